What follows belongs to an exercise in optimizing a design on an open flow for small area; a production flow would make more cautious choices. Where RTL was checked, it was by simulation tests only, not by an equivalence proof against the original. Runs are listed by start time; runs that overlapped did not see each other's results, and the first one shown may already differ from the original design. Not every run is shown, and edits may drop behaviour that the tests do not exercise. Only the layout flow was run in runs 10 to 13; the RTL was not checked for function there. Power and IR drop assume default switching activity.

`flow/run.sh`:
```
#!/bin/bash
# synth_recipe.tcl (not shown) runs the flow's synth.tcl, then flattens the netlist and writes it again
# the make line also repeats each setting of config.mk as NAME=value (left out here)
make -C /OpenROAD-flow-scripts/flow DESIGN_CONFIG=/design/flow/config.mk WORK_HOME=/design/flow/orfs CLKGATE_MAP_FILE= SYNTH_SCRIPT=/design/flow/synth_recipe.tcl finish
```
`flow/config.mk`:
```
export PLATFORM = sky130hd
export DESIGN_NAME = lidar_system_top
export DESIGN_NICKNAME = lidar_system_top
export VERILOG_FILES = /design/flow/design.v
export SDC_FILE = /design/flow/constraint.sdc
export NUM_CORES = 4
export LEC_CHECK = 0
export CAP_MARGIN = 20
export CORE_MARGIN = 2
export CORE_UTILIZATION = 40
export PLACE_DENSITY = 0.6
export SLEW_MARGIN = 20
```
`flow/constraint.sdc`:
```
create_clock -name core_clock -period 10.0 [get_ports {clk}]
set_input_delay 2.0000 -clock core_clock [delete_from_list [all_inputs] [get_ports {clk}]]
set_output_delay 2.0000 -clock core_clock [all_outputs]
set_load 0.01 [all_outputs]
```
`flow/design.v`:
```
`timescale 1ns/1ps
module RxD (
    input  wire       clk,
    input  wire       rx,        
    input  wire       rst,       
    output reg [7:0]  data,
    output reg        data_valid
);
    parameter CLK_FREQ = 100_000_000;            
    parameter BAUD     = 115200;
    localparam integer BAUD_TICKS = 868;         
    localparam integer HALF_BAUD  = 434;         
    reg [15:0] counter;                          
    reg [3:0]  bit_index;                        
    reg [9:0]  shift_reg;       
    reg [9:0]  next_shift;                      
    reg        receiving;                
    reg rx_ff1, rx_ff2; 
    wire rx_sync;
    always @(posedge clk) begin
        if (rst) begin
            rx_ff1 <= 1'b1;
            rx_ff2 <= 1'b1;
        end else begin
            rx_ff1 <= rx;
            rx_ff2 <= rx_ff1;
        end
    end
    assign rx_sync = rx_ff2;
    always @(posedge clk) begin
        if (rst) begin                           
            receiving  <= 1'b0;
            counter    <= 0;
            bit_index  <= 0;
            shift_reg  <= 10'b1111111111;
            data       <= 8'h00;
            data_valid <= 1'b0;
        end else begin
            data_valid <= 1'b0;                  
            if (!receiving) begin                
                if (rx_sync == 1'b0) begin
                    receiving <= 1'b1;           
                    counter   <= HALF_BAUD;      
                    bit_index <= 0;              
                end
            end else begin                       
                if (counter == BAUD_TICKS - 1) begin     
                    counter <= 0;                
                    next_shift = {rx_sync, shift_reg[9:1]};
                    shift_reg <= next_shift;
                    if (bit_index == 9) begin    
                        receiving  <= 1'b0;
                        data       <= next_shift[8:1];       
                        data_valid <= 1'b1;                  
                    end
                    bit_index <= bit_index + 1;      
                end else begin
                    counter <= counter + 1;          
                end
            end
        end
    end
endmodule
module TxD (
    input wire clk,
    input wire [7:0] data,
    input wire send,
    input wire rst,
    output reg tx,
    output reg busy
);
    parameter CLK_FREQ = 100000000;  
    parameter BAUD     = 115200;
    localparam integer BAUD_TICKS = 868;
    reg [15:0] counter;
    reg [3:0]  bit_index;
    reg [9:0]  shift_reg;
    always @(posedge clk) begin
        if (rst) begin
            busy      <= 1'b0;                 
            tx        <= 1'b1;                 
            counter   <= 0;
            bit_index <= 0;
            shift_reg <= 10'b1111111111;
        end 
        else begin
            if (!busy) begin
                tx <= 1'b1;  
                if (send) begin
                    shift_reg <= {1'b1, data, 1'b0}; 
                    busy      <= 1'b1;
                    counter   <= 0;
                    bit_index <= 0;
                end
            end 
            else begin 
                if (counter == BAUD_TICKS - 1) begin
                    counter   <= 0;
                    tx        <= shift_reg[0];  
                    shift_reg <= {1'b1, shift_reg[9:1]};  
                    bit_index <= bit_index + 1;
                    if (bit_index == 9) begin
                        busy <= 1'b0; 
                    end
                end 
                else begin
                    counter <= counter + 1;
                end
            end
        end
    end
endmodule
module data_parser (
    input  wire        clk,
    input  wire        rst,
    input  wire [7:0]  data_in,              
    input  wire        data_valid,           
    output reg  [7:0]  CT_out,               
    output reg [15:0]  FSA_out,
    output reg [15:0]  LSA_out,
    output reg         start_frame,          
    output reg         frame_done,
    output reg         sample_valid,         
    output reg [15:0]  sample_value,         
    output reg [15:0]  sample_idx           
);
    localparam S_HDR1      = 4'd0;          
    localparam S_HDR2      = 4'd1;
    localparam S_CT        = 4'd2;
    localparam S_FSA_LO    = 4'd3;
    localparam S_FSA_HI    = 4'd4;
    localparam S_LSA_LO    = 4'd5;
    localparam S_LSA_HI    = 4'd6;
    localparam S_SAMPLE_LO = 4'd7;
    localparam S_SAMPLE_HI = 4'd8;
    reg [3:0] state;                         
    reg [7:0] sample_lo;                     
    reg [15:0] next_sample_idx;              
    reg [15:0] sample_value_buf;
    reg [15:0] sample_idx_buf;
    reg        sample_ready;          
    reg        frame_done_pending;    
    always @(posedge clk) begin
        if (rst) begin                       
            state            <= S_HDR1;
            CT_out           <= 8'd0;
            FSA_out          <= 16'd0;
            LSA_out          <= 16'd0;
            start_frame      <= 1'b0;
            sample_valid     <= 1'b0;
            sample_value     <= 16'd0;
            sample_idx       <= 16'd0;
            frame_done       <= 1'b0;
            sample_lo        <= 8'd0;
            next_sample_idx  <= 16'd0;
            sample_value_buf <= 16'd0;
            sample_idx_buf   <= 16'd0;
            sample_ready     <= 1'b0;
            frame_done_pending<=1'b0;
        end else begin                       
            start_frame  <= 1'b0;
            sample_valid <= 1'b0;
            frame_done   <= 1'b0;
            if (sample_ready) begin
                sample_valid <= 1'b1;
                sample_value <= sample_value_buf;
                sample_idx   <= sample_idx_buf;
                if (frame_done_pending) begin
                    frame_done <= 1'b1;
                end
                sample_ready      <= 1'b0;
                frame_done_pending<= 1'b0;
            end
            case (state)
                S_HDR1: if (data_valid && data_in == 8'h55) state <= S_HDR2;      
                S_HDR2: if (data_valid) begin                       
                    if (data_in == 8'hAA) state <= S_CT;
                    else if (data_in == 8'h55) state <= S_HDR2;      
                    else state <= S_HDR1;                            
                end
                S_CT: if (data_valid) begin              
                    CT_out <= data_in;
                    start_frame <= 1'b1;
                    state <= S_FSA_LO;
                end
                S_FSA_LO: if (data_valid) begin          
                    FSA_out[7:0] <= data_in;
                    state <= S_FSA_HI;
                end
                S_FSA_HI: if (data_valid) begin          
                    FSA_out[15:8] <= data_in;
                    state <= S_LSA_LO;
                end
                S_LSA_LO: if (data_valid) begin          
                    LSA_out[7:0] <= data_in;
                    state <= S_LSA_HI;
                end
                S_LSA_HI: if (data_valid) begin          
                    LSA_out[15:8] <= data_in;
                    next_sample_idx <= 16'd0;            
                    state <= S_SAMPLE_LO;
                end
                S_SAMPLE_LO: if (data_valid) begin       
                    sample_lo <= data_in;
                    state <= S_SAMPLE_HI;
                end
                S_SAMPLE_HI: if (data_valid) begin
                    sample_value_buf <= {data_in, sample_lo};        
                    sample_idx_buf   <= next_sample_idx;
                    sample_ready     <= 1'b1;
                    if (next_sample_idx + 1 == CT_out) begin         
                        frame_done_pending <= 1'b1;
                        next_sample_idx <= 16'd0;
                        state <= S_HDR1;
                    end else begin
                        next_sample_idx <= next_sample_idx + 1;      
                        state <= S_SAMPLE_LO;
                    end
                end
                default: state <= S_HDR1;                            
            endcase
        end
    end
endmodule
module sample_processor (
    input  wire        clk,
    input  wire        rst,
    input  wire        start_frame,
    input  wire        sample_valid,
    input  wire [15:0] sample_value,
    input  wire [15:0] sample_idx_in,
    output reg  [15:0] max_idx,
    output reg  [15:0] min_idx,
    output reg  [15:0] max_dist,
    output reg  [15:0] min_dist,
    output reg  [15:0] obs_alert
);
    wire [10:0] THRESH = 11'b10000000000;
    wire is_close = sample_value < THRESH;
    wire [15:0] mask = (sample_idx_in < 16) ? (16'h1 << sample_idx_in) : 16'h0;
    always @(posedge clk) begin
        if (rst) begin                       
            max_idx  <= 16'd0;
            min_idx  <= 16'd0;
            max_dist <= 16'd0;
            min_dist <= 16'hFFFF;
            obs_alert<= 16'd0;
        end else if (start_frame) begin
            max_idx  <= 16'd0;                       
            min_idx  <= 16'd0;
            max_dist <= 16'd0;
            min_dist <= 16'hFFFF;
            obs_alert<= 16'd0;
        end else if (sample_valid) begin
            if (sample_value > max_dist) begin       
                max_dist <= sample_value;
                max_idx  <= sample_idx_in;
            end
            if (sample_value < min_dist) begin
                min_dist <= sample_value;
                min_idx  <= sample_idx_in;
            end
            obs_alert <= obs_alert | (mask & {16{is_close}});
        end
    end
endmodule
module angle_calc_simple (
    input  wire        clk,
    input  wire        rst,         
    input  wire        start,       
    input  wire [15:0] FSA,
    input  wire [15:0] LSA,
    input  wire [7:0]  CT,         
    input  wire [15:0] max_idx, 
    input  wire [15:0] min_idx,
    output reg  [15:0] max_angle,
    output reg  [15:0] min_angle,
    output reg         done         
);
    function [4:0] ct_log2;
        input [7:0] in_ct;
        begin
            case (in_ct)
                8'd1:   ct_log2 = 5'd0;
                8'd2:   ct_log2 = 5'd1;
                8'd4:   ct_log2 = 5'd2;
                8'd8:   ct_log2 = 5'd3;
                8'd16:  ct_log2 = 5'd4;
                8'd32:  ct_log2 = 5'd5;
                8'd64:  ct_log2 = 5'd6;
                8'd128: ct_log2 = 5'd7;
                default: ct_log2 = 5'd0;
            endcase
        end
    endfunction
    reg [15:0] FSA_r, LSA_r;
    reg [7:0]  CT_r;
    reg [15:0] max_idx_r, min_idx_r;
    reg [31:0] span_r;    
    reg [4:0]  k_r;       
    reg        do_calc;   
    wire [31:0] delta_w;
    assign delta_w = (k_r == 5'd0) ? span_r : (span_r >> k_r);
    wire [47:0] prod_max_w = delta_w * max_idx_r;
    wire [47:0] prod_min_w = delta_w * min_idx_r;
    wire [47:0] sum_max_w = prod_max_w + {32'd0, FSA_r};
    wire [47:0] sum_min_w = prod_min_w + {32'd0, FSA_r};
    wire [47:0] sum_max_adj_w = (sum_max_w >= 48'd36000) ? (sum_max_w - 48'd36000) : sum_max_w;
    wire [47:0] sum_min_adj_w = (sum_min_w >= 48'd36000) ? (sum_min_w - 48'd36000) : sum_min_w;
    always @(posedge clk) begin
        if (rst) begin                                   
            FSA_r     <= 16'd0;
            LSA_r     <= 16'd0;
            CT_r      <= 8'd0;
            max_idx_r <= 16'd0;
            min_idx_r <= 16'd0;
            span_r    <= 32'd0;
            k_r       <= 5'd0;
            do_calc   <= 1'b0;
            max_angle <= 16'd0;
            min_angle <= 16'd0;
            done      <= 1'b0;
        end else begin
            done <= 1'b0;
            if (start) begin                             
                FSA_r     <= FSA;
                LSA_r     <= LSA;
                CT_r      <= CT;
                max_idx_r <= max_idx;
                min_idx_r <= min_idx;
                if (LSA >= FSA) span_r <= LSA - FSA;     
                else             span_r <= (LSA + 16'd36000) - FSA;
                k_r <= ct_log2(CT);
                do_calc <= 1'b1;
            end else if (do_calc) begin                  
                max_angle <= sum_max_adj_w[15:0];
                min_angle <= sum_min_adj_w[15:0];
                done <= 1'b1;
                do_calc <= 1'b0;
            end
        end
    end
endmodule
`timescale 1ns/1ps
module distance_process (
    input  wire        clk,
    input  wire        rst,
    input  wire [7:0]  data_in,
    input  wire        data_valid,
    output wire [15:0] max_idx,
    output wire [15:0] min_idx,
    output wire [15:0] max_dist,
    output wire [15:0] min_dist,
    output wire [15:0] obs_alert,
    output wire [15:0] max_angle,
    output wire [15:0] min_angle,
    output wire        angle_done
);
    wire [7:0]  CT_w;
    wire [15:0] FSA_w, LSA_w;
    wire        start_frame_w;
    wire        sample_valid_w;
    wire [15:0] sample_value_w;
    wire [15:0] sample_idx_w;
    wire        frame_done_w;
    data_parser u_parser (
        .clk(clk),
        .rst(rst),
        .data_in(data_in),
        .data_valid(data_valid),
        .CT_out(CT_w),
        .FSA_out(FSA_w),
        .LSA_out(LSA_w),
        .start_frame(start_frame_w),
        .sample_valid(sample_valid_w),
        .sample_value(sample_value_w),
        .sample_idx(sample_idx_w),
        .frame_done(frame_done_w)
    );
    sample_processor u_sp (
        .clk(clk),
        .rst(rst),
        .start_frame(start_frame_w),
        .sample_valid(sample_valid_w),
        .sample_value(sample_value_w),
        .sample_idx_in(sample_idx_w),
        .max_idx(max_idx),
        .min_idx(min_idx),
        .max_dist(max_dist),
        .min_dist(min_dist),
        .obs_alert(obs_alert)
    );
    reg frame_done_d;
    reg angle_start_pulse;
    always @(posedge clk) begin
        if (rst) begin
            frame_done_d <= 1'b0;                
            angle_start_pulse <= 1'b0;
        end else begin
            frame_done_d <= frame_done_w;        
            angle_start_pulse <= frame_done_d;
        end
    end
    angle_calc_simple u_angle (
        .clk(clk),
        .rst(rst),
        .start(angle_start_pulse),
        .FSA(FSA_w),
        .LSA(LSA_w),
        .CT(CT_w),
        .max_idx(max_idx),
        .min_idx(min_idx),
        .max_angle(max_angle),
        .min_angle(min_angle),
        .done(angle_done)
    );
endmodule
`timescale 1ns/1ps
module lidar_system_top (
    input  wire clk,
    input  wire rst,
    input  wire rx,      
    output wire tx,      
    output wire [15:0] dbg_max_idx,
    output wire [15:0] dbg_min_idx,
    output wire [15:0] dbg_max_dist,
    output wire [15:0] dbg_min_dist,
    output wire [15:0] dbg_obs_alert,
    output wire [15:0] dbg_max_angle,
    output wire [15:0] dbg_min_angle,
    output wire        dbg_angle_done
);
    wire [7:0] rx_data;
    wire       rx_valid;
    RxD u_rxd (
        .clk(clk),
        .rx(rx),
        .rst(rst),
        .data(rx_data),
        .data_valid(rx_valid)
    );
    wire [15:0] max_idx, min_idx, max_dist, min_dist, obs_alert;
    wire [15:0] max_angle, min_angle;
    wire        angle_done;
    distance_process u_dp (
        .clk(clk),
        .rst(rst),
        .data_in(rx_data),
        .data_valid(rx_valid),
        .max_idx(max_idx),
        .min_idx(min_idx),
        .max_dist(max_dist),
        .min_dist(min_dist),
        .obs_alert(obs_alert),
        .max_angle(max_angle),
        .min_angle(min_angle),
        .angle_done(angle_done)
    );
    reg [7:0] tx_data;               
    reg       tx_send;               
    wire      tx_busy;               
    reg [31:0] tx_packet;            
    TxD u_txd (
        .clk(clk),
        .rst(rst),
        .data(tx_data),
        .send(tx_send),
        .tx(tx),
        .busy(tx_busy)
    );
    localparam TX_IDLE  = 3'd0;  
    localparam TX_PREP  = 3'd1;  
    localparam TX_SEND  = 3'd2;  
    localparam TX_WAIT  = 3'd3;  
    reg [2:0] tx_state;     
    reg [1:0] byte_ptr;     
    reg [15:0] send_word;   
    reg angle_done_d;
    always @(posedge clk) begin
        if (rst) angle_done_d <= 1'b0;
        else     angle_done_d <= angle_done;
    end
    always @(posedge clk) begin
        if (rst) begin                           
            tx_state   <= TX_IDLE;
            tx_send    <= 1'b0;
            tx_data    <= 8'd0;
            tx_packet  <= 32'd0;
            byte_ptr   <= 2'd0;
        end else begin
            tx_send <= 1'b0;
            case (tx_state)
                TX_IDLE: begin
                    if (angle_done_d) begin
                        tx_packet <= { min_angle[15:8], min_angle[7:0], max_angle[15:8], max_angle[7:0] };
                        byte_ptr <= 2'd0;            
                        tx_state <= TX_PREP;         
                    end
                end
                TX_PREP: begin
                    case (byte_ptr)                 
                        2'd0: tx_data <= tx_packet[7:0];     
                        2'd1: tx_data <= tx_packet[15:8];    
                        2'd2: tx_data <= tx_packet[23:16];   
                        2'd3: tx_data <= tx_packet[31:24];   
                        default: tx_data <= 8'h00;
                    endcase
                    tx_state <= TX_SEND;
                end
                TX_SEND: begin
                    if (!tx_busy) begin          
                        tx_send <= 1'b1;
                        tx_state <= TX_WAIT;
                    end
                end
                TX_WAIT: begin                       
                    if (!tx_busy) begin
                        if (byte_ptr == 2'd3) begin  
                            byte_ptr <= 2'd0;
                            tx_state <= TX_IDLE;
                       end else begin                
                            byte_ptr <= byte_ptr + 1'b1;
                            tx_state <= TX_PREP;
                        end
                    end
                end
                default: tx_state <= TX_IDLE;        
            endcase
        end
    end
    assign dbg_max_idx   = max_idx;
    assign dbg_min_idx   = min_idx;
    assign dbg_max_dist  = max_dist;
    assign dbg_min_dist  = min_dist;
    assign dbg_obs_alert = obs_alert;
    assign dbg_max_angle = max_angle;
    assign dbg_min_angle = min_angle;
    assign dbg_angle_done = angle_done;
endmodule
```
==> run notes, run 1 <==
worst setup path endpoint: u_dp.u_angle.min_angle[8]
Met1 Wirelength: 70.9 mm
Total GRT Usage: 0.238
Reg2Reg Setup Slack: 0.60 ns
synthesized area: 0.0528 mm^2
ys flop type: dfxtp_1
largest net degree at the start of global routing: 64
Top Metal Used: met4
CTS root buf: clkbuf_16
Fill cells: 13059
share of cells above drive strength 1: 0.0435
port bufs: 116
Post-Synthesis Cells: 6231
Ports: 117
drt drc: 0
via density per instance: 5.26
Post-synth EDFFs: 0
share of the synthesized area in the top cell type: 0.308
Max Clk Rate: 0.106 GHz
Setup TNS Final: 0 ns
RSZ-0062 raised after global routing: false
Die ar.: 0.135 mm^2
H-tree Lvls: 2
RePlAce Congestion: 0.912
sequential fraction of the synthesis area: 0.166
CTS tree: yes
max FFs per register: 32
Layout Utilization: 0.438
largest register by flop count: tx_packet
n_diodes: 0
Critical Path RT: 10.52 ns
total CTS buffers: 47
RR Endpoint: u_dp.u_angle.min_angle[8]
critical path fanouts, max: 21
Layout area overhead: 8.87%
worst skew pair latency: 0.64 ns
Hold WC Path Type: reg2reg
leading registers by flop count: tx_packet x32, u_dp.u_angle.span_r x18
relative slew slack: 0.247
site row count: 133
Buf+Inv Stages, Crit Path: 7
# resized after CTS: 0
Arrival @ worst endpoint: 9.92 ns
Place WS: 0.429 ns
Async S/R FF share, synth: 0
Tmin final: 9.40 ns
Slowest-stage cell, CP: mux2i_2
Final Max Slew Viols: 0
DR WL/cell: 19.9 um
crit path capture type: flip-flop
Core Region: 0.131 mm^2
worst slew pin tran: 1.13 ns
dominant cell type by area after synthesis: fa_1
Top Family by Delay on Critical Path: adder cells
global route overflow: 0
CTS Sinks: 439
post-route setup slack: 0.603 ns
status: complete, no violations
setup violators final: 0
largest cells by area after synthesis: fa_1 31%, dfxtp_1 17%, ha_1 8.6%
Crit Path Category: reg2reg
FF+latch count, synth: 439
hold path start: u_dp.frame_done_d
met3 WL post-DR: 8.61 mm
Post-Layout Inst Area: 0.0575 mm^2
Crit path largest cell delay: 0.62 ns
Tcrit/Tclk final: 0.940
FF-to-FF Start: u_dp.u_angle.k_r[1]
crit path from: u_dp.u_angle.k_r[1]
Ys Warns: 7
Max clock buf depth: 3
clock transition at the registers of the reported paths: 0.06 ns
DP Area: 0.0558 mm^2
chip width: 367 um
Post-CTS Setup Bufs: 0
CP Depth: 31
first-pass GRT wire length: 254 mm
reg2reg path depth: 31
CTS Hold Bufs: 0
Initial Util: 0.402
average cell area after synthesis: 8.48 um^2
die height: 367 um
Post-DP HPWL: 126 mm
initial antenna violation count: 2
1st-iter DRT viols: 2945
max cap viols: 0
vias in the first global route: 43715
Fin. Hold Viols: 0
Top cell by count, worst path: fa_1
WL final: 158 mm
Nets: 7350
clock skew: 0.0322 ns
Synth cell types: 98
Final ANT Viol Nets: 0
via count: 41873
TritonRoute pass-1 iters: 7
WL met2: 73.6 mm
CP startpoint kind: flip-flop
==> Yosys cell counts, types with 7 or more instances <==
master    instances
inv_1          1073
nand3_1          89
or3_1            24
a211oi_1         36
o21ai_1          21
mux2i_1         231
nand3b_1         11
nor2_1          513
nor3b_1          14
nand2_1         850
a21oi_1         299
dfxtp_1         439
o211ai_1         25
o21ai_0         165
and3_1           42
ha_1            362
a22o_1           11
nand2b_1         32
mux2_2            9
buf_1             8
a211o_1          10
nor3_1           44
or2_2            10
nand4_1          40
a22oi_1           8
a31oi_1          34
a311oi_1         11
nor2b_1          30
o21bai_1         10
nor4_1           27
o31ai_1          12
a222oi_1          8
buf_2             9
o21a_1           21
and2_1          295
o22ai_1           7
xnor2_1          66
clkbuf_1        305
fa_1            814
a21o_1           46
xor2_1           49
==> worst min path at each step <==
stage,to,slack [ns],depth (start not counted)
6_report,u_dp.angle_start_pulse,0.43,1
5_1_grt,u_dp.angle_start_pulse,0.44,1
4_1_cts,u_rxd.rx_ff2,0.43,1
2_1_floorplan,u_rxd.rx_ff2,0.39,1
3_3_place_gp,u_rxd.rx_ff2,0.41,1
3_5_place_dp,u_rxd.rx_ff2,0.41,1
==> final cells by class <==
cell class                      count  area (um^2)  area share
Clock buffer                       67         1420      0.0247
Clock inverter                     18          256     0.00446
Inverter                         1075         4040      0.0702
Multi-Input combinational cell   4389        38900       0.676
Sequential cell                   439         8800       0.153
Tap cell                         1755         2200      0.0382
Timing Repair Buffer              219         1950      0.0339
==> cells in the final DEF (no fill, tap or decap), types with 34 or more instances in the layout <==
master,n
a211oi_1,34
a21o_1,46
a21oi_1,298
a31oi_1,34
and2_1,294
and3_1,42
buf_4,102
clkbuf_16,48
clkdlybuf4s50_1,115
dfxtp_1,435
fa_1,814
ha_1,362
inv_1,1073
mux2i_1,229
nand2_1,849
nand3_1,88
nand4_1,40
nor2_1,510
nor3_1,44
o21ai_0,156
xnor2_1,66
xor2_1,49
==> worst reg2reg max path: cells and delay by family (launching register included) <==
kind	cells	cell delay, ns
adders and majority gates	7	3.45
and+or+nand+nor	7	1.66
AOI/OAI and AO/OA	7	1.59
buffers and inverters	7	0.97
muxes	2	0.74
DFF	1	0.59
xor gates and xnor gates	1	0.30
==> metal layers <==
| metal | track usage | vias up |
|---|---|---|
| met5 | 0 | - |
| met4 | 0.0742 | 0 |
| met3 | 0.0305 | 213 |
| met2 | 0.390 | 1099 |
| met1 | 0.326 | 21092 |
| li1 | - | 19469 |
==> kinds of logic after synthesis <==
| family | after synthesis | share of synthesized area |
|---|---|---|
| compound gates | 803 | 0.0952 |
| xor+xnor | 115 | 0.0191 |
| fa+ha+maj | 1176 | 0.394 |
| buf+inv | 1403 | 0.101 |
| flops | 439 | 0.166 |
| mux | 242 | 0.0462 |
| simple gates | 2053 | 0.178 |
==> metrics by stage <==
stage | cells | hold slack [ns]
floorplan | 6231 | 0.389
global placement | 7877 | 0.407
detailed placement | 7877 | 0.413
CTS | 7962 | 0.428
global route | 7962 | 0.439
finish | 7962 | 0.426
Power of run 1 is not shown: the default activity estimate is doubtful for this run.
==> run 2: changes to the inputs <==
==> flow/design.v (replaced) <==
`timescale 1ns/1ps
module lidar_system_top (
    input  wire clk,
    input  wire rst,
    input  wire rx,
    output wire tx,
    output wire [15:0] dbg_max_idx,
    output wire [15:0] dbg_min_idx,
    output wire [15:0] dbg_max_dist,
    output wire [15:0] dbg_min_dist,
    output wire [15:0] dbg_obs_alert,
    output wire [15:0] dbg_max_angle,
    output wire [15:0] dbg_min_angle,
    output wire        dbg_angle_done
);
    localparam [15:0] K36 = 16'd36000;
    localparam [15:0] K29 = 16'd29536;           
    reg        rxs;
    reg        rbusy;
    reg  [9:0] rcnt;
    reg  [3:0] rbit;
    reg [15:0] rsh;                              
    reg        rvalid;
    wire rtick = rbusy && (rcnt == 10'd867);
    always @(posedge clk) rxs <= rx;
    always @(posedge clk) begin
        if (rst) begin
            rbusy  <= 1'b0;
            rvalid <= 1'b0;
        end else begin
            rvalid <= rtick && (rbit == 4'd9);
            if (!rbusy) begin
                if (!rxs) rbusy <= 1'b1;
            end else if (rtick && (rbit == 4'd9)) begin
                rbusy <= 1'b0;
            end
        end
    end
    always @(posedge clk) begin
        if (!rbusy) begin
            rcnt <= 10'd434;
            rbit <= 4'd0;
        end else if (rtick) begin
            rcnt <= 10'd0;
            rbit <= rbit + 4'd1;
        end else begin
            rcnt <= rcnt + 10'd1;
        end
    end
    localparam [3:0] P_H1 = 4'd0, P_H2 = 4'd1, P_CT = 4'd2, P_F0 = 4'd3, P_F1 = 4'd4,
                     P_L0 = 4'd5, P_L1 = 4'd6, P_S0 = 4'd7, P_S1 = 4'd8;
    localparam [2:0] J_IDLE = 3'd0, J_COPY = 3'd1, J_ADJ = 3'd2, J_SPAN = 3'd3,
                     J_ADD36 = 3'd4, J_SHIFT = 3'd5, J_SAMP = 3'd6;
    reg  [3:0] st;
    reg  [7:0] ct;
    reg  [7:0] idx;
    reg  [2:0] js;
    reg        arm;
    reg  [3:0] ph;
    reg [15:0] acc, delta;
    reg        c, ge, sub, neg;
    reg        done;
    reg [15:0] max_dist, min_dist, max_angle, min_angle, obs;
    reg  [7:0] max_idx, min_idx;
    wire [7:0] byte_in = rsh[15:8];
    wire [7:0] idx_inc = idx + 8'd1;
    wire       is_last = (idx_inc == ct);
    wire       pow2 = (ct != 8'd0) && ((ct & (ct - 8'd1)) == 8'd0);
    wire [2:0] kk   = pow2 ? {|ct[7:4], ct[7] | ct[6] | ct[3] | ct[2], ct[7] | ct[5] | ct[3] | ct[1]}
                           : 3'd0;
    wire       doshift = (idx[2:0] != kk);
    wire p0  = (ph == 4'd0);
    wire p15 = (ph == 4'd15);
    wire op_copy  = arm && (js == J_COPY);
    wire op_adj   = arm && (js == J_ADJ);
    wire op_span  = arm && (js == J_SPAN);
    wire op_add36 = arm && (js == J_ADD36);
    wire op_shift = arm && (js == J_SHIFT);
    wire op_samp  = arm && (js == J_SAMP);
    wire k36b = K36[ph];
    wire k29b = K29[ph];
    wire cin  = p0 ? op_span : c;
    wire fa_a = (op_copy || op_span) ? rsh[0] : op_add36 ? delta[0] : acc[0];
    wire fa_b = op_adj ? k29b : op_span ? ~acc[0] : op_add36 ? k36b : op_samp ? delta[0] : 1'b0;
    wire sum  = fa_a ^ fa_b ^ cin;
    wire cout = (fa_a & fa_b) | (cin & (fa_a ^ fa_b));
    wire ge_in  = p0 ? 1'b1 : ge;
    wire ge_new = (sum != k36b) ? sum : ge_in;    
    wire last = (st == P_H1);                     
    always @(posedge clk) begin
        c  <= cout;
        ge <= ge_new;
        ph <= rst ? 4'd0 : ph + 4'd1;
        acc   <= {(op_copy || op_adj || op_samp) ? sum : acc[0], acc[15:1]};
        delta <= {(op_span || op_add36) ? sum :
                  (op_shift && doshift) ? (p15 ? neg : delta[1]) : delta[0], delta[15:1]};
    end
    always @(posedge clk) begin
        if (op_copy || op_span)
            rsh <= {rsh[0], rsh[15:1]};
        else if (rtick && (rbit != 4'd0) && (rbit != 4'd9))
            rsh <= {rxs, rsh[15:1]};
    end
    always @(posedge clk) begin
        if (rst) begin
            st   <= P_H1;
            js   <= J_IDLE;
            arm  <= 1'b0;
            done <= 1'b0;
        end else begin
            done <= 1'b0;
            if (rvalid) begin
                case (st)
                    P_H1: if (byte_in == 8'h55) st <= P_H2;
                    P_H2: if (byte_in == 8'hAA) st <= P_CT;
                          else if (byte_in != 8'h55) st <= P_H1;
                    P_CT: st <= P_F0;
                    P_F0: st <= P_F1;
                    P_F1: begin st <= P_L0; js <= J_COPY; end
                    P_L0: st <= P_L1;
                    P_L1: begin st <= P_S0; js <= J_SPAN; end
                    P_S0: st <= P_S1;
                    P_S1: begin st <= is_last ? P_H1 : P_S0; js <= J_SAMP; end
                    default: st <= P_H1;
                endcase
            end
            if (p15) begin
                if (!arm) begin
                    arm <= (js != J_IDLE);
                end else begin
                    case (js)
                        J_COPY:  begin js <= J_IDLE; arm <= 1'b0; end
                        J_ADJ:   begin js <= J_IDLE; arm <= 1'b0; end
                        J_SPAN:  begin js <= cout ? J_SHIFT : J_ADD36; end
                        J_ADD36: begin js <= J_SHIFT; end
                        J_SHIFT: if (!doshift) begin js <= sub ? J_ADJ : J_IDLE; arm <= sub; end
                        J_SAMP:  begin
                            js  <= (!sub && (cout || neg || ge_new)) ? J_ADJ : J_IDLE;
                            arm <= (!sub && (cout || neg || ge_new));
                            done <= last;
                        end
                        default: begin js <= J_IDLE; arm <= 1'b0; end
                    endcase
                end
            end
        end
    end
    always @(posedge clk) begin
        if (rvalid && st == P_CT) ct <= byte_in;
        if (p15 && op_copy) sub <= ge_new;
        if (p15 && op_adj)  sub <= 1'b1;
        if (p15 && op_span && cout) neg <= 1'b0;
        if (p15 && op_add36) neg <= ~cout;
        if (rvalid && st == P_L1) idx <= 8'd0;
        else if (op_shift && p15) idx <= doshift ? idx_inc : 8'd0;
        else if (op_samp && (p0 || (last && !idx[4] && !idx[7:5]))) idx <= idx_inc;
        if (op_samp && idx[7:4] == 4'd0) begin
            if (p0) obs <= {~|rsh[15:10], obs[15:1]};
            else if (last) obs <= {1'b0, obs[15:1]};
        end
        if (op_samp && p0) begin
            if ((idx == 8'd0) || (rsh > max_dist)) begin
                max_dist  <= rsh;
                max_idx   <= idx;
                max_angle <= acc;
            end
            if ((idx == 8'd0) || (rsh < min_dist)) begin
                min_dist  <= rsh;
                min_idx   <= idx;
                min_angle <= acc;
            end
        end
    end
    reg       tact;
    reg [1:0] tbyte;
    reg [3:0] tbit;
    reg [9:0] tcnt;
    wire ttick = (tcnt == 10'd867);
    always @(posedge clk) begin
        if (rst) tact <= 1'b0;
        else if (done) tact <= 1'b1;
        else if (ttick && (tbit == 4'd8) && (tbyte == 2'd3)) tact <= 1'b0;
    end
    always @(posedge clk) begin
        if (!tact) begin
            tcnt  <= 10'd0;
            tbit  <= 4'd15;
            tbyte <= 2'd0;
        end else if (ttick) begin
            tcnt <= 10'd0;
            if (tbit == 4'd8) begin
                tbit  <= 4'd15;
                tbyte <= tbyte + 2'd1;
            end else begin
                tbit <= tbit + 4'd1;
            end
        end else begin
            tcnt <= tcnt + 10'd1;
        end
    end
    wire [31:0] tword = {min_angle, max_angle};
    wire        tdata = tword[{tbyte, tbit[2:0]}];
    assign tx = ~tact | (tbit[3] ? ~tbit[0] : tdata);
    assign dbg_max_idx    = {8'd0, max_idx};
    assign dbg_min_idx    = {8'd0, min_idx};
    assign dbg_max_dist   = max_dist;
    assign dbg_min_dist   = min_dist;
    assign dbg_obs_alert  = obs;
    assign dbg_max_angle  = max_angle;
    assign dbg_min_angle  = min_angle;
    assign dbg_angle_done = done;
endmodule
==> run notes, run 2 <==
Layout area overhead: 22.8%
Die ar.: 0.0235 mm^2
Place WS: 5.14 ns
Commonest cells post-synth: 121 x edfxtp_1, 90 x dfxtp_1, 74 x nor2_1
n_diodes: 0
placed cells: 1102
Arrival @ worst endpoint: 3.37 ns
Ports: 117
VDD IR max: 103 uV
relative slew slack: 0.430
reg2reg path depth: 6
area of the multi-input gates: 0.00317 mm^2
clock skew: 0.0153 ns
CTS Hold Bufs: 0
commonest cells after routing, fill and taps aside: 121 x edfxtp_1, 100 x clkdlybuf4s50_1, 90 x dfxtp_1, 74 x nor2_1, 49 x inv_1
Post-CTS Setup Bufs: 0
total CTS buffers: 23
largest cells by area after synthesis: edfxtp_1 41%, dfxtp_1 20%, ha_1 6.2%
P_leak: 3.96 nW
status: complete, no violations
Fill cells: 1913
RSZ-0062 raised after global routing: false
sequential fraction of the synthesis area: 0.611
vias in the first global route: 5420
initial antenna violation count: 0
synthesized area: 0.00890 mm^2
crit path cell chain: mux4_2, mux4_2, mux2_2, o21ai_0, nand2_1, clkdlybuf4s50_1
Initial Util: 0.408
Core Region: 0.0218 mm^2
Max clock buf depth: 3
post-route setup slack: 4.63 ns
most common cell after layout, fill and taps aside: edfxtp_1
WL final: 17.8 mm
register area: 0.00544 mm^2
H-tree Lvls: 1
critical path fanouts, max: 13
via density per instance: 4.97
Tmin final: 5.37 ns
Synth cell types: 65
RePlAce Congestion: 0.819
Nets: 895
clock transition at the registers of the reported paths: 0.06 ns
worst skew pair latency: 0.52 ns
1st-iter DRT viols: 310
CP startpoint kind: flip-flop
Crit Path Category: reg2out
CTS root buf: clkbuf_16
ys flop type: edfxtp_1
share of the synthesized area in the top cell type: 0.408
Post-DP HPWL: 12.7 mm
via count: 5680
chip width: 153 um
drt drc: 0
Finished Layout Cells: 1144
Layout Utilization: 0.501
worst slew pin tran: 0.855 ns
Slowest-stage cell, CP: dfxtp_1
Top cell by count, worst path: mux4_2
Max Clk Rate: 0.186 GHz
Final ANT Viol Nets: 0
pwr dens: 163 mW/mm^2
max cap viols: 0
Crit path largest cell delay: 0.80 ns
Setup TNS Final: 0 ns
CTS tree: yes
share of cells above drive strength 1: 0.0729
Fin. Hold Viols: 0
Post-Synthesis Cells: 739
setup violators final: 0
Total GRT Usage: 0.151
DR WL/cell: 15.6 um
port bufs: 100
crit path capture type: primary output
average cell area after synthesis: 12.0 um^2
CTS Sinks: 211
Async S/R FF share, synth: 0
Final Max Slew Viols: 0
TritonRoute pass-1 iters: 5
# resized after CTS: 0
Critical Path RT: 8.00 ns
site row count: 54
Post-synth EDFFs: 121
Worst Hold Depth: 0
most common cell in the netlist: edfxtp_1
dominant cell type by area after synthesis: edfxtp_1
first-pass GRT wire length: 29.0 mm
hold_ws: 0.315 ns
largest net degree at the start of global routing: 41
global route overflow: 0
Hold WC Path Type: reg2reg
FF+latch count, synth: 211
Ys Warns: 1
Tcrit/Tclk final: 0.537
die height: 153 um
run 2: final timing paths:
check	start	to	slack, ns
worst max-delay path	tbit[0]	tx	4.63
worst min-delay path	delta[9]	delta[8]	0.32
worst max register to register	idx[4]	max_angle[12]	6.44
worst min register to register	delta[9]	delta[8]	0.32
run 2: report_power, final:
part | switching [W] | leakage, nW | total (W) | internal [W]
combinational | 0.0000169 | 1.82 | 0.0000277 | 0.0000108
clock | 0.000334 | 0.381 | 0.000835 | 0.000501
sequential | 0.00000866 | 1.76 | 0.000922 | 0.000913
run 2: cell families after synthesis:
logic type               after synthesis  share of synthesized area
AND/OR/NAND/NOR                      227                      0.127
flip-flops                           211                      0.611
AO/OA/AOI/OAI                        114                     0.0824
adder cells (fa/ha/maj)               46                     0.0652
other                                  1                   0.000421
XOR/XNOR                              40                     0.0394
buffers and inverters                 85                     0.0437
multiplexers                          15                     0.0311
run 2: metrics by stage:
step	instance area, um^2	total power, W
after floorplan	8960	0.000965
after global placement	10200	0.000968
after detailed placement	10200	0.000968
after CTS	10900	0.00181
after global routing	10900	0.00185
final	10900	0.00178
run 2: worst max-delay path: cells and delay by family, from the launching register on:
kind / cells / cell delay, ns
muxes: 3 / 1.35
DFF: 1 / 0.80
buffers and inverters: 1 / 0.48
AOI/OAI and AO/OA: 1 / 0.15
and+or+nand+nor: 1 / 0.07
run 2: final cells by class:
class,instances,share of cell area
flip-flops and latches,211,0.497
multi-input cells,458,0.290
repair buffers,104,0.0944
clock buffers,30,0.0578
well taps,280,0.0321
inverters,49,0.0168
clock inverters,12,0.0117
run 2: routing by layer:
layer,GRT usage,share of wire,up-vias
met1,0.219,0.48,2651
met3,0.0252,0.050,31
li1,-,-,2852
met2,0.233,0.45,146
met5,0,0,-
met4,0.0441,0.025,0
==> run 3: changes to the inputs <==
==> flow/design.v (replaced) <==
`timescale 1ns/1ps
module lidar_system_top (
    input  wire clk,
    input  wire rst,
    input  wire rx,
    output wire tx,
    output wire [15:0] dbg_max_idx,
    output wire [15:0] dbg_min_idx,
    output wire [15:0] dbg_max_dist,
    output wire [15:0] dbg_min_dist,
    output wire [15:0] dbg_obs_alert,
    output wire [15:0] dbg_max_angle,
    output wire [15:0] dbg_min_angle,
    output wire        dbg_angle_done
);
    localparam [15:0] K36 = 16'd36000;
    localparam [15:0] K29 = 16'd29536;           
    reg  [7:0] pre;
    wire       ptick = (pre == 8'd216);
    always @(posedge clk) pre <= (rst || ptick) ? 8'd0 : pre + 8'd1;
    reg  [3:0] ph;
    always @(posedge clk) ph <= rst ? 4'd0 : ph + 4'd1;
    wire p0  = (ph == 4'd0);
    wire p15 = (ph == 4'd15);
    reg        rxs;
    reg        rbusy;
    reg  [5:0] rq;
    reg        rpend;
    wire rsamp = ptick && rbusy && (rq[1:0] == 2'd1);
    always @(posedge clk) rxs <= rx;
    always @(posedge clk) begin
        if (rst) rbusy <= 1'b0;
        else if (ptick) begin
            if (!rbusy) rbusy <= !rxs;
            else if (rsamp && (rq[5:2] == 4'd9)) rbusy <= 1'b0;
        end
    end
    always @(posedge clk) begin
        if (!rbusy) rq <= 6'd0;
        else if (ptick) rq <= rq + 6'd1;
    end
    localparam [3:0] J_IDLE = 4'd0, J_RXBIT = 4'd1, J_COPY = 4'd2, J_ADJ = 4'd3,
                     J_SPAN = 4'd4, J_ADD36 = 4'd5, J_SHIFT = 4'd6, J_CMP = 4'd7,
                     J_SAMP = 4'd8;
    localparam [3:0] P_H1 = 4'd0, P_H2 = 4'd1, P_CT = 4'd2, P_F0 = 4'd3, P_F1 = 4'd4,
                     P_L0 = 4'd5, P_L1 = 4'd6, P_S0 = 4'd7, P_S1 = 4'd8;
    reg  [3:0] js;
    reg  [3:0] st;
    reg  [7:0] ct;
    reg  [7:0] idx;
    reg [15:0] rsh, acc, delta;
    reg        c, ge, sub, neg, gt, lt;
    reg        done;
    reg [15:0] max_dist, min_dist, max_angle, min_angle, obs;
    reg  [7:0] max_idx, min_idx;
    wire op_rxbit = (js == J_RXBIT);
    wire op_copy  = (js == J_COPY);
    wire op_adj   = (js == J_ADJ);
    wire op_span  = (js == J_SPAN);
    wire op_add36 = (js == J_ADD36);
    wire op_shift = (js == J_SHIFT);
    wire op_cmp   = (js == J_CMP);
    wire op_samp  = (js == J_SAMP);
    wire [7:0] byte_in = {rsh[0], rsh[15:9]};
    wire [7:0] idx_inc = idx + 8'd1;
    wire       is_last = (idx_inc == ct);
    wire       first   = (idx == 8'd0);
    wire       last    = (st == P_H1);            
    wire       pow2 = (ct != 8'd0) && ((ct & (ct - 8'd1)) == 8'd0);
    wire [2:0] kk   = pow2 ? {|ct[7:4], ct[7] | ct[6] | ct[3] | ct[2], ct[7] | ct[5] | ct[3] | ct[1]}
                           : 3'd0;
    wire       doshift = (idx[2:0] != kk);
    wire k36b = K36[ph];
    wire k29b = K29[ph];
    wire cin  = p0 ? op_span : c;
    wire fa_a = (op_copy || op_span) ? rsh[0] : op_add36 ? delta[0] : acc[0];
    wire fa_b = op_adj ? k29b : op_span ? ~acc[0] : op_add36 ? k36b : op_samp ? delta[0] : 1'b0;
    wire sum  = fa_a ^ fa_b ^ cin;
    wire cout = (fa_a & fa_b) | (cin & (fa_a ^ fa_b));
    wire ge_new = (sum != k36b) ? sum : (p0 | ge);    
    wire gt_new = (rsh[0] != max_dist[0]) ? rsh[0]       : (!p0 & gt);
    wire lt_new = (rsh[0] != min_dist[0]) ? min_dist[0]  : (!p0 & lt);
    always @(posedge clk) begin
        c  <= cout;
        ge <= ge_new;
        rsh   <= {op_rxbit ? (p15 ? rxs : rsh[1]) : rsh[0], rsh[15:1]};
        acc   <= {(op_copy || op_adj || op_samp) ? sum : acc[0], acc[15:1]};
        delta <= {(op_span || op_add36) ? sum :
                  (op_shift && doshift) ? (p15 ? neg : delta[1]) : delta[0], delta[15:1]};
        if (op_cmp) begin
            gt <= gt_new | (p15 & first);
            lt <= lt_new | (p15 & first);
        end
    end
    always @(posedge clk) begin
        if (rst) begin
            st    <= P_H1;
            js    <= J_IDLE;
            rpend <= 1'b0;
            done  <= 1'b0;
        end else begin
            if (rsamp && (rq[5:2] != 4'd0)) rpend <= 1'b1;
            done <= 1'b0;
            if (p15) begin
                case (js)
                    J_IDLE: if (rpend) begin
                        rpend <= 1'b0;
                        if (rbusy) js <= J_RXBIT;
                        else begin
                            case (st)
                                P_H1: if (byte_in == 8'h55) st <= P_H2;
                                P_H2: if (byte_in == 8'hAA) st <= P_CT;
                                      else if (byte_in != 8'h55) st <= P_H1;
                                P_CT: st <= P_F0;
                                P_F0: st <= P_F1;
                                P_F1: begin st <= P_L0; js <= J_COPY; end
                                P_L0: st <= P_L1;
                                P_L1: begin st <= P_S0; js <= J_SPAN; end
                                P_S0: st <= P_S1;
                                P_S1: begin st <= is_last ? P_H1 : P_S0; js <= J_CMP; end
                                default: st <= P_H1;
                            endcase
                        end
                    end
                    J_SPAN:  js <= cout ? J_SHIFT : J_ADD36;
                    J_ADD36: js <= J_SHIFT;
                    J_SHIFT: if (!doshift) js <= sub ? J_ADJ : J_IDLE;
                    J_CMP:   js <= J_SAMP;
                    J_SAMP:  begin
                        js   <= (!sub && (cout || neg || ge_new)) ? J_ADJ : J_IDLE;
                        done <= last;
                    end
                    default: js <= J_IDLE;
                endcase
            end
        end
    end
    always @(posedge clk) begin
        if (p15 && js == J_IDLE && rpend && !rbusy && st == P_CT) ct <= byte_in;
        if (p15 && op_copy) sub <= ge_new;
        if (p15 && op_adj)  sub <= 1'b1;
        if (p15 && op_span && cout) neg <= 1'b0;
        if (p15 && op_add36) neg <= ~cout;
        if (p15 && js == J_IDLE && st == P_L1) idx <= 8'd0;
        else if (op_shift && p15) idx <= doshift ? idx_inc : 8'd0;
        else if (op_samp && (p0 || (last && idx[7:4] == 4'd0))) idx <= idx_inc;
        if (op_samp && idx[7:4] == 4'd0) begin
            if (p0) obs <= {~|rsh[15:10], obs[15:1]};
            else if (last) obs <= {1'b0, obs[15:1]};
        end
        if (op_samp && p0) begin
            if (gt) max_idx <= idx;
            if (lt) min_idx <= idx;
        end
        if (op_cmp || op_samp) begin
            max_dist <= {(op_samp && gt) ? rsh[0] : max_dist[0], max_dist[15:1]};
            min_dist <= {(op_samp && lt) ? rsh[0] : min_dist[0], min_dist[15:1]};
        end
        if (op_samp) begin
            max_angle <= {gt ? acc[0] : max_angle[0], max_angle[15:1]};
            min_angle <= {lt ? acc[0] : min_angle[0], min_angle[15:1]};
        end
    end
    reg       tact;
    reg [1:0] tbyte;
    reg [3:0] tbit;
    reg [1:0] tq;
    wire      tend = ptick && (tbit == 4'd8) && (tq == 2'd3);
    always @(posedge clk) begin
        if (rst) tact <= 1'b0;
        else if (done) tact <= 1'b1;
        else if (tend && (tbyte == 2'd3)) tact <= 1'b0;
    end
    always @(posedge clk) begin
        if (!tact) begin
            tbit  <= 4'd14;
            tq    <= 2'd3;
            tbyte <= 2'd0;
        end else if (tend) begin
            tbit  <= 4'd15;
            tq    <= 2'd0;
            tbyte <= tbyte + 2'd1;
        end else if (ptick) begin
            {tbit, tq} <= {tbit, tq} + 6'd1;
        end
    end
    wire [31:0] tword = {min_angle, max_angle};
    wire        tdata = tword[{tbyte, tbit[2:0]}];
    assign tx = ~tact | (tbit[3] ? ~&tbit[2:0] : tdata);
    assign dbg_max_idx    = {8'd0, max_idx};
    assign dbg_min_idx    = {8'd0, min_idx};
    assign dbg_max_dist   = max_dist;
    assign dbg_min_dist   = min_dist;
    assign dbg_obs_alert  = obs;
    assign dbg_max_angle  = max_angle;
    assign dbg_min_angle  = min_angle;
    assign dbg_angle_done = done;
endmodule
==> run notes, run 3 <==
Top Family by Delay on Critical Path: multiplexers
Critical Path RT: 8.00 ns
ys flop type: edfxtp_1
TritonRoute pass-1 iters: 4
Die ar.: 0.0208 mm^2
RePlAce Congestion: 0.855
Nets: 730
crit path capture type: primary output
sequential fraction of the synthesis area: 0.657
Post-DP HPWL: 10.5 mm
clock transition at the registers of the reported paths: 0.06 ns
Max clock buf depth: 3
# resized after CTS: 0
H-tree Lvls: 1
via density per instance: 5.02
commonest cells after routing, fill and taps aside: 107 x edfxtp_1, 100 x clkdlybuf4s50_1, 98 x dfxtp_1, 48 x nand2_1, 41 x nor2_1
status: complete, no violations
Setup TNS Final: 0 ns
CTS Sinks: 205
pwr dens: 177 mW/mm^2
Crit Path Category: reg2out
Final Max Slew Viols: 0
Commonest cells post-synth: 107 x edfxtp_1, 98 x dfxtp_1, 48 x nand2_1
critical path fanouts, max: 14
share of cells above drive strength 1: 0.0848
Tmin final: 5.32 ns
Layout area overhead: 24.5%
Hold WC Path Type: reg2reg
Arrival @ worst endpoint: 3.32 ns
Slowest-stage cell, CP: dfxtp_1
most common cell in the netlist: edfxtp_1
initial antenna violation count: 0
CTS Hold Bufs: 0
dominant cell type by area after synthesis: edfxtp_1
via count: 5002
Post-CTS Setup Bufs: 0
die height: 144 um
Async S/R FF share, synth: 0
vias in the first global route: 4805
setup violators final: 0
Final ANT Viol Nets: 0
global route overflow: 0
register area: 0.00517 mm^2
drt drc: 0
average cell area after synthesis: 12.8 um^2
most common cell after layout, fill and taps aside: edfxtp_1
Fin. Hold Viols: 0
largest cells by area after synthesis: edfxtp_1 41%, dfxtp_1 25%, mux4_2 2.9%
Layout Utilization: 0.506
1st-iter DRT viols: 350
Fill cells: 1717
chip width: 144 um
CTS root buf: clkbuf_16
site row count: 51
worst slew pin tran: 1.04 ns
relative slew slack: 0.298
port bufs: 100
Ports: 117
Synth cell types: 66
Max Clk Rate: 0.188 GHz
area of the multi-input gates: 0.00248 mm^2
Crit path largest cell delay: 0.79 ns
Ys Warns: 1
max cap viols: 0
CP startpoint kind: flip-flop
synthesized area: 0.00788 mm^2
largest net degree at the start of global routing: 37
WL final: 15.5 mm
first-pass GRT wire length: 24.8 mm
CTS tree: yes
FF+latch count, synth: 205
Core Region: 0.0194 mm^2
Top cell by count, worst path: mux4_2
Buf+Inv Stages, Crit Path: 1
Post-synth EDFFs: 107
P_leak: 3.43 nW
Tcrit/Tclk final: 0.532
Initial Util: 0.406
share of the synthesized area in the top cell type: 0.408
clock skew: 0.0159 ns
RSZ-0062 raised after global routing: false
Post-Synthesis Cells: 616
total CTS buffers: 22
hold_ws: 0.322 ns
worst skew pair latency: 0.49 ns
Total GRT Usage: 0.148
DR WL/cell: 15.5 um
crit path cell chain: mux4_2, mux4_2, mux2_2, o21ai_1, nand2_1, clkdlybuf4s50_1
VDD IR max: 113 uV
n_diodes: 0
-- run 3: worst paths after layout --
| check | startpoint | endpoint | slack (ns) | cells after the start |
|---|---|---|---|---|
| setup reg to reg | js[2] | js[0] | 6.72 | 11 |
| hold / removal | delta[7] | delta[6] | 0.32 | 0 |
| setup / recovery | tbit[0] | tx | 4.68 | 6 |
| hold reg to reg | delta[7] | delta[6] | 0.32 | 0 |
-- run 3: routing by layer --
| layer | GRT usage | routed length [um] | vias to the layer above |
|---|---|---|---|
| li1 | - | - | 2394 |
| met1 | 0.204 | 6980 | 2410 |
| met2 | 0.236 | 7170 | 170 |
| met3 | 0.0288 | 976 | 28 |
| met4 | 0.0506 | 327 | 0 |
| met5 | 0 | 0 | - |
-- run 3: worst reg2reg max path, delay by kind of cell (launching register included) --
family	cells	cell delay (ns)
fa+ha+maj	2	0.92
compound gates	4	0.91
flops	1	0.51
simple gates	5	0.84
-- run 3: through the flow --
step / cell area (um^2) / instances / power, W / setup WS, ns
2_1_floorplan: 7940 / 631 / 0.000934 / 5.98
3_3_place_gp: 9070 / 956 / 0.000938 / 5.13
3_5_place_dp: 9070 / 956 / 0.000939 / 5.12
4_1_cts: 9810 / 996 / 0.00176 / 4.60
5_1_grt: 9810 / 996 / 0.00180 / 4.45
6_report: 9810 / 996 / 0.00174 / 4.68
-- run 3: cells by family after synthesis --
kind of cell / after synthesis / synth area share
flip-flops: 205 / 0.657
AND/OR/NAND/NOR: 196 / 0.128
AO/OA/AOI/OAI: 84 / 0.0710
buffers and inverters: 60 / 0.0380
XOR/XNOR: 38 / 0.0440
multiplexers: 18 / 0.0397
adder cells (fa/ha/maj): 14 / 0.0226
other: 1 / 0.000476
-- run 3: layout make-up --
| cell class | instances | share of cell area |
|---|---|---|
| clock inverters | 8 | 0.0114 |
| inverters | 18 | 0.00689 |
| multi-input cells | 366 | 0.253 |
| flip-flops and latches | 205 | 0.528 |
| clock buffers | 32 | 0.0642 |
| well taps | 265 | 0.0338 |
| repair buffers | 102 | 0.104 |
-- run 3: where the power goes --
part	internal (W)	switching, W
clock network	0.000512	0.000306
logic	0.0000110	0.0000186
registers	0.000883	0.00000822
total	0.00141	0.000332
==> run 4: changes to the inputs <==
--- a/flow/config.mk
+++ b/flow/config.mk
@@ -8,5 +8,8 @@
 export CAP_MARGIN = 20
 export CORE_MARGIN = 2
 export CORE_UTILIZATION = 40
+export CTS_BUF_LIST = sky130_fd_sc_hd__clkbuf_8
+export CTS_CLUSTER_DIAMETER = 60
+export CTS_CLUSTER_SIZE = 20
 export PLACE_DENSITY = 0.6
 export SLEW_MARGIN = 20
==> run notes, run 4 <==
Crit Path Category: reg2out
Hold WC Path Type: reg2reg
commonest cells after routing, fill and taps aside: 107 x edfxtp_1, 100 x clkdlybuf4s50_1, 98 x dfxtp_1, 48 x nand2_1, 41 x nor2_1
RSZ-0062 raised after global routing: false
most common cell after layout, fill and taps aside: edfxtp_1
Critical Path RT: 8.00 ns
design internal power: 0.00118 W
port bufs: 100
drt drc: 0
worst slew pin tran: 1.01 ns
H-tree Lvls: 1
ys flop type: edfxtp_1
Nets: 725
Synth cell types: 66
Tcrit/Tclk final: 0.537
Initial Util: 0.406
worst skew pair latency: 0.52 ns
CTS Sinks: 205
Max Clk Rate: 0.186 GHz
Clk network pwr share: 0.386
Core Region: 0.0194 mm^2
total CTS buffers: 17
WL final: 15.3 mm
P_leak: 3.31 nW
Ys Warns: 1
n_diodes: 0
chip width: 144 um
Tmin final: 5.37 ns
clock transition at the registers of the reported paths: 0.11 ns
critical path fanouts, max: 14
Pwr Total: 0.00150 W
crit path capture type: primary output
RePlAce Congestion: 0.855
1st-iter DRT viols: 380
DR WL/cell: 15.5 um
share of cells above drive strength 1: 0.0846
Post-synth EDFFs: 107
Max clock buf depth: 3
CTS Hold Bufs: 0
initial antenna violation count: 0
Post-CTS Setup Bufs: 0
Total GRT Usage: 0.146
Setup TNS Final: 0 ns
Final Max Slew Viols: 0
Ports: 117
register share of total power: 0.594
Post-DP HPWL: 10.5 mm
status: complete, no violations
Comb power frac: 0.020
via count: 4953
VDD IR max: 81.2 uV
Commonest cells post-synth: 107 x edfxtp_1, 98 x dfxtp_1, 48 x nand2_1
Final ANT Viol Nets: 0
CTS root buf: clkbuf_8
Die ar.: 0.0208 mm^2
CP startpoint kind: flip-flop
switch share: 0.213
TritonRoute pass-1 iters: 5
clock skew: 0.0277 ns
average cell area after synthesis: 12.8 um^2
largest cells by area after synthesis: edfxtp_1 41%, dfxtp_1 25%, mux4_2 2.9%
die height: 144 um
first-pass GRT wire length: 24.5 mm
dominant cell type by area after synthesis: edfxtp_1
setup violators final: 0
global route overflow: 0
FF+latch count, synth: 205
Post-Synthesis Cells: 616
largest net degree at the start of global routing: 37
sw power: 0.000320 W
# resized after CTS: 0
site row count: 51
synthesized area: 0.00788 mm^2
relative slew slack: 0.324
max cap viols: 0
sequential fraction of the synthesis area: 0.657
vias in the first global route: 4733
Arrival @ worst endpoint: 3.37 ns
Async S/R FF share, synth: 0
CTS tree: yes
Fin. Hold Viols: 0
share of the synthesized area in the top cell type: 0.408
via density per instance: 5.02
Layout area overhead: 20.9%
pwr dens: 157 mW/mm^2
most common cell in the netlist: edfxtp_1
[run 4: metal layers]
metal / vias up / track usage / part of all wire
met4: 0 / 0.0465 / 0.021
met1: 2405 / 0.203 / 0.46
li1: 2381 / - / -
met2: 138 / 0.233 / 0.46
met5: - / 0 / 0
met3: 29 / 0.0278 / 0.057
[run 4: final cells by class]
type / instances / area (um^2)
flip-flops and latches: 205 / 5170
fillers: 1742 / 9870
well taps: 265 / 332
clock buffers: 18 / 248
repair buffers: 102 / 1020
clock inverters: 12 / 209
inverters: 18 / 67.6
multi-input cells: 366 / 2480
[run 4: cells by family after synthesis]
family / share of synthesized area
compound gates: 0.0710
xor+xnor: 0.0440
fa+ha+maj: 0.0226
buf+inv: 0.0380
flops: 0.657
mux: 0.0397
other cells: 0.000476
simple gates: 0.128
[run 4: worst max-delay path: stages, from the launching register on]
cell and delay, ns:
dfxtp_1 0.82, mux4_2 0.61, mux4_2 0.46, mux2_2 0.27
o21ai_1 0.13, nand2_1 0.07, clkdlybuf4s50_1 0.49
[run 4: metrics by stage]
step	setup slack (ns)	hold slack [ns]	cells	cell area, um^2	utilization
final	4.63	0.333	986	9530	0.491
after global routing	4.39	0.333	986	9530	0.491
after CTS	4.54	0.333	986	9520	0.491
after detailed placement	5.12	0.312	956	9070	0.467
after global placement	5.13	0.313	956	9070	0.467
after floorplan	5.98	0.310	631	7940	-
[run 4: path summary, 6_finish.rpt]
path            from      to  slack, ns  depth (start not counted)
min           rsh[7]  rsh[6]       0.33                          0
min reg2reg   rsh[7]  rsh[6]       0.33                          0
max reg2reg    js[2]   js[0]       6.67                         11
max          tbit[0]      tx       4.63                          6
[run 4: power by group through the flow]
stage	clock (W)	combinational (W)	sequential, W
after floorplan	0	0.0000287	0.000905
after global placement	0	0.0000286	0.000909
after detailed placement	0	0.0000293	0.000910
after CTS	0.000604	0.0000295	0.000891
after global routing	0.000632	0.0000337	0.000892
final	0.000579	0.0000294	0.000890
==> run 5: changes to the inputs <==
--- a/flow/config.mk
+++ b/flow/config.mk
@@ -8,8 +8,8 @@
 export CAP_MARGIN = 20
 export CORE_MARGIN = 2
 export CORE_UTILIZATION = 40
-export CTS_BUF_LIST = sky130_fd_sc_hd__clkbuf_8
-export CTS_CLUSTER_DIAMETER = 60
-export CTS_CLUSTER_SIZE = 20
+export CTS_BUF_LIST = sky130_fd_sc_hd__clkbuf_4
+export CTS_CLUSTER_DIAMETER = 40
+export CTS_CLUSTER_SIZE = 10
 export PLACE_DENSITY = 0.6
 export SLEW_MARGIN = 20
==> run notes, run 5 <==
Arrival @ worst endpoint: 3.52 ns
initial antenna violation count: 1
Post-Synthesis Cells: 616
Top Family by Delay on Critical Path: multiplexers
Synth cell types: 66
commonest cells after routing, fill and taps aside: 107 x edfxtp_1, 100 x clkdlybuf4s50_1, 98 x dfxtp_1, 48 x nand2_1, 41 x nor2_1
Fin. Hold Viols: 0
worst skew pair latency: 0.67 ns
Post-DP HPWL: 10.5 mm
most common cell after layout, fill and taps aside: edfxtp_1
Total GRT Usage: 0.148
Layout area overhead: 21.9%
Post-synth EDFFs: 107
first-pass GRT wire length: 24.8 mm
Slowest-stage cell, CP: dfxtp_1
via count: 5042
synthesized area: 0.00788 mm^2
Commonest cells post-synth: 107 x edfxtp_1, 98 x dfxtp_1, 48 x nand2_1
critical path fanouts, max: 14
port bufs: 100
clock skew: 0.0424 ns
H-tree Lvls: 1
Max Clk Rate: 0.181 GHz
Reg2Reg Setup Slack: 6.67 ns
Buf+Inv Stages, Crit Path: 1
dominant cell type by area after synthesis: edfxtp_1
Clk network pwr share: 0.411
Final ANT Viol Nets: 0
max cap viols: 0
Setup TNS Final: 0 ns
Die ar.: 0.0208 mm^2
sequential fraction of the synthesis area: 0.657
CP startpoint kind: flip-flop
share of cells above drive strength 1: 0.113
P_leak: 3.37 nW
relative slew slack: 0.294
Post-Layout Inst Area: 0.00960 mm^2
sw power: 0.000324 W
RePlAce Congestion: 0.855
setup violators final: 0
DR WL/cell: 15.4 um
pwr dens: 163 mW/mm^2
Crit Path Category: reg2out
CTS Sinks: 205
switch share: 0.207
Tcrit/Tclk final: 0.552
Ys Warns: 1
CTS root buf: clkbuf_4
clock transition at the registers of the reported paths: 0.11 ns
# resized after CTS: 0
Max clock buf depth: 3
Post-CTS Setup Bufs: 0
site row count: 51
Comb power frac: 0.019
design internal power: 0.00124 W
via density per instance: 4.98
most common cell in the netlist: edfxtp_1
CTS Hold Bufs: 0
global route overflow: 0
status: complete, no violations
Layout Utilization: 0.495
largest cells by area after synthesis: edfxtp_1 41%, dfxtp_1 25%, mux4_2 2.9%
register share of total power: 0.570
DP Area: 0.00907 mm^2
vias in the first global route: 4835
1st-iter DRT viols: 346
largest net degree at the start of global routing: 37
TritonRoute pass-1 iters: 5
Critical Path RT: 8.00 ns
Tmin final: 5.52 ns
Initial Util: 0.406
Nets: 738
FF+latch count, synth: 205
crit path cell chain: mux4_2, mux4_2, mux2_2, o21ai_1, nand2_1, clkdlybuf4s50_1
chip width: 144 um
total CTS buffers: 30
share of the synthesized area in the top cell type: 0.408
Final Max Slew Viols: 0
Top cell by count, worst path: mux4_2
die height: 144 um
worst slew pin tran: 1.05 ns
ys flop type: edfxtp_1
average cell area after synthesis: 12.8 um^2
Ports: 117
RSZ-0062 raised after global routing: false
VDD IR max: 75.3 uV
Hold WC Path Type: reg2reg
Async S/R FF share, synth: 0
WL final: 15.6 mm
Core Region: 0.0194 mm^2
crit path capture type: primary output
Crit path largest cell delay: 0.81 ns
drt drc: 0
CTS tree: yes
run 5: cell counts after synthesis:
Identical to the previous run, type by type.
run 5: worst reg2reg max path, cell delays in order, from the launching register on:
cell and delay, ns:
dfxtp_1 0.53, nand2b_1 0.17, nor2_1 0.31, nand2_1 0.16, nor2_1 0.14, nor3_1 0.05, a41oi_1 0.24, fa_1 0.51
maj3_1 0.41, a311oi_1 0.38, a21oi_1 0.10, o41ai_2 0.21
run 5: final timing paths:
kind,endpoint,cells after the start,from
setup / recovery,tx,6,tbit[0]
hold / removal,rsh[4],0,rsh[5]
setup reg to reg,js[0],11,js[2]
hold reg to reg,rsh[4],0,rsh[5]
run 5: area by class of cell:
cell class	instances	area (um^2)
Antenna cell	1	2.50
Clock buffer	39	293
Clock inverter	16	239
Fill cell	1763	9800
Inverter	18	67.6
Multi-Input combinational cell	366	2480
Sequential cell	205	5170
Tap cell	265	332
Timing Repair Buffer	102	1020
run 5: kinds of logic (layout without fill, tap and decap cells):
| logic type | after synthesis | count (layout) | synth area share |
|---|---|---|---|
| flip-flops | 205 | 205 | 0.657 |
| AND/OR/NAND/NOR | 196 | 196 | 0.128 |
| AO/OA/AOI/OAI | 84 | 84 | 0.0710 |
| buffers and inverters | 60 | 175 | 0.0380 |
| XOR/XNOR | 38 | 38 | 0.0440 |
| multiplexers | 18 | 18 | 0.0397 |
| adder cells (fa/ha/maj) | 14 | 14 | 0.0226 |
| other | 1 | 17 | 0.000476 |
run 5: metal layers:
metal / track usage / wire (um)
met1: 0.202 / 7170
met4: 0.0521 / 385
met2: 0.233 / 7140
met5: 0 / 0
met3: 0.0331 / 880
run 5: power groups by stage:
stage,logic [W],registers (W),clock network (W)
final,0.0000295,0.000890,0.000641
after CTS,0.0000294,0.000890,0.000665
after global placement,0.0000286,0.000909,0
after global routing,0.0000338,0.000892,0.000700
after detailed placement,0.0000293,0.000910,0
after floorplan,0.0000287,0.000905,0
run 5: through the flow:
| stage | std cells | power, W | hold slack [ns] | setup slack, ns |
|---|---|---|---|---|
| floorplan | 631 | 0.000934 | 0.310 | 5.98 |
| global placement | 956 | 0.000938 | 0.313 | 5.13 |
| detailed placement | 956 | 0.000939 | 0.312 | 5.12 |
| CTS | 1011 | 0.00158 | 0.321 | 4.38 |
| global route | 1012 | 0.00163 | 0.327 | 4.22 |
| finish | 1012 | 0.00156 | 0.318 | 4.48 |
==> run 6: changes to the inputs <==
==> flow/flow/run.sh (new file) <==
#!/bin/bash
# Standard synthesis, then the standard ORFS steps with two changes:
#  - port buffers use sky130_fd_sc_hd__buf_1
#  - clock tree: small buffers and sink clusters, no dummy loads
set -euo pipefail
bash standard.sh synth > synth.log 2>&1
export BUFFER_PORTS_ARGS="-buffer_cell sky130_fd_sc_hd__buf_1"
export CTS_ARGS="-sink_clustering_enable -repair_clock_nets -dont_use_dummy_load -buf_list sky130_fd_sc_hd__clkbuf_4 -root_buf sky130_fd_sc_hd__clkbuf_16 -sink_clustering_size 12 -sink_clustering_max_diameter 50"
bash standard.sh finish > finish.log 2>&1
==> flow/standard.sh (new file) <==
#!/bin/bash
# synth_recipe.tcl (not shown) runs the flow's synth.tcl, then flattens the netlist and writes it again
# the make line also repeats each setting of config.mk as NAME=value (left out here)
make -C /OpenROAD-flow-scripts/flow DESIGN_CONFIG=/design/flow/config.mk WORK_HOME=/design/flow/orfs CLKGATE_MAP_FILE= SYNTH_SCRIPT=/design/flow/synth_recipe.tcl "${@:-finish}"
--- a/flow/config.mk
+++ b/flow/config.mk
@@ -8,8 +8,5 @@
 export CAP_MARGIN = 20
 export CORE_MARGIN = 2
 export CORE_UTILIZATION = 40
-export CTS_BUF_LIST = sky130_fd_sc_hd__clkbuf_4
-export CTS_CLUSTER_DIAMETER = 40
-export CTS_CLUSTER_SIZE = 10
 export PLACE_DENSITY = 0.6
 export SLEW_MARGIN = 20
removed: flow/run.sh
==> run notes, run 6 <==
Fin. Hold Viols: 0
Max clock buf depth: 3
worst skew pair latency: 0.49 ns
Synth Area in XOR/XNOR: 0.0440
site row count: 51
Fill cells: 1797
# resized after CTS: 0
Die ar.: 0.0208 mm^2
Total GRT Usage: 0.141
Simple-Gate Fraction of Synth Area: 0.128
Tcrit/Tclk final: 0.498
Post-CTS Setup Bufs: 0
largest cells by area after synthesis: edfxtp_1 41%, dfxtp_1 25%, mux4_2 2.9%
TritonRoute pass-1 iters: 5
max cap viols: 0
Arrival @ worst endpoint: 2.98 ns
Final Max Slew Viols: 0
Commonest cells post-synth: 107 x edfxtp_1, 98 x dfxtp_1, 48 x nand2_1
register area: 0.00517 mm^2
Async S/R FF share, synth: 0
sequential fraction of the synthesis area: 0.657
vias in the first global route: 4685
total CTS buffers: 23
Crit Path Category: reg2out
commonest cells after routing, fill and taps aside: 107 x edfxtp_1, 100 x buf_1, 98 x dfxtp_1, 48 x nand2_1, 41 x nor2_1
Nets: 732
VDD IR max: 83.6 uV
most common cell in the netlist: edfxtp_1
most common cell after layout, fill and taps aside: edfxtp_1
drt drc: 0
via count: 4913
P_leak: 2.93 nW
Worst Hold Path EP: delta[6]
clock transition at the registers of the reported paths: 0.11 ns
CTS Hold Bufs: 0
Ys Warns: 1
FF+latch count, synth: 205
share of the synthesized area in the top cell type: 0.408
H-tree Lvls: 1
status: complete, no violations
CP startpoint kind: flip-flop
hold path start: delta[7]
die height: 144 um
post-route setup slack: 5.02 ns
relative slew slack: 0.348
WL final: 14.8 mm
port bufs: 100
RePlAce Congestion: 0.874
CTS root buf: clkbuf_16
RSZ-0062 raised after global routing: false
largest net degree at the start of global routing: 38
pwr dens: 151 mW/mm^2
CTS tree: yes
area of the multi-input gates: 0.00248 mm^2
first-pass GRT wire length: 23.5 mm
Final ANT Viol Nets: 0
Layout area overhead: 10.1%
Reg2Reg Setup Slack: 6.73 ns
Hold WC Path Type: reg2reg
CTS Sinks: 205
Post-DP HPWL: 10.3 mm
FF-to-FF Start: js[3]
Initial Util: 0.406
Max Clk Rate: 0.201 GHz
global route overflow: 0
chip width: 144 um
Core Region: 0.0194 mm^2
share of cells above drive strength 1: 0.0783
1st-iter DRT viols: 310
critical path fanouts, max: 14
reg2reg path depth: 11
average cell area after synthesis: 12.8 um^2
Worst Hold Depth: 0
via density per instance: 5.01
Synth cell types: 66
Critical Path RT: 8.00 ns
Post-synth EDFFs: 107
dominant cell type by area after synthesis: edfxtp_1
complex-gate fraction of the synthesized area: 0.0710
Tmin final: 4.98 ns
DR WL/cell: 15.2 um
Ports: 117
Place WS: 5.46 ns
clock skew: 0.0599 ns
Setup TNS Final: 0 ns
RR Endpoint: js[0]
synthesized area: 0.00788 mm^2
worst slew pin tran: 0.970 ns
initial antenna violation count: 0
setup violators final: 0
multiplexer area fraction after synthesis: 0.0397
largest family of logic cells by synthesized area: simple AND/OR/NAND/NOR gates
crit path capture type: primary output
post-synthesis adder-cell area fraction: 0.0226
Post-Synthesis Cells: 616
Layout Utilization: 0.447
n_diodes: 0
ys flop type: edfxtp_1
Post-Layout Inst Area: 0.00867 mm^2
DP Area: 0.00845 mm^2
## run 6: logic make-up after synthesis
logic type | Yosys count
mux | 18
other cells | 1
fa+ha+maj | 14
simple gates | 196
flops | 205
buf+inv | 60
compound gates | 84
xor+xnor | 38
## run 6: how the worst max path moves through the flow
stage	from	to	slack [ns]	cells after the start
after global placement	tbit[0]	tx	5.48	6
after global routing	tbit[0]	tx	4.84	6
final	tbit[0]	tx	5.02	6
after floorplan	tbit[0]	tx	5.98	7
after detailed placement	tbit[0]	tx	5.46	6
after CTS	tbit[0]	tx	4.95	6
## run 6: layout make-up
type                       instances  area share
multi-input combinational        366       0.286
sequential                       205       0.597
clock buffer                      23      0.0260
inverter                          18     0.00779
tap                              265      0.0382
timing repair buffer             103      0.0459
## run 6: routing by layer
metal / part of all wire / global-route usage
met4: 0.021 / 0.0491
met5: 0 / 0
met2: 0.48 / 0.231
met1: 0.45 / 0.186
met3: 0.050 / 0.0291
## run 6: worst max-delay path, stage by stage, from the launching register on
cell,delay [ns]
dfxtp_1,0.81
mux4_2,0.60
mux4_2,0.48
mux2_2,0.27
o21ai_1,0.14
nand2_1,0.07
buf_1,0.15
## run 6: stage by stage
stage               hold slack [ns]  instances  power (W)
detailed placement            0.312        957   0.000938
floorplan                     0.310        631   0.000934
global route                  0.324        980    0.00137
global placement              0.312        957   0.000938
CTS                           0.322        980    0.00133
finish                        0.317        980    0.00131
## run 6: where the power goes
group	leakage (nW)	internal, W	switching [W]
Combinational	1.05	0.0000107	0.0000182
Clock	0.129	0.000147	0.000244
Sequential	1.76	0.000882	0.00000823
Total	2.93	0.00104	0.000270
==> run 7: changes to the inputs <==
==> flow/flow/run.sh (replaced) <==
#!/bin/bash
# Standard synthesis, then the standard ORFS steps with two changes:
#  - port buffers use sky130_fd_sc_hd__buf_1
#  - clock tree: small buffers and sink clusters, no dummy loads
set -euo pipefail
bash standard.sh synth > synth.log 2>&1
export BUFFER_PORTS_ARGS="-buffer_cell sky130_fd_sc_hd__buf_1"
export CTS_ARGS="-sink_clustering_enable -repair_clock_nets -dont_use_dummy_load -buf_list sky130_fd_sc_hd__clkbuf_4 -root_buf sky130_fd_sc_hd__clkbuf_8 -sink_clustering_size 10 -sink_clustering_max_diameter 40"
bash standard.sh finish > finish.log 2>&1
==> run notes, run 7 <==
share of the synthesized area in the top cell type: 0.408
n_diodes: 0
Finished Layout Cells: 986
CTS Hold Bufs: 0
crit path capture type: primary output
Critical Path RT: 8.00 ns
setup violators final: 0
share of cells above drive strength 1: 0.0860
TritonRoute pass-1 iters: 5
Post-Layout Inst Area: 0.00869 mm^2
Hold WC Path Type: reg2reg
Async S/R FF share, synth: 0
VDD IR max: 76.7 uV
chip width: 144 um
crit path cell chain: mux4_2, mux4_2, mux2_2, o21ai_1, nand2_1, buf_1
Max clock buf depth: 3
Crit path largest cell delay: 0.82 ns
Arrival @ worst endpoint: 3.06 ns
site row count: 51
CP startpoint kind: flip-flop
worst skew pair latency: 0.55 ns
Tmin final: 5.06 ns
Die ar.: 0.0208 mm^2
Layout area overhead: 10.2%
ys flop type: edfxtp_1
worst slew pin tran: 0.979 ns
Max Clk Rate: 0.197 GHz
CTS tree: yes
CTS root buf: clkbuf_8
global route overflow: 0
die height: 144 um
pwr dens: 152 mW/mm^2
DP Area: 0.00845 mm^2
clock skew: 0.0767 ns
Synth cell types: 66
max cap viols: 0
via count: 4935
# resized after CTS: 0
Final ANT Viol Nets: 0
Fin. Hold Viols: 0
status: complete, no violations
area of the multi-input gates: 0.00248 mm^2
average cell area after synthesis: 12.8 um^2
largest cells by area after synthesis: edfxtp_1 41%, dfxtp_1 25%, mux4_2 2.9%
critical path fanouts, max: 14
port bufs: 100
relative slew slack: 0.343
hold_ws: 0.279 ns
Post-Synthesis Cells: 616
CTS Sinks: 205
P_leak: 2.95 nW
Initial Util: 0.406
H-tree Lvls: 1
vias in the first global route: 4698
Ports: 117
Core Region: 0.0194 mm^2
most common cell after layout, fill and taps aside: edfxtp_1
drt drc: 0
Tcrit/Tclk final: 0.506
Total GRT Usage: 0.140
via density per instance: 5.01
dominant cell type by area after synthesis: edfxtp_1
Buf+Inv Stages, Crit Path: 1
Nets: 738
synthesized area: 0.00788 mm^2
Commonest cells post-synth: 107 x edfxtp_1, 98 x dfxtp_1, 48 x nand2_1
FF+latch count, synth: 205
1st-iter DRT viols: 318
Slowest-stage cell, CP: dfxtp_1
register area: 0.00517 mm^2
WL final: 14.8 mm
placed cells: 957
total CTS buffers: 29
Fill cells: 1801
Setup TNS Final: 0 ns
RSZ-0062 raised after global routing: false
sequential fraction of the synthesis area: 0.657
first-pass GRT wire length: 23.4 mm
Post-synth EDFFs: 107
RePlAce Congestion: 0.874
Top cell by count, worst path: mux4_2
Final Max Slew Viols: 0
Pwr Total: 0.00132 W
initial antenna violation count: 0
most common cell in the netlist: edfxtp_1
largest net degree at the start of global routing: 38
Top Family by Delay on Critical Path: multiplexers
Crit Path Category: reg2out
clock transition at the registers of the reported paths: 0.09 ns
Ys Warns: 1
commonest cells after routing, fill and taps aside: 107 x edfxtp_1, 100 x buf_1, 98 x dfxtp_1, 48 x nand2_1, 41 x nor2_1
DR WL/cell: 15.0 um
Post-CTS Setup Bufs: 0
Post-DP HPWL: 10.3 mm
==> run 7: path summary, 6_finish.rpt <==
check	slack [ns]	end	depth (start not counted)	from
hold reg to reg	0.28	acc[5]	0	acc[6]
hold / removal	0.28	acc[5]	0	acc[6]
setup reg to reg	6.78	js[0]	11	js[3]
setup / recovery	4.94	tx	6	tbit[0]
==> run 7: layer usage <==
metal	track usage	share of wire	vias up
li1	-	-	2384
met1	0.182	0.45	2356
met2	0.229	0.47	165
met4	0.0501	0.023	0
met3	0.0318	0.057	30
met5	0	0	-
==> run 7: where the power goes <==
group / internal (W) / switching [W]
registers: 0.000882 / 0.00000824
logic: 0.0000107 / 0.0000181
clock network: 0.000147 / 0.000250
==> run 7: worst register-to-register path, delay by kind of cell, from the launching register on <==
family                   cells  cell delay [ns]
AND/OR/NAND/NOR              5             0.87
AO/OA/AOI/OAI                4             0.94
adder cells (fa/ha/maj)      2             0.92
flip-flops                   1             0.41
==> run 7: cells by family (layout without fill, tap and decap cells) <==
group                    after synthesis  in the layout  synth area share
flip-flops                           205            205             0.657
AND/OR/NAND/NOR                      196            196             0.128
XOR/XNOR                              38             38            0.0440
other                                  1             16          0.000476
buffers and inverters                 60            150            0.0380
adder cells (fa/ha/maj)               14             14            0.0226
multiplexers                          18             18            0.0397
AO/OA/AOI/OAI                         84             84            0.0710
==> run 7: through the flow <==
stage / utilization / setup slack (ns)
floorplan: - / 5.98
global placement: 0.436 / 5.48
detailed placement: 0.436 / 5.46
CTS: 0.448 / 4.85
global route: 0.448 / 4.74
finish: 0.448 / 4.94
==> run 7: final cells by class <==
cell class,instances,area share
Sequential cell,205,0.596
Multi-Input combinational cell,366,0.285
Timing Repair Buffer,103,0.0458
Tap cell,265,0.0382
Clock buffer,29,0.0272
Inverter,18,0.00778
==> run 8: changes to the inputs <==
--- a/flow/flow/run.sh
+++ b/flow/flow/run.sh
@@ -1,7 +1,10 @@
 #!/bin/bash
-# Standard synthesis, then the standard ORFS steps with two changes:
+# Standard synthesis, then the standard ORFS steps with these changes:
 #  - port buffers use sky130_fd_sc_hd__buf_1
 #  - clock tree: small buffers and sink clusters, no dummy loads
+#  - non-critical gates downsized (RECOVER_POWER), one tie cell per constant
+export RECOVER_POWER=100
+export SKIP_REPAIR_TIE_FANOUT=1
 set -euo pipefail
 bash standard.sh synth > synth.log 2>&1
 export BUFFER_PORTS_ARGS="-buffer_cell sky130_fd_sc_hd__buf_1"
==> run notes, run 8 <==
ys flop type: edfxtp_1
commonest cells after routing, fill and taps aside: 107 x edfxtp_1, 100 x buf_1, 98 x dfxtp_1, 48 x nand2_1, 41 x nor2_1
Final ANT Viol Nets: 0
register share of total power: 0.671
area of the multi-input gates: 0.00238 mm^2
total CTS buffers: 31
sw power: 0.000278 W
clock skew: 0.0642 ns
Layout Utilization: 0.443
average cell area after synthesis: 12.8 um^2
worst slew pin tran: 4.20 ns
Synth cell types: 66
Arrival @ worst endpoint: 3.04 ns
WL final: 15.1 mm
synthesized area: 0.00788 mm^2
DR WL/cell: 15.5 um
die height: 144 um
largest cells by area after synthesis: edfxtp_1 41%, dfxtp_1 25%, mux4_2 2.9%
CTS tree: yes
Async S/R FF share, synth: 0
Post-CTS Setup Bufs: 0
RePlAce Congestion: 0.805
global route overflow: 0
Total GRT Usage: 0.143
Max Clk Rate: 0.199 GHz
Critical Path RT: 8.00 ns
most common cell in the netlist: edfxtp_1
pwr dens: 154 mW/mm^2
Clk network pwr share: 0.308
Hold WC Path Type: reg2reg
vias in the first global route: 4732
reg2reg path depth: 3
Nets: 726
Ports: 117
RSZ-0062 raised after global routing: false
drt drc: 0
worst skew pair latency: 0.55 ns
via count: 4927
Layout Check Failures: max-capacitance violations, max-slew violations
Max clock buf depth: 3
CTS Sinks: 205
dominant cell type by area after synthesis: edfxtp_1
P_leak: 2.88 nW
Tmin final: 5.04 ns
Layout area overhead: 9.05%
Initial Util: 0.406
H-tree Lvls: 1
CP startpoint kind: flip-flop
Worst Hold Depth: 0
1st-iter DRT viols: 363
sequential fraction of the synthesis area: 0.657
Commonest cells post-synth: 107 x edfxtp_1, 98 x dfxtp_1, 48 x nand2_1
site row count: 51
Fin. Hold Viols: 0
Final Max Slew Viols: 70
Post-DP HPWL: 10.3 mm
crit path capture type: primary output
register area: 0.00517 mm^2
relative slew slack: -1.83
Die ar.: 0.0208 mm^2
setup violators final: 0
largest net degree at the start of global routing: 37
n_diodes: 0
design internal power: 0.00105 W
CTS Hold Bufs: 0
Post-synth EDFFs: 107
switch share: 0.210
first-pass GRT wire length: 23.9 mm
status: finished with violations
clock transition at the registers of the reported paths: 0.09 ns
CTS root buf: clkbuf_8
Post-Synthesis Cells: 616
critical path fanouts, max: 14
Comb power frac: 0.021
share of the synthesized area in the top cell type: 0.408
initial antenna violation count: 0
Core Region: 0.0194 mm^2
Fill cells: 1831
max cap viols: 2
chip width: 144 um
Crit Path Category: reg2out
FF+latch count, synth: 205
Setup TNS Final: 0 ns
via density per instance: 5.06
VDD IR max: 81.0 uV
Tcrit/Tclk final: 0.504
share of cells above drive strength 1: 0.0733
# resized after CTS: 0
most common cell after layout, fill and taps aside: edfxtp_1
Ys Warns: 1
port bufs: 100
TritonRoute pass-1 iters: 5
run 8: cell counts after synthesis:
Identical to the previous run, type by type.
run 8: area by class of cell:
type | count | share of cell area
sequential | 205 | 0.602
multi-input combinational | 351 | 0.277
tap | 265 | 0.0386
inverter | 18 | 0.00786
timing repair buffer | 104 | 0.0454
clock buffer | 31 | 0.0293
run 8: final timing paths:
kind	start	end	slack (ns)
worst max-delay path	tbit[0]	tx	4.96
worst min-delay path	delta[11]	delta[10]	0.30
worst max register to register	js[2]	min_dist[7]	5.48
worst min register to register	delta[11]	delta[10]	0.30
run 8: power groups by stage:
stage                     Sequential, W  Combinational [W]  Clock, W
after floorplan                0.000905          0.0000287         0
after global placement         0.000910          0.0000286         0
after detailed placement       0.000910          0.0000290         0
after CTS                      0.000891          0.0000291  0.000428
after global routing           0.000892          0.0000319  0.000462
final                          0.000891          0.0000275  0.000408
run 8: critical path, cell delays in order (launching register included):
cell and delay [ns]:
dfxtp_1 0.80, mux4_2 0.59, mux4_2 0.49, mux2_2 0.28
o21ai_0 0.14, nand2_1 0.07, buf_1 0.14
run 8: cell families (layout without fill, tap and decap cells):
| kind of cell | Yosys count | count (layout) | synth area share |
|---|---|---|---|
| multiplexers | 18 | 18 | 0.0397 |
| buffers and inverters | 60 | 153 | 0.0380 |
| adder cells (fa/ha/maj) | 14 | 14 | 0.0226 |
| flip-flops | 205 | 205 | 0.657 |
| AND/OR/NAND/NOR | 196 | 196 | 0.128 |
| XOR/XNOR | 38 | 38 | 0.0440 |
| other | 1 | 1 | 0.000476 |
| AO/OA/AOI/OAI | 84 | 84 | 0.0710 |
run 8: through the flow:
step | power (W) | area, um^2 | hold slack (ns) | cells | setup WS (ns)
floorplan | 0.000934 | 7880 | 0.310 | 616 | 5.98
global placement | 0.000938 | 8390 | 0.314 | 942 | 5.48
detailed placement | 0.000939 | 8390 | 0.312 | 942 | 5.48
CTS | 0.00135 | 8640 | 0.297 | 973 | 4.91
global route | 0.00139 | 8590 | 0.297 | 974 | 4.71
finish | 0.00133 | 8590 | 0.298 | 974 | 4.96
run 8: routing by layer:
layer	wire, um	global-route usage	vias up
met5	0	0	-
met4	459	0.0531	0
met3	812	0.0315	41
met2	6990	0.231	152
met1	6790	0.189	2344
li1	-	-	2390
==> run 9: changes to the inputs <==
--- a/flow/flow/run.sh
+++ b/flow/flow/run.sh
@@ -2,9 +2,8 @@
 # Standard synthesis, then the standard ORFS steps with these changes:
 #  - port buffers use sky130_fd_sc_hd__buf_1
 #  - clock tree: small buffers and sink clusters, no dummy loads
-#  - non-critical gates downsized (RECOVER_POWER), one tie cell per constant
+#  - non-critical gates downsized (RECOVER_POWER)
 export RECOVER_POWER=100
-export SKIP_REPAIR_TIE_FANOUT=1
 set -euo pipefail
 bash standard.sh synth > synth.log 2>&1
 export BUFFER_PORTS_ARGS="-buffer_cell sky130_fd_sc_hd__buf_1"
==> run notes, run 9 <==
Post-synth EDFFs: 107
Fin. Hold Viols: 0
sequential fraction of the synthesis area: 0.657
n_diodes: 0
Crit path largest cell delay: 0.82 ns
port bufs: 100
status: finished with violations
Arrival @ worst endpoint: 3.11 ns
P_leak: 2.92 nW
dominant cell type by area after synthesis: edfxtp_1
most common cell after layout, fill and taps aside: edfxtp_1
chip width: 144 um
# resized after CTS: 0
drt drc: 0
critical path fanouts, max: 14
worst skew pair latency: 0.55 ns
1st-iter DRT viols: 314
CTS Hold Bufs: 0
Core Region: 0.0194 mm^2
Reg2Reg Setup Slack: 5.52 ns
vias in the first global route: 4698
WL final: 14.8 mm
largest net degree at the start of global routing: 38
max cap viols: 2
share of the synthesized area in the top cell type: 0.408
ys flop type: edfxtp_1
Post-CTS Setup Bufs: 0
Final ANT Viol Nets: 0
Final Max Slew Viols: 71
RSZ-0062 raised after global routing: false
pwr dens: 152 mW/mm^2
Post-Synthesis Cells: 616
clock transition at the registers of the reported paths: 0.09 ns
TritonRoute pass-1 iters: 5
Nets: 738
Setup TNS Final: 0 ns
RePlAce Congestion: 0.874
Total GRT Usage: 0.140
share of cells above drive strength 1: 0.0735
synthesized area: 0.00788 mm^2
Ys Warns: 1
CTS tree: yes
Async S/R FF share, synth: 0
VDD IR max: 76.9 uV
Initial Util: 0.406
Layout Check Failures: max-capacitance violations, max-slew violations
Die ar.: 0.0208 mm^2
Tcrit/Tclk final: 0.511
CTS Sinks: 205
Commonest cells post-synth: 107 x edfxtp_1, 98 x dfxtp_1, 48 x nand2_1
setup violators final: 0
initial antenna violation count: 0
clock skew: 0.0777 ns
Post-Layout Inst Area: 0.00865 mm^2
Tmin final: 5.11 ns
most common cell in the netlist: edfxtp_1
H-tree Lvls: 1
CP startpoint kind: flip-flop
FF+latch count, synth: 205
worst slew pin tran: 4.07 ns
commonest cells after routing, fill and taps aside: 107 x edfxtp_1, 100 x buf_1, 98 x dfxtp_1, 48 x nand2_1, 41 x nor2_1
average cell area after synthesis: 12.8 um^2
Critical Path RT: 8.00 ns
relative slew slack: -1.74
Hold WC Path Type: reg2reg
Ports: 117
Slowest-stage cell, CP: dfxtp_1
global route overflow: 0
Synth cell types: 66
total CTS buffers: 29
Max clock buf depth: 3
crit path capture type: primary output
Max Clk Rate: 0.196 GHz
die height: 144 um
largest cells by area after synthesis: edfxtp_1 41%, dfxtp_1 25%, mux4_2 2.9%
via count: 4964
first-pass GRT wire length: 23.4 mm
DP Area: 0.00845 mm^2
Post-DP HPWL: 10.3 mm
Layout area overhead: 9.80%
site row count: 51
DR WL/cell: 15.1 um
Top cell by count, worst path: mux4_2
via density per instance: 5.03
CTS root buf: clkbuf_8
crit path cell chain: mux4_2, mux4_2, mux2_2, o21ai_0, nand2_1, buf_1
Crit Path Category: reg2out
==> run 9: cell count changes in the layout (fill, tap and decap cells not counted) <==
cell	before	now
inv_2	0	1
o2111ai_2	0	1
and2_1	8	3
clkbuf_4	28	26
nor4_4	0	1
nor4_1	7	6
clkbuf_1	4	3
conb_1	1	16
o2111ai_1	1	0
and2_0	2	7
inv_1	18	17
==> run 9: worst max-delay path: cells and delay by family (launching register included) <==
| kind | cells | cell delay, ns |
|---|---|---|
| compound gates | 1 | 0.18 |
| simple gates | 1 | 0.08 |
| flops | 1 | 0.82 |
| mux | 3 | 1.36 |
| buf+inv | 1 | 0.15 |
==> run 9: layout make-up <==
type | count | area (um^2)
clock buffer | 29 | 236
fill | 1808 | 10700
inverter | 18 | 67.6
multi-input combinational | 366 | 2450
sequential | 205 | 5170
tap | 265 | 332
timing repair buffer | 103 | 387
==> run 9: power by group <==
group / switching, W / internal (W) / total [W]
Sequential: 0.00000823 / 0.000882 / 0.000890
Combinational: 0.0000179 / 0.0000103 / 0.0000283
Clock: 0.000250 / 0.000147 / 0.000397
==> run 9: cell families (layout without fill, tap and decap cells) <==
family,after synthesis,count (layout),synth area share
and+or+nand+nor,196,196,0.128
xor gates and xnor gates,38,38,0.0440
DFF,205,205,0.657
muxes,18,18,0.0397
adders and majority gates,14,14,0.0226
AOI/OAI and AO/OA,84,84,0.0710
other,1,16,0.000476
buffers and inverters,60,150,0.0380
==> run 9: worst paths after layout <==
| check | from | depth (start not counted) | endpoint |
|---|---|---|---|
| worst min-delay path | acc[6] | 0 | acc[5] |
| worst max register to register | js[1] | 2 | max_dist[2] |
| worst min register to register | acc[6] | 0 | acc[5] |
| worst max-delay path | tbit[0] | 6 | tx |
==> run 9: routing by layer <==
layer | track usage | share of wire | up-vias
met3 | 0.0318 | 0.061 | 31
met4 | 0.0501 | 0.023 | 0
met1 | 0.182 | 0.45 | 2373
met5 | 0 | 0 | -
met2 | 0.229 | 0.47 | 177
li1 | - | - | 2383
==> run 9: metrics by stage <==
step	total power (W)	std cells	hold WS (ns)	utilization	worst slack, ns
6_report	0.00132	986	0.279	0.446	4.89
2_1_floorplan	0.000934	631	0.310	-	5.98
4_1_cts	0.00134	986	0.281	0.448	4.85
3_3_place_gp	0.000938	957	0.312	0.436	5.48
5_1_grt	0.00137	986	0.279	0.446	4.69
3_5_place_dp	0.000938	957	0.312	0.436	5.46
==> run 10: changes to the inputs <==
--- a/flow/design.v
+++ b/flow/design.v
@@ -80,12 +80,15 @@
     wire ge_new = (sum != k36b) ? sum : (p0 | ge);    
     wire gt_new = (rsh[0] != max_dist[0]) ? rsh[0]       : (!p0 & gt);
     wire lt_new = (rsh[0] != min_dist[0]) ? min_dist[0]  : (!p0 & lt);
+    wire max_angle_in = gt ? acc[0] : max_angle[0];
+    wire min_angle_in = lt ? acc[0] : min_angle[0];
     always @(posedge clk) begin
         c  <= cout;
         ge <= ge_new;
         rsh   <= {op_rxbit ? (p15 ? rxs : rsh[1]) : rsh[0], rsh[15:1]};
-        acc   <= {(op_copy || op_adj || op_samp) ? sum : acc[0], acc[15:1]};
-        delta <= {(op_span || op_add36) ? sum :
+        acc   <= {(op_samp && last) ? max_angle_in : (op_copy || op_adj || op_samp) ? sum : acc[0],
+                  acc[15:1]};
+        delta <= {(op_samp && last) ? min_angle_in : (op_span || op_add36) ? sum :
                   (op_shift && doshift) ? (p15 ? neg : delta[1]) : delta[0], delta[15:1]};
         if (op_cmp) begin
             gt <= gt_new | (p15 & first);
@@ -127,7 +130,7 @@
                     J_SHIFT: if (!doshift) js <= sub ? J_ADJ : J_IDLE;
                     J_CMP:   js <= J_SAMP;
                     J_SAMP:  begin
-                        js   <= (!sub && (cout || neg || ge_new)) ? J_ADJ : J_IDLE;
+                        js   <= (!last && !sub && (cout || neg || ge_new)) ? J_ADJ : J_IDLE;
                         done <= last;
                     end
                     default: js <= J_IDLE;
@@ -157,8 +160,8 @@
             min_dist <= {(op_samp && lt) ? rsh[0] : min_dist[0], min_dist[15:1]};
         end
         if (op_samp) begin
-            max_angle <= {gt ? acc[0] : max_angle[0], max_angle[15:1]};
-            min_angle <= {lt ? acc[0] : min_angle[0], min_angle[15:1]};
+            max_angle <= {max_angle_in, max_angle[15:1]};
+            min_angle <= {min_angle_in, min_angle[15:1]};
         end
     end
     reg       tact;
@@ -184,9 +187,13 @@
             {tbit, tq} <= {tbit, tq} + 6'd1;
         end
     end
-    wire [31:0] tword = {min_angle, max_angle};
-    wire        tdata = tword[{tbyte, tbit[2:0]}];
-    assign tx = ~tact | (tbit[3] ? ~&tbit[2:0] : tdata);
+    reg        tnext, tcur;
+    wire [3:0] tnidx = {tbyte[0], tbit[2:0] + 3'd1};
+    always @(posedge clk) begin
+        if (ph == tnidx) tnext <= tbyte[1] ? delta[0] : acc[0];
+        if (ptick && tq == 2'd3) tcur <= tnext;
+    end
+    assign tx = ~tact | (tbit[3] ? ~&tbit[2:0] : tcur);
     assign dbg_max_idx    = {8'd0, max_idx};
     assign dbg_min_idx    = {8'd0, min_idx};
     assign dbg_max_dist   = max_dist;
--- a/flow/flow/run.sh
+++ b/flow/flow/run.sh
@@ -1,9 +1,7 @@
 #!/bin/bash
-# Standard synthesis, then the standard ORFS steps with these changes:
+# Standard synthesis, then the standard ORFS steps with two changes:
 #  - port buffers use sky130_fd_sc_hd__buf_1
 #  - clock tree: small buffers and sink clusters, no dummy loads
-#  - non-critical gates downsized (RECOVER_POWER)
-export RECOVER_POWER=100
 set -euo pipefail
 bash standard.sh synth > synth.log 2>&1
 export BUFFER_PORTS_ARGS="-buffer_cell sky130_fd_sc_hd__buf_1"
==> run notes, run 10 <==
DR WL/cell: 14.5 um
Total GRT Usage: 0.137
critical path fanouts, max: 4
Die ar.: 0.0206 mm^2
die height: 144 um
via density per instance: 4.90
Clk network pwr share: 0.302
VDD IR max: 72.8 uV
Max Clk Rate: 0.270 GHz
Hold WC Path Type: reg2reg
Post-DP HPWL: 9.96 mm
Post-CTS Setup Bufs: 0
RePlAce Congestion: 0.862
CTS root buf: clkbuf_8
n_diodes: 0
Core Region: 0.0193 mm^2
crit path capture type: primary output
setup violators final: 0
Slowest-stage cell, CP: dfxtp_1
Ys Warns: 1
Initial Util: 0.405
port bufs: 100
Layout area overhead: 10.4%
# resized after CTS: 0
FF+latch count, synth: 207
sw power: 0.000280 W
commonest cells after routing, fill and taps aside: 109 x edfxtp_1, 100 x buf_1, 98 x dfxtp_1, 52 x nor2_1, 50 x nand2_1
worst skew pair latency: 0.53 ns
P_leak: 2.95 nW
Arrival @ worst endpoint: 1.71 ns
max cap viols: 0
register share of total power: 0.672
Tcrit/Tclk final: 0.371
Ports: 117
Final Max Slew Viols: 0
Comb power frac: 0.026
Synth cell types: 64
drt drc: 0
1st-iter DRT viols: 268
worst slew pin tran: 0.784 ns
share of the synthesized area in the top cell type: 0.420
synthesized area: 0.00780 mm^2
Async S/R FF share, synth: 0
Critical Path RT: 8.00 ns
CTS Sinks: 207
largest cells by area after synthesis: edfxtp_1 42%, dfxtp_1 25%, nor2_1 2.5%
H-tree Lvls: 1
CP startpoint kind: flip-flop
pwr dens: 156 mW/mm^2
clock skew: 0.0701 ns
dominant cell type by area after synthesis: edfxtp_1
total CTS buffers: 31
Post-Synthesis Cells: 621
WL final: 14.4 mm
Commonest cells post-synth: 109 x edfxtp_1, 98 x dfxtp_1, 52 x nor2_1
RSZ-0062 raised after global routing: false
share of cells above drive strength 1: 0.0729
crit path cell chain: ha_1, ha_1, nand2_1, o21ai_0, nand2_1, buf_1
Final ANT Viol Nets: 0
average cell area after synthesis: 12.6 um^2
Setup TNS Final: 0 ns
Worst Hold Path EP: rsh[3]
FF-to-FF Start: js[2]
most common cell after layout, fill and taps aside: edfxtp_1
sequential fraction of the synthesis area: 0.671
initial antenna violation count: 0
site row count: 51
switch share: 0.208
clock transition at the registers of the reported paths: 0.10 ns
via count: 4864
TritonRoute pass-1 iters: 4
reg2reg path depth: 11
relative slew slack: 0.478
Post-synth EDFFs: 109
most common cell in the netlist: edfxtp_1
first-pass GRT wire length: 22.9 mm
Reg2Reg Setup Slack: 6.46 ns
Worst Hold Depth: 0
ys flop type: edfxtp_1
Nets: 747
hold path start: rsh[4]
CTS Hold Bufs: 0
hold_ws: 0.296 ns
Max clock buf depth: 3
chip width: 144 um
largest net degree at the start of global routing: 37
Crit Path Category: reg2out
design internal power: 0.00106 W
CTS tree: yes
vias in the first global route: 4627
Tmin final: 3.71 ns
Crit path largest cell delay: 0.36 ns
global route overflow: 0
RR Endpoint: js[1]
status: complete, no violations
Fin. Hold Viols: 0
-- run 10: power groups by stage --
stage,Sequential [W],Combinational [W],Clock (W)
2_1_floorplan,0.000915,0.0000368,0
3_3_place_gp,0.000920,0.0000342,0
3_5_place_dp,0.000921,0.0000352,0
4_1_cts,0.000902,0.0000354,0.000432
5_1_grt,0.000903,0.0000398,0.000467
6_report,0.000901,0.0000352,0.000405
-- run 10: worst max-delay path by stage --
stage | startpoint | to | slack, ns
after floorplan | js[3] | obs[0] | 6.65
after global placement | js[2] | js[1] | 6.70
after detailed placement | js[2] | js[1] | 6.57
after CTS | tbit[0] | tx | 6.24
after global routing | js[2] | js[1] | 6.13
final | tbit[0] | tx | 6.29
-- run 10: cells by family after synthesis --
group,Yosys count,share of synthesized area
simple gates,204,0.131
compound gates,79,0.0704
flops,207,0.671
buf+inv,61,0.0384
fa+ha+maj,17,0.0276
mux,11,0.0148
other cells,1,0.000481
xor+xnor,41,0.0461
-- run 10: metal layers --
layer,GRT usage,part of all wire,vias up
li1,-,-,2388
met1,0.178,0.44,2305
met2,0.224,0.47,141
met3,0.0327,0.065,30
met4,0.0454,0.021,0
met5,0,0,-
-- run 10: cell type report --
| type | count | area [um^2] |
|---|---|---|
| Tap cell | 265 | 332 |
| Inverter | 16 | 60.1 |
| Multi-Input combinational cell | 368 | 2320 |
| Timing Repair Buffer | 105 | 413 |
| Clock buffer | 31 | 251 |
| Fill cell | 1799 | 10700 |
| Sequential cell | 207 | 5240 |
-- run 10: metrics by stage --
stage                util  worst slack, ns  total power [W]  area [um^2]  std cells
global placement    0.434             6.70         0.000954         8360        961
floorplan               -             6.65         0.000952         7850        636
finish              0.447             6.29          0.00134         8610        992
global route        0.447             6.13          0.00141         8610        992
CTS                 0.447             6.24          0.00137         8610        992
detailed placement  0.434             6.57         0.000956         8360        961
-- run 10: worst max-delay path, delay by kind of cell, from the launching register on --
| kind | cells | cell delay [ns] |
|---|---|---|
| buffers and inverters | 1 | 0.15 |
| AOI/OAI and AO/OA | 1 | 0.08 |
| DFF | 1 | 0.36 |
| adders and majority gates | 2 | 0.43 |
| and+or+nand+nor | 2 | 0.15 |
==> run 11: changes to the inputs <==
==> flow/flow/run.sh (replaced) <==
#!/bin/bash
# Standard synthesis, then the standard ORFS steps with two changes:
#  - port buffers use sky130_fd_sc_hd__buf_1
#  - clock tree: small buffers and sink clusters, no dummy loads
set -euo pipefail
bash standard.sh synth > synth.log 2>&1
export BUFFER_PORTS_ARGS="-buffer_cell sky130_fd_sc_hd__buf_1"
export CTS_ARGS="-sink_clustering_enable -repair_clock_nets -dont_use_dummy_load -buf_list sky130_fd_sc_hd__clkbuf_8 -root_buf sky130_fd_sc_hd__clkbuf_16 -sink_clustering_size 20 -sink_clustering_max_diameter 60"
bash standard.sh finish > finish.log 2>&1
==> run notes, run 11 <==
Tmin final: 3.65 ns
hold_ws: 0.318 ns
largest family of logic cells by synthesized area: simple AND/OR/NAND/NOR gates
via density per instance: 4.90
Ys Warns: 1
Commonest cells post-synth: 109 x edfxtp_1, 98 x dfxtp_1, 52 x nor2_1
relative slew slack: 0.479
Met1 Wirelength: 6.54 mm
first-pass GRT wire length: 22.5 mm
largest cells by area after synthesis: edfxtp_1 42%, dfxtp_1 25%, nor2_1 2.5%
met3 WL post-DR: 773 um
1st-iter DRT viols: 312
complex-gate fraction of the synthesized area: 0.0704
Fill cells: 1802
DR WL/cell: 14.7 um
Pwr Total: 0.00136 W
share of cells above drive strength 1: 0.0534
Async S/R FF share, synth: 0
CTS tree: yes
post-synthesis adder-cell area fraction: 0.0276
n_diodes: 0
# resized after CTS: 0
Crit path largest cell delay: 0.37 ns
Arrival @ worst endpoint: 1.65 ns
crit path capture type: primary output
dominant cell type by area after synthesis: edfxtp_1
Final ANT Viol Nets: 0
Post-DP HPWL: 9.96 mm
Synth Area in XOR/XNOR: 0.0461
clock transition at the registers of the reported paths: 0.10 ns
Layout area overhead: 10.5%
worst skew pair latency: 0.47 ns
RePlAce Congestion: 0.862
P_leak: 2.93 nW
CP startpoint kind: flip-flop
Hold WC Path Type: reg2reg
Setup TNS Final: 0 ns
RSZ-0062 raised after global routing: false
ys flop type: edfxtp_1
largest net degree at the start of global routing: 37
sw power: 0.000279 W
crit path cell chain: ha_1, ha_1, nand2_1, o21ai_0, nand2_1, buf_1
port bufs: 100
Ports: 117
die height: 144 um
switch share: 0.205
setup violators final: 0
multiplexer area fraction after synthesis: 0.0148
VDD IR max: 79.9 uV
average cell area after synthesis: 12.6 um^2
DP Area: 0.00836 mm^2
status: complete, no violations
worst slew pin tran: 0.781 ns
total CTS buffers: 16
chip width: 144 um
vias in the first global route: 4487
Slowest-stage cell, CP: dfxtp_1
Nets: 732
Post-CTS Setup Bufs: 0
via count: 4786
max cap viols: 0
Max clock buf depth: 3
initial antenna violation count: 0
Core Region: 0.0193 mm^2
site row count: 51
CTS Sinks: 207
share of the synthesized area in the top cell type: 0.420
Buf+Inv Stages, Crit Path: 1
Top Family by Delay on Critical Path: adder cells
Max Clk Rate: 0.274 GHz
CTS root buf: clkbuf_16
Die ar.: 0.0206 mm^2
clock skew: 0.0662 ns
drt drc: 0
WL final: 14.4 mm
Tcrit/Tclk final: 0.365
Critical Path RT: 8.00 ns
register share of total power: 0.665
Post-Layout Inst Area: 0.00861 mm^2
Crit Path Category: reg2out
FF+latch count, synth: 207
Post-synth EDFFs: 109
WL met2: 6.71 mm
sequential fraction of the synthesis area: 0.671
Total GRT Usage: 0.135
CTS Hold Bufs: 0
Post-Synthesis Cells: 621
Clk network pwr share: 0.309
Fin. Hold Viols: 0
most common cell in the netlist: edfxtp_1
Simple-Gate Fraction of Synth Area: 0.131
pwr dens: 157 mW/mm^2
Top Metal Used: met4
H-tree Lvls: 1
global route overflow: 0
synthesized area: 0.00780 mm^2
Initial Util: 0.405
Comb power frac: 0.026
Final Max Slew Viols: 0
Synth cell types: 64
TritonRoute pass-1 iters: 5
critical path fanouts, max: 4
commonest cells after routing, fill and taps aside: 109 x edfxtp_1, 100 x buf_1, 98 x dfxtp_1, 52 x nor2_1, 50 x nand2_1
design internal power: 0.00108 W
most common cell after layout, fill and taps aside: edfxtp_1
run 11: cell counts after synthesis:
No cell type changed its count.
run 11: metal layers:
layer	up-vias	global-route usage
li1	2347	-
met1	2298	0.179
met2	117	0.222
met3	24	0.0280
met4	0	0.0408
met5	-	0
run 11: per-stage QoR:
step | utilization | instances | setup WS, ns
2_1_floorplan | - | 636 | 6.65
3_3_place_gp | 0.434 | 961 | 6.70
3_5_place_dp | 0.434 | 961 | 6.57
4_1_cts | 0.447 | 977 | 6.32
5_1_grt | 0.447 | 977 | 6.21
6_report | 0.447 | 977 | 6.35
run 11: cell type report:
cell class | instances | area, um^2 | area share
inverter | 16 | 60.1 | 0.00697
clock buffer | 16 | 254 | 0.0295
multi-input combinational | 368 | 2320 | 0.269
timing repair buffer | 105 | 413 | 0.0479
sequential | 207 | 5240 | 0.608
tap | 265 | 332 | 0.0385
run 11: power by group through the flow:
stage                     Sequential, W  Combinational, W  Clock (W)
after detailed placement       0.000921         0.0000352          0
final                          0.000902         0.0000352   0.000419
after CTS                      0.000902         0.0000354   0.000438
after global routing           0.000903         0.0000398   0.000465
after global placement         0.000920         0.0000342          0
after floorplan                0.000915         0.0000368          0
run 11: cell families (layout without fill, tap and decap cells):
| logic type | after synthesis | in the layout |
|---|---|---|
| flip-flops | 207 | 207 |
| AND/OR/NAND/NOR | 204 | 204 |
| AO/OA/AOI/OAI | 79 | 79 |
| buffers and inverters | 61 | 137 |
| XOR/XNOR | 41 | 41 |
| adder cells (fa/ha/maj) | 17 | 17 |
| multiplexers | 11 | 11 |
| other | 1 | 16 |
run 11: path summary, 6_finish.rpt:
path                               end  depth (start not counted)  slack [ns]    start
worst max-delay path                tx                          6        6.35  tbit[0]
worst min-delay path            rsh[3]                          0        0.32   rsh[4]
worst max register to register   js[1]                         11        6.53    js[2]
worst min register to register  rsh[3]                          0        0.32   rsh[4]
==> run 12: changes to the inputs <==
==> flow/flow/run.sh (replaced) <==
#!/bin/bash
# Standard synthesis, then the standard ORFS steps with two changes:
#  - port buffers use sky130_fd_sc_hd__buf_1
#  - clock tree: small buffers and sink clusters, no dummy loads
set -euo pipefail
bash standard.sh synth > synth.log 2>&1
export BUFFER_PORTS_ARGS="-buffer_cell sky130_fd_sc_hd__buf_1"
export CTS_ARGS="-sink_clustering_enable -repair_clock_nets -dont_use_dummy_load -buf_list sky130_fd_sc_hd__clkbuf_4 -root_buf sky130_fd_sc_hd__clkbuf_8 -sink_clustering_size 10 -sink_clustering_max_diameter 40"
bash standard.sh finish > finish.log 2>&1
--- a/flow/config.mk
+++ b/flow/config.mk
@@ -7,6 +7,6 @@
 export LEC_CHECK = 0
 export CAP_MARGIN = 20
 export CORE_MARGIN = 2
-export CORE_UTILIZATION = 40
-export PLACE_DENSITY = 0.6
+export CORE_UTILIZATION = 60
+export PLACE_DENSITY = 0.75
 export SLEW_MARGIN = 20
==> run notes, run 12 <==
Post-DP HPWL: 9.69 mm
worst slew pin tran: 0.845 ns
H-tree Lvls: 1
TritonRoute pass-1 iters: 5
initial antenna violation count: 0
Tmin final: 3.59 ns
Nets: 746
first-pass GRT wire length: 22.6 mm
Tcrit/Tclk final: 0.359
vias in the first global route: 4697
P_leak: 2.94 nW
largest net degree at the start of global routing: 37
placed cells: 868
worst skew pair latency: 0.51 ns
Critical Path RT: 8.00 ns
grt peak-use layer: met2
FF+latch count, synth: 207
hold_ws: 0.334 ns
met2 Track Usage GR: 0.313
via count: 4973
dominant cell type by area after synthesis: edfxtp_1
DP Area: 0.00824 mm^2
Post-CTS Setup Bufs: 0
pwr dens: 157 mW/mm^2
CP startpoint kind: flip-flop
Die ar.: 0.0139 mm^2
DR WL/cell: 15.5 um
Initial Util: 0.615
Top Family by Delay on Critical Path: adder cells
Post-synth EDFFs: 109
Max Clk Rate: 0.278 GHz
Post-Layout Inst Area: 0.00849 mm^2
WL final: 14.0 mm
# resized after CTS: 0
total CTS buffers: 30
drt drc: 0
crit path capture type: primary output
VDD IR max: 95.5 uV
via density per instance: 5.54
most common cell after layout, fill and taps aside: edfxtp_1
Commonest cells post-synth: 109 x edfxtp_1, 98 x dfxtp_1, 52 x nor2_1
most common cell in the netlist: edfxtp_1
Pwr Total: 0.00133 W
1st-iter DRT viols: 412
largest family of logic cells by synthesized area: simple AND/OR/NAND/NOR gates
Hold WC Path Type: reg2reg
clock skew: 0.0560 ns
global route overflow: 0
Total GRT Usage: 0.198
CTS Hold Bufs: 0
share of the synthesized area in the top cell type: 0.420
Setup TNS Final: 0 ns
Finished Layout Cells: 898
Final Max Slew Viols: 0
Buf+Inv Stages, Crit Path: 1
RSZ-0062 raised after global routing: false
commonest cells after routing, fill and taps aside: 109 x edfxtp_1, 100 x buf_1, 98 x dfxtp_1, 52 x nor2_1, 50 x nand2_1
ys flop type: edfxtp_1
clock transition at the registers of the reported paths: 0.09 ns
register area: 0.00524 mm^2
share of cells above drive strength 1: 0.0716
critical path fanouts, max: 4
CTS root buf: clkbuf_8
Ys Warns: 1
site row count: 41
Async S/R FF share, synth: 0
Fill cells: 934
Synth Area in XOR/XNOR: 0.0461
port bufs: 100
Simple-Gate Fraction of Synth Area: 0.131
area of the multi-input gates: 0.00232 mm^2
met3 GRT Util: 0.0475
RePlAce Congestion: 0.894
average cell area after synthesis: 12.6 um^2
Global Route met1 Usage: 0.272
CTS tree: yes
crit path cell chain: ha_1, ha_1, nand2_1, o21ai_0, nand2_1, buf_1
Ports: 117
die height: 118 um
Max clock buf depth: 3
Final ANT Viol Nets: 0
Arrival @ worst endpoint: 1.59 ns
Slowest-stage cell, CP: dfxtp_1
Core Region: 0.0127 mm^2
largest cells by area after synthesis: edfxtp_1 42%, dfxtp_1 25%, nor2_1 2.5%
Crit Path Category: reg2out
sequential fraction of the synthesis area: 0.671
status: complete, no violations
synthesized area: 0.00780 mm^2
Crit path largest cell delay: 0.36 ns
Post-Synthesis Cells: 621
max cap viols: 0
Synth cell types: 64
setup violators final: 0
multiplexer area fraction after synthesis: 0.0148
relative slew slack: 0.436
Layout area overhead: 8.84%
chip width: 118 um
CTS Sinks: 207
complex-gate fraction of the synthesized area: 0.0704
post-synthesis adder-cell area fraction: 0.0276
Fin. Hold Viols: 0
n_diodes: 0
==> run 12: cell counts after synthesis <==
Identical to the previous run, type by type.
==> run 12: cells by family after synthesis <==
family,Yosys count
flops,207
simple gates,204
compound gates,79
buf+inv,61
xor+xnor,41
fa+ha+maj,17
mux,11
other cells,1
==> run 12: worst register-to-register path, cell delays in order, from the launching register on <==
cell	delay (ns)
dfxtp_1	0.49
nor2b_1	0.32
nand2b_1	0.26
mux2i_1	0.18
a221o_1	0.38
fa_1	0.62
inv_1	0.06
maj3_1	0.38
nor3_1	0.15
nor3_1	0.09
a211oi_1	0.29
a311oi_2	0.13
==> run 12: final cells by class <==
type,count,area share
clock buffers,30,0.0287
well taps,172,0.0254
multi-input cells,368,0.273
inverters,16,0.00708
repair buffers,105,0.0487
flip-flops and latches,207,0.617
==> run 12: layer usage <==
layer,vias up,routed length [um]
met1,2349,6390
met3,25,973
li1,2384,-
met2,215,6350
met4,0,247
met5,-,0
==> run 12: power breakdown <==
part	internal [W]	total (W)	switching, W	leakage (nW)
clock network	0.000152	0.000391	0.000239	0.146
logic	0.0000143	0.0000363	0.0000219	1.04
registers	0.000892	0.000902	0.0000102	1.75
==> run 12: worst paths after layout <==
kind,from,to,cells past startpoint,slack (ns)
hold / removal,delta[13],delta[12],0,0.33
setup reg to reg,js[2],js[1],11,6.50
hold reg to reg,delta[13],delta[12],0,0.33
setup / recovery,tbit[0],tx,6,6.41
==> run 12: metrics by stage <==
step,util,setup WS (ns)
5_1_grt,0.670,6.25
3_5_place_dp,0.651,6.59
3_3_place_gp,0.651,6.61
4_1_cts,0.670,6.37
2_1_floorplan,-,6.65
6_report,0.670,6.41
==> run 13: changes to the inputs <==
--- a/flow/config.mk
+++ b/flow/config.mk
@@ -5,8 +5,9 @@
 export SDC_FILE = /design/flow/constraint.sdc
 export NUM_CORES = 4
 export LEC_CHECK = 0
+export ABC_AREA = 1
 export CAP_MARGIN = 20
 export CORE_MARGIN = 2
-export CORE_UTILIZATION = 60
-export PLACE_DENSITY = 0.75
+export CORE_UTILIZATION = 40
+export PLACE_DENSITY = 0.6
 export SLEW_MARGIN = 20
==> run notes, run 13 <==
total CTS buffers: 30
Tmin final: 3.61 ns
met3 GRT Util: 0.0337
RSZ-0062 raised after global routing: false
dominant cell type by area after synthesis: edfxtp_1
drt drc: 0
average cell area after synthesis: 10.9 um^2
CTS root buf: clkbuf_8
Worst Hold Depth: 0
critical path fanouts, max: 6
Post-DP HPWL: 10.2 mm
reg2reg path depth: 16
Arrival @ worst endpoint: 1.61 ns
Post-Synthesis Cells: 716
Post-CTS Setup Bufs: 0
Final Max Slew Viols: 0
Final ANT Viol Nets: 0
Ports: 117
commonest cells after routing, fill and taps aside: 124 x nand2_1, 109 x edfxtp_1, 100 x buf_1, 98 x dfxtp_1, 82 x inv_1
Post-synth EDFFs: 109
n_diodes: 0
Setup TNS Final: 0 ns
via count: 5101
port bufs: 100
chip width: 144 um
synthesized area: 0.00779 mm^2
Max Clk Rate: 0.277 GHz
global route overflow: 0
CP startpoint kind: flip-flop
die height: 144 um
FF+latch count, synth: 207
sequential fraction of the synthesis area: 0.672
site row count: 51
share of cells above drive strength 1: 0.0607
clock transition at the registers of the reported paths: 0.08 ns
crit path capture type: primary output
Die ar.: 0.0206 mm^2
Place WS: 6.85 ns
Critical Path RT: 8.00 ns
post-route setup slack: 6.39 ns
via density per instance: 4.62
Pwr Total: 0.00131 W
max cap viols: 0
setup violators final: 0
Nets: 860
Async S/R FF share, synth: 0
clock skew: 0.0574 ns
largest net degree at the start of global routing: 38
worst skew pair latency: 0.53 ns
1st-iter DRT viols: 339
Layout Utilization: 0.449
Core Region: 0.0193 mm^2
DP Area: 0.00840 mm^2
worst slew pin tran: 0.793 ns
Post-Layout Inst Area: 0.00865 mm^2
most common cell in the netlist: nand2_1
Global Route met1 Usage: 0.194
Total GRT Usage: 0.140
Synth cell types: 45
largest cells by area after synthesis: edfxtp_1 42%, dfxtp_1 25%, nand2_1 6.0%
met2 Track Usage GR: 0.215
Initial Util: 0.404
CTS tree: yes
Crit Path Category: reg2out
grt peak-use layer: met2
first-pass GRT wire length: 23.2 mm
share of the synthesized area in the top cell type: 0.420
initial antenna violation count: 0
Layout area overhead: 11.1%
most common cell after layout, fill and taps aside: nand2_1
TritonRoute pass-1 iters: 4
P_leak: 3.15 nW
relative slew slack: 0.472
Tcrit/Tclk final: 0.361
pwr dens: 152 mW/mm^2
WL final: 14.4 mm
CTS Hold Bufs: 0
H-tree Lvls: 1
Max clock buf depth: 3
VDD IR max: 79.2 uV
status: complete, no violations
# resized after CTS: 0
CTS Sinks: 207
vias in the first global route: 4776
RePlAce Congestion: 0.832
Commonest cells post-synth: 124 x nand2_1, 109 x edfxtp_1, 98 x dfxtp_1
ys flop type: edfxtp_1
Ys Warns: 1
Hold WC Path Type: reg2reg
DR WL/cell: 13.0 um
Fin. Hold Viols: 0
[run 13: layout make-up]
| type | count | area [um^2] |
|---|---|---|
| Timing Repair Buffer | 101 | 383 |
| Fill cell | 1884 | 10600 |
| Tap cell | 265 | 332 |
| Clock buffer | 30 | 244 |
| Sequential cell | 207 | 5240 |
| Inverter | 86 | 327 |
| Multi-Input combinational cell | 416 | 2130 |
[run 13: metrics by stage]
stage	instances	hold slack (ns)
finish	1105	0.276
global route	1105	0.285
CTS	1105	0.271
detailed placement	1075	0.312
global placement	1075	0.310
floorplan	731	0.310
[run 13: path summary, 6_finish.rpt]
path / from / to / slack [ns]
worst max-delay path: tbit[0] / tx / 6.39
worst min-delay path: delta[11] / delta[10] / 0.28
worst max register to register: ph[0] / js[0] / 7.18
worst min register to register: delta[11] / delta[10] / 0.28
[run 13: worst max-delay path, stage by stage, from the launching register on]
cell	delay (ns)
dfxtp_1	0.37
ha_1	0.24
ha_1	0.17
o21ai_0	0.15
buf_1	0.17
[run 13: layer usage]
| layer | share of wire | up-vias |
|---|---|---|
| met5 | 0 | - |
| met4 | 0.020 | 0 |
| met3 | 0.064 | 27 |
| met2 | 0.42 | 133 |
| met1 | 0.50 | 2319 |
| li1 | - | 2622 |
[run 13: logic make-up (layout without fill, tap and decap cells)]
family,count (synthesis),after routing,share of synthesized area
other,1,16,0.000481
AND/OR/NAND/NOR,286,286,0.161
adder cells (fa/ha/maj),15,15,0.0251
AO/OA/AOI/OAI,87,87,0.0636
buffers and inverters,108,217,0.0622
flip-flops,207,207,0.672
multiplexers,1,1,0.00129
XOR/XNOR,11,11,0.0141
[run 13: report_power, final]
part	total (W)	internal [W]	leakage (nW)	switching, W
registers	0.000893	0.000889	1.74	0.00000385
clock network	0.000398	0.000152	0.146	0.000246
logic	0.0000216	0.00000624	1.27	0.0000153
==> run 14: changes to the inputs <==
--- a/flow/design.v
+++ b/flow/design.v
@@ -24,20 +24,26 @@
     wire p15 = (ph == 4'd15);
     reg        rxs;
     reg        rbusy;
-    reg  [5:0] rq;
+    reg  [3:0] rqb;
+    reg  [1:0] rqq;
     reg        rpend;
-    wire rsamp = ptick && rbusy && (rq[1:0] == 2'd1);
+    wire rsamp = ptick && rbusy && (rqq == 2'b01);
     always @(posedge clk) rxs <= rx;
     always @(posedge clk) begin
         if (rst) rbusy <= 1'b0;
         else if (ptick) begin
             if (!rbusy) rbusy <= !rxs;
-            else if (rsamp && (rq[5:2] == 4'd9)) rbusy <= 1'b0;
-        end
-    end
-    always @(posedge clk) begin
-        if (!rbusy) rq <= 6'd0;
-        else if (ptick) rq <= rq + 6'd1;
+            else if (rsamp && (rqb == 4'd9)) rbusy <= 1'b0;
+        end
+    end
+    always @(posedge clk) begin
+        if (!rbusy) begin
+            rqq <= 2'b00;
+            rqb <= 4'd0;
+        end else if (ptick) begin
+            rqq <= {rqq[0], ~rqq[1]};
+            if (rqq == 2'b10) rqb <= rqb + 4'd1;
+        end
     end
     localparam [3:0] J_IDLE = 4'd0, J_RXBIT = 4'd1, J_COPY = 4'd2, J_ADJ = 4'd3,
                      J_SPAN = 4'd4, J_ADD36 = 4'd5, J_SHIFT = 4'd6, J_CMP = 4'd7,
@@ -102,7 +108,7 @@
             rpend <= 1'b0;
             done  <= 1'b0;
         end else begin
-            if (rsamp && (rq[5:2] != 4'd0)) rpend <= 1'b1;
+            if (rsamp && (rqb != 4'd0)) rpend <= 1'b1;
             done <= 1'b0;
             if (p15) begin
                 case (js)
@@ -168,7 +174,7 @@
     reg [1:0] tbyte;
     reg [3:0] tbit;
     reg [1:0] tq;
-    wire      tend = ptick && (tbit == 4'd8) && (tq == 2'd3);
+    wire      tend = ptick && (tbit == 4'd8) && (tq == 2'b10);
     always @(posedge clk) begin
         if (rst) tact <= 1'b0;
         else if (done) tact <= 1'b1;
@@ -177,21 +183,22 @@
     always @(posedge clk) begin
         if (!tact) begin
             tbit  <= 4'd14;
-            tq    <= 2'd3;
+            tq    <= 2'b10;
             tbyte <= 2'd0;
         end else if (tend) begin
             tbit  <= 4'd15;
-            tq    <= 2'd0;
+            tq    <= 2'b00;
             tbyte <= tbyte + 2'd1;
         end else if (ptick) begin
-            {tbit, tq} <= {tbit, tq} + 6'd1;
+            tq <= {tq[0], ~tq[1]};
+            if (tq == 2'b10) tbit <= tbit + 4'd1;
         end
     end
     reg        tnext, tcur;
     wire [3:0] tnidx = {tbyte[0], tbit[2:0] + 3'd1};
     always @(posedge clk) begin
         if (ph == tnidx) tnext <= tbyte[1] ? delta[0] : acc[0];
-        if (ptick && tq == 2'd3) tcur <= tnext;
+        if (ptick && tq == 2'b10) tcur <= tnext;
     end
     assign tx = ~tact | (tbit[3] ? ~&tbit[2:0] : tcur);
     assign dbg_max_idx    = {8'd0, max_idx};
==> run notes, run 14 <==
hold_ws: 0.307 ns
max cap viols: 0
Post-Layout Inst Area: 0.00866 mm^2
CTS root buf: clkbuf_8
VDD IR max: 97.1 uV
setup violators final: 0
P_leak: 3.18 nW
most common cell after layout, fill and taps aside: nand2_1
Critical Path RT: 8.00 ns
crit path capture type: primary output
CP startpoint kind: flip-flop
Nets: 859
pwr dens: 152 mW/mm^2
Place WS: 6.95 ns
initial antenna violation count: 0
die height: 144 um
worst skew pair latency: 0.53 ns
clock skew: 0.0600 ns
RSZ-0062 raised after global routing: false
Tmin final: 3.52 ns
area of the multi-input gates: 0.00214 mm^2
Post-synth EDFFs: 109
Tcrit/Tclk final: 0.352
Max Clk Rate: 0.284 GHz
relative slew slack: 0.483
WL final: 14.4 mm
Async S/R FF share, synth: 0
vias in the first global route: 4693
post-route setup slack: 6.48 ns
site row count: 51
Final Max Slew Viols: 0
Initial Util: 0.404
Arrival @ worst endpoint: 1.52 ns
synthesized area: 0.00779 mm^2
post-synthesis adder-cell area fraction: 0.0250
Simple-Gate Fraction of Synth Area: 0.164
multiplexer area fraction after synthesis: 0
port bufs: 100
DR WL/cell: 13.0 um
1st-iter DRT viols: 298
largest family of logic cells by synthesized area: simple AND/OR/NAND/NOR gates
share of cells above drive strength 1: 0.0691
n_diodes: 0
Core Region: 0.0193 mm^2
Fill cells: 1885
CTS Sinks: 207
complex-gate fraction of the synthesized area: 0.0641
Fin. Hold Viols: 0
total CTS buffers: 30
chip width: 144 um
Final ANT Viol Nets: 0
CTS tree: yes
Pwr Total: 0.00132 W
most common cell in the netlist: nand2_1
Max clock buf depth: 3
clock transition at the registers of the reported paths: 0.09 ns
via count: 5138
Die ar.: 0.0206 mm^2
register area: 0.00524 mm^2
Total GRT Usage: 0.136
Ports: 117
share of the synthesized area in the top cell type: 0.420
DP Area: 0.00842 mm^2
Commonest cells post-synth: 118 x nand2_1, 109 x edfxtp_1, 98 x dfxtp_1
TritonRoute pass-1 iters: 4
FF+latch count, synth: 207
dominant cell type by area after synthesis: edfxtp_1
Synth Area in XOR/XNOR: 0.0135
H-tree Lvls: 1
RePlAce Congestion: 0.879
CTS Hold Bufs: 0
largest net degree at the start of global routing: 40
via density per instance: 4.65
commonest cells after routing, fill and taps aside: 118 x nand2_1, 109 x edfxtp_1, 100 x buf_1, 98 x dfxtp_1, 78 x inv_1
ys flop type: edfxtp_1
critical path fanouts, max: 5
Post-DP HPWL: 10.3 mm
drt drc: 0
# resized after CTS: 0
Setup TNS Final: 0 ns
worst slew pin tran: 0.772 ns
Post-Synthesis Cells: 714
global route overflow: 0
Crit Path Category: reg2out
Synth cell types: 43
sequential fraction of the synthesis area: 0.672
Post-CTS Setup Bufs: 0
first-pass GRT wire length: 22.7 mm
reg2reg path depth: 19
largest cells by area after synthesis: edfxtp_1 42%, dfxtp_1 25%, nand2_1 5.7%
Worst Hold Depth: 0
Layout area overhead: 11.1%
Hold WC Path Type: reg2reg
average cell area after synthesis: 10.9 um^2
Ys Warns: 1
status: complete, no violations
run 14: cell count changes in the layout (fill, tap and decap cells not counted), sizes merged, moves of 4 or more:
| cell | before | now |
|---|---|---|
| a21oi | 34 | 39 |
| nand2 | 125 | 121 |
| nand3 | 34 | 44 |
| nand4 | 14 | 6 |
| o211ai | 3 | 7 |
| o21ai | 35 | 30 |
run 14: logic make-up after synthesis:
group / Yosys count
xor+xnor: 12
buf+inv: 107
fa+ha+maj: 15
compound gates: 88
flops: 207
other cells: 1
simple gates: 284
run 14: area by class of cell:
cell class	instances	area share
well taps	265	0.0383
multi-input cells	415	0.247
flip-flops and latches	207	0.605
repair buffers	101	0.0442
inverters	86	0.0376
clock buffers	30	0.0282
run 14: metal layers:
layer,GRT usage,share of wire
met2,0.214,0.46
met4,0.0526,0.023
met3,0.0323,0.053
met5,0,0
met1,0.183,0.47
run 14: through the flow:
step                       util  std cells
final                     0.449       1104
after global routing      0.449       1104
after CTS                 0.449       1104
after detailed placement  0.437       1074
after global placement    0.437       1074
after floorplan               -        729
run 14: where the power goes:
part | internal (W) | total, W | leakage, nW | switching, W
combinational | 0.00000618 | 0.0000215 | 1.26 | 0.0000153
clock | 0.000151 | 0.000402 | 0.146 | 0.000251
sequential | 0.000889 | 0.000892 | 1.77 | 0.00000359
run 14: path summary, 6_finish.rpt:
kind	startpoint	slack [ns]	endpoint
max	tbit[0]	6.48	tx
min reg2reg	rsh[5]	0.31	rsh[4]
min	rsh[5]	0.31	rsh[4]
max reg2reg	js[2]	7.05	js[0]
run 14: worst max-delay path: stages, from the launching register on:
cell and delay, ns:
dfxtp_1 0.35, ha_1 0.21, ha_1 0.17, o21ai_0 0.14
buf_1 0.16
==> run 15: changes to the inputs <==
--- a/flow/design.v
+++ b/flow/design.v
@@ -15,9 +15,11 @@
 );
     localparam [15:0] K36 = 16'd36000;
     localparam [15:0] K29 = 16'd29536;           
+    localparam [7:0] PEND = 8'd202;
     reg  [7:0] pre;
-    wire       ptick = (pre == 8'd216);
-    always @(posedge clk) pre <= (rst || ptick) ? 8'd0 : pre + 8'd1;
+    wire       ptick = (pre == PEND);
+    always @(posedge clk)
+        pre <= (rst || ptick) ? 8'd1 : {pre[6:0], pre[7] ^ pre[5] ^ pre[4] ^ pre[3]};
     reg  [3:0] ph;
     always @(posedge clk) ph <= rst ? 4'd0 : ph + 4'd1;
     wire p0  = (ph == 4'd0);
@@ -33,16 +35,16 @@
         if (rst) rbusy <= 1'b0;
         else if (ptick) begin
             if (!rbusy) rbusy <= !rxs;
-            else if (rsamp && (rqb == 4'd9)) rbusy <= 1'b0;
+            else if (rsamp && (rqb == 4'd11)) rbusy <= 1'b0;
         end
     end
     always @(posedge clk) begin
         if (!rbusy) begin
             rqq <= 2'b00;
-            rqb <= 4'd0;
+            rqb <= 4'd1;
         end else if (ptick) begin
             rqq <= {rqq[0], ~rqq[1]};
-            if (rqq == 2'b10) rqb <= rqb + 4'd1;
+            if (rqq == 2'b10) rqb <= {rqb[2:0], rqb[3] ^ rqb[2]};
         end
     end
     localparam [3:0] J_IDLE = 4'd0, J_RXBIT = 4'd1, J_COPY = 4'd2, J_ADJ = 4'd3,
@@ -108,7 +110,7 @@
             rpend <= 1'b0;
             done  <= 1'b0;
         end else begin
-            if (rsamp && (rqb != 4'd0)) rpend <= 1'b1;
+            if (rsamp && (rqb != 4'd1)) rpend <= 1'b1;
             done <= 1'b0;
             if (p15) begin
                 case (js)
--- a/flow/config.mk
+++ b/flow/config.mk
@@ -5,7 +5,6 @@
 export SDC_FILE = /design/flow/constraint.sdc
 export NUM_CORES = 4
 export LEC_CHECK = 0
-export ABC_AREA = 1
 export CAP_MARGIN = 20
 export CORE_MARGIN = 2
 export CORE_UTILIZATION = 40
==> run notes, run 15 <==
status: complete, no violations
largest net degree at the start of global routing: 40
crit path capture type: primary output
Die ar.: 0.0207 mm^2
Arrival @ worst endpoint: 1.64 ns
Core Region: 0.0193 mm^2
Post-CTS Setup Bufs: 0
Tmin final: 3.64 ns
largest cells by area after synthesis: edfxtp_1 42%, dfxtp_1 25%, nand2_1 2.2%
Post-Synthesis Cells: 612
largest family of logic cells by synthesized area: simple AND/OR/NAND/NOR gates
max cap viols: 0
Ys Warns: 1
clock transition at the registers of the reported paths: 0.10 ns
Nets: 735
Reg2Reg Setup Slack: 6.38 ns
chip width: 144 um
Final Max Slew Viols: 0
TritonRoute pass-1 iters: 5
P_leak: 2.94 nW
ys flop type: edfxtp_1
Total GRT Usage: 0.147
die height: 144 um
first-pass GRT wire length: 24.2 mm
Synth cell types: 77
Tcrit/Tclk final: 0.364
worst skew pair latency: 0.55 ns
most common cell after layout, fill and taps aside: edfxtp_1
Fin. Hold Viols: 0
Hold WC Path Type: reg2reg
Post-DP HPWL: 10.5 mm
setup violators final: 0
hold_ws: 0.297 ns
WL final: 15.2 mm
CTS tree: yes
area of the multi-input gates: 0.00232 mm^2
worst slew pin tran: 1.01 ns
via count: 4949
synthesized area: 0.00784 mm^2
critical path fanouts, max: 6
sequential fraction of the synthesis area: 0.668
Fill cells: 1789
port bufs: 100
post-synthesis adder-cell area fraction: 0.0214
via density per instance: 5.03
VDD IR max: 94.0 uV
pwr dens: 156 mW/mm^2
Setup TNS Final: 0 ns
H-tree Lvls: 1
average cell area after synthesis: 12.8 um^2
share of the synthesized area in the top cell type: 0.417
Layout area overhead: 9.85%
1st-iter DRT viols: 338
Max Clk Rate: 0.275 GHz
initial antenna violation count: 0
Initial Util: 0.406
RSZ-0062 raised after global routing: false
CP startpoint kind: flip-flop
Async S/R FF share, synth: 0
register area: 0.00524 mm^2
Max clock buf depth: 3
drt drc: 0
multiplexer area fraction after synthesis: 0.0163
share of cells above drive strength 1: 0.0808
global route overflow: 0
DR WL/cell: 15.5 um
n_diodes: 0
Synth Area in XOR/XNOR: 0.0313
total CTS buffers: 29
CTS Sinks: 207
Final ANT Viol Nets: 0
dominant cell type by area after synthesis: edfxtp_1
Simple-Gate Fraction of Synth Area: 0.132
Crit Path Category: reg2out
relative slew slack: 0.324
CTS root buf: clkbuf_8
site row count: 51
FF+latch count, synth: 207
clock skew: 0.0903 ns
RePlAce Congestion: 0.870
CTS Hold Bufs: 0
Post-synth EDFFs: 109
Ports: 117
Critical Path RT: 8.00 ns
# resized after CTS: 0
most common cell in the netlist: edfxtp_1
Commonest cells post-synth: 109 x edfxtp_1, 98 x dfxtp_1, 47 x nand2_1
vias in the first global route: 4704
commonest cells after routing, fill and taps aside: 109 x edfxtp_1, 100 x buf_1, 98 x dfxtp_1, 47 x nand2_1, 33 x nor2_1
complex-gate fraction of the synthesized area: 0.0855
-- run 15: changes by cell type after synthesis, sizes merged, moves of 6 or more --
cell,change
clkbuf,+21
mux2i,+6
nand2,-74
a21oi,-18
xnor2,+12
nor2,-45
nor2b,+11
and3,+7
mux2,+6
nand3,-27
inv,-66
o21ai,-10
-- run 15: worst paths after layout --
check | from | to | depth (start not counted)
min reg2reg | delta[5] | delta[4] | 0
max reg2reg | js[2] | js[1] | 9
min | delta[5] | delta[4] | 0
max | tbit[0] | tx | 6
-- run 15: area by class of cell --
cell class / count / share of cell area
clock buffers: 29 / 0.0275
repair buffers: 105 / 0.0479
multi-input cells: 356 / 0.269
inverters: 21 / 0.00915
flip-flops and latches: 207 / 0.608
well taps: 265 / 0.0385
-- run 15: stage by stage --
step | cell area (um^2) | cells | worst slack (ns) | utilization | power, W
finish | 8610 | 983 | 6.36 | 0.445 | 0.00134
global route | 8610 | 983 | 5.91 | 0.445 | 0.00140
CTS | 8610 | 983 | 6.32 | 0.445 | 0.00136
detailed placement | 8370 | 954 | 6.48 | 0.433 | 0.000955
global placement | 8370 | 954 | 6.50 | 0.433 | 0.000954
floorplan | 7900 | 627 | 6.73 | - | 0.000951
-- run 15: report_power, final --
group	total (W)	switching [W]	internal, W
clock	0.000405	0.000258	0.000147
sequential	0.000902	0.00000885	0.000893
combinational	0.0000346	0.0000209	0.0000137
-- run 15: routing by layer --
layer | global-route usage | up-vias | wire length (um)
met5 | 0 | - | 0
met4 | 0.0542 | 0 | 412
met3 | 0.0255 | 37 | 875
met2 | 0.241 | 148 | 7230
met1 | 0.197 | 2367 | 6730
li1 | - | 2397 | -
-- run 15: kinds of logic after synthesis --
family                   Yosys count
XOR/XNOR                          28
other                              1
flip-flops                       207
AND/OR/NAND/NOR                  194
buffers and inverters             64
multiplexers                      12
AO/OA/AOI/OAI                     93
adder cells (fa/ha/maj)           13
-- run 15: worst max-delay path: stages, from the launching register on --
cell     delay, ns
dfxtp_1       0.37
ha_1          0.23
ha_1          0.18
nand2_1       0.06
o21ai_0       0.08
nand2_1       0.07
buf_1         0.15
==> run 16: changes to the inputs <==
--- a/flow/design.v
+++ b/flow/design.v
@@ -15,11 +15,9 @@
 );
     localparam [15:0] K36 = 16'd36000;
     localparam [15:0] K29 = 16'd29536;           
-    localparam [7:0] PEND = 8'd202;
     reg  [7:0] pre;
-    wire       ptick = (pre == PEND);
-    always @(posedge clk)
-        pre <= (rst || ptick) ? 8'd1 : {pre[6:0], pre[7] ^ pre[5] ^ pre[4] ^ pre[3]};
+    wire       ptick = (pre == 8'd216);
+    always @(posedge clk) pre <= (rst || ptick) ? 8'd0 : pre + 8'd1;
     reg  [3:0] ph;
     always @(posedge clk) ph <= rst ? 4'd0 : ph + 4'd1;
     wire p0  = (ph == 4'd0);
@@ -35,16 +33,16 @@
         if (rst) rbusy <= 1'b0;
         else if (ptick) begin
             if (!rbusy) rbusy <= !rxs;
-            else if (rsamp && (rqb == 4'd11)) rbusy <= 1'b0;
+            else if (rsamp && (rqb == 4'd9)) rbusy <= 1'b0;
         end
     end
     always @(posedge clk) begin
         if (!rbusy) begin
             rqq <= 2'b00;
-            rqb <= 4'd1;
+            rqb <= 4'd0;
         end else if (ptick) begin
             rqq <= {rqq[0], ~rqq[1]};
-            if (rqq == 2'b10) rqb <= {rqb[2:0], rqb[3] ^ rqb[2]};
+            if (rqq == 2'b10) rqb <= rqb + 4'd1;
         end
     end
     localparam [3:0] J_IDLE = 4'd0, J_RXBIT = 4'd1, J_COPY = 4'd2, J_ADJ = 4'd3,
@@ -110,7 +108,7 @@
             rpend <= 1'b0;
             done  <= 1'b0;
         end else begin
-            if (rsamp && (rqb != 4'd1)) rpend <= 1'b1;
+            if (rsamp && (rqb != 4'd0)) rpend <= 1'b1;
             done <= 1'b0;
             if (p15) begin
                 case (js)
==> run notes, run 16 <==
setup violators final: 0
share of the synthesized area in the top cell type: 0.423
RR Endpoint: js[0]
synthesized area: 0.00774 mm^2
n_diodes: 0
FF+latch count, synth: 207
global route overflow: 0
first-pass GRT wire length: 23.3 mm
reg2reg path depth: 13
total CTS buffers: 30
P_leak: 2.86 nW
ys flop type: edfxtp_1
dominant cell type by area after synthesis: edfxtp_1
CTS Sinks: 207
CP startpoint kind: flip-flop
Reg2Reg Setup Slack: 6.69 ns
Die ar.: 0.0205 mm^2
Tmin final: 3.59 ns
Max Clk Rate: 0.279 GHz
Post-Synthesis Cells: 621
sequential fraction of the synthesis area: 0.676
RePlAce Congestion: 0.892
die height: 143 um
hold path start: rsh[6]
most common cell after layout, fill and taps aside: edfxtp_1
Async S/R FF share, synth: 0
worst skew pair latency: 0.54 ns
clock skew: 0.0571 ns
Core Region: 0.0188 mm^2
largest cells by area after synthesis: edfxtp_1 42%, dfxtp_1 25%, nor2_1 2.8%
relative slew slack: 0.443
FF-to-FF Start: js[2]
status: complete, no violations
commonest cells after routing, fill and taps aside: 109 x edfxtp_1, 100 x buf_1, 98 x dfxtp_1, 57 x nor2_1, 44 x nand2_1
site row count: 50
via count: 4957
1st-iter DRT viols: 289
H-tree Lvls: 1
Fill cells: 1747
Initial Util: 0.411
TritonRoute pass-1 iters: 7
Fin. Hold Viols: 0
Critical Path RT: 8.00 ns
Post-CTS Setup Bufs: 0
Crit Path Category: reg2out
Commonest cells post-synth: 109 x edfxtp_1, 98 x dfxtp_1, 57 x nor2_1
Worst Hold Depth: 0
CTS tree: yes
initial antenna violation count: 0
Synth cell types: 55
Setup TNS Final: 0 ns
max cap viols: 0
Pwr Total: 0.00134 W
chip width: 143 um
Ys Warns: 1
vias in the first global route: 4688
Total GRT Usage: 0.140
Post-synth EDFFs: 109
VDD IR max: 81.4 uV
via density per instance: 5.01
Arrival @ worst endpoint: 1.59 ns
Final ANT Viol Nets: 0
crit path capture type: primary output
RSZ-0062 raised after global routing: false
most common cell in the netlist: edfxtp_1
Hold WC Path Type: reg2reg
DR WL/cell: 15.0 um
CTS root buf: clkbuf_8
port bufs: 100
# resized after CTS: 0
Layout area overhead: 10.7%
worst slew pin tran: 0.828 ns
Post-DP HPWL: 10.3 mm
clock transition at the registers of the reported paths: 0.08 ns
CTS Hold Bufs: 0
Tcrit/Tclk final: 0.359
WL final: 14.8 mm
share of cells above drive strength 1: 0.0603
pwr dens: 156 mW/mm^2
drt drc: 0
Final Max Slew Viols: 0
Ports: 117
average cell area after synthesis: 12.5 um^2
Max clock buf depth: 3
Nets: 750
largest net degree at the start of global routing: 39
critical path fanouts, max: 6
Worst Hold Path EP: rsh[5]
==> run 16: cell types whose count changed in the layout (fill, tap and decap cells not counted), moves of 4 or more <==
cell	change
nor2_1	+24
nor3_1	-6
xnor2_1	+7
nand2b_1	+5
nor4_1	+4
a21oi_1	+6
==> run 16: cell type report <==
class / instances / area (um^2) / area share
clock buffer: 30 / 244 / 0.0285
inverter: 22 / 82.6 / 0.00964
multi-input combinational: 367 / 2270 / 0.265
sequential: 207 / 5240 / 0.611
tap: 260 / 325 / 0.0380
timing repair buffer: 104 / 405 / 0.0473
==> run 16: cell families (layout without fill, tap and decap cells) <==
group | after synthesis | in the layout | share of synthesized area
other | 1 | 16 | 0.000484
buffers and inverters | 62 | 156 | 0.0380
DFF | 207 | 207 | 0.676
xor gates and xnor gates | 37 | 37 | 0.0419
and+or+nand+nor | 203 | 203 | 0.134
muxes | 9 | 9 | 0.0123
AOI/OAI and AO/OA | 86 | 86 | 0.0705
adders and majority gates | 16 | 16 | 0.0265
==> run 16: worst max-delay path by stage <==
stage                     slack [ns]     from     end
final                           6.41  tbit[0]      tx
after global routing            6.30  tbit[0]      tx
after CTS                       6.36  tbit[0]      tx
after detailed placement        6.77    js[2]   js[0]
after global placement          6.84      rst  pre[4]
after floorplan                 7.04    js[3]   js[0]
==> run 16: per-stage QoR <==
stage                     utilization  hold WS [ns]  instances  setup slack, ns  cell area, um^2
after global routing            0.455         0.301        990             6.30             8570
after global placement          0.442         0.313        960             6.84             8320
final                           0.455         0.298        990             6.41             8570
after CTS                       0.455         0.305        990             6.36             8570
after detailed placement        0.442         0.312        960             6.77             8320
after floorplan                     -         0.310        636             7.04             7800
==> run 16: report_power, final <==
part / total [W] / internal, W / switching (W)
logic: 0.0000309 / 0.0000121 / 0.0000188
clock network: 0.000407 / 0.000152 / 0.000255
registers: 0.000899 / 0.000890 / 0.00000828
total: 0.00134 / 0.00105 / 0.000282
==> run 16: per-layer routing <==
metal,GRT usage,part of all wire
met4,0.0526,0.028
met1,0.185,0.45
met2,0.222,0.45
met3,0.0372,0.076
met5,0,0
==> run 16: worst max-delay path, cell delays in order, from the launching register on <==
cell and delay [ns]:
dfxtp_1 0.36, ha_1 0.22, ha_1 0.18, nand2_1 0.06, o21ai_0 0.07, nand2_1 0.07
buf_1 0.15
==> run 17: changes to the inputs <==
==> flow/flow/run.sh (replaced) <==
#!/bin/bash
# The standard ORFS flow (standard.sh) with these changes:
#  - synthesis: the standard script, but abc maps the logic for area
#    (flow/area.abc); flip-flops are the standard synthesis's
#  - port buffers use sky130_fd_sc_hd__buf_1
#  - clock tree: clkbuf_4 buffers, small sink clusters, no dummy loads
# Tool logs: orfs/logs/..., make output in finish.log.
set -euo pipefail
F=$PWD/flow
export MY_ABC_SCRIPT=$F/area.abc
export BUFFER_PORTS_ARGS="-buffer_cell sky130_fd_sc_hd__buf_1"
export CTS_ARGS="-sink_clustering_enable -repair_clock_nets -dont_use_dummy_load -buf_list sky130_fd_sc_hd__clkbuf_4 -root_buf sky130_fd_sc_hd__clkbuf_8 -sink_clustering_size 10 -sink_clustering_max_diameter 40"
bash standard.sh finish SYNTH_SCRIPT=$F/my_synth.tcl > finish.log 2>&1
==> flow/flow/area.abc (new file) <==
strash
ifraig
dc2
dch -f
amap -m -F 2 -A 8
==> flow/flow/my_synth.tcl (new file) <==
# synth_recipe.tcl (the standard synthesis: synth without fsm and share,
# then flattened and renamed) with one change: abc maps the logic with the
# area-oriented script in MY_ABC_SCRIPT instead of ORFS's speed script.
# Flip-flops are mapped before abc runs, so they are the standard ones.
proc synth {args} { yosys synth -nofsm -noshare {*}$args }
proc abc {args} {
  set i [lsearch -exact $args -script]
  if {$i >= 0 && [info exists ::env(MY_ABC_SCRIPT)]} {
    set args [lreplace $args [expr {$i + 1}] [expr {$i + 1}] $::env(MY_ABC_SCRIPT)]
  }
  yosys abc {*}$args
}
source $::env(SCRIPTS_DIR)/synth.tcl
# left out here: clear keep_hierarchy, flatten, clean up, hide names made inside functions, write 1_2_yosys.v
==> run notes, run 17 <==
post-synthesis adder-cell area fraction: 0.0265
CTS Sinks: 207
via density per instance: 5.08
Initial Util: 0.408
clock transition at the registers of the reported paths: 0.09 ns
Layout area overhead: 11.8%
most common cell after layout, fill and taps aside: edfxtp_1
global route overflow: 0
crit path from: js[0]
first-pass GRT wire length: 22.6 mm
share of the synthesized area in the top cell type: 0.445
critical path fanouts, max: 38
Worst Hold Path EP: rsh[3]
Setup TNS Final: 0 ns
Max clock buf depth: 3
FF-to-FF Start: js[0]
initial antenna violation count: 0
hold path start: rsh[4]
Synth cell types: 40
Critical Path RT: 10.34 ns
complex-gate fraction of the synthesized area: 0.110
Final ANT Viol Nets: 0
Tmin final: 3.79 ns
Ys Warns: 1
Crit Path Category: reg2reg
Post-Synthesis Cells: 599
Layout Utilization: 0.456
synthesized area: 0.00735 mm^2
status: complete, no violations
H-tree Lvls: 1
Async S/R FF share, synth: 0
worst slew pin tran: 0.994 ns
max cap viols: 0
Post-CTS Setup Bufs: 0
1st-iter DRT viols: 285
site row count: 49
Post-DP HPWL: 9.84 mm
most common cell in the netlist: edfxtp_1
Place WS: 6.25 ns
CTS root buf: clkbuf_8
RR Endpoint: js[0]
largest family of logic cells by synthesized area: compound AO/OA/AOI/OAI gates
Hold WC Path Type: reg2reg
port bufs: 100
RSZ-0062 raised after global routing: false
via count: 4868
chip width: 140 um
n_diodes: 0
die height: 140 um
total CTS buffers: 29
commonest cells after routing, fill and taps aside: 109 x edfxtp_1, 100 x buf_1, 98 x dfxtp_1, 73 x clkinv_1, 73 x nor2_1
Core Region: 0.0180 mm^2
# resized after CTS: 0
Synth Area in XOR/XNOR: 0.00119
CP startpoint kind: flip-flop
CTS tree: yes
sequential fraction of the synthesis area: 0.712
Final Max Slew Viols: 0
VDD IR max: 87.2 uV
dominant cell type by area after synthesis: edfxtp_1
Die ar.: 0.0195 mm^2
Total GRT Usage: 0.138
setup violators final: 0
Max Clk Rate: 0.264 GHz
Worst Hold Depth: 0
largest net degree at the start of global routing: 39
ys flop type: edfxtp_1
largest cells by area after synthesis: edfxtp_1 45%, dfxtp_1 27%, clkinv_1 3.7%
RePlAce Congestion: 0.909
CTS Hold Bufs: 0
clock skew: 0.0569 ns
reg2reg path depth: 16
Ports: 117
Simple-Gate Fraction of Synth Area: 0.0965
TritonRoute pass-1 iters: 4
drt drc: 0
Reg2Reg Setup Slack: 6.21 ns
Tcrit/Tclk final: 0.379
share of cells above drive strength 1: 0.0466
vias in the first global route: 4752
P_leak: 2.70 nW
Pwr Total: 0.00133 W
post-route setup slack: 6.21 ns
pwr dens: 162 mW/mm^2
DR WL/cell: 14.4 um
crit path capture type: flip-flop
Post-synth EDFFs: 109
multiplexer area fraction after synthesis: 0
relative slew slack: 0.332
worst skew pair latency: 0.53 ns
FF+latch count, synth: 207
average cell area after synthesis: 12.3 um^2
WL final: 13.8 mm
Commonest cells post-synth: 109 x edfxtp_1, 98 x dfxtp_1, 73 x clkinv_1, 73 x nor2_1, 30 x o21ai_0
Fin. Hold Viols: 0
Nets: 750
Arrival @ worst endpoint: 4.13 ns
[run 17: cell types whose count changed in the layout (fill, tap and decap cells not counted), sizes merged, moves of 7 or more]
cell,previous run,this run
xnor2,22,1
nor4,12,5
o22ai,0,15
nor3,15,27
nand2,44,27
xor2,15,0
nand3,15,8
inv,22,0
clkinv,0,73
o21ai,21,30
nor2,57,73
nand2b,9,0
[run 17: worst max-delay path by stage]
stage / endpoint / cells after the start
2_1_floorplan: js[0] / 15
3_3_place_gp: js[0] / 16
3_5_place_dp: js[0] / 16
4_1_cts: js[0] / 16
5_1_grt: js[0] / 16
6_report: js[0] / 16
[run 17: critical path, stage by stage (launching register included)]
cell,delay (ns)
dfxtp_1,0.37
clkinv_1,0.15
nand2_1,0.12
nor3_2,0.16
buf_4,0.42
clkinv_1,0.26
o21ai_0,0.19
o21ai_0,0.11
a31oi_1,0.16
a31oi_1,0.08
fa_1,0.60
a21oi_1,0.08
o21bai_1,0.20
o31ai_1,0.23
o221ai_1,0.16
a31oi_1,0.24
a221oi_1,0.09
[run 17: power breakdown]
| part | internal (W) | total (W) | switching (W) |
|---|---|---|---|
| Clock | 0.000147 | 0.000395 | 0.000248 |
| Sequential | 0.000894 | 0.000903 | 0.00000879 |
| Combinational | 0.0000118 | 0.0000348 | 0.0000230 |
[run 17: cells by family after synthesis]
family,after synthesis
AND/OR/NAND/NOR,160
buffers and inverters,89
AO/OA/AOI/OAI,126
flip-flops,207
XOR/XNOR,1
other,1
adder cells (fa/ha/maj),15
[run 17: layer usage]
metal  global-route usage  wire (um)  vias up
met1                0.179       6270     2287
met2                0.226       6320      152
li1                     -          -     2393
met3               0.0296        859       36
met4               0.0537        341        0
met5                    0          0        -
[run 17: area by class of cell]
| type | instances | area [um^2] |
|---|---|---|
| Fill cell | 1693 | 9800 |
| Sequential cell | 207 | 5240 |
| Multi-Input combinational cell | 318 | 1790 |
| Timing Repair Buffer | 103 | 398 |
| Tap cell | 229 | 287 |
| Inverter | 73 | 274 |
| Clock buffer | 29 | 236 |
[run 17: stage by stage]
step	instance area, um^2	hold slack, ns	std cells
finish	8220	0.310	959
global route	8220	0.317	959
CTS	8210	0.316	959
detailed placement	7980	0.312	930
global placement	7980	0.310	930
floorplan	7410	0.310	614
==> run 18: changes to the inputs <==
--- a/flow/design.v
+++ b/flow/design.v
@@ -15,9 +15,11 @@
 );
     localparam [15:0] K36 = 16'd36000;
     localparam [15:0] K29 = 16'd29536;           
+    localparam [7:0] PEND = 8'd202;
     reg  [7:0] pre;
-    wire       ptick = (pre == 8'd216);
-    always @(posedge clk) pre <= (rst || ptick) ? 8'd0 : pre + 8'd1;
+    wire       ptick = (pre == PEND);
+    always @(posedge clk)
+        pre <= (rst || ptick) ? 8'd1 : {pre[6:0], pre[7] ^ pre[5] ^ pre[4] ^ pre[3]};
     reg  [3:0] ph;
     always @(posedge clk) ph <= rst ? 4'd0 : ph + 4'd1;
     wire p0  = (ph == 4'd0);
@@ -33,16 +35,16 @@
         if (rst) rbusy <= 1'b0;
         else if (ptick) begin
             if (!rbusy) rbusy <= !rxs;
-            else if (rsamp && (rqb == 4'd9)) rbusy <= 1'b0;
+            else if (rsamp && (rqb == 4'd11)) rbusy <= 1'b0;
         end
     end
     always @(posedge clk) begin
         if (!rbusy) begin
             rqq <= 2'b00;
-            rqb <= 4'd0;
+            rqb <= 4'd1;
         end else if (ptick) begin
             rqq <= {rqq[0], ~rqq[1]};
-            if (rqq == 2'b10) rqb <= rqb + 4'd1;
+            if (rqq == 2'b10) rqb <= {rqb[2:0], rqb[3] ^ rqb[2]};
         end
     end
     localparam [3:0] J_IDLE = 4'd0, J_RXBIT = 4'd1, J_COPY = 4'd2, J_ADJ = 4'd3,
@@ -108,7 +110,7 @@
             rpend <= 1'b0;
             done  <= 1'b0;
         end else begin
-            if (rsamp && (rqb != 4'd0)) rpend <= 1'b1;
+            if (rsamp && (rqb != 4'd1)) rpend <= 1'b1;
             done <= 1'b0;
             if (p15) begin
                 case (js)
==> flow/flow/run.sh (replaced) <==
#!/bin/bash
# The standard ORFS flow (standard.sh) with these changes:
#  - synthesis: the standard script, but abc maps the logic for area
#    (flow/area.abc), adders included (no ADDER_MAP_FILE); flip-flops are
#    the standard synthesis's
#  - port buffers use sky130_fd_sc_hd__buf_1
#  - clock tree: clkbuf_8 buffers, sink clusters of 20, no dummy loads
# Tool logs: orfs/logs/..., make output in finish.log.
set -euo pipefail
F=$PWD/flow
export MY_ABC_SCRIPT=$F/area.abc
export BUFFER_PORTS_ARGS="-buffer_cell sky130_fd_sc_hd__buf_1"
export CTS_ARGS="-sink_clustering_enable -repair_clock_nets -dont_use_dummy_load -buf_list sky130_fd_sc_hd__clkbuf_8 -root_buf sky130_fd_sc_hd__clkbuf_8 -sink_clustering_size 20 -sink_clustering_max_diameter 60"
bash standard.sh finish SYNTH_SCRIPT=$F/my_synth.tcl ADDER_MAP_FILE= > finish.log 2>&1
==> flow/flow/area.abc (replaced) <==
strash
ifraig
dc2
dch -f
amap -m -F 4 -A 16
==> run notes, run 18 <==
vias in the first global route: 4446
VDD IR max: 98.6 uV
synthesized area: 0.00716 mm^2
critical path fanouts, max: 5
share of cells above drive strength 1: 0.0311
status: complete, no violations
crit path capture type: primary output
relative slew slack: 0.358
Post-CTS Setup Bufs: 0
clock transition at the registers of the reported paths: 0.11 ns
max cap viols: 0
RSZ-0062 raised after global routing: false
Core Region: 0.0174 mm^2
Ports: 117
most common cell in the netlist: edfxtp_1
n_diodes: 0
global route overflow: 0
Max clock buf depth: 3
Fin. Hold Viols: 0
CTS Sinks: 207
Arrival @ worst endpoint: 1.81 ns
Pwr Total: 0.00132 W
average cell area after synthesis: 12.2 um^2
Ys Warns: 1
most common cell after layout, fill and taps aside: edfxtp_1
Finished Layout Cells: 932
P_leak: 2.57 nW
Reg2Reg Setup Slack: 6.36 ns
Max Clk Rate: 0.263 GHz
die height: 138 um
RR Endpoint: st[2]
placed cells: 916
dominant cell type by area after synthesis: edfxtp_1
initial antenna violation count: 0
H-tree Lvls: 1
setup violators final: 0
sequential fraction of the synthesis area: 0.732
clock skew: 0.0688 ns
Post-DP HPWL: 9.99 mm
Post-synth EDFFs: 109
chip width: 138 um
hold_ws: 0.287 ns
worst slew pin tran: 0.956 ns
worst skew pair latency: 0.50 ns
DR WL/cell: 14.8 um
1st-iter DRT viols: 277
RePlAce Congestion: 0.915
ys flop type: edfxtp_1
Hold WC Path Type: reg2reg
Layout Utilization: 0.460
Async S/R FF share, synth: 0
via density per instance: 5.04
share of the synthesized area in the top cell type: 0.457
port bufs: 100
Initial Util: 0.411
Final Max Slew Viols: 0
Critical Path RT: 8.00 ns
Commonest cells post-synth: 109 x edfxtp_1, 98 x dfxtp_1, 81 x nor2_1
FF-to-FF Start: idx[0]
Setup TNS Final: 0 ns
hold path start: delta[8]
Layout area overhead: 12.0%
FF+latch count, synth: 207
largest net degree at the start of global routing: 36
pwr dens: 165 mW/mm^2
CTS tree: yes
reg2reg path depth: 20
Post-Synthesis Cells: 587
total CTS buffers: 16
CTS Hold Bufs: 0
Die ar.: 0.0190 mm^2
via count: 4701
Worst Hold Depth: 0
TritonRoute pass-1 iters: 4
largest cells by area after synthesis: edfxtp_1 46%, dfxtp_1 27%, nor2_1 4.2%
Tcrit/Tclk final: 0.381
first-pass GRT wire length: 21.6 mm
WL final: 13.8 mm
Worst Hold Path EP: delta[7]
Synth cell types: 39
Total GRT Usage: 0.140
Nets: 712
CP startpoint kind: flip-flop
CTS root buf: clkbuf_8
Tmin final: 3.81 ns
Crit Path Category: reg2out
commonest cells after routing, fill and taps aside: 109 x edfxtp_1, 100 x buf_1, 98 x dfxtp_1, 81 x nor2_1, 73 x clkinv_1
drt drc: 0
site row count: 48
Final ANT Viol Nets: 0
# resized after CTS: 0
==> run 18: changes by cell type after synthesis, moves of 3 or more <==
cell      delta
ha_1        -14
nor3_1       -3
a211oi_1     -7
nand4_1      +3
a31oi_1      -4
nand3_1      -4
a22oi_1      -3
o21ai_0      +8
nor2b_1      -3
nor2_1       +8
==> run 18: layer usage <==
metal,GRT usage,part of all wire
met3,0.0298,0.071
met5,0,0
met4,0.0334,0.019
met1,0.193,0.46
met2,0.228,0.45
==> run 18: layout make-up <==
class / instances / area [um^2]
fill: 1571 / 9400
inverter: 73 / 274
sequential: 207 / 5240
multi-input combinational: 306 / 1590
tap: 225 / 282
clock buffer: 16 / 220
timing repair buffer: 105 / 413
==> run 18: logic make-up (layout without fill, tap and decap cells) <==
logic type             Yosys count  after routing  synth area share
flip-flops                     207            207             0.732
other                            1             16          0.000524
AO/OA/AOI/OAI                  123            123             0.109
AND/OR/NAND/NOR                167            167             0.103
buffers and inverters           89            194            0.0551
==> run 18: critical path: stages, from the launching register on <==
cell	delay (ns)
dfxtp_1	0.40
clkinv_1	0.17
nor2_1	0.15
nand2_1	0.11
a221o_1	0.36
buf_1	0.13
==> run 18: where the power goes <==
group          internal (W)   total, W  switching (W)
sequential         0.000897   0.000906     0.00000897
clock              0.000145   0.000379       0.000234
combinational     0.0000131  0.0000405      0.0000273
==> run 18: worst max-delay path by stage <==
| stage | from | to | slack (ns) |
|---|---|---|---|
| 6_report | tbit[0] | tx | 6.19 |
| 5_1_grt | idx[0] | st[2] | 5.88 |
| 4_1_cts | tbit[0] | tx | 6.17 |
| 3_5_place_dp | idx[0] | st[2] | 6.40 |
| 3_3_place_gp | idx[0] | st[2] | 6.62 |
| 2_1_floorplan | js[0] | obs[0] | 3.53 |
==> run 18: metrics by stage <==
stage	worst slack, ns	cell area, um^2
6_report	6.19	8010
5_1_grt	5.88	8010
4_1_cts	6.17	8010
3_5_place_dp	6.40	7790
3_3_place_gp	6.62	7790
2_1_floorplan	3.53	7210
==> run 19: changes to the inputs <==
==> flow/flow/run.sh (replaced) <==
#!/bin/bash
# The standard ORFS flow (standard.sh) with these changes:
#  - synthesis: the standard script, but abc maps the logic for area
#    (flow/area.abc), adders included (no ADDER_MAP_FILE); flip-flops are
#    the standard synthesis's
#  - port buffers use sky130_fd_sc_hd__buf_1
#  - clock tree: clkbuf_4 buffers, small sink clusters, no dummy loads
# Tool logs: orfs/logs/..., make output in finish.log.
set -euo pipefail
F=$PWD/flow
export MY_ABC_SCRIPT=$F/area.abc
export BUFFER_PORTS_ARGS="-buffer_cell sky130_fd_sc_hd__buf_1"
export CTS_ARGS="-sink_clustering_enable -repair_clock_nets -dont_use_dummy_load -buf_list sky130_fd_sc_hd__clkbuf_4 -root_buf sky130_fd_sc_hd__clkbuf_8 -sink_clustering_size 10 -sink_clustering_max_diameter 40"
bash standard.sh finish SYNTH_SCRIPT=$F/my_synth.tcl ADDER_MAP_FILE= > finish.log 2>&1
==> run notes, run 19 <==
DR WL/cell: 14.8 um
first-pass GRT wire length: 21.9 mm
synthesized area: 0.00716 mm^2
worst setup path endpoint: tx
FF-to-FF Start: idx[0]
ys flop type: edfxtp_1
clock skew: 0.0508 ns
Critical Path RT: 8.00 ns
Post-synth EDFFs: 109
total CTS buffers: 28
Buf+Inv Stages, Crit Path: 2
CP startpoint kind: flip-flop
dominant cell type by area after synthesis: edfxtp_1
initial antenna violation count: 0
Setup TNS Final: 0 ns
worst skew pair latency: 0.51 ns
sequential fraction of the synthesis area: 0.732
RR Endpoint: st[2]
Async S/R FF share, synth: 0
share of cells above drive strength 1: 0.0473
Ports: 117
Tcrit/Tclk final: 0.382
Arrival @ worst endpoint: 1.82 ns
pwr dens: 166 mW/mm^2
VDD IR max: 86.9 uV
Initial Util: 0.411
site row count: 48
Slowest-stage cell, CP: dfxtp_1
Max Clk Rate: 0.262 GHz
Post-DP HPWL: 9.99 mm
CTS Sinks: 207
drt drc: 0
Hold WC Path Type: reg2reg
H-tree Lvls: 1
TritonRoute pass-1 iters: 5
CP Depth: 5
1st-iter DRT viols: 275
P_leak: 2.59 nW
Synth cell types: 39
Final Max Slew Viols: 0
CTS Hold Bufs: 0
RePlAce Congestion: 0.915
CTS tree: yes
commonest cells after routing, fill and taps aside: 109 x edfxtp_1, 100 x buf_1, 98 x dfxtp_1, 81 x nor2_1, 73 x clkinv_1
Tmin final: 3.82 ns
Post-CTS Setup Bufs: 0
Nets: 724
Top Family by Delay on Critical Path: flip-flops
clock transition at the registers of the reported paths: 0.10 ns
most common cell after layout, fill and taps aside: edfxtp_1
Ys Warns: 1
die height: 138 um
DP Area: 0.00779 mm^2
Core Region: 0.0174 mm^2
Fin. Hold Viols: 0
relative slew slack: 0.363
Total GRT Usage: 0.142
largest net degree at the start of global routing: 36
# resized after CTS: 0
via count: 4769
reg2reg path depth: 20
WL final: 13.9 mm
setup violators final: 0
most common cell in the netlist: edfxtp_1
crit path cell chain: clkinv_1, nor2_1, nand2_1, a221o_1, buf_1
FF+latch count, synth: 207
n_diodes: 0
via density per instance: 5.05
Crit path largest cell delay: 0.39 ns
average cell area after synthesis: 12.2 um^2
Final ANT Viol Nets: 0
Die ar.: 0.0190 mm^2
Post-Synthesis Cells: 587
worst slew pin tran: 0.948 ns
Crit Path Category: reg2out
Reg2Reg Setup Slack: 6.34 ns
Post-Layout Inst Area: 0.00802 mm^2
status: complete, no violations
global route overflow: 0
CTS root buf: clkbuf_8
share of the synthesized area in the top cell type: 0.457
Commonest cells post-synth: 109 x edfxtp_1, 98 x dfxtp_1, 81 x nor2_1
chip width: 138 um
max cap viols: 0
port bufs: 100
RSZ-0062 raised after global routing: false
vias in the first global route: 4545
critical path fanouts, max: 5
crit path from: tbit[0]
Layout area overhead: 12.1%
Max clock buf depth: 3
crit path capture type: primary output
largest cells by area after synthesis: edfxtp_1 46%, dfxtp_1 27%, nor2_1 4.2%
[run 19: how the worst min path moves through the flow]
| stage | startpoint | endpoint | depth (start not counted) |
|---|---|---|---|
| final | acc[9] | acc[8] | 0 |
| after global routing | acc[12] | acc[11] | 0 |
| after CTS | acc[9] | acc[8] | 0 |
| after detailed placement | delta[4] | delta[3] | 0 |
| after global placement | acc[14] | acc[13] | 0 |
| after floorplan | acc[1] | acc[0] | 0 |
[run 19: power breakdown]
part           switching, W  internal (W)
Clock              0.000244      0.000143
Combinational     0.0000273     0.0000131
Sequential       0.00000912      0.000897
[run 19: logic make-up (layout without fill, tap and decap cells)]
group	after synthesis	after routing	share of synthesized area
AO/OA/AOI/OAI	123	123	0.109
AND/OR/NAND/NOR	167	167	0.103
other	1	16	0.000524
flip-flops	207	207	0.732
buffers and inverters	89	206	0.0551
[run 19: layout make-up]
cell class / instances / area, um^2
multi-input combinational: 306 / 1590
inverter: 73 / 274
sequential: 207 / 5240
fill: 1570 / 9400
timing repair buffer: 105 / 413
clock buffer: 28 / 229
tap: 225 / 282
[run 19: per-stage QoR]
| stage | setup slack, ns | hold WS [ns] | instances | total power, W | util |
|---|---|---|---|---|---|
| detailed placement | 6.40 | 0.312 | 916 | 0.000965 | 0.447 |
| global route | 5.88 | 0.321 | 944 | 0.00140 | 0.461 |
| CTS | 6.16 | 0.315 | 944 | 0.00135 | 0.461 |
| finish | 6.18 | 0.307 | 944 | 0.00133 | 0.461 |
| floorplan | 3.53 | 0.310 | 602 | 0.000957 | - |
| global placement | 6.62 | 0.312 | 916 | 0.000964 | 0.447 |
[run 19: worst register-to-register path: stages, from the launching register on]
cell	delay, ns
dfxtp_1	0.44
clkinv_1	0.19
nor2_1	0.17
clkinv_1	0.10
nor2_1	0.12
clkinv_1	0.09
nor2_1	0.12
clkinv_1	0.09
nor2_1	0.13
clkinv_1	0.10
nor2_1	0.13
clkinv_1	0.09
o21ai_0	0.14
o221ai_1	0.16
a2111oi_0	0.31
o2111ai_1	0.17
a21oi_1	0.14
o21ai_0	0.12
or2_0	0.28
a311oi_1	0.32
nor3_1	0.09
[run 19: metal layers]
| metal | global-route usage | wire length [um] |
|---|---|---|
| met1 | 0.193 | 6320 |
| met2 | 0.230 | 6370 |
| met3 | 0.0320 | 1030 |
| met5 | 0 | 0 |
| met4 | 0.0363 | 227 |
==> run 20: changes to the inputs <==
--- a/flow/design.v
+++ b/flow/design.v
@@ -28,7 +28,6 @@
     reg        rbusy;
     reg  [3:0] rqb;
     reg  [1:0] rqq;
-    reg        rpend;
     wire rsamp = ptick && rbusy && (rqq == 2'b01);
     always @(posedge clk) rxs <= rx;
     always @(posedge clk) begin
@@ -49,7 +48,7 @@
     end
     localparam [3:0] J_IDLE = 4'd0, J_RXBIT = 4'd1, J_COPY = 4'd2, J_ADJ = 4'd3,
                      J_SPAN = 4'd4, J_ADD36 = 4'd5, J_SHIFT = 4'd6, J_CMP = 4'd7,
-                     J_SAMP = 4'd8;
+                     J_SAMP = 4'd8, J_PEND = 4'd9;
     localparam [3:0] P_H1 = 4'd0, P_H2 = 4'd1, P_CT = 4'd2, P_F0 = 4'd3, P_F1 = 4'd4,
                      P_L0 = 4'd5, P_L1 = 4'd6, P_S0 = 4'd7, P_S1 = 4'd8;
     reg  [3:0] js;
@@ -107,15 +106,15 @@
         if (rst) begin
             st    <= P_H1;
             js    <= J_IDLE;
-            rpend <= 1'b0;
             done  <= 1'b0;
         end else begin
-            if (rsamp && (rqb != 4'd1)) rpend <= 1'b1;
+            if (rsamp && (rqb != 4'd1) && js == J_IDLE) js <= J_PEND;
             done <= 1'b0;
             if (p15) begin
                 case (js)
-                    J_IDLE: if (rpend) begin
-                        rpend <= 1'b0;
+                    J_IDLE: ;
+                    J_PEND: begin
+                        js <= J_IDLE;
                         if (rbusy) js <= J_RXBIT;
                         else begin
                             case (st)
@@ -147,7 +146,7 @@
         end
     end
     always @(posedge clk) begin
-        if (p15 && js == J_IDLE && rpend && !rbusy && st == P_CT) ct <= byte_in;
+        if (p15 && js == J_PEND && !rbusy && st == P_CT) ct <= byte_in;
         if (p15 && op_copy) sub <= ge_new;
         if (p15 && op_adj)  sub <= 1'b1;
         if (p15 && op_span && cout) neg <= 1'b0;
==> run notes, run 20 <==
status: complete, no violations
Max clock buf depth: 3
clock skew: 0.0534 ns
Total GRT Usage: 0.142
Final ANT Viol Nets: 0
Ports: 117
Tcrit/Tclk final: 0.379
most common cell in the netlist: edfxtp_1
largest net degree at the start of global routing: 42
crit path capture type: primary output
n_diodes: 0
clock transition at the registers of the reported paths: 0.10 ns
CTS root buf: clkbuf_8
Hold WC Path Type: reg2reg
DP Area: 0.00771 mm^2
reg2reg path depth: 12
CTS Hold Bufs: 0
largest cells by area after synthesis: edfxtp_1 46%, dfxtp_1 27%, nor2_1 3.6%
Post-synth EDFFs: 109
VDD IR max: 78.9 uV
crit path from: tbit[0]
sequential fraction of the synthesis area: 0.738
commonest cells after routing, fill and taps aside: 109 x edfxtp_1, 100 x buf_1, 97 x dfxtp_1, 68 x nor2_1, 63 x clkinv_1
RSZ-0062 raised after global routing: false
global route overflow: 0
TritonRoute pass-1 iters: 5
Ys Warns: 1
Core Region: 0.0173 mm^2
port bufs: 100
design internal power: 0.00104 W
FF+latch count, synth: 206
share of cells above drive strength 1: 0.0474
Place WS: 6.53 ns
CTS Sinks: 206
setup violators final: 0
Post-CTS Setup Bufs: 0
Async S/R FF share, synth: 0
CTS tree: yes
H-tree Lvls: 1
Post-Synthesis Cells: 565
via density per instance: 5.09
Post-DP HPWL: 9.81 mm
Clk network pwr share: 0.287
Fin. Hold Viols: 0
WL final: 13.7 mm
total CTS buffers: 27
Critical Path RT: 8.00 ns
Max Clk Rate: 0.264 GHz
dominant cell type by area after synthesis: edfxtp_1
Post-Layout Inst Area: 0.00793 mm^2
worst skew pair latency: 0.51 ns
worst setup path endpoint: tx
Finished Layout Cells: 921
RePlAce Congestion: 0.926
Synth cell types: 36
Comb power frac: 0.031
relative slew slack: 0.359
Nets: 701
via count: 4689
FF-to-FF Start: ct[1]
P_leak: 2.59 nW
pwr dens: 166 mW/mm^2
die height: 137 um
average cell area after synthesis: 12.5 um^2
Commonest cells post-synth: 109 x edfxtp_1, 97 x dfxtp_1, 68 x nor2_1
Arrival @ worst endpoint: 1.79 ns
share of the synthesized area in the top cell type: 0.463
vias in the first global route: 4313
sw power: 0.000276 W
Fill cells: 1564
most common cell after layout, fill and taps aside: edfxtp_1
switch share: 0.209
Tmin final: 3.79 ns
drt drc: 0
synthesized area: 0.00707 mm^2
Die ar.: 0.0188 mm^2
placed cells: 894
Final Max Slew Viols: 0
ys flop type: edfxtp_1
first-pass GRT wire length: 21.3 mm
Reg2Reg Setup Slack: 6.40 ns
CP startpoint kind: flip-flop
critical path fanouts, max: 5
post-route setup slack: 6.21 ns
register share of total power: 0.682
max cap viols: 0
initial antenna violation count: 0
DR WL/cell: 14.9 um
site row count: 48
1st-iter DRT viols: 262
Initial Util: 0.409
RR Endpoint: idx[6]
worst slew pin tran: 0.960 ns
hold_ws: 0.273 ns
Layout area overhead: 12.1%
Crit Path Category: reg2out
Setup TNS Final: 0 ns
# resized after CTS: 0
chip width: 137 um
run 20: logic make-up (layout without fill, tap and decap cells):
family / after synthesis / after routing / synth area share
flops: 206 / 206 / 0.738
simple gates: 161 / 161 / 0.101
compound gates: 118 / 118 / 0.111
buf+inv: 79 / 195 / 0.0504
other cells: 1 / 16 / 0.000530
run 20: how the worst min path moves through the flow:
stage          startpoint        end  depth (start not counted)
2_1_floorplan      acc[1]     acc[0]                          0
5_1_grt         delta[15]  delta[14]                          0
3_5_place_dp       acc[3]     acc[2]                          0
6_report        delta[15]  delta[14]                          0
3_3_place_gp    delta[10]   delta[9]                          0
4_1_cts         delta[15]  delta[14]                          0
run 20: power by group through the flow:
stage                     combinational [W]  clock [W]  sequential [W]
after floorplan                   0.0000352          0        0.000916
after global placement            0.0000389          0        0.000919
after detailed placement          0.0000399          0        0.000919
after CTS                         0.0000401   0.000400        0.000900
after global routing              0.0000462   0.000433        0.000902
final                             0.0000408   0.000379        0.000900
run 20: worst max-delay path, cell delays in order (launching register included):
cell and delay [ns]:
dfxtp_1 0.39, clkinv_1 0.15, nor2_1 0.16, nand2_1 0.11, a221o_1 0.36, buf_1 0.13
run 20: metal layers:
| metal | up-vias | share of wire | track usage |
|---|---|---|---|
| met5 | - | 0 | 0 |
| met4 | 0 | 0.020 | 0.0481 |
| met3 | 23 | 0.076 | 0.0333 |
| met2 | 178 | 0.43 | 0.214 |
| met1 | 2200 | 0.47 | 0.200 |
| li1 | 2288 | - | - |
run 20: area by class of cell:
| cell class | count | area, um^2 | share of cell area |
|---|---|---|---|
| sequential | 206 | 5220 | 0.658 |
| multi-input combinational | 295 | 1560 | 0.197 |
| timing repair buffer | 105 | 413 | 0.0521 |
| tap | 225 | 282 | 0.0355 |
| inverter | 63 | 236 | 0.0298 |
| clock buffer | 27 | 221 | 0.0279 |
run 20: metrics by stage:
stage                     utilization  total power, W
after floorplan                     -        0.000951
after global placement          0.446        0.000958
after detailed placement        0.446        0.000959
after CTS                       0.458         0.00134
after global routing            0.458         0.00138
final                           0.458         0.00132
==> run 21: changes to the inputs <==
--- a/flow/design.v
+++ b/flow/design.v
@@ -48,12 +48,12 @@
     end
     localparam [3:0] J_IDLE = 4'd0, J_RXBIT = 4'd1, J_COPY = 4'd2, J_ADJ = 4'd3,
                      J_SPAN = 4'd4, J_ADD36 = 4'd5, J_SHIFT = 4'd6, J_CMP = 4'd7,
-                     J_SAMP = 4'd8, J_PEND = 4'd9;
+                     J_SAMP = 4'd8, J_PEND = 4'd9, J_CTLD = 4'd10;
     localparam [3:0] P_H1 = 4'd0, P_H2 = 4'd1, P_CT = 4'd2, P_F0 = 4'd3, P_F1 = 4'd4,
                      P_L0 = 4'd5, P_L1 = 4'd6, P_S0 = 4'd7, P_S1 = 4'd8;
     reg  [3:0] js;
     reg  [3:0] st;
-    reg  [7:0] ct;
+    reg  [7:0] ct;                               
     reg  [7:0] idx;
     reg [15:0] rsh, acc, delta;
     reg        c, ge, sub, neg, gt, lt;
@@ -68,15 +68,18 @@
     wire op_shift = (js == J_SHIFT);
     wire op_cmp   = (js == J_CMP);
     wire op_samp  = (js == J_SAMP);
+    wire op_ctld  = (js == J_CTLD);
     wire [7:0] byte_in = {rsh[0], rsh[15:9]};
     wire [7:0] idx_inc = idx + 8'd1;
-    wire       is_last = (idx_inc == ct);
+    wire [7:0] ct15    = {ct[0], ct[7:1]};
+    wire       is_last = (idx_inc == ct15);
     wire       first   = (idx == 8'd0);
     wire       last    = (st == P_H1);            
-    wire       pow2 = (ct != 8'd0) && ((ct & (ct - 8'd1)) == 8'd0);
-    wire [2:0] kk   = pow2 ? {|ct[7:4], ct[7] | ct[6] | ct[3] | ct[2], ct[7] | ct[5] | ct[3] | ct[1]}
+    wire       pow2 = (ct15 != 8'd0) && ((ct15 & (ct15 - 8'd1)) == 8'd0);
+    wire [2:0] kk   = pow2 ? {|ct15[7:4], ct15[7] | ct15[6] | ct15[3] | ct15[2],
+                              ct15[7] | ct15[5] | ct15[3] | ct15[1]}
                            : 3'd0;
-    wire       doshift = (idx[2:0] != kk);
+    wire       kdone = (idx_inc[2:0] == kk);     
     wire k36b = K36[ph];
     wire k29b = K29[ph];
     wire cin  = p0 ? op_span : c;
@@ -96,7 +99,8 @@
         acc   <= {(op_samp && last) ? max_angle_in : (op_copy || op_adj || op_samp) ? sum : acc[0],
                   acc[15:1]};
         delta <= {(op_samp && last) ? min_angle_in : (op_span || op_add36) ? sum :
-                  (op_shift && doshift) ? (p15 ? neg : delta[1]) : delta[0], delta[15:1]};
+                  op_shift ? (p15 ? neg : delta[1]) : delta[0], delta[15:1]};
+        ct    <= {(op_ctld && ph[3]) ? rsh[0] : ct[0], ct[7:1]};
         if (op_cmp) begin
             gt <= gt_new | (p15 & first);
             lt <= lt_new | (p15 & first);
@@ -121,7 +125,7 @@
                                 P_H1: if (byte_in == 8'h55) st <= P_H2;
                                 P_H2: if (byte_in == 8'hAA) st <= P_CT;
                                       else if (byte_in != 8'h55) st <= P_H1;
-                                P_CT: st <= P_F0;
+                                P_CT: begin st <= P_F0; js <= J_CTLD; end
                                 P_F0: st <= P_F1;
                                 P_F1: begin st <= P_L0; js <= J_COPY; end
                                 P_L0: st <= P_L1;
@@ -132,9 +136,9 @@
                             endcase
                         end
                     end
-                    J_SPAN:  js <= cout ? J_SHIFT : J_ADD36;
-                    J_ADD36: js <= J_SHIFT;
-                    J_SHIFT: if (!doshift) js <= sub ? J_ADJ : J_IDLE;
+                    J_SPAN:  js <= !cout ? J_ADD36 : (kk != 3'd0) ? J_SHIFT : sub ? J_ADJ : J_IDLE;
+                    J_ADD36: js <= (kk != 3'd0) ? J_SHIFT : sub ? J_ADJ : J_IDLE;
+                    J_SHIFT: if (kdone) js <= sub ? J_ADJ : J_IDLE;
                     J_CMP:   js <= J_SAMP;
                     J_SAMP:  begin
                         js   <= (!last && !sub && (cout || neg || ge_new)) ? J_ADJ : J_IDLE;
@@ -146,13 +150,12 @@
         end
     end
     always @(posedge clk) begin
-        if (p15 && js == J_PEND && !rbusy && st == P_CT) ct <= byte_in;
         if (p15 && op_copy) sub <= ge_new;
         if (p15 && op_adj)  sub <= 1'b1;
         if (p15 && op_span && cout) neg <= 1'b0;
         if (p15 && op_add36) neg <= ~cout;
         if (p15 && js == J_IDLE && st == P_L1) idx <= 8'd0;
-        else if (op_shift && p15) idx <= doshift ? idx_inc : 8'd0;
+        else if (op_shift && p15) idx <= kdone ? 8'd0 : idx_inc;
         else if (op_samp && (p0 || (last && idx[7:4] == 4'd0))) idx <= idx_inc;
         if (op_samp && idx[7:4] == 4'd0) begin
             if (p0) obs <= {~|rsh[15:10], obs[15:1]};
==> run notes, run 21 <==
status: complete, no violations
Final Max Slew Viols: 0
share of cells above drive strength 1: 0.0466
share of the synthesized area in the top cell type: 0.431
Fill cells: 1588
largest net degree at the start of global routing: 44
most common cell in the netlist: dfxtp_1
via count: 4777
Slowest-stage cell, CP: a2111oi_0
Layout Utilization: 0.458
die height: 137 um
RePlAce Congestion: 0.908
Core Region: 0.0172 mm^2
reg2reg path depth: 16
clock skew: 0.0703 ns
FF+latch count, synth: 206
relative slew slack: 0.359
Post-DP HPWL: 10.2 mm
Ys Warns: 1
Max clock buf depth: 3
Layout area overhead: 12.2%
total CTS buffers: 27
# resized after CTS: 0
CP startpoint kind: flip-flop
setup violators final: 0
P_leak: 2.64 nW
largest cells by area after synthesis: edfxtp_1 43%, dfxtp_1 30%, nor2_1 3.7%
Final ANT Viol Nets: 0
CTS Sinks: 206
Setup TNS Final: 0 ns
n_diodes: 0
Commonest cells post-synth: 105 x dfxtp_1, 101 x edfxtp_1, 70 x nor2_1
Tmin final: 3.90 ns
Top Family by Delay on Critical Path: compound AO/OA/AOI/OAI gates
synthesized area: 0.00704 mm^2
dominant cell type by area after synthesis: edfxtp_1
ys flop type: dfxtp_1
Post-CTS Setup Bufs: 0
CTS tree: yes
DR WL/cell: 15.1 um
Fin. Hold Viols: 0
CTS Hold Bufs: 0
Hold WC Path Type: reg2reg
worst slew pin tran: 0.937 ns
Total GRT Usage: 0.150
Buf+Inv Stages, Crit Path: 3
H-tree Lvls: 1
CP Depth: 16
chip width: 137 um
initial antenna violation count: 0
Post-Synthesis Cells: 577
clock transition at the registers of the reported paths: 0.10 ns
global route overflow: 0
drt drc: 0
Async S/R FF share, synth: 0
Crit path largest cell delay: 0.79 ns
Place WS: 6.14 ns
site row count: 48
Nets: 713
RSZ-0062 raised after global routing: false
Crit Path Category: reg2reg
max cap viols: 0
VDD IR max: 79.9 uV
Die ar.: 0.0187 mm^2
average cell area after synthesis: 12.2 um^2
Initial Util: 0.408
most common cell after layout, fill and taps aside: dfxtp_1
worst skew pair latency: 0.53 ns
post-route setup slack: 6.10 ns
CTS root buf: clkbuf_8
first-pass GRT wire length: 22.5 mm
Arrival @ worst endpoint: 4.27 ns
sequential fraction of the synthesis area: 0.730
WL final: 14.1 mm
TritonRoute pass-1 iters: 4
Critical Path RT: 10.37 ns
critical path fanouts, max: 5
crit path capture type: flip-flop
pwr dens: 167 mW/mm^2
Pwr Total: 0.00132 W
Worst Hold Depth: 0
1st-iter DRT viols: 323
commonest cells after routing, fill and taps aside: 105 x dfxtp_1, 101 x edfxtp_1, 100 x buf_1, 70 x nor2_1, 65 x clkinv_1
crit path cell chain: nor2_1, nand2_1, nor2_1, nand2_1, clkinv_1, o22ai_1, a2111oi_0, o21ai_0, a31oi_1, a21oi_1, a2111oi_0, clkinv_1, o21ai_0, clkinv_1, a22oi_1, nor2_1
Post-synth EDFFs: 101
hold_ws: 0.296 ns
Synth cell types: 34
port bufs: 100
Max Clk Rate: 0.256 GHz
via density per instance: 5.12
vias in the first global route: 4513
Tcrit/Tclk final: 0.390
Ports: 117
==> run 21: cell types whose count changed after synthesis, moves of 5 or more <==
cell / delta
edfxtp_1: -8
o22ai_1: +5
nand2_1: -5
nor3_1: +7
nand3_1: -5
a31oi_1: +5
dfxtp_1: +8
a21oi_1: +7
==> run 21: layer usage <==
layer,up-vias,global-route usage,share of wire
met5,-,0,0
met4,0,0.0556,0.027
met3,32,0.0278,0.058
met2,155,0.244,0.47
met1,2251,0.201,0.45
li1,2339,-,-
==> run 21: worst paths after layout <==
path / startpoint / endpoint / slack [ns]
max: ct[1] / idx[2] / 6.10
min: delta[3] / delta[2] / 0.30
max reg2reg: ct[1] / idx[2] / 6.10
min reg2reg: delta[3] / delta[2] / 0.30
==> run 21: cell type report <==
| type | count | area (um^2) | share of cell area |
|---|---|---|---|
| Inverter | 65 | 244 | 0.0309 |
| Timing Repair Buffer | 105 | 413 | 0.0523 |
| Tap cell | 225 | 282 | 0.0357 |
| Multi-Input combinational cell | 305 | 1600 | 0.202 |
| Clock buffer | 27 | 221 | 0.0281 |
| Sequential cell | 206 | 5130 | 0.651 |
==> run 21: report_power, final <==
group          internal (W)  switching [W]  total [W]
logic             0.0000151      0.0000306  0.0000457
registers          0.000886     0.00000714   0.000893
clock network      0.000139       0.000242   0.000381
==> run 21: kinds of logic (layout without fill, tap and decap cells) <==
| family | after synthesis | after routing | share of synthesized area |
|---|---|---|---|
| compound gates | 126 | 126 | 0.114 |
| buf+inv | 81 | 197 | 0.0518 |
| flops | 206 | 206 | 0.730 |
| other cells | 1 | 16 | 0.000533 |
| simple gates | 163 | 163 | 0.104 |
==> run 21: metrics by stage <==
stage	std cells	cell area [um^2]
floorplan	592	7090
global placement	906	7670
detailed placement	906	7670
CTS	933	7890
global route	933	7890
finish	933	7890
==> run 22: changes to the inputs <==
--- a/flow/design.v
+++ b/flow/design.v
@@ -72,7 +72,7 @@
     wire [7:0] byte_in = {rsh[0], rsh[15:9]};
     wire [7:0] idx_inc = idx + 8'd1;
     wire [7:0] ct15    = {ct[0], ct[7:1]};
-    wire       is_last = (idx_inc == ct15);
+    wire       is_last = (idx_inc == ct15) && (ct15 != 8'd0);
     wire       first   = (idx == 8'd0);
     wire       last    = (st == P_H1);            
     wire       pow2 = (ct15 != 8'd0) && ((ct15 & (ct15 - 8'd1)) == 8'd0);
==> run notes, run 22 <==
Layout area overhead: 12.2%
Nets: 709
sequential fraction of the synthesis area: 0.730
via density per instance: 5.12
share of the synthesized area in the top cell type: 0.431
dominant cell type by area after synthesis: edfxtp_1
Pwr Total: 0.00132 W
Tcrit/Tclk final: 0.384
relative slew slack: 0.308
Max clock buf depth: 3
n_diodes: 0
DR WL/cell: 15.0 um
setup violators final: 0
CTS Hold Bufs: 0
met3 WL post-DR: 1.08 mm
first-pass GRT wire length: 22.3 mm
port bufs: 100
Max Clk Rate: 0.260 GHz
Commonest cells post-synth: 105 x dfxtp_1, 101 x edfxtp_1, 79 x nor2_1
most common cell in the netlist: dfxtp_1
CTS root buf: clkbuf_8
CTS tree: yes
Fin. Hold Viols: 0
chip width: 137 um
RSZ-0062 raised after global routing: false
WL final: 14.0 mm
worst slew pin tran: 1.01 ns
initial antenna violation count: 0
Arrival @ worst endpoint: 1.84 ns
H-tree Lvls: 1
site row count: 48
Core Region: 0.0172 mm^2
Crit Path Category: reg2out
largest cells by area after synthesis: edfxtp_1 43%, dfxtp_1 30%, nor2_1 4.2%
TritonRoute pass-1 iters: 5
most common cell after layout, fill and taps aside: dfxtp_1
Initial Util: 0.408
Critical Path RT: 8.00 ns
placed cells: 901
Post-synth EDFFs: 101
Setup TNS Final: 0 ns
Post-DP HPWL: 9.92 mm
commonest cells after routing, fill and taps aside: 105 x dfxtp_1, 101 x edfxtp_1, 100 x buf_1, 79 x nor2_1, 60 x clkinv_1
RePlAce Congestion: 0.879
Place WS: 6.50 ns
Ports: 117
Tmin final: 3.84 ns
synthesized area: 0.00704 mm^2
Fill cells: 1624
via count: 4760
Finished Layout Cells: 929
P_leak: 2.60 nW
CP startpoint kind: flip-flop
Hold WC Path Type: reg2reg
post-route setup slack: 6.16 ns
drt drc: 0
# resized after CTS: 0
Final ANT Viol Nets: 0
Post-Synthesis Cells: 573
Met1 Wirelength: 6.12 mm
pwr dens: 168 mW/mm^2
Total GRT Usage: 0.149
Synth cell types: 36
Die ar.: 0.0187 mm^2
Ys Warns: 1
ys flop type: dfxtp_1
crit path capture type: primary output
FF+latch count, synth: 206
1st-iter DRT viols: 323
VDD IR max: 76.4 uV
CTS Sinks: 206
share of cells above drive strength 1: 0.0483
average cell area after synthesis: 12.3 um^2
worst skew pair latency: 0.51 ns
Final Max Slew Viols: 0
vias in the first global route: 4658
critical path fanouts, max: 4
clock skew: 0.0296 ns
max cap viols: 0
Top Metal Used: met4
clock transition at the registers of the reported paths: 0.10 ns
WL met2: 6.57 mm
status: complete, no violations
Async S/R FF share, synth: 0
Post-CTS Setup Bufs: 0
total CTS buffers: 28
die height: 137 um
largest net degree at the start of global routing: 40
global route overflow: 0
==> run 22: cell count changes after synthesis, moves of 3 or more <==
| cell | change |
|---|---|
| a2111oi_0 | -3 |
| a22oi_1 | +3 |
| a211oi_1 | -3 |
| o22ai_1 | -7 |
| a31oi_1 | -5 |
| nand2_1 | -4 |
| nor2_1 | +9 |
| nand3_1 | +5 |
| clkinv_1 | -5 |
==> run 22: stage by stage <==
step	hold WS (ns)	utilization	cell area [um^2]
global route	0.320	0.458	7900
detailed placement	0.313	0.445	7670
floorplan	0.310	-	7090
global placement	0.313	0.445	7670
CTS	0.320	0.458	7900
finish	0.314	0.458	7900
==> run 22: path summary, 6_finish.rpt <==
check,from,to,slack (ns),depth (start not counted)
hold / removal,rsh[5],rsh[4],0.31,0
setup reg to reg,ct[2],idx[5],6.44,12
hold reg to reg,rsh[5],rsh[4],0.31,0
setup / recovery,tbit[0],tx,6.16,5
==> run 22: final cells by class <==
cell class / instances / area [um^2] / share of cell area
Inverter: 60 / 225 / 0.0285
Clock buffer: 28 / 229 / 0.0290
Sequential cell: 206 / 5130 / 0.650
Tap cell: 225 / 282 / 0.0356
Multi-Input combinational cell: 306 / 1620 / 0.205
Timing Repair Buffer: 104 / 405 / 0.0513
==> run 22: logic make-up after synthesis <==
family	after synthesis	synth area share
other	1	0.000533
AO/OA/AOI/OAI	119	0.112
AND/OR/NAND/NOR	171	0.109
buffers and inverters	76	0.0491
flip-flops	206	0.730
==> run 22: power breakdown <==
| group | total (W) | internal [W] | leakage (nW) | switching (W) |
|---|---|---|---|---|
| registers | 0.000895 | 0.000886 | 1.75 | 0.00000904 |
| logic | 0.0000411 | 0.0000134 | 0.721 | 0.0000277 |
| clock network | 0.000387 | 0.000143 | 0.137 | 0.000244 |
==> run 22: layer usage <==
layer / up-vias / track usage
li1: 2317 / -
met1: 2239 / 0.196
met2: 188 / 0.247
met3: 16 / 0.0341
met4: 0 / 0.0428
met5: - / 0
==> run 22: worst max-delay path: stages, from the launching register on <==
cell      delay, ns
dfxtp_1        0.40
clkinv_1       0.14
nor2_1         0.18
nand2_1        0.12
a221o_1        0.36
buf_1          0.13
==> run 23: changes to the inputs <==
--- a/flow/design.v
+++ b/flow/design.v
@@ -48,7 +48,7 @@
     end
     localparam [3:0] J_IDLE = 4'd0, J_RXBIT = 4'd1, J_COPY = 4'd2, J_ADJ = 4'd3,
                      J_SPAN = 4'd4, J_ADD36 = 4'd5, J_SHIFT = 4'd6, J_CMP = 4'd7,
-                     J_SAMP = 4'd8, J_PEND = 4'd9, J_CTLD = 4'd10;
+                     J_SAMP = 4'd8, J_PEND = 4'd9, J_CTLD = 4'd10, J_CMPD = 4'd11;
     localparam [3:0] P_H1 = 4'd0, P_H2 = 4'd1, P_CT = 4'd2, P_F0 = 4'd3, P_F1 = 4'd4,
                      P_L0 = 4'd5, P_L1 = 4'd6, P_S0 = 4'd7, P_S1 = 4'd8;
     reg  [3:0] js;
@@ -66,13 +66,14 @@
     wire op_span  = (js == J_SPAN);
     wire op_add36 = (js == J_ADD36);
     wire op_shift = (js == J_SHIFT);
-    wire op_cmp   = (js == J_CMP);
+    wire op_dec   = (js == J_CMPD);              
+    wire op_cmp   = (js == J_CMP) || op_dec;
     wire op_samp  = (js == J_SAMP);
     wire op_ctld  = (js == J_CTLD);
     wire [7:0] byte_in = {rsh[0], rsh[15:9]};
     wire [7:0] idx_inc = idx + 8'd1;
     wire [7:0] ct15    = {ct[0], ct[7:1]};
-    wire       is_last = (idx_inc == ct15) && (ct15 != 8'd0);
+    wire       is_last = (ct15 == 8'd1);
     wire       first   = (idx == 8'd0);
     wire       last    = (st == P_H1);            
     wire       pow2 = (ct15 != 8'd0) && ((ct15 & (ct15 - 8'd1)) == 8'd0);
@@ -83,8 +84,8 @@
     wire k36b = K36[ph];
     wire k29b = K29[ph];
     wire cin  = p0 ? op_span : c;
-    wire fa_a = (op_copy || op_span) ? rsh[0] : op_add36 ? delta[0] : acc[0];
-    wire fa_b = op_adj ? k29b : op_span ? ~acc[0] : op_add36 ? k36b : op_samp ? delta[0] : 1'b0;
+    wire fa_a = (op_copy || op_span) ? rsh[0] : op_add36 ? delta[0] : op_dec ? ct[0] : acc[0];
+    wire fa_b = op_adj ? k29b : op_span ? ~acc[0] : op_add36 ? k36b : op_samp ? delta[0] : op_dec;
     wire sum  = fa_a ^ fa_b ^ cin;
     wire cout = (fa_a & fa_b) | (cin & (fa_a ^ fa_b));
     wire ge_new = (sum != k36b) ? sum : (p0 | ge);    
@@ -100,7 +101,7 @@
                   acc[15:1]};
         delta <= {(op_samp && last) ? min_angle_in : (op_span || op_add36) ? sum :
                   op_shift ? (p15 ? neg : delta[1]) : delta[0], delta[15:1]};
-        ct    <= {(op_ctld && ph[3]) ? rsh[0] : ct[0], ct[7:1]};
+        ct    <= {(op_ctld && ph[3]) ? rsh[0] : (op_dec && !ph[3]) ? sum : ct[0], ct[7:1]};
         if (op_cmp) begin
             gt <= gt_new | (p15 & first);
             lt <= lt_new | (p15 & first);
@@ -131,7 +132,10 @@
                                 P_L0: st <= P_L1;
                                 P_L1: begin st <= P_S0; js <= J_SPAN; end
                                 P_S0: st <= P_S1;
-                                P_S1: begin st <= is_last ? P_H1 : P_S0; js <= J_CMP; end
+                                P_S1: begin
+                                    st <= is_last ? P_H1 : P_S0;
+                                    js <= (ct15 != 8'd0) ? J_CMPD : J_CMP;
+                                end
                                 default: st <= P_H1;
                             endcase
                         end
@@ -139,7 +143,7 @@
                     J_SPAN:  js <= !cout ? J_ADD36 : (kk != 3'd0) ? J_SHIFT : sub ? J_ADJ : J_IDLE;
                     J_ADD36: js <= (kk != 3'd0) ? J_SHIFT : sub ? J_ADJ : J_IDLE;
                     J_SHIFT: if (kdone) js <= sub ? J_ADJ : J_IDLE;
-                    J_CMP:   js <= J_SAMP;
+                    J_CMP, J_CMPD: js <= J_SAMP;
                     J_SAMP:  begin
                         js   <= (!last && !sub && (cout || neg || ge_new)) ? J_ADJ : J_IDLE;
                         done <= last;
==> run notes, run 23 <==
status: complete, no violations
sw power: 0.000281 W
most common cell after layout, fill and taps aside: dfxtp_1
met2 Track Usage GR: 0.234
Post-synth EDFFs: 101
CTS tree: yes
via density per instance: 5.15
Hold WC Path Type: reg2reg
total CTS buffers: 31
Post-DP HPWL: 9.59 mm
Final ANT Viol Nets: 0
first-pass GRT wire length: 21.7 mm
RSZ-0062 raised after global routing: false
via count: 4759
Ports: 117
TritonRoute pass-1 iters: 5
largest net degree at the start of global routing: 37
initial antenna violation count: 0
WL final: 13.8 mm
Fill cells: 1621
Layout area overhead: 12.7%
Commonest cells post-synth: 105 x dfxtp_1, 101 x edfxtp_1, 69 x nor2_1
max cap viols: 0
critical path fanouts, max: 5
Arrival @ worst endpoint: 1.85 ns
Slowest-stage cell, CP: dfxtp_1
largest cells by area after synthesis: edfxtp_1 44%, dfxtp_1 30%, nor2_1 3.7%
Initial Util: 0.406
synthesized area: 0.00697 mm^2
Setup TNS Final: 0 ns
H-tree Lvls: 1
Critical Path RT: 8.00 ns
Top Family by Delay on Critical Path: flip-flops
drt drc: 0
RePlAce Congestion: 0.987
pwr dens: 170 mW/mm^2
clock skew: 0.0535 ns
P_leak: 2.57 nW
Crit path largest cell delay: 0.41 ns
Clk network pwr share: 0.306
sequential fraction of the synthesis area: 0.737
Die ar.: 0.0185 mm^2
share of the synthesized area in the top cell type: 0.435
vias in the first global route: 4376
Ys Warns: 1
Synth cell types: 38
Post-Synthesis Cells: 564
most common cell in the netlist: dfxtp_1
worst slew pin tran: 0.919 ns
design internal power: 0.00105 W
hold_ws: 0.293 ns
Async S/R FF share, synth: 0
crit path capture type: primary output
share of cells above drive strength 1: 0.0529
setup violators final: 0
Post-CTS Setup Bufs: 0
worst skew pair latency: 0.53 ns
die height: 136 um
register share of total power: 0.670
Fin. Hold Viols: 0
grt peak-use layer: met2
Final Max Slew Viols: 0
Comb power frac: 0.024
switch share: 0.211
Tmin final: 3.85 ns
FF+latch count, synth: 206
clock transition at the registers of the reported paths: 0.10 ns
Tcrit/Tclk final: 0.385
site row count: 48
VDD IR max: 81.7 uV
commonest cells after routing, fill and taps aside: 105 x dfxtp_1, 101 x edfxtp_1, 100 x buf_1, 69 x nor2_1, 63 x clkinv_1
ys flop type: dfxtp_1
relative slew slack: 0.380
Nets: 704
1st-iter DRT viols: 262
chip width: 136 um
crit path cell chain: clkinv_1, nor2_1, nand2_1, a221o_1, buf_1
CP startpoint kind: flip-flop
global route overflow: 0
# resized after CTS: 0
average cell area after synthesis: 12.4 um^2
CTS root buf: clkbuf_8
Global Route met1 Usage: 0.191
port bufs: 100
dominant cell type by area after synthesis: edfxtp_1
Max clock buf depth: 3
Core Region: 0.0172 mm^2
Buf+Inv Stages, Crit Path: 2
Max Clk Rate: 0.260 GHz
register area: 0.00513 mm^2
met3 GRT Util: 0.0343
n_diodes: 0
DR WL/cell: 14.9 um
Total GRT Usage: 0.145
CTS Hold Bufs: 0
area of the multi-input gates: 0.00154 mm^2
CTS Sinks: 206
Crit Path Category: reg2out
-- run 23: cell count changes after synthesis, moves of 3 or more --
cell,change
nor2_1,-10
clkinv_1,+3
or2_0,-3
or3_1,-5
nand3_1,+5
nor2b_1,+3
a22oi_1,-6
nor4_1,+3
nor3_1,+3
-- run 23: worst reg2reg max path, delay by kind of cell, from the launching register on --
| kind | cells | cell delay [ns] |
|---|---|---|
| AO/OA/AOI/OAI | 9 | 1.91 |
| buffers and inverters | 3 | 0.86 |
| AND/OR/NAND/NOR | 3 | 0.33 |
| flip-flops | 1 | 0.38 |
-- run 23: final cells by class --
cell class / instances / share of cell area
inverter: 63 / 0.0301
tap: 225 / 0.0358
clock buffer: 31 / 0.0320
timing repair buffer: 105 / 0.0526
multi-input combinational: 294 / 0.196
sequential: 206 / 0.654
-- run 23: power by group through the flow --
stage	clock (W)	combinational [W]	sequential, W
final	0.000408	0.0000316	0.000894
after global routing	0.000463	0.0000355	0.000895
after CTS	0.000430	0.0000309	0.000894
after detailed placement	0	0.0000307	0.000913
after global placement	0	0.0000293	0.000912
after floorplan	0	0.0000276	0.000910
-- run 23: logic make-up (layout without fill, tap and decap cells) --
family | count (synthesis) | after routing | synth area share
AOI/OAI and AO/OA | 109 | 109 | 0.101
buffers and inverters | 79 | 199 | 0.0512
DFF | 206 | 206 | 0.737
muxes | 1 | 1 | 0.00162
other | 1 | 16 | 0.000538
and+or+nand+nor | 168 | 168 | 0.109
-- run 23: metal layers --
metal	vias up	share of wire
li1	2287	-
met2	213	0.46
met5	-	0
met1	2215	0.44
met3	44	0.075
met4	0	0.028
-- run 23: path summary, 6_finish.rpt --
| check | to | from | slack (ns) | depth (start not counted) |
|---|---|---|---|---|
| hold / removal | rsh[1] | rsh[2] | 0.29 | 0 |
| setup reg to reg | js[0] | js[3] | 6.44 | 15 |
| hold reg to reg | rsh[1] | rsh[2] | 0.29 | 0 |
| setup / recovery | tx | tbit[0] | 6.15 | 5 |
-- run 23: per-stage QoR --
stage	setup WS (ns)	util	cells	power, W	cell area (um^2)
4_1_cts	6.12	0.457	924	0.00135	7860
3_5_place_dp	6.53	0.443	893	0.000943	7600
2_1_floorplan	4.59	-	579	0.000937	7030
5_1_grt	6.00	0.457	924	0.00139	7860
3_3_place_gp	6.78	0.443	893	0.000941	7600
6_report	6.15	0.457	924	0.00133	7860
==> run 24: changes to the inputs <==
--- a/flow/config.mk
+++ b/flow/config.mk
@@ -5,8 +5,8 @@
 export SDC_FILE = /design/flow/constraint.sdc
 export NUM_CORES = 4
 export LEC_CHECK = 0
-export CAP_MARGIN = 20
+export CAP_MARGIN = 0
 export CORE_MARGIN = 2
 export CORE_UTILIZATION = 40
 export PLACE_DENSITY = 0.6
-export SLEW_MARGIN = 20
+export SLEW_MARGIN = 0
==> run notes, run 24 <==
crit path cell chain: clkinv_1, nor2_1, nand2_1, a221o_1, buf_1
most common cell after layout, fill and taps aside: dfxtp_1
Commonest cells post-synth: 105 x dfxtp_1, 101 x edfxtp_1, 69 x nor2_1
global route overflow: 0
chip width: 136 um
sw power: 0.000281 W
Final ANT Viol Nets: 0
total CTS buffers: 31
CTS tree: yes
DR WL/cell: 14.9 um
RSZ-0062 raised after global routing: false
Fin. Hold Viols: 0
RePlAce Congestion: 0.987
CTS Hold Bufs: 0
WL final: 13.8 mm
initial antenna violation count: 0
Final Max Slew Viols: 0
synthesized area: 0.00697 mm^2
Arrival @ worst endpoint: 1.85 ns
average cell area after synthesis: 12.4 um^2
pwr dens: 170 mW/mm^2
Die ar.: 0.0185 mm^2
share of the synthesized area in the top cell type: 0.435
port bufs: 100
relative slew slack: 0.380
Initial Util: 0.406
CTS Sinks: 206
clock skew: 0.0535 ns
Reg2Reg Setup Slack: 6.44 ns
setup violators final: 0
worst slew pin tran: 0.919 ns
Total GRT Usage: 0.145
CP startpoint kind: flip-flop
largest cells by area after synthesis: edfxtp_1 44%, dfxtp_1 30%, nor2_1 3.7%
Clk network pwr share: 0.306
CTS root buf: clkbuf_8
Critical Path RT: 8.00 ns
Tcrit/Tclk final: 0.385
Max Clk Rate: 0.260 GHz
Crit path largest cell delay: 0.41 ns
Ys Warns: 1
P_leak: 2.57 nW
ys flop type: dfxtp_1
worst skew pair latency: 0.53 ns
H-tree Lvls: 1
Post-synth EDFFs: 101
Hold WC Path Type: reg2reg
Slowest-stage cell, CP: dfxtp_1
reg2reg path depth: 15
crit path capture type: primary output
dominant cell type by area after synthesis: edfxtp_1
via density per instance: 5.15
register share of total power: 0.670
largest net degree at the start of global routing: 37
drt drc: 0
vias in the first global route: 4376
design internal power: 0.00105 W
Post-Synthesis Cells: 564
via count: 4759
sequential fraction of the synthesis area: 0.737
hold_ws: 0.293 ns
first-pass GRT wire length: 21.7 mm
TritonRoute pass-1 iters: 5
Post-DP HPWL: 9.59 mm
commonest cells after routing, fill and taps aside: 105 x dfxtp_1, 101 x edfxtp_1, 100 x buf_1, 69 x nor2_1, 63 x clkinv_1
Synth cell types: 38
most common cell in the netlist: dfxtp_1
clock transition at the registers of the reported paths: 0.10 ns
Async S/R FF share, synth: 0
Layout area overhead: 12.7%
Tmin final: 3.85 ns
Setup TNS Final: 0 ns
share of cells above drive strength 1: 0.0529
Post-CTS Setup Bufs: 0
Nets: 704
n_diodes: 0
critical path fanouts, max: 5
switch share: 0.211
status: complete, no violations
FF+latch count, synth: 206
site row count: 48
VDD IR max: 81.7 uV
Max clock buf depth: 3
Ports: 117
# resized after CTS: 0
1st-iter DRT viols: 262
die height: 136 um
max cap viols: 0
Comb power frac: 0.024
Core Region: 0.0172 mm^2
Crit Path Category: reg2out
Worst Hold Depth: 0
[run 24: worst paths after layout]
path / to / from
setup / recovery: tx / tbit[0]
hold / removal: rsh[1] / rsh[2]
setup reg to reg: js[0] / js[3]
hold reg to reg: rsh[1] / rsh[2]
[run 24: metal layers]
layer / routed length (um) / up-vias / share of wire / GRT usage
met3: 1030 / 44 / 0.075 / 0.0343
met5: 0 / - / 0 / 0
met4: 382 / 0 / 0.028 / 0.0561
met1: 6060 / 2215 / 0.44 / 0.191
li1: - / 2287 / - / -
met2: 6340 / 213 / 0.46 / 0.234
[run 24: cells by family (layout without fill, tap and decap cells)]
family | after synthesis | in the layout | share of synthesized area
AOI/OAI and AO/OA | 109 | 109 | 0.101
buffers and inverters | 79 | 199 | 0.0512
DFF | 206 | 206 | 0.737
muxes | 1 | 1 | 0.00162
other | 1 | 16 | 0.000538
and+or+nand+nor | 168 | 168 | 0.109
[run 24: cell type report]
type | count | area (um^2)
sequential | 206 | 5130
tap | 225 | 282
timing repair buffer | 105 | 413
clock buffer | 31 | 251
inverter | 63 | 236
fill | 1621 | 9320
multi-input combinational | 294 | 1540
[run 24: power groups by stage]
stage	registers, W	logic [W]	clock network [W]
2_1_floorplan	0.000910	0.0000276	0
4_1_cts	0.000894	0.0000309	0.000430
6_report	0.000894	0.0000316	0.000408
3_5_place_dp	0.000913	0.0000307	0
3_3_place_gp	0.000912	0.0000293	0
5_1_grt	0.000895	0.0000355	0.000463
[run 24: worst max-delay path, delay by kind of cell (launching register included)]
kind                   cells  cell delay [ns]
flip-flops                 1             0.41
AO/OA/AOI/OAI              1             0.35
buffers and inverters      2             0.31
AND/OR/NAND/NOR            2             0.26
[run 24: through the flow]
step           power, W  cell area [um^2]   util  cells  setup slack [ns]
5_1_grt         0.00139              7860  0.457    924              6.00
2_1_floorplan  0.000937              7030      -    579              4.59
4_1_cts         0.00135              7860  0.457    924              6.12
6_report        0.00133              7860  0.457    924              6.15
3_3_place_gp   0.000941              7600  0.443    893              6.78
3_5_place_dp   0.000943              7600  0.443    893              6.53
==> run 25: changes to the inputs <==
--- a/flow/flow/run.sh
+++ b/flow/flow/run.sh
@@ -10,5 +10,5 @@
 F=$PWD/flow
 export MY_ABC_SCRIPT=$F/area.abc
 export BUFFER_PORTS_ARGS="-buffer_cell sky130_fd_sc_hd__buf_1"
-export CTS_ARGS="-sink_clustering_enable -repair_clock_nets -dont_use_dummy_load -buf_list sky130_fd_sc_hd__clkbuf_4 -root_buf sky130_fd_sc_hd__clkbuf_8 -sink_clustering_size 10 -sink_clustering_max_diameter 40"
+export CTS_ARGS="-sink_clustering_enable -repair_clock_nets -dont_use_dummy_load -buf_list sky130_fd_sc_hd__clkbuf_4 -root_buf sky130_fd_sc_hd__clkbuf_16 -sink_clustering_size 10 -sink_clustering_max_diameter 60"
 bash standard.sh finish SYNTH_SCRIPT=$F/my_synth.tcl ADDER_MAP_FILE= > finish.log 2>&1
--- a/flow/config.mk
+++ b/flow/config.mk
@@ -5,8 +5,8 @@
 export SDC_FILE = /design/flow/constraint.sdc
 export NUM_CORES = 4
 export LEC_CHECK = 0
-export CAP_MARGIN = 0
+export CAP_MARGIN = 20
 export CORE_MARGIN = 2
 export CORE_UTILIZATION = 40
 export PLACE_DENSITY = 0.6
-export SLEW_MARGIN = 0
+export SLEW_MARGIN = 20
==> run notes, run 25 <==
status: complete, no violations
relative slew slack: 0.392
most common cell after layout, fill and taps aside: dfxtp_1
via density per instance: 5.17
setup violators final: 0
Core Region: 0.0172 mm^2
Arrival @ worst endpoint: 1.79 ns
Layout area overhead: 12.5%
register area: 0.00513 mm^2
first-pass GRT wire length: 21.5 mm
Max clock buf depth: 3
placed cells: 893
Post-CTS Setup Bufs: 0
dominant cell type by area after synthesis: edfxtp_1
commonest cells after routing, fill and taps aside: 105 x dfxtp_1, 101 x edfxtp_1, 100 x buf_1, 69 x nor2_1, 63 x clkinv_1
sequential fraction of the synthesis area: 0.737
Final Max Slew Viols: 0
Slowest-stage cell, CP: dfxtp_1
CTS Hold Bufs: 0
Clk network pwr share: 0.299
DR WL/cell: 15.0 um
clock transition at the registers of the reported paths: 0.10 ns
Post-Synthesis Cells: 564
n_diodes: 0
# resized after CTS: 0
Fin. Hold Viols: 0
die height: 136 um
Async S/R FF share, synth: 0
Max Clk Rate: 0.264 GHz
CTS tree: yes
share of the synthesized area in the top cell type: 0.435
via count: 4742
worst skew pair latency: 0.47 ns
initial antenna violation count: 0
Post-synth EDFFs: 101
H-tree Lvls: 1
Ports: 117
Commonest cells post-synth: 105 x dfxtp_1, 101 x edfxtp_1, 69 x nor2_1
DP Area: 0.00760 mm^2
worst slew pin tran: 0.900 ns
critical path fanouts, max: 5
share of cells above drive strength 1: 0.0434
most common cell in the netlist: dfxtp_1
TritonRoute pass-1 iters: 5
design internal power: 0.00105 W
Finished Layout Cells: 917
Die ar.: 0.0185 mm^2
crit path cell chain: clkinv_1, nor2_1, nand2_1, a221o_1, buf_1
synthesized area: 0.00697 mm^2
Ys Warns: 1
Crit Path Category: reg2out
site row count: 48
Critical Path RT: 8.00 ns
RePlAce Congestion: 0.987
global route overflow: 0
Fill cells: 1609
ys flop type: dfxtp_1
hold_ws: 0.326 ns
Top Family by Delay on Critical Path: flip-flops
Setup TNS Final: 0 ns
crit path capture type: primary output
Nets: 697
largest net degree at the start of global routing: 37
1st-iter DRT viols: 259
Pwr Total: 0.00132 W
Hold WC Path Type: reg2reg
total CTS buffers: 24
CTS root buf: clkbuf_16
Buf+Inv Stages, Crit Path: 2
Comb power frac: 0.024
port bufs: 100
Reg2Reg Setup Slack: 6.44 ns
Synth cell types: 38
vias in the first global route: 4323
WL final: 13.8 mm
Tcrit/Tclk final: 0.379
drt drc: 0
max cap viols: 0
Crit path largest cell delay: 0.41 ns
average cell area after synthesis: 12.4 um^2
Final ANT Viol Nets: 0
FF+latch count, synth: 206
CP startpoint kind: flip-flop
P_leak: 2.55 nW
clock skew: 0.0266 ns
chip width: 136 um
Total GRT Usage: 0.145
Post-Layout Inst Area: 0.00784 mm^2
area of the multi-input gates: 0.00154 mm^2
largest cells by area after synthesis: edfxtp_1 44%, dfxtp_1 30%, nor2_1 3.7%
VDD IR max: 72.4 uV
Initial Util: 0.406
register share of total power: 0.677
pwr dens: 168 mW/mm^2
CTS Sinks: 206
Post-DP HPWL: 9.59 mm
RSZ-0062 raised after global routing: false
switch share: 0.206
Tmin final: 3.79 ns
sw power: 0.000272 W
==> run 25: cell count changes in the layout (fill, tap and decap cells not counted) <==
| cell | delta |
|---|---|
| clkbuf_16 | +3 |
| clkbuf_4 | -7 |
| clkbuf_8 | -3 |
==> run 25: path summary, 6_finish.rpt <==
kind / start / end / cells past startpoint
min: delta[3] / delta[2] / 0
min reg2reg: delta[3] / delta[2] / 0
max: tbit[0] / tx / 5
max reg2reg: js[0] / js[0] / 14
==> run 25: routing by layer <==
layer / GRT usage / up-vias / part of all wire
li1: - / 2269 / -
met1: 0.190 / 2226 / 0.44
met2: 0.234 / 201 / 0.45
met3: 0.0343 / 46 / 0.077
met4: 0.0590 / 0 / 0.031
met5: 0 / - / 0
==> run 25: power groups by stage <==
stage               Sequential [W]  Combinational [W]  Clock (W)
floorplan                 0.000910          0.0000276          0
global placement          0.000912          0.0000293          0
global route              0.000895          0.0000356   0.000447
CTS                       0.000893          0.0000309   0.000420
detailed placement        0.000913          0.0000307          0
finish                    0.000893          0.0000316   0.000394
==> run 25: cell families after synthesis <==
group | after synthesis | synth area share
AO/OA/AOI/OAI | 109 | 0.101
buffers and inverters | 79 | 0.0512
AND/OR/NAND/NOR | 168 | 0.109
flip-flops | 206 | 0.737
other | 1 | 0.000538
multiplexers | 1 | 0.00162
==> run 25: metrics by stage <==
step,util,worst slack [ns]
2_1_floorplan,-,4.59
3_5_place_dp,0.443,6.53
4_1_cts,0.456,6.17
6_report,0.456,6.21
3_3_place_gp,0.443,6.78
5_1_grt,0.456,6.04
==> run 25: cell type report <==
type,count,share of cell area
Inverter,63,0.0302
Multi-Input combinational cell,294,0.196
Clock buffer,24,0.0297
Timing Repair Buffer,105,0.0527
Tap cell,225,0.0359
Sequential cell,206,0.655
==> run 25: worst reg2reg max path: stages, from the launching register on <==
cell,delay (ns)
dfxtp_1,0.44
nor3_2,0.20
buf_4,0.41
clkinv_1,0.33
o21ai_0,0.25
a211oi_1,0.07
a31oi_1,0.21
clkinv_1,0.12
o22ai_1,0.22
o21ai_0,0.25
o22ai_1,0.28
nor3_1,0.08
o41ai_1,0.35
a2111oi_0,0.10
o21ai_0,0.17
==> run 26: changes to the inputs <==
--- a/flow/flow/run.sh
+++ b/flow/flow/run.sh
@@ -10,5 +10,5 @@
 F=$PWD/flow
 export MY_ABC_SCRIPT=$F/area.abc
 export BUFFER_PORTS_ARGS="-buffer_cell sky130_fd_sc_hd__buf_1"
-export CTS_ARGS="-sink_clustering_enable -repair_clock_nets -dont_use_dummy_load -buf_list sky130_fd_sc_hd__clkbuf_4 -root_buf sky130_fd_sc_hd__clkbuf_16 -sink_clustering_size 10 -sink_clustering_max_diameter 60"
+export CTS_ARGS="-sink_clustering_enable -repair_clock_nets -dont_use_dummy_load -buf_list sky130_fd_sc_hd__clkbuf_8 -root_buf sky130_fd_sc_hd__clkbuf_16 -sink_clustering_size 16 -sink_clustering_max_diameter 50"
 bash standard.sh finish SYNTH_SCRIPT=$F/my_synth.tcl ADDER_MAP_FILE= > finish.log 2>&1
==> run notes, run 26 <==
status: complete, no violations
Ys Warns: 1
Max clock buf depth: 3
CTS Sinks: 206
VDD IR max: 91.5 uV
worst skew pair latency: 0.47 ns
WL final: 13.8 mm
Fin. Hold Viols: 0
port bufs: 100
DR WL/cell: 15.1 um
# resized after CTS: 0
Critical Path RT: 8.00 ns
RePlAce Congestion: 0.987
ys flop type: dfxtp_1
sequential fraction of the synthesis area: 0.737
initial antenna violation count: 0
pwr dens: 175 mW/mm^2
Post-synth EDFFs: 101
clock skew: 0.0347 ns
total CTS buffers: 21
reg2reg path depth: 14
via count: 4736
CTS Hold Bufs: 0
synthesized area: 0.00697 mm^2
hold_ws: 0.298 ns
first-pass GRT wire length: 21.4 mm
most common cell after layout, fill and taps aside: dfxtp_1
Post-Synthesis Cells: 564
Synth cell types: 38
largest net degree at the start of global routing: 37
setup violators final: 0
share of the synthesized area in the top cell type: 0.435
Core Region: 0.0172 mm^2
dominant cell type by area after synthesis: edfxtp_1
placed cells: 893
Initial Util: 0.406
Max Clk Rate: 0.266 GHz
Final Max Slew Viols: 0
critical path fanouts, max: 5
Total GRT Usage: 0.144
Final ANT Viol Nets: 0
Post-CTS Setup Bufs: 0
TritonRoute pass-1 iters: 6
Nets: 694
vias in the first global route: 4268
Finished Layout Cells: 914
relative slew slack: 0.374
CTS root buf: clkbuf_16
Arrival @ worst endpoint: 1.76 ns
Tmin final: 3.76 ns
Crit Path Category: reg2out
Die ar.: 0.0185 mm^2
Place WS: 6.53 ns
CP startpoint kind: flip-flop
die height: 136 um
Setup TNS Final: 0 ns
CTS tree: yes
Commonest cells post-synth: 105 x dfxtp_1, 101 x edfxtp_1, 69 x nor2_1
chip width: 136 um
worst slew pin tran: 0.927 ns
clock transition at the registers of the reported paths: 0.08 ns
P_leak: 2.58 nW
Pwr Total: 0.00139 W
RSZ-0062 raised after global routing: false
site row count: 48
commonest cells after routing, fill and taps aside: 105 x dfxtp_1, 101 x edfxtp_1, 100 x buf_1, 69 x nor2_1, 63 x clkinv_1
FF+latch count, synth: 206
largest cells by area after synthesis: edfxtp_1 44%, dfxtp_1 30%, nor2_1 3.7%
H-tree Lvls: 1
share of cells above drive strength 1: 0.0392
global route overflow: 0
via density per instance: 5.18
Layout area overhead: 13.8%
max cap viols: 0
Async S/R FF share, synth: 0
Tcrit/Tclk final: 0.376
Ports: 117
average cell area after synthesis: 12.4 um^2
post-route setup slack: 6.24 ns
n_diodes: 0
1st-iter DRT viols: 265
Hold WC Path Type: reg2reg
Post-DP HPWL: 9.59 mm
drt drc: 0
Worst Hold Depth: 0
crit path capture type: primary output
most common cell in the netlist: dfxtp_1
## run 26: cell counts after synthesis
No cell type changed its count.
## run 26: path summary, 6_finish.rpt
| check | to | startpoint | slack, ns |
|---|---|---|---|
| setup / recovery | tx | tbit[0] | 6.24 |
| hold / removal | rsh[1] | rsh[2] | 0.30 |
| setup reg to reg | js[0] | js[0] | 6.45 |
| hold reg to reg | rsh[1] | rsh[2] | 0.30 |
## run 26: cell families after synthesis
family	after synthesis	share of synthesized area
and+or+nand+nor	168	0.109
buffers and inverters	79	0.0512
other	1	0.000538
AOI/OAI and AO/OA	109	0.101
DFF	206	0.737
muxes	1	0.00162
## run 26: worst max-delay path: stages (launching register included)
cell,delay [ns]
dfxtp_1,0.40
clkinv_1,0.18
nor2_1,0.16
nand2_1,0.10
a221o_1,0.35
buf_1,0.13
## run 26: area by class of cell
cell class	count	area, um^2
fillers	1601	9250
well taps	225	282
clock buffers	21	323
inverters	63	236
repair buffers	105	413
flip-flops and latches	206	5130
multi-input cells	294	1540
## run 26: stage by stage
| step | area, um^2 | utilization |
|---|---|---|
| floorplan | 7030 | - |
| global placement | 7600 | 0.443 |
| detailed placement | 7600 | 0.443 |
| CTS | 7930 | 0.462 |
| global route | 7930 | 0.462 |
| finish | 7930 | 0.462 |
## run 26: power breakdown
group          switching [W]  total [W]  internal, W
registers         0.00000807   0.000894     0.000886
clock network       0.000250   0.000465     0.000215
logic              0.0000218  0.0000317   0.00000994
total               0.000280    0.00139      0.00111
## run 26: per-layer routing
layer,wire length [um],global-route usage,vias to the layer above,share of wire
met5,0,0,-,0
met4,336,0.0550,0,0.024
met3,1050,0.0324,34,0.076
met2,6360,0.232,215,0.46
met1,6070,0.191,2234,0.44
li1,-,-,2253,-

## port drivers added, routing unchanged
In the flow no input, the clock included, has a driving cell. The finished layouts below were timed again as built, in two steps.
Step 1, drivers: a clkbuf_16 drives clk and a buf_2 each remaining input, both assumed.
Step 2 moves the port delays by t, midway between the first and last clock arrival at a register: inputs arrive t later, outputs are due t later. That takes back most of the time a late clock gives input paths.
a / b / c = ideal / step 1 / step 2; a / b = the first two.
run	shift t [ns]	slack for setup (ns)	latest minus earliest clock arrival (ns)	slew at the worst register clock pin (ns)
run 1	0.700	0.603 / 0.603 / 0.603	0.034 / 0.035	0.07 / 0.07
run 2	0.557	4.635 / 4.590 / 5.147	0.016 / 0.016	0.06 / 0.06
run 3	0.528	4.679 / 4.639 / 5.167	0.016 / 0.017	0.06 / 0.06
run 4	0.548	4.625 / 4.587 / 5.135	0.033 / 0.033	0.11 / 0.11
run 5	0.681	4.480 / 4.444 / 5.125	0.044 / 0.044	0.11 / 0.11
run 6	0.504	5.016 / 4.972 / 5.476	0.060 / 0.060	0.13 / 0.13
run 7	0.549	4.936 / 4.898 / 5.447	0.077 / 0.077	0.11 / 0.11
run 8	0.556	4.964 / 4.927 / 5.475	0.064 / 0.064	0.11 / 0.11
run 9	0.550	4.885 / 4.847 / 5.397	0.078 / 0.078	0.11 / 0.11
run 10	0.540	6.290 / 6.249 / 6.458	0.077 / 0.077	0.10 / 0.10
run 11	0.490	6.346 / 6.302 / 6.525	0.075 / 0.075	0.11 / 0.11
run 12	0.516	6.409 / 6.372 / 6.500	0.058 / 0.058	0.10 / 0.10
run 13	0.539	6.393 / 6.354 / 6.839	0.060 / 0.059	0.10 / 0.10
run 14	0.539	6.485 / 6.448 / 6.956	0.060 / 0.060	0.10 / 0.10
run 15	0.545	6.360 / 6.323 / 6.382	0.090 / 0.091	0.11 / 0.11
run 16	0.545	6.412 / 6.375 / 6.692	0.067 / 0.067	0.11 / 0.11
run 17	0.531	6.210 / 6.210 / 6.210	0.063 / 0.063	0.11 / 0.11
run 18	0.503	6.193 / 6.159 / 6.359	0.069 / 0.068	0.12 / 0.12
run 19	0.520	6.185 / 6.152 / 6.340	0.051 / 0.051	0.10 / 0.10
run 20	0.525	6.214 / 6.176 / 6.396	0.054 / 0.054	0.10 / 0.10
run 21	0.533	6.096 / 6.096 / 6.096	0.071 / 0.070	0.10 / 0.10
run 22	0.527	6.156 / 6.119 / 6.443	0.030 / 0.030	0.10 / 0.10
run 23	0.539	6.155 / 6.122 / 6.435	0.066 / 0.066	0.10 / 0.10
run 24	0.539	6.155 / 6.122 / 6.435	0.066 / 0.066	0.10 / 0.10
run 25	0.508	6.213 / 6.167 / 6.442	0.027 / 0.027	0.11 / 0.11
run 26	0.495	6.241 / 6.196 / 6.449	0.046 / 0.045	0.09 / 0.09
